This is an optimization exercise on Yosys and OpenROAD, whose aim is small area, not a production implementation.
RTL that was checked went through simulation tests only; none was proved equivalent to the original.
Runs are listed by start time; runs that overlapped did not see each other's results, and the first one shown may already differ from the original design.
Not every run is shown, and edits may drop behaviour that the tests do not exercise.
Only the layout flow was run in runs 3 to 5 and 11; the RTL was not checked for function there.

File: run.sh
#!/bin/bash
# synth_recipe.tcl (not shown) runs the flow's synth.tcl, then flattens the netlist and writes it again
# the make line also repeats each setting of config.mk as NAME=value (left out here)
make -C /OpenROAD-flow-scripts/flow DESIGN_CONFIG=/design/flow/config.mk WORK_HOME=/design/flow/orfs CLKGATE_MAP_FILE= SYNTH_SCRIPT=/design/flow/synth_recipe.tcl finish
File: config.mk
export PLATFORM = sky130hd
export DESIGN_NAME = predictor_top
export DESIGN_NICKNAME = predictor_top
export VERILOG_FILES = /design/flow/design.v
export SDC_FILE = /design/flow/constraint.sdc
export NUM_CORES = 4
export LEC_CHECK = 0
export CAP_MARGIN = 20
export CORE_MARGIN = 2
export CORE_UTILIZATION = 40
export PLACE_DENSITY = 0.6
export SLEW_MARGIN = 20
File: constraint.sdc
create_clock -name core_clock -period 6.0 [get_ports {clk}]
set_input_delay 1.2000 -clock core_clock [delete_from_list [all_inputs] [get_ports {clk}]]
set_output_delay 1.2000 -clock core_clock [all_outputs]
set_load 0.01 [all_outputs]
File: design.v
module branch_history_register #(parameter M = 4) (
    input logic clk,
    input logic reset,
    input logic branch_outcome,   
    output logic [M-1:0] bhr_out  
);
    always_ff @(posedge clk or posedge reset) begin
        if (reset) 
            bhr_out <= 0;  
        else 
            bhr_out <= {bhr_out[M-2:0], branch_outcome};  
    end
endmodule
module mnk_bit_predictor #(parameter K = 4,
                        parameter N = 2,
                        parameter M = 4
                        ) (
    input logic clk,
    input logic reset,
    input logic [K-1:0] index,
    input logic [M-1:0] bhr_in,
    input logic branch_outcome,        
    output logic prediction            
);
    logic [N-1:0] pht [((1<<K)*(1<<M))-1:0];  
    logic [K + M -1:0] new_index;
    assign new_index = {bhr_in,index};
    assign prediction = pht[new_index][N-1];
    always_ff @(posedge clk , posedge reset) begin
        if (reset) begin
            for (int i = 0; i < (1<<K)*(1<<M); i++)
                pht[i] <= 0;  
        end
        else begin
            if (branch_outcome) begin
                if (~(&pht[new_index]))
                    pht[new_index] <= pht[new_index] + 1;
            end
            else begin
                if (pht[new_index] > 0)
                    pht[new_index] <= pht[new_index] - 1;
            end
        end
    end
endmodule
module predictor_top #(parameter M = 3, parameter K = 4, parameter N = 3) (
    input logic clk,
    input logic reset,
    input logic [K-1:0] index,
    input logic branch_outcome,  
    output logic prediction,      
    output logic success
);
    logic [M-1:0] bhr_out;      
    branch_history_register #(M) bhr_inst (
        .clk(clk),
        .reset(reset),
        .branch_outcome(branch_outcome),
        .bhr_out(bhr_out)
    );
    mnk_bit_predictor #(K, N, M) pht_inst (
        .clk(clk),
        .reset(reset),
        .index(index),
        .bhr_in (bhr_out),
        .branch_outcome(branch_outcome),
        .prediction(prediction)
    );
    always_comb  begin
        if (prediction == branch_outcome)
        begin success = 1; end
        else begin
        success = 0;
        end
    end 
endmodule
==> results of run 1 <==
-- worst max-delay path, delay by kind of cell --
family                    cells  cell delay, ns
xor gates and xnor gates      1            0.22
and+or+nand+nor               6            1.90
buffers and inverters         4            1.18
AOI/OAI and AO/OA             1            0.11
-- area by class of cell --
cell class | instances | area, sq um
clock buffer | 60 | 1290
antenna | 2 | 5.00
fill | 4350 | 24900
inverter | 15 | 60.1
multi-input combinational | 1212 | 8970
clock inverter | 23 | 318
timing repair buffer | 203 | 1990
tap | 615 | 769
sequential | 387 | 9690
-- worst paths after layout --
check	to	slack, ns	depth (start not counted)
setup / recovery	success	0.17	12
hold / removal	pht_inst.pht[98][1]$_DFFE_PP0P_	0.49	1
setup reg to reg	pht_inst.pht[10][0]$_DFFE_PP0P_	1.08	15
hold reg to reg	pht_inst.pht[98][1]$_DFFE_PP0P_	0.49	1
max in group asynchronous	pht_inst.pht[98][1]$_DFFE_PP0P_	3.98	3
min in group asynchronous	pht_inst.pht[6][2]$_DFFE_PP0P_	1.17	3
-- per-stage QoR --
step                cells  setup TNS [ns]
finish               2517               0
global route         2515               0
CTS                  2515               0
detailed placement   2432         -0.0136
global placement     2431         -0.0648
floorplan            1795         -156.32
-- synthesized netlist by cell type, drive strengths merged (3+ instances only) --
cell	n	area share, %
inv	15	0.29
o211ai	36	1.7
or2	8	0.26
a31oi	5	0.16
o2bb2ai	6	0.27
buf	96	3.0
nor4	13	0.45
a32o	5	0.26
a21oi	21	0.54
mux2	277	16
a211o	4	0.18
or3	3	0.096
and2	7	0.22
and3b	19	0.85
clkbuf	85	1.6
nand4	16	0.51
nand3b	8	0.31
o221ai	3	0.17
and3	15	0.48
a222oi	4	0.21
nand2b	4	0.13
nand4bb	3	0.17
nor3	9	0.23
nand3	67	1.7
o31ai	5	0.19
and4b	7	0.36
nor4bb	12	0.62
a22oi	58	2.2
nor3b	16	0.72
a22o	10	0.45
nor2b	17	0.55
a32oi	27	1.2
nor2	137	2.7
or3b	3	0.13
a2111oi	4	0.19
o22ai	20	0.64
o2111ai	4	0.18
o32ai	5	0.22
nand2	61	1.2
dfrtp	387	50
o21ai	248	6.4
and4	3	0.13
nor4b	8	0.52
mux2i	7	0.36
-- per-layer routing --
layer,GRT usage [%],vias up,wire length (um),part of all wire [%]
li1,-,6766,-,-
met1,47.9,8536,36100,41
met2,52.3,983,38100,44
met3,7.96,233,8450,9.7
met4,15.6,0,4590,5.3
met5,0,-,0,0
-- cells by family (layout without fill, tap and decap cells) --
family / after synthesis / after routing / synth area share (%)
compound gates: 483 / 483 / 16.0
fa+ha+maj: 1 / 1 / 0.103
other cells: 0 / 2 / 0
mux: 284 / 284 / 16.7
flops: 387 / 387 / 49.6
buf+inv: 196 / 301 / 4.89
simple gates: 441 / 441 / 12.6
xor+xnor: 3 / 3 / 0.135
-- sequential cells by signal, summed over array words and instances, names as in the netlist --
register	count
pht_inst.pht	384
bhr_inst.bhr_out	3
-- cells in the final DEF (no fill, tap or decap), drive strengths merged, types with 8 or more instances in the layout --
| master | n |
|---|---|
| a21oi | 21 |
| a22o | 10 |
| a22oi | 58 |
| a32oi | 27 |
| and3 | 15 |
| and3b | 19 |
| buf | 198 |
| clkbuf | 61 |
| clkinv | 11 |
| dfrtp | 387 |
| inv | 18 |
| mux2 | 277 |
| nand2 | 61 |
| nand3 | 67 |
| nand3b | 8 |
| nand4 | 16 |
| nor2 | 137 |
| nor2b | 17 |
| nor3 | 9 |
| nor3b | 16 |
| nor4 | 13 |
| nor4b | 8 |
| nor4bb | 12 |
| o211ai | 36 |
| o21ai | 248 |
| o22ai | 20 |
| or2 | 8 |
-- what timing repair did --
| action | 4_1_cts | 5_1_grt |
|---|---|---|
| resized for setup | 2 | 5 |
| buffers inserted | 0 | 0 |
| setup endpoints to repair | 1 | 1 |
==> summary.txt, run 1 <==
Placement
  • Minimum setup slack after placement: -0.0136 ns
  • Post-detailed-placement cell area: 0.0215 sq mm
  • IO Port Bufs: 8
  • DPL Wire Length: 60800 um
  • Gpl congestion: 1.03

Synthesis
  • Post-synthesis instance area: 0.0195 sq mm
  • Async set-or-reset flop fraction in the synthesized netlist: 100%
  • Part of the Yosys area used for sequential elements: 49.6%
  • Number of enable-type register cells in the synthesized netlist: 0
  • Flip-flop and latch count after synthesis: 387
  • Cells after Synth: 1795
  • Mean post-synth cell area: 10.9 sq um
  • Synthesis Warnings: 4
  • Number of distinct library cells after synthesis: 85
  • Leading register cell type out of synthesis: sky130_fd_sc_hd__dfrtp_1
  • Nets in the synthesized netlist: 1803

Global routing
  • Remaining Overflow, GRT: 0
  • Initial antenna violation count: 3
  • Total track usage: 34.8%
  • Number of global-route vias before repair: 16.2k
  • Pin count of the biggest net entering global routing: 134
  • First-pass GRT wire length: 124000 um

Route
  • First DRT Iteration DRCs: 2393
  • Remaining design rule violation count: 0
  • Ratio of routed vias to standard cells: 6.56
  • Post-detailed-route count of antenna-violating nets: 0
  • Wire length per cell: 34.7 um
  • Via count: 16.5k
  • First-pass DRT Iterations: 5
  • Overall routed net length: 87300 um

Clocking
  • Clock tree from TritonCTS: done
  • Number of sinks handled by clock tree synthesis: 387
  • Clock H-tree levels: 2
  • Maximum buffer depth of the clock tree: 3
  • Root Buffer: sky130_fd_sc_hd__clkbuf_16
  • Worst-Skew Late Latency: 0.60 ns
  • Num CTS Buffers: 45
  • Clk pin slew, worst setup/hold paths: 0.06 ns
  • Hold-fix buffers at CTS: 0

Die
  • Row count: 80
  • Initial Util: 40.7%
  • Die Ht: 225 um
  • Ports: 9
  • Chip width: 225 um
  • Core ar.: 0.0479 sq mm
  • Area of the die: 0.0506 sq mm

Timing
  • Hold slack: 0.488 ns
  • Worst setup skew after layout: 0.0250 ns
  • Worst max-slew margin expressed relative to the limit: 32.2%
  • Slew Viols, Final: 0
  • Slew at the pin with the worst max-slew slack: 1.01 ns
  • Final worst path period need: 5.83 ns
  • Hold Violations, Final: 0
  • Unrepaired setup endpoints after global routing: false
  • Final WS setup: 0.174 ns
  • Period utilisation layout: 97.1%
  • Setup violation total in the final timing report: 0
  • Maximum achievable frequency: 172 MHz

Final layout
  • Fraction of layout cells with a size suffix above 1: 31.3%
  • Post-layout util: 48.2%
  • Post-layout nets: 1872
  • Area overhead of the layout relative to synthesis: 18.4%
  • Area of all placed cells without fillers: 0.0231 sq mm

Setup path
  • Required time of the critical path: 4.80 ns
  • Critical Setup Path Class: input pin to output port
  • Cell-by-cell trace of the critical path: buf_2 -> buf_12 -> nor2_1 -> or3_1 -> o2111ai_1 -> or4_1 -> or2_0 -> buf_4 -> nor2_1 -> nor2_1 -> xnor2_1 -> clkdlybuf4s50_1
  • Launch instance of the worst register-to-register path: bhr_inst.bhr_out[1]$_DFF_PP0_
  • Worst-path cell with the longest stage delay: sky130_fd_sc_hd__nor2_1
  • Kind of start point of the critical path: input pin
  • Largest stage delay on the critical path: 0.68 ns
  • Most repeated library cell on the critical path: sky130_fd_sc_hd__nor2_1
  • CP Launch Point: index[1]
  • Kind of end point of the critical path: output port
  • Peak fanout along the critical path: 10
  • Signal arrival time at the worst endpoint: 4.63 ns

Worst hold path
  • Worst Hold Launch: pht_inst.pht[98][1]$_DFFE_PP0P_
  • Class of the tightest hold or removal check: flip-flop to flip-flop

Job
  • # Max-Cap Violations: 0

Status
  • Status: timing/DRC/antenna clean
Power of run 1 is not shown: the default activity estimate is doubtful for this run.
==> inputs of run 2 (changes only) <==
==> design.v (replaced) <==
module branch_history_register #(parameter M = 4) (
    input logic clk,
    input logic reset,
    input logic branch_outcome,   
    output logic [M-1:0] bhr_out  
);
    always_ff @(posedge clk or posedge reset) begin
        if (reset)
            bhr_out <= '0;  
        else
            bhr_out <= {bhr_out[M-2:0], branch_outcome};  
    end
endmodule
module pht_counter #(parameter N = 3) (
    input  logic         clk,
    input  logic         row,       
    input  logic         col,       
    input  logic [N-1:0] rownew,    
    output logic [N-1:0] q
);
    logic hold;
    assign hold = ~(row & col);
    always_ff @(posedge clk)
        q <= (q & {N{hold}}) | ({N{col}} & rownew);
endmodule
module pht_row #(parameter N = 3, parameter C = 16) (
    input  logic           clk,
    input  logic           row,
    input  logic [C-1:0]   col,
    input  logic [N-1:0]   rownew,
    output logic [N-1:0]   rd        
);
    logic [C*N-1:0] q;
    genvar gc;
    generate
        for (gc = 0; gc < C; gc++) begin : g_c
            pht_counter #(N) ctr (
                .clk(clk), .row(row), .col(col[gc]),
                .rownew(rownew), .q(q[gc*N +: N])
            );
        end
    endgenerate
    always_comb begin
        rd = '0;
        for (int c = 0; c < C; c++)
            rd = rd | ({N{col[c]}} & q[c*N +: N]);
    end
endmodule
module mnk_bit_predictor #(parameter K = 4,
                        parameter N = 2,
                        parameter M = 4
                        ) (
    input logic clk,
    input logic reset,
    input logic [K-1:0] index,
    input logic [M-1:0] bhr_in,
    input logic branch_outcome,        
    output logic prediction            
);
    localparam R = 1 << M;    
    localparam C = 1 << K;    
    logic [R-1:0] row;
    logic [C-1:0] col;
    logic [N-1:0] nxt;
    logic [R*N-1:0] rownew;
    logic [R*N-1:0] rd;
    genvar gr, gc;
    generate
        for (gr = 0; gr < R; gr++) begin : g_rsel
            assign row[gr] = (bhr_in == M'(gr)) | reset;
            assign rownew[gr*N +: N] = {N{row[gr]}} & nxt;
        end
        for (gc = 0; gc < C; gc++) begin : g_csel
            assign col[gc] = (index == K'(gc)) | reset;
        end
        for (gr = 0; gr < R; gr++) begin : g_r
            pht_row #(N, C) prow (
                .clk(clk), .row(row[gr]), .col(col), .rownew(rownew[gr*N +: N]),
                .rd(rd[gr*N +: N])
            );
        end
    endgenerate
    logic [N-1:0] cur;
    always_comb begin
        cur = '0;
        for (int r = 0; r < R; r++)
            cur = cur | ({N{row[r]}} & rd[r*N +: N]);
    end
    assign prediction = cur[N-1];
    always_comb begin
        if (reset)
            nxt = '0;
        else if (branch_outcome)
            nxt = (&cur) ? cur : cur + 1'b1;
        else
            nxt = (|cur) ? cur - 1'b1 : cur;
    end
endmodule
module predictor_top #(parameter M = 3, parameter K = 4, parameter N = 3) (
    input logic clk,
    input logic reset,
    input logic [K-1:0] index,
    input logic branch_outcome,  
    output logic prediction,      
    output logic success
);
    logic [M-1:0] bhr_out;
    branch_history_register #(M) bhr_inst (
        .clk(clk),
        .reset(reset),
        .branch_outcome(branch_outcome),
        .bhr_out(bhr_out)
    );
    mnk_bit_predictor #(K, N, M) pht_inst (
        .clk(clk),
        .reset(reset),
        .index(index),
        .bhr_in(bhr_out),
        .branch_outcome(branch_outcome),
        .prediction(prediction)
    );
    assign success = ~(prediction ^ branch_outcome);
endmodule
--- a/config.mk
+++ b/config.mk
@@ -12 +12,3 @@
 export SLEW_MARGIN = 20
+export SYNTH_HIERARCHICAL = 1
+export SYNTH_MINIMUM_KEEP_SIZE = 0
==> summary.txt, run 2 <==
Route
  • Ratio of routed vias to standard cells: 6.16
  • Overall routed net length: 42900 um
  • First DRT Iteration DRCs: 934
  • Via count: 12.2k
  • Length of routed met3 wiring: 2510 um
  • First-pass DRT Iterations: 7
  • Routed length on met1: 20300 um
  • Remaining design rule violation count: 0
  • Met2 wirelength from detailed routing: 18900 um
  • Highest routing layer actually used: met4
  • Wire length per cell: 21.6 um
  • Post-detailed-route count of antenna-violating nets: 0

Timing
  • Hold Violations, Final: 0
  • Worst setup skew after layout: 0.0219 ns
  • Worst max-slew margin expressed relative to the limit: 34.5%
  • Setup violation total in the final timing report: 0
  • Maximum achievable frequency: 169 MHz
  • Slew at the pin with the worst max-slew slack: 0.983 ns
  • Period utilisation layout: 98.6%
  • Final WS setup: 0.0841 ns
  • Final worst path period need: 5.92 ns
  • Unrepaired setup endpoints after global routing: false
  • Slew Viols, Final: 0

Final layout
  • Fraction of layout cells with a size suffix above 1: 27.1%
  • Flip-flop count of the largest register after layout: 384
  • Post-layout nets: 1491
  • Register with the highest flop count: pht_inst.g_r.prow.g_c.ctr.q
  • Post-layout util: 50.6%
  • Largest registers ranked by flip-flop count: pht_inst.g_r.prow.g_c.ctr.q (384), bhr_inst.bhr_out (3)
  • Most frequent cells in the layout: sky130_fd_sc_hd__a22o_1, sky130_fd_sc_hd__dfxtp_1, sky130_fd_sc_hd__buf_4, sky130_fd_sc_hd__nand2_2, sky130_fd_sc_hd__a221oi_1
  • Area overhead of the layout relative to synthesis: 24.6%
  • Most common cell after layout, fill and taps aside: sky130_fd_sc_hd__a22o_1

Synthesis
  • Nets in the synthesized netlist: 1275
  • Leading register cell type out of synthesis: sky130_fd_sc_hd__dfxtp_1
  • Synthesis Warnings: 10
  • Number of enable-type register cells in the synthesized netlist: 0
  • Mean post-synth cell area: 11.7 sq um
  • Post-synthesis instance area: 0.0149 sq mm
  • Leading post-synthesis cells by cell area: sky130_fd_sc_hd__dfxtp_1, sky130_fd_sc_hd__a22o_1, sky130_fd_sc_hd__a221oi_1, sky130_fd_sc_hd__nand2_2, sky130_fd_sc_hd__nand4_1
  • Cells after Synth: 1266
  • Cell taking the most area after synthesis: sky130_fd_sc_hd__dfxtp_1
  • Area fraction of the dominant cell type after synthesis: 51.7%
  • Async set-or-reset flop fraction in the synthesized netlist: 0.775%
  • Cell with the most instances after synthesis: sky130_fd_sc_hd__a22o_1
  • Flip-flop and latch count after synthesis: 387
  • Part of the Yosys area used for sequential elements: 52.2%
  • Ranking of synthesized cells by instance count: sky130_fd_sc_hd__a22o_1, sky130_fd_sc_hd__dfxtp_1, sky130_fd_sc_hd__nand2_2
  • Number of distinct library cells after synthesis: 54

Setup path
  • Critical Setup Path Class: input pin to output port
  • Largest stage delay on the critical path: 0.54 ns
  • Required time of the critical path: 4.80 ns
  • Kind of start point of the critical path: input pin
  • Cell-by-cell trace of the critical path: clkdlybuf4s50_1 -> buf_12 -> a31o_2 -> buf_12 -> a22o_1 -> a221oi_1 -> buf_4 -> nand4_1 -> mux4_2 -> mux2_4 -> nor2_8 -> inv_2 -> buf_4 -> clkdlybuf4s50_1
  • Signal arrival time at the worst endpoint: 4.72 ns
  • Worst-path cell with the longest stage delay: sky130_fd_sc_hd__mux4_2
  • Count of cells along the worst register-to-register path: 16
  • Kind of end point of the critical path: output port
  • Peak fanout along the critical path: 15

Global routing
  • First-pass GRT wire length: 67700 um
  • Initial antenna violation count: 1
  • Number of global-route vias before repair: 11.8k
  • Pin count of the biggest net entering global routing: 22
  • Remaining Overflow, GRT: 0
  • Total track usage: 22.1%

Die
  • Ports: 9
  • Core ar.: 0.0366 sq mm
  • Die Ht: 197 um
  • Area of the die: 0.0387 sq mm
  • Row count: 70
  • Initial Util: 40.6%
  • Chip width: 197 um

Clocking
  • Number of sinks handled by clock tree synthesis: 387
  • Root Buffer: sky130_fd_sc_hd__clkbuf_16
  • Clock tree from TritonCTS: done
  • Clk pin slew, worst setup/hold paths: 0.06 ns
  • Worst-Skew Late Latency: 0.56 ns
  • Hold-fix buffers at CTS: 0
  • Num CTS Buffers: 41
  • Clock H-tree levels: 2
  • Maximum buffer depth of the clock tree: 3

Worst hold path
  • Worst hold path stage count: 1
  • Class of the tightest hold or removal check: flip-flop to flip-flop

Placement
  • Gpl congestion: 0.867
  • IO Port Bufs: 8
  • DPL Wire Length: 29000 um
  • Minimum setup slack after placement: -0.233 ns

Job
  • # Max-Cap Violations: 0

Status
  • Status: timing/DRC/antenna clean
## run 2: changes by cell type in the layout (fill, tap and decap cells not counted), moves of 53 or more
cell                       change
sky130_fd_sc_hd__mux2_2      -252
sky130_fd_sc_hd__o21ai_0     -246
sky130_fd_sc_hd__nor2_1      -118
sky130_fd_sc_hd__a221oi_1     +90
sky130_fd_sc_hd__dfrtp_1     -382
sky130_fd_sc_hd__nand2_2     +128
sky130_fd_sc_hd__a22oi_1      -58
sky130_fd_sc_hd__dfxtp_1     +384
sky130_fd_sc_hd__a22o_1      +470
sky130_fd_sc_hd__nand3_1      -64
sky130_fd_sc_hd__nand2_1      -53
## run 2: area by class of cell
type,instances,area (sq um)
fillers,3258,18100
diodes,2,5.00
multi-input cells,862,7090
flip-flops and latches,387,7760
inverters,6,22.5
clock inverters,12,171
repair buffers,184,1670
clock buffers,60,1220
well taps,468,586
## run 2: worst paths after layout
check / slack, ns / to / start
min: 0.47 / pht_inst.g_r[0].prow.g_c[13].ctr.q[1]$_DFF_P_ / pht_inst.g_r[0].prow.g_c[13].ctr.q[1]$_DFF_P_
min in group asynchronous: 1.29 / bhr_inst.bhr_out[0]$_DFF_PP0_ / reset
max in group asynchronous: 4.59 / bhr_inst.bhr_out[1]$_DFF_PP0_ / reset
max reg2reg: 2.11 / pht_inst.g_r[6].prow.g_c[1].ctr.q[1]$_DFF_P_ / pht_inst.g_r[1].prow.g_c[5].ctr.q[0]$_DFF_P_
min reg2reg: 0.47 / pht_inst.g_r[0].prow.g_c[13].ctr.q[1]$_DFF_P_ / pht_inst.g_r[0].prow.g_c[13].ctr.q[1]$_DFF_P_
max: 0.08 / prediction / reset
## run 2: kinds of logic after synthesis
family / count (synthesis) / synth area share, %
AO/OA/AOI/OAI: 636 / 37.1
flip-flops: 387 / 52.2
AND/OR/NAND/NOR: 206 / 8.43
buffers and inverters: 17 / 0.572
multiplexers: 17 / 1.41
adder cells (fa/ha/maj): 2 / 0.168
XOR/XNOR: 1 / 0.0589
## run 2: critical path: cells and delay by family
family                 cells  cell delay, ns
buffers and inverters      7            1.62
multiplexers               2            0.85
AO/OA/AOI/OAI              3            0.72
AND/OR/NAND/NOR            2            0.31
## run 2: repair_timing
action / in CTS / in global routing
setup endpoints to repair: 2 / 1
buffers inserted: 1 / 0
pin swaps: 3 / 2
gates resized for setup: 13 / 3
## run 2: through the flow
step	hold WS [ns]	instance area, sq um	TNS, ns	instances
final	0.470	18500	0	1981
after global routing	0.481	18500	0	1979
after CTS	0.473	18500	0	1979
after detailed placement	0.454	17100	-16.28	1906
after global placement	0.453	17100	-8.86	1906
after floorplan	0.374	14900	0	1266
## run 2: per-layer routing
| layer | vias up | global-route usage [%] |
|---|---|---|
| met2 | 343 | 34.0 |
| met1 | 6021 | 31.5 |
| met3 | 71 | 4.26 |
| met5 | - | 0 |
| met4 | 0 | 6.82 |
| li1 | 5769 | - |
Power of run 2 is not shown: the default activity estimate is doubtful for this run.
==> inputs of run 3 (changes only) <==
--- a/design.v
+++ b/design.v
@@ -25,24 +25,34 @@
 endmodule
-module pht_row #(parameter N = 3, parameter C = 16) (
+module pht_sel #(parameter W = 8) (
+    input  logic [W-1:0] sel,
+    input  logic [W-1:0] d,
+    output logic         y
+);
+    assign y = |(sel & d);
+endmodule
+module pht_col #(parameter N = 3, parameter R = 8) (
     input  logic           clk,
-    input  logic           row,
-    input  logic [C-1:0]   col,
-    input  logic [N-1:0]   rownew,
+    input  logic [R-1:0]   row_w,    
+    input  logic [R-1:0]   row_r,    
+    input  logic           col_w,    
+    input  logic [R*N-1:0] rownew,
     output logic [N-1:0]   rd        
 );
-    logic [C*N-1:0] q;
-    genvar gc;
+    logic [N-1:0] q [R-1:0];
+    logic [R-1:0] qb [N-1:0];
+    genvar gr, gb;
     generate
-        for (gc = 0; gc < C; gc++) begin : g_c
+        for (gr = 0; gr < R; gr++) begin : g_r
             pht_counter #(N) ctr (
-                .clk(clk), .row(row), .col(col[gc]),
-                .rownew(rownew), .q(q[gc*N +: N])
+                .clk(clk), .row(row_w[gr]), .col(col_w),
+                .rownew(rownew[gr*N +: N]), .q(q[gr])
             );
+            for (gb = 0; gb < N; gb++) begin : g_b
+                assign qb[gb][gr] = q[gr][gb];
+            end
+        end
+        for (gb = 0; gb < N; gb++) begin : g_rd
+            pht_sel #(R) rsel (.sel(row_r), .d(qb[gb]), .y(rd[gb]));
         end
     endgenerate
-    always_comb begin
-        rd = '0;
-        for (int c = 0; c < C; c++)
-            rd = rd | ({N{col[c]}} & q[c*N +: N]);
-    end
 endmodule
@@ -61,29 +71,33 @@
     localparam C = 1 << K;    
-    logic [R-1:0] row;
-    logic [C-1:0] col;
+    logic [R-1:0] row_r, row_w;
+    logic [C-1:0] col_r, col_w;
     logic [N-1:0] nxt;
     logic [R*N-1:0] rownew;
-    logic [R*N-1:0] rd;
-    genvar gr, gc;
+    logic [N-1:0] rd [C-1:0];
+    logic [C-1:0] rdb [N-1:0];
+    logic [N-1:0] cur;
+    genvar gr, gc, gb;
     generate
         for (gr = 0; gr < R; gr++) begin : g_rsel
-            assign row[gr] = (bhr_in == M'(gr)) | reset;
-            assign rownew[gr*N +: N] = {N{row[gr]}} & nxt;
+            assign row_r[gr] = (bhr_in == M'(gr));
+            assign row_w[gr] = row_r[gr] | reset;
+            assign rownew[gr*N +: N] = {N{row_w[gr]}} & nxt;
         end
         for (gc = 0; gc < C; gc++) begin : g_csel
-            assign col[gc] = (index == K'(gc)) | reset;
+            assign col_r[gc] = (index == K'(gc));
+            assign col_w[gc] = col_r[gc] | reset;
         end
-        for (gr = 0; gr < R; gr++) begin : g_r
-            pht_row #(N, C) prow (
-                .clk(clk), .row(row[gr]), .col(col), .rownew(rownew[gr*N +: N]),
-                .rd(rd[gr*N +: N])
+        for (gc = 0; gc < C; gc++) begin : g_c
+            pht_col #(N, R) pcol (
+                .clk(clk), .row_w(row_w), .row_r(row_r), .col_w(col_w[gc]),
+                .rownew(rownew), .rd(rd[gc])
             );
+            for (gb = 0; gb < N; gb++) begin : g_b
+                assign rdb[gb][gc] = rd[gc][gb];
+            end
+        end
+        for (gb = 0; gb < N; gb++) begin : g_rd
+            pht_sel #(C) csel (.sel(col_r), .d(rdb[gb]), .y(cur[gb]));
         end
     endgenerate
-    logic [N-1:0] cur;
-    always_comb begin
-        cur = '0;
-        for (int r = 0; r < R; r++)
-            cur = cur | ({N{row[r]}} & rd[r*N +: N]);
-    end
     assign prediction = cur[N-1];
--- a/config.mk
+++ b/config.mk
@@ -7,7 +7,8 @@
 export LEC_CHECK = 0
-export CAP_MARGIN = 20
+export CAP_MARGIN = 0
 export CORE_MARGIN = 2
-export CORE_UTILIZATION = 40
-export PLACE_DENSITY = 0.6
-export SLEW_MARGIN = 20
+export CORE_UTILIZATION = 60
+export CTS_BUF_LIST = sky130_fd_sc_hd__clkbuf_4 sky130_fd_sc_hd__clkbuf_8
+export PLACE_DENSITY = 0.75
+export SLEW_MARGIN = 0
 export SYNTH_HIERARCHICAL = 1
==> summary.txt, run 3 <==
Clocking
  • Num CTS Buffers: 59
  • Number of sinks handled by clock tree synthesis: 387
  • Clock H-tree levels: 2
  • Hold-fix buffers at CTS: 0
  • Root Buffer: sky130_fd_sc_hd__clkbuf_8
  • Number of post-CTS setup repair buffers: 0
  • Clk pin slew, worst setup/hold paths: 0.06 ns
  • Worst-Skew Late Latency: 0.61 ns
  • Cells resized by post-CTS repair: 0
  • Clock tree from TritonCTS: done
  • Maximum buffer depth of the clock tree: 3

Setup path
  • Most repeated library cell on the critical path: sky130_fd_sc_hd__nand4_1
  • Required time of the critical path: 4.80 ns
  • Worst-path cell with the longest stage delay: sky130_fd_sc_hd__clkdlybuf4s50_1
  • Kind of start point of the critical path: flip-flop
  • Family with the most delay on the worst path: simple AND/OR/NAND/NOR gates
  • Total buffers and inverters traversed by the critical path: 2
  • Largest stage delay on the critical path: 0.56 ns
  • Count of cells along the worst register-to-register path: 14
  • Critical Setup Path Class: flip-flop to output port
  • Signal arrival time at the worst endpoint: 4.38 ns
  • Total stage count of the critical path: 10
  • Peak fanout along the critical path: 38
  • Kind of end point of the critical path: output port
  • Cell-by-cell trace of the critical path: nor2b_1 -> and2_2 -> buf_4 -> a22oi_1 -> nand4_1 -> a22o_1 -> a221oi_2 -> nand4_1 -> xnor2_1 -> clkdlybuf4s50_1

Synthesis
  • Flip-flop and latch count after synthesis: 387
  • Post-synthesis instance area: 0.0146 sq mm
  • Ranking of synthesized cells by instance count: sky130_fd_sc_hd__a22o_1, sky130_fd_sc_hd__dfxtp_1, sky130_fd_sc_hd__a22oi_1
  • Async set-or-reset flop fraction in the synthesized netlist: 0.775%
  • Number of distinct library cells after synthesis: 34
  • Mean post-synth cell area: 11.4 sq um
  • Number of enable-type register cells in the synthesized netlist: 0
  • Part of the Yosys area used for sequential elements: 53.1%
  • Cell with the most instances after synthesis: sky130_fd_sc_hd__a22o_1
  • Nets in the synthesized netlist: 1292
  • Leading register cell type out of synthesis: sky130_fd_sc_hd__dfxtp_1
  • Area fraction of the dominant cell type after synthesis: 52.6%
  • Cell taking the most area after synthesis: sky130_fd_sc_hd__dfxtp_1
  • Leading post-synthesis cells by cell area: sky130_fd_sc_hd__dfxtp_1, sky130_fd_sc_hd__a22o_1, sky130_fd_sc_hd__a22oi_1, sky130_fd_sc_hd__nand2_2, sky130_fd_sc_hd__nand4_1
  • Synthesis Warnings: 16
  • Cells after Synth: 1283

Route
  • Ratio of routed vias to standard cells: 7.19
  • Remaining design rule violation count: 0
  • Overall routed net length: 47700 um
  • Wire length per cell: 27.2 um
  • Post-detailed-route count of antenna-violating nets: 0
  • Via count: 12.6k
  • First-pass DRT Iterations: 6
  • First DRT Iteration DRCs: 1706

Global routing
  • Pin count of the biggest net entering global routing: 50
  • First-pass GRT wire length: 72400 um
  • Initial antenna violation count: 1
  • Total track usage: 36.8%
  • Number of global-route vias before repair: 11.9k
  • Remaining Overflow, GRT: 0

Die
  • Row count: 57
  • Area of the die: 0.0256 sq mm
  • Core ar.: 0.0241 sq mm
  • Die Ht: 160 um
  • Initial Util: 60.7%
  • Chip width: 160 um
  • Ports: 9

Placement
  • IO Port Bufs: 8
  • Gpl congestion: 1.01
  • DPL Wire Length: 30700 um

Timing
  • Fin Setup TNS: 0 ns
  • Worst max-slew margin expressed relative to the limit: 7.98%
  • Final worst path period need: 5.58 ns
  • Hold Violations, Final: 0
  • Slew at the pin with the worst max-slew slack: 1.37 ns
  • Maximum achievable frequency: 179 MHz
  • Unrepaired setup endpoints after global routing: false
  • Worst setup skew after layout: 0.0217 ns
  • Period utilisation layout: 93.0%
  • Slew Viols, Final: 0
  • Setup violation total in the final timing report: 0

Final layout
  • Area taken by multi-input logic gates: 0.00695 sq mm
  • Post-layout nets: 1392
  • Flip-flop and latch area: 0.00776 sq mm
  • Filler instances: 1829
  • Area overhead of the layout relative to synthesis: 15.0%
  • Most common cell after layout, fill and taps aside: sky130_fd_sc_hd__a22o_1
  • Flip-flop count of the largest register after layout: 384
  • Register with the highest flop count: pht_inst.g_c.pcol.g_r.ctr.q
  • Fraction of layout cells with a size suffix above 1: 23.9%
  • Largest registers ranked by flip-flop count: pht_inst.g_c.pcol.g_r.ctr.q (384), bhr_inst.bhr_out (3)
  • Most frequent cells in the layout: sky130_fd_sc_hd__a22o_1, sky130_fd_sc_hd__dfxtp_1, sky130_fd_sc_hd__a22oi_1, sky130_fd_sc_hd__nand2_2, sky130_fd_sc_hd__clkbuf_8

Status
  • Status: timing/DRC/antenna clean

Job
  • # Max-Cap Violations: 0

Worst hold path
  • Worst hold path stage count: 1
  • Class of the tightest hold or removal check: flip-flop to flip-flop
==> run 3: changes by cell type in the layout (fill, tap and decap cells not counted), moves of 23 or more <==
cell                        before  now
sky130_fd_sc_hd__a221oi_1       91    0
sky130_fd_sc_hd__clkbuf_16      42    0
sky130_fd_sc_hd__or2_2           0   24
sky130_fd_sc_hd__clkbuf_8       10   82
sky130_fd_sc_hd__nand4_1        28   51
sky130_fd_sc_hd__a22oi_1         0  192
sky130_fd_sc_hd__buf_4         154   32
sky130_fd_sc_hd__a22o_1        480  396
==> run 3: worst reg2reg max path, stage by stage, from the launching register on <==
cell and delay, ns:
sky130_fd_sc_hd__dfrtp_1 0.51, sky130_fd_sc_hd__nor2_1 0.13, sky130_fd_sc_hd__and2_2 0.57, sky130_fd_sc_hd__a22oi_1 0.46
sky130_fd_sc_hd__nand4_1 0.34, sky130_fd_sc_hd__a22o_1 0.33, sky130_fd_sc_hd__a221oi_2 0.16, sky130_fd_sc_hd__nand4_1 0.29
sky130_fd_sc_hd__inv_1 0.13, sky130_fd_sc_hd__ha_1 0.18, sky130_fd_sc_hd__mux2_2 0.16, sky130_fd_sc_hd__o211ai_2 0.22
sky130_fd_sc_hd__nor3_2 0.96, sky130_fd_sc_hd__buf_4 0.36, sky130_fd_sc_hd__a22o_1 0.17
==> run 3: final timing paths <==
| kind | start | endpoint | slack (ns) |
|---|---|---|---|
| worst max-delay path | bhr_inst.bhr_out[1]$_DFF_PP0_ | success | 0.42 |
| worst min-delay path | pht_inst.g_c[4].pcol.g_r[2].ctr.q[1]$_DFF_P_ | pht_inst.g_c[4].pcol.g_r[2].ctr.q[1]$_DFF_P_ | 0.47 |
| worst max register to register | bhr_inst.bhr_out[0]$_DFF_PP0_ | pht_inst.g_c[0].pcol.g_r[1].ctr.q[2]$_DFF_P_ | 0.99 |
| worst min register to register | pht_inst.g_c[4].pcol.g_r[2].ctr.q[1]$_DFF_P_ | pht_inst.g_c[4].pcol.g_r[2].ctr.q[1]$_DFF_P_ | 0.47 |
| max in group asynchronous | reset | bhr_inst.bhr_out[0]$_DFF_PP0_ | 4.85 |
| min in group asynchronous | reset | bhr_inst.bhr_out[2]$_DFF_PP0_ | 1.00 |
==> run 3: cells by family (layout without fill, tap and decap cells) <==
| group | Yosys count | after routing | share of synthesized area [%] |
|---|---|---|---|
| fa+ha+maj | 2 | 2 | 0.171 |
| mux | 1 | 1 | 0.0770 |
| xor+xnor | 1 | 1 | 0.0599 |
| flops | 387 | 387 | 53.1 |
| other cells | 0 | 1 | 0 |
| simple gates | 270 | 270 | 10.9 |
| compound gates | 614 | 614 | 35.5 |
| buf+inv | 8 | 154 | 0.257 |
==> run 3: cell type report <==
type / count / area share (%)
Clock inverter: 8 / 0.253
Inverter: 4 / 0.0893
Sequential cell: 387 / 46.2
Timing Repair Buffer: 43 / 2.26
Antenna cell: 1 / 0.0149
Tap cell: 324 / 2.41
Multi-Input combinational cell: 888 / 41.3
Clock buffer: 99 / 7.47
==> run 3: routing by layer <==
metal	vias up	track usage (%)	part of all wire, %
met5	-	0	0
met4	0	16.0	4.4
met3	154	8.18	11
met2	793	53.8	43
met1	6151	52.6	42
li1	5509	-	-
==> run 3: through the flow <==
stage | hold WS [ns] | std cells | util (%) | area (sq um) | worst slack, ns
after floorplan | 0.440 | 1283 | - | 14600 | 0.258
after global routing | 0.483 | 1753 | 69.7 | 16800 | 0.323
final | 0.470 | 1754 | 69.7 | 16800 | 0.423
after detailed placement | 0.453 | 1646 | 64.3 | 15500 | 0.866
after global placement | 0.452 | 1646 | 64.3 | 15500 | 0.947
after CTS | 0.473 | 1753 | 69.7 | 16800 | 0.513
Power of run 3 is not shown: the default activity estimate is doubtful for this run.
==> inputs of run 4 (changes only) <==
--- a/config.mk
+++ b/config.mk
@@ -7,8 +7,7 @@
 export LEC_CHECK = 0
-export CAP_MARGIN = 0
+export CAP_MARGIN = 20
 export CORE_MARGIN = 2
-export CORE_UTILIZATION = 60
-export CTS_BUF_LIST = sky130_fd_sc_hd__clkbuf_4 sky130_fd_sc_hd__clkbuf_8
-export PLACE_DENSITY = 0.75
-export SLEW_MARGIN = 0
+export CORE_UTILIZATION = 40
+export PLACE_DENSITY = 0.6
+export SLEW_MARGIN = 20
 export SYNTH_HIERARCHICAL = 1
==> summary.txt, run 4 <==
Timing
  • Slew at the pin with the worst max-slew slack: 1.07 ns
  • Slew Viols, Final: 0
  • Period utilisation layout: 90.2%
  • Hold Violations, Final: 0
  • Hold slack: 0.472 ns
  • Final worst path period need: 5.41 ns
  • Final WS setup: 0.588 ns
  • Worst setup skew after layout: 0.0184 ns
  • Fin Setup TNS: 0 ns
  • Worst max-slew margin expressed relative to the limit: 28.4%
  • Unrepaired setup endpoints after global routing: false
  • Maximum achievable frequency: 185 MHz
  • Setup violation total in the final timing report: 0

Synthesis
  • Leading register cell type out of synthesis: sky130_fd_sc_hd__dfxtp_1
  • Number of distinct library cells after synthesis: 34
  • Number of enable-type register cells in the synthesized netlist: 0
  • Cell with the most instances after synthesis: sky130_fd_sc_hd__a22o_1
  • Cells after Synth: 1283
  • Mean post-synth cell area: 11.4 sq um
  • Leading post-synthesis cells by cell area: sky130_fd_sc_hd__dfxtp_1, sky130_fd_sc_hd__a22o_1, sky130_fd_sc_hd__a22oi_1, sky130_fd_sc_hd__nand2_2, sky130_fd_sc_hd__nand4_1
  • Post-synthesis instance area: 0.0146 sq mm
  • Async set-or-reset flop fraction in the synthesized netlist: 0.775%
  • Synthesis Warnings: 16
  • Nets in the synthesized netlist: 1292
  • Cell taking the most area after synthesis: sky130_fd_sc_hd__dfxtp_1
  • Ranking of synthesized cells by instance count: sky130_fd_sc_hd__a22o_1, sky130_fd_sc_hd__dfxtp_1, sky130_fd_sc_hd__a22oi_1
  • Flip-flop and latch count after synthesis: 387
  • Part of the Yosys area used for sequential elements: 53.1%
  • Area fraction of the dominant cell type after synthesis: 52.6%

Clocking
  • Clock H-tree levels: 2
  • Hold-fix buffers at CTS: 0
  • Worst-Skew Late Latency: 0.54 ns
  • Clock tree from TritonCTS: done
  • Number of sinks handled by clock tree synthesis: 387
  • Cells resized by post-CTS repair: 0
  • Num CTS Buffers: 42
  • Number of post-CTS setup repair buffers: 0
  • Root Buffer: sky130_fd_sc_hd__clkbuf_16
  • Clk pin slew, worst setup/hold paths: 0.05 ns
  • Maximum buffer depth of the clock tree: 3

Route
  • Wire length per cell: 26.6 um
  • First-pass DRT Iterations: 5
  • Ratio of routed vias to standard cells: 6.47
  • Remaining design rule violation count: 0
  • Post-detailed-route count of antenna-violating nets: 0
  • Via count: 12.1k
  • Overall routed net length: 49700 um
  • First DRT Iteration DRCs: 1328

Status
  • Status: timing/DRC/antenna clean

Die
  • Die Ht: 195 um
  • Core ar.: 0.0363 sq mm
  • Initial Util: 40.2%
  • Chip width: 195 um
  • Area of the die: 0.0381 sq mm
  • Row count: 70
  • Ports: 9

Setup path
  • Critical Setup Path Class: flip-flop to output port
  • Count of cells along the worst register-to-register path: 14
  • Kind of start point of the critical path: flip-flop
  • Launch instance of the worst register-to-register path: bhr_inst.bhr_out[0]$_DFF_PP0_
  • Required time of the critical path: 4.80 ns
  • Setup slack, reg-to-reg: 1.02 ns
  • Peak fanout along the critical path: 37
  • Kind of end point of the critical path: output port
  • Signal arrival time at the worst endpoint: 4.21 ns
  • Reg2Reg Capture Point: pht_inst.g_c[12].pcol.g_r[0].ctr.q[2]$_DFF_P_

Final layout
  • Most frequent cells in the layout: sky130_fd_sc_hd__a22o_1, sky130_fd_sc_hd__dfxtp_1, sky130_fd_sc_hd__a22oi_1, sky130_fd_sc_hd__nand2_2, sky130_fd_sc_hd__nand4_1
  • Most common cell after layout, fill and taps aside: sky130_fd_sc_hd__a22o_1
  • Flip-flop count of the largest register after layout: 384
  • Post-layout nets: 1380
  • Fraction of layout cells with a size suffix above 1: 21.5%
  • Area overhead of the layout relative to synthesis: 16.8%
  • Largest registers ranked by flip-flop count: pht_inst.g_c.pcol.g_r.ctr.q (384), bhr_inst.bhr_out (3)
  • Register with the highest flop count: pht_inst.g_c.pcol.g_r.ctr.q

Worst hold path
  • Class of the tightest hold or removal check: flip-flop to flip-flop
  • Worst hold path stage count: 1
  • Worst Hold Launch: pht_inst.g_c[9].pcol.g_r[0].ctr.q[1]$_DFF_P_
  • Worst-case hold path end point: pht_inst.g_c[9].pcol.g_r[0].ctr.q[1]$_DFF_P_

Placement
  • Minimum setup slack after placement: 0.953 ns
  • Gpl congestion: 0.913
  • DPL Wire Length: 33100 um
  • IO Port Bufs: 8

Global routing
  • Total track usage: 25.6%
  • Remaining Overflow, GRT: 0
  • Number of global-route vias before repair: 11.5k
  • First-pass GRT wire length: 74000 um
  • Initial antenna violation count: 1
  • Pin count of the biggest net entering global routing: 49

Job
  • # Max-Cap Violations: 0
-- run 4: layout make-up --
type                       count  area (sq um)
antenna                        1          2.50
clock buffer                  61          1250
clock inverter                10           128
fill                        3329         19300
inverter                       4          15.0
multi-input combinational    888          6950
sequential                   387          7760
tap                          468           586
timing repair buffer          48           393
-- run 4: routing by layer --
metal  part of all wire, %  global-route usage [%]  wire length, um
met1                    45                    35.5            22200
met4                   3.7                    10.4             1860
met5                     0                       0                0
met3                   7.1                    4.58             3520
met2                    44                    39.6            22100
-- run 4: cell families (layout without fill, tap and decap cells) --
| kind of cell | after synthesis | count (layout) | synth area share, % |
|---|---|---|---|
| AND/OR/NAND/NOR | 270 | 270 | 10.9 |
| AO/OA/AOI/OAI | 614 | 614 | 35.5 |
| flip-flops | 387 | 387 | 53.1 |
| adder cells (fa/ha/maj) | 2 | 2 | 0.171 |
| buffers and inverters | 8 | 123 | 0.257 |
| XOR/XNOR | 1 | 1 | 0.0599 |
| multiplexers | 1 | 1 | 0.0770 |
| other | 0 | 1 | 0 |
-- run 4: per-stage QoR --
stage,utilization [%],area (sq um),cells
floorplan,-,14600,1283
global placement,43.2,15700,1795
detailed placement,43.2,15700,1795
CTS,47.0,17100,1866
global route,47.0,17100,1867
finish,47.0,17100,1867
-- run 4: worst max-delay path, cell delays in order, from the launching register on --
cell and delay, ns:
sky130_fd_sc_hd__dfrtp_1 0.47, sky130_fd_sc_hd__nor2b_1 0.21, sky130_fd_sc_hd__and2_2 0.50, sky130_fd_sc_hd__buf_4 0.35, sky130_fd_sc_hd__a22oi_1 0.31, sky130_fd_sc_hd__nand4_1 0.17, sky130_fd_sc_hd__a22o_1 0.24, sky130_fd_sc_hd__a221oi_2 0.17
sky130_fd_sc_hd__nand4_1 0.41, sky130_fd_sc_hd__xnor2_1 0.28, sky130_fd_sc_hd__clkdlybuf4s50_1 0.57
-- run 4: worst max-delay path by stage --
stage	from	to	slack, ns	depth (start not counted)
6_report	bhr_inst.bhr_out[1]$_DFF_PP0_	success	0.59	10
5_1_grt	bhr_inst.bhr_out[0]$_DFF_PP0_	success	0.42	10
4_1_cts	bhr_inst.bhr_out[1]$_DFF_PP0_	success	0.66	10
3_5_place_dp	index[3]	pht_inst.g_c[5].pcol.g_r[3].ctr.q[1]$_DFF_P_	0.95	11
3_3_place_gp	index[3]	pht_inst.g_c[5].pcol.g_r[3].ctr.q[1]$_DFF_P_	0.95	11
2_1_floorplan	bhr_inst.bhr_out[2]$_DFF_PP0_	pht_inst.g_c[0].pcol.g_r[0].ctr.q[2]$_DFF_P_	0.26	13
Power of run 4 is not shown: the default activity estimate is doubtful for this run.
==> inputs of run 5 (changes only) <==
--- a/config.mk
+++ b/config.mk
@@ -7,7 +7,10 @@
 export LEC_CHECK = 0
-export CAP_MARGIN = 20
+export CAP_MARGIN = 0
 export CORE_MARGIN = 2
-export CORE_UTILIZATION = 40
-export PLACE_DENSITY = 0.6
-export SLEW_MARGIN = 20
+export CORE_UTILIZATION = 60
+export CTS_BUF_LIST = sky130_fd_sc_hd__clkbuf_8 sky130_fd_sc_hd__clkbuf_16
+export CTS_CLUSTER_DIAMETER = 100
+export CTS_CLUSTER_SIZE = 30
+export PLACE_DENSITY = 0.75
+export SLEW_MARGIN = 0
 export SYNTH_HIERARCHICAL = 1
==> summary.txt, run 5 <==
Global routing
  • Pin count of the biggest net entering global routing: 50
  • Total track usage: 35.8%
  • First-pass GRT wire length: 70500 um
  • Initial antenna violation count: 0
  • Number of global-route vias before repair: 11.4k
  • Remaining Overflow, GRT: 0

Status
  • Status: timing/DRC/antenna clean

Setup path
  • Total buffers and inverters traversed by the critical path: 2
  • Kind of start point of the critical path: flip-flop
  • Signal arrival time at the worst endpoint: 4.34 ns
  • Cell-by-cell trace of the critical path: nor2b_1 -> and2_2 -> buf_4 -> a22oi_1 -> nand4_1 -> a22o_1 -> a221oi_2 -> nand4_1 -> xnor2_1 -> clkdlybuf4s50_1
  • Critical Setup Path Class: flip-flop to output port
  • Peak fanout along the critical path: 38
  • Family with the most delay on the worst path: simple AND/OR/NAND/NOR gates
  • Kind of end point of the critical path: output port
  • Largest stage delay on the critical path: 0.56 ns
  • Worst-path cell with the longest stage delay: sky130_fd_sc_hd__clkdlybuf4s50_1
  • Required time of the critical path: 4.80 ns
  • Most repeated library cell on the critical path: sky130_fd_sc_hd__nand4_1

Clocking
  • Clock tree from TritonCTS: done
  • Number of post-CTS setup repair buffers: 0
  • Worst-Skew Late Latency: 0.53 ns
  • Number of sinks handled by clock tree synthesis: 387
  • Cells resized by post-CTS repair: 0
  • Num CTS Buffers: 16
  • Clock H-tree levels: 1
  • Clk pin slew, worst setup/hold paths: 0.12 ns
  • Hold-fix buffers at CTS: 0
  • Maximum buffer depth of the clock tree: 3
  • Root Buffer: sky130_fd_sc_hd__clkbuf_16

Timing
  • Worst max-slew margin expressed relative to the limit: 7.96%
  • Slew at the pin with the worst max-slew slack: 1.37 ns
  • Fin Setup TNS: 0 ns
  • Setup violation total in the final timing report: 0
  • Final WS setup: 0.457 ns
  • Unrepaired setup endpoints after global routing: false
  • Final worst path period need: 5.54 ns
  • Slew Viols, Final: 0
  • Hold Violations, Final: 0
  • Period utilisation layout: 92.4%
  • Maximum achievable frequency: 180 MHz
  • Worst setup skew after layout: 0.0197 ns

Die
  • Chip width: 160 um
  • Row count: 57
  • Area of the die: 0.0256 sq mm
  • Die Ht: 160 um
  • Initial Util: 60.7%
  • Core ar.: 0.0241 sq mm
  • Ports: 9

Final layout
  • Post-layout nets: 1349
  • Area of all placed cells without fillers: 0.0159 sq mm
  • Number of antenna cells inserted: 0
  • Most frequent cells in the layout: sky130_fd_sc_hd__a22o_1, sky130_fd_sc_hd__dfxtp_1, sky130_fd_sc_hd__a22oi_1, sky130_fd_sc_hd__nand2_2, sky130_fd_sc_hd__nand4_1
  • Register with the highest flop count: pht_inst.g_c.pcol.g_r.ctr.q
  • Post-layout util: 66.2%
  • Fraction of layout cells with a size suffix above 1: 18.9%
  • Flip-flop count of the largest register after layout: 384
  • Area overhead of the layout relative to synthesis: 9.05%
  • Flip-flop and latch area: 0.00776 sq mm
  • Most common cell after layout, fill and taps aside: sky130_fd_sc_hd__a22o_1
  • Filler instances: 1938
  • Area taken by multi-input logic gates: 0.00695 sq mm
  • Largest registers ranked by flip-flop count: pht_inst.g_c.pcol.g_r.ctr.q (384), bhr_inst.bhr_out (3)

Synthesis
  • Synthesis Warnings: 16
  • Area fraction of the dominant cell type after synthesis: 52.6%
  • Async set-or-reset flop fraction in the synthesized netlist: 0.775%
  • Ranking of synthesized cells by instance count: sky130_fd_sc_hd__a22o_1, sky130_fd_sc_hd__dfxtp_1, sky130_fd_sc_hd__a22oi_1
  • Leading register cell type out of synthesis: sky130_fd_sc_hd__dfxtp_1
  • Cell taking the most area after synthesis: sky130_fd_sc_hd__dfxtp_1
  • Cells after Synth: 1283
  • Part of the Yosys area used for sequential elements: 53.1%
  • Cell with the most instances after synthesis: sky130_fd_sc_hd__a22o_1
  • Number of distinct library cells after synthesis: 34
  • Leading post-synthesis cells by cell area: sky130_fd_sc_hd__dfxtp_1, sky130_fd_sc_hd__a22o_1, sky130_fd_sc_hd__a22oi_1, sky130_fd_sc_hd__nand2_2, sky130_fd_sc_hd__nand4_1
  • Nets in the synthesized netlist: 1292
  • Post-synthesis instance area: 0.0146 sq mm
  • Number of enable-type register cells in the synthesized netlist: 0
  • Mean post-synth cell area: 11.4 sq um
  • Flip-flop and latch count after synthesis: 387

Route
  • Remaining design rule violation count: 0
  • Via count: 12.2k
  • Ratio of routed vias to standard cells: 7.32
  • First-pass DRT Iterations: 7
  • Post-detailed-route count of antenna-violating nets: 0
  • Wire length per cell: 28.0 um
  • Overall routed net length: 46600 um
  • First DRT Iteration DRCs: 1691

Placement
  • DPL Wire Length: 30700 um
  • Minimum setup slack after placement: 0.866 ns
  • IO Port Bufs: 8
  • Gpl congestion: 1.01
  • Post-detailed-placement cell area: 0.0155 sq mm

Job
  • # Max-Cap Violations: 0

Worst hold path
  • Class of the tightest hold or removal check: flip-flop to flip-flop
==> run 5: cell counts after synthesis <==
Identical to the previous run, type by type.
==> run 5: logic make-up (layout without fill, tap and decap cells) <==
| kind of cell | count (synthesis) | after routing | share of synthesized area, % |
|---|---|---|---|
| mux | 1 | 1 | 0.0770 |
| fa+ha+maj | 2 | 2 | 0.171 |
| buf+inv | 8 | 67 | 0.257 |
| flops | 387 | 387 | 53.1 |
| simple gates | 270 | 270 | 10.9 |
| compound gates | 614 | 614 | 35.5 |
| xor+xnor | 1 | 1 | 0.0599 |
==> run 5: worst paths after layout <==
path                                                                    from                                           end  slack [ns]  cells past startpoint
worst max-delay path                           bhr_inst.bhr_out[1]$_DFF_PP0_                                       success        0.46                     10
worst min-delay path            pht_inst.g_c[7].pcol.g_r[1].ctr.q[1]$_DFF_P_  pht_inst.g_c[7].pcol.g_r[1].ctr.q[1]$_DFF_P_        0.48                      1
worst max register to register                 bhr_inst.bhr_out[1]$_DFF_PP0_  pht_inst.g_c[0].pcol.g_r[1].ctr.q[2]$_DFF_P_        0.93                     14
min in group asynchronous                                              reset                 bhr_inst.bhr_out[1]$_DFF_PP0_        1.07                      3
worst min register to register  pht_inst.g_c[7].pcol.g_r[1].ctr.q[1]$_DFF_P_  pht_inst.g_c[7].pcol.g_r[1].ctr.q[1]$_DFF_P_        0.48                      1
max in group asynchronous                                              reset                 bhr_inst.bhr_out[0]$_DFF_PP0_        4.80                      3
==> run 5: stage by stage <==
stage,cells,hold WS (ns)
floorplan,1283,0.440
detailed placement,1646,0.453
global placement,1646,0.452
global route,1666,0.498
finish,1666,0.483
CTS,1666,0.484
==> run 5: cell type report <==
type | count | area share [%]
inverters | 4 | 0.0942
well taps | 324 | 2.54
clock buffers | 17 | 2.67
multi-input cells | 888 | 43.6
flip-flops and latches | 387 | 48.7
repair buffers | 43 | 2.39
clock inverters | 3 | 0.0785
==> run 5: metal layers <==
metal / global-route usage (%) / share of wire, % / up-vias
met4: 12.2 / 3.8 / 0
met2: 53.7 / 43 / 690
met3: 6.23 / 9.8 / 111
met1: 52.3 / 43 / 6013
li1: - / - / 5384
met5: 0 / 0 / -
Power of run 5 is not shown: the default activity estimate is doubtful for this run.
==> inputs of run 6 (changes only) <==
--- a/design.v
+++ b/design.v
@@ -13,5 +13,17 @@
 endmodule
+module pht_nand2 (input logic a, input logic b, output logic y);
+    assign y = ~(a & b);
+endmodule
+module pht_nand3 (input logic a, input logic b, input logic c, output logic y);
+    assign y = ~(a & b & c);
+endmodule
+module pht_nand4 (input logic [3:0] a, output logic y);
+    assign y = ~(&a);
+endmodule
+module pht_aoi222 (input logic [2:0] s, input logic [2:0] d, output logic y);
+    assign y = ~((s[0] & d[0]) | (s[1] & d[1]) | (s[2] & d[2]));
+endmodule
 module pht_counter #(parameter N = 3) (
     input  logic         clk,
-    input  logic         row,       
+    input  logic         hold,      
     input  logic         col,       
@@ -20,4 +32,2 @@
 );
-    logic hold;
-    assign hold = ~(row & col);
     always_ff @(posedge clk)
@@ -25,8 +35,31 @@
 endmodule
-module pht_sel #(parameter W = 8) (
-    input  logic [W-1:0] sel,
-    input  logic [W-1:0] d,
-    output logic         y
+module pht_sel8 (
+    input  logic [7:0] sel,
+    input  logic [7:0] d,
+    output logic       y
 );
-    assign y = |(sel & d);
+    logic [3:0] t;
+    pht_aoi222 g0 (.s(sel[2:0]), .d(d[2:0]), .y(t[0]));
+    pht_aoi222 g1 (.s(sel[5:3]), .d(d[5:3]), .y(t[1]));
+    pht_nand2  g2 (.a(sel[6]), .b(d[6]), .y(t[2]));
+    pht_nand2  g3 (.a(sel[7]), .b(d[7]), .y(t[3]));
+    pht_nand4  g4 (.a(t), .y(y));
+endmodule
+module pht_sel16 (
+    input  logic [15:0] sel,
+    input  logic [15:0] d,
+    output logic        y
+);
+    logic [5:0] t;
+    logic [1:0] u;
+    genvar i;
+    generate
+        for (i = 0; i < 5; i++) begin : g_a
+            pht_aoi222 g (.s(sel[3*i +: 3]), .d(d[3*i +: 3]), .y(t[i]));
+        end
+    endgenerate
+    pht_nand2 g5 (.a(sel[15]), .b(d[15]), .y(t[5]));
+    pht_nand3 g6 (.a(t[0]), .b(t[1]), .c(t[2]), .y(u[0]));
+    pht_nand3 g7 (.a(t[3]), .b(t[4]), .c(t[5]), .y(u[1]));
+    assign y = u[0] | u[1];
 endmodule
@@ -42,2 +75,3 @@
     logic [R-1:0] qb [N-1:0];
+    logic [R-1:0] hold;
     genvar gr, gb;
@@ -45,4 +79,5 @@
         for (gr = 0; gr < R; gr++) begin : g_r
+            pht_nand2 hg (.a(row_w[gr]), .b(col_w), .y(hold[gr]));
             pht_counter #(N) ctr (
-                .clk(clk), .row(row_w[gr]), .col(col_w),
+                .clk(clk), .hold(hold[gr]), .col(col_w),
                 .rownew(rownew[gr*N +: N]), .q(q[gr])
@@ -54,3 +89,3 @@
         for (gb = 0; gb < N; gb++) begin : g_rd
-            pht_sel #(R) rsel (.sel(row_r), .d(qb[gb]), .y(rd[gb]));
+            pht_sel8 rsel (.sel(row_r), .d(qb[gb]), .y(rd[gb]));
         end
@@ -99,3 +134,3 @@
         for (gb = 0; gb < N; gb++) begin : g_rd
-            pht_sel #(C) csel (.sel(col_r), .d(rdb[gb]), .y(cur[gb]));
+            pht_sel16 csel (.sel(col_r), .d(rdb[gb]), .y(cur[gb]));
         end
==> summary.txt, run 6 <==
Status
  • Status: timing/DRC/antenna clean

Global routing
  • First-pass GRT wire length: 67400 um
  • Number of global-route vias before repair: 11.3k
  • Initial antenna violation count: 0
  • Total track usage: 35.7%
  • Remaining Overflow, GRT: 0
  • Pin count of the biggest net entering global routing: 50

Synthesis
  • Area fraction of the dominant cell type after synthesis: 54.6%
  • Nets in the synthesized netlist: 1292
  • Part of the Yosys area used for sequential elements: 55.1%
  • Synthesis Warnings: 16
  • Async set-or-reset flop fraction in the synthesized netlist: 0.775%
  • Mean post-synth cell area: 11.0 sq um
  • Post-synthesis instance area: 0.0141 sq mm
  • Ranking of synthesized cells by instance count: sky130_fd_sc_hd__a22o_1, sky130_fd_sc_hd__dfxtp_1, sky130_fd_sc_hd__nand2_1
  • Cells after Synth: 1283
  • Number of distinct library cells after synthesis: 33
  • Leading post-synthesis cells by cell area: sky130_fd_sc_hd__dfxtp_1, sky130_fd_sc_hd__a22o_1, sky130_fd_sc_hd__a222oi_1, sky130_fd_sc_hd__nand2_1, sky130_fd_sc_hd__nand4_1
  • Leading register cell type out of synthesis: sky130_fd_sc_hd__dfxtp_1
  • Flip-flop and latch count after synthesis: 387
  • Number of enable-type register cells in the synthesized netlist: 0
  • Cell taking the most area after synthesis: sky130_fd_sc_hd__dfxtp_1

Setup path
  • Critical Setup Path Class: flip-flop to output port
  • Required time of the critical path: 4.80 ns
  • Worst-path cell with the longest stage delay: sky130_fd_sc_hd__and2_2
  • Largest stage delay on the critical path: 0.59 ns
  • Most repeated library cell on the critical path: sky130_fd_sc_hd__a222oi_1
  • Cell-by-cell trace of the critical path: nor2b_1 -> and2_2 -> a222oi_1 -> nand4_1 -> a222oi_1 -> nand3_1 -> or2_1 -> xnor2_1 -> clkdlybuf4s50_1
  • Signal arrival time at the worst endpoint: 4.34 ns
  • Kind of end point of the critical path: output port
  • Kind of start point of the critical path: flip-flop
  • Peak fanout along the critical path: 49
  • Count of cells along the worst register-to-register path: 14

Timing
  • Unrepaired setup endpoints after global routing: false
  • Slew Viols, Final: 0
  • Slew at the pin with the worst max-slew slack: 1.24 ns
  • Final worst path period need: 5.54 ns
  • Maximum achievable frequency: 181 MHz
  • Worst setup skew after layout: 0.0205 ns
  • Fin Setup TNS: 0 ns
  • Setup violation total in the final timing report: 0
  • Hold Violations, Final: 0
  • Period utilisation layout: 92.3%
  • Worst max-slew margin expressed relative to the limit: 17.4%

Placement
  • Gpl congestion: 0.947
  • IO Port Bufs: 8
  • DPL Wire Length: 28900 um

Final layout
  • Area overhead of the layout relative to synthesis: 9.02%
  • Register with the highest flop count: pht_inst.g_c.pcol.g_r.ctr.q
  • Most frequent cells in the layout: sky130_fd_sc_hd__a22o_1, sky130_fd_sc_hd__dfxtp_1, sky130_fd_sc_hd__nand2_1, sky130_fd_sc_hd__a222oi_1, sky130_fd_sc_hd__nand4_1
  • Post-layout nets: 1345
  • Number of antenna cells inserted: 0
  • Post-layout util: 66.0%
  • Largest registers ranked by flip-flop count: pht_inst.g_c.pcol.g_r.ctr.q (384), bhr_inst.bhr_out (3)
  • Fraction of layout cells with a size suffix above 1: 8.15%
  • Flip-flop count of the largest register after layout: 384

Die
  • Die Ht: 157 um
  • Core ar.: 0.0233 sq mm
  • Row count: 56
  • Initial Util: 60.6%
  • Chip width: 157 um
  • Ports: 9
  • Area of the die: 0.0247 sq mm

Job
  • # Max-Cap Violations: 0

Clocking
  • Worst-Skew Late Latency: 0.53 ns
  • Num CTS Buffers: 16
  • Maximum buffer depth of the clock tree: 3
  • Clk pin slew, worst setup/hold paths: 0.12 ns
  • Cells resized by post-CTS repair: 0
  • Clock tree from TritonCTS: done
  • Hold-fix buffers at CTS: 0
  • Root Buffer: sky130_fd_sc_hd__clkbuf_16
  • Number of post-CTS setup repair buffers: 0
  • Number of sinks handled by clock tree synthesis: 387
  • Clock H-tree levels: 1

Route
  • Wire length per cell: 27.2 um
  • First-pass DRT Iterations: 8
  • Post-detailed-route count of antenna-violating nets: 0
  • First DRT Iteration DRCs: 2025
  • Via count: 12.2k
  • Overall routed net length: 45000 um
  • Remaining design rule violation count: 0
  • Ratio of routed vias to standard cells: 7.35

Worst hold path
  • Worst hold path stage count: 1
  • Class of the tightest hold or removal check: flip-flop to flip-flop
run 6: cell count changes in the layout (fill, tap and decap cells not counted), sizes merged:
cell,delta
inv,-1
nand3,+6
a22oi,-192
nand4,-3
a22o,-12
or2,+3
a221oi,-12
buf,-4
nand2,+99
a222oi,+111
run 6: path summary, 6_finish.rpt:
kind | from | endpoint | slack (ns)
hold / removal | pht_inst.g_c[9].pcol.g_r[4].ctr.q[0]$_DFF_P_ | pht_inst.g_c[9].pcol.g_r[4].ctr.q[0]$_DFF_P_ | 0.49
max in group asynchronous | reset | bhr_inst.bhr_out[2]$_DFF_PP0_ | 4.23
hold reg to reg | pht_inst.g_c[9].pcol.g_r[4].ctr.q[0]$_DFF_P_ | pht_inst.g_c[9].pcol.g_r[4].ctr.q[0]$_DFF_P_ | 0.49
setup reg to reg | bhr_inst.bhr_out[0]$_DFF_PP0_ | pht_inst.g_c[7].pcol.g_r[0].ctr.q[2]$_DFF_P_ | 0.78
setup / recovery | bhr_inst.bhr_out[0]$_DFF_PP0_ | success | 0.46
min in group asynchronous | reset | bhr_inst.bhr_out[0]$_DFF_PP0_ | 1.58
run 6: per-module statistics from Yosys (local to each module, per instance), excerpt:
module,flip-flops and latches,cells,copies in the design
pht_aoi222,0,1,111
pht_nand3,0,1,6
pht_nand2,0,1,227
pht_sel16,0,1,3
predictor_top,0,1,1
pht_nand4,0,1,48
run 6: worst max-delay path: cells and delay by family, from the launching register on:
kind | cells | cell delay, ns
compound gates | 2 | 1.01
simple gates | 5 | 1.53
flops | 1 | 0.48
xor+xnor | 1 | 0.21
buf+inv | 1 | 0.56
run 6: cell families after synthesis:
kind of cell    after synthesis  share of synthesized area [%]
simple gates                375                           11.9
buf+inv                       8                          0.266
mux                           1                         0.0799
fa+ha+maj                     2                          0.178
compound gates              509                           32.4
flops                       387                           55.1
xor+xnor                      1                         0.0622
run 6: layout make-up:
class	count	area (sq um)
clock buffer	17	425
fill	1860	7900
tap	319	399
multi-input combinational	888	6410
sequential	387	7760
inverter	4	15.0
clock inverter	2	8.76
timing repair buffer	39	338
run 6: per-layer routing:
metal | part of all wire (%) | vias to the layer above | global-route usage (%)
li1 | - | 5372 | -
met1 | 41 | 5983 | 49.3
met2 | 43 | 687 | 53.5
met3 | 11 | 131 | 8.34
met4 | 4.6 | 0 | 16.1
met5 | 0 | - | 0
run 6: metrics by stage:
| stage | setup slack (ns) | hold WS, ns | std cells | instance area, sq um |
|---|---|---|---|---|
| global placement | 0.913 | 0.461 | 1637 | 14900 |
| floorplan | 0.340 | 0.448 | 1283 | 14100 |
| global route | 0.317 | 0.503 | 1656 | 15400 |
| detailed placement | 0.903 | 0.463 | 1637 | 14900 |
| finish | 0.464 | 0.490 | 1656 | 15400 |
| CTS | 0.537 | 0.493 | 1656 | 15400 |
Power of run 6 is not shown: the default activity estimate is doubtful for this run.
==> inputs of run 7 (changes only) <==
--- a/config.mk
+++ b/config.mk
@@ -9,3 +9,3 @@
 export CORE_MARGIN = 2
-export CORE_UTILIZATION = 60
+export CORE_UTILIZATION = 75
 export CTS_BUF_LIST = sky130_fd_sc_hd__clkbuf_8 sky130_fd_sc_hd__clkbuf_16
@@ -13,3 +13,4 @@
 export CTS_CLUSTER_SIZE = 30
-export PLACE_DENSITY = 0.75
+export GPL_TIMING_DRIVEN = 0
+export PLACE_DENSITY = 0.9
 export SLEW_MARGIN = 0
==> summary.txt, run 7 <==
Final layout
  • Area overhead of the layout relative to synthesis: 10.3%
  • Fraction of layout cells with a size suffix above 1: 8.48%
  • Flip-flop count of the largest register after layout: 384
  • Filler-free cell count of the finished design: 1578
  • Number of antenna cells inserted: 0
  • Largest registers ranked by flip-flop count: pht_inst.g_c.pcol.g_r.ctr.q (384), bhr_inst.bhr_out (3)
  • Filler instances: 1062
  • Register with the highest flop count: pht_inst.g_c.pcol.g_r.ctr.q
  • Area of all placed cells without fillers: 0.0155 sq mm
  • Post-layout nets: 1352
  • Area taken by multi-input logic gates: 0.00641 sq mm
  • Most frequent cells in the layout: sky130_fd_sc_hd__a22o_1, sky130_fd_sc_hd__dfxtp_1, sky130_fd_sc_hd__nand2_1, sky130_fd_sc_hd__a222oi_1, sky130_fd_sc_hd__nand4_1
  • Flip-flop and latch area: 0.00776 sq mm

Setup path
  • Critical Setup Path Class: flip-flop to output port
  • Worst-path cell with the longest stage delay: sky130_fd_sc_hd__dfrtp_1
  • Signal arrival time at the worst endpoint: 4.63 ns
  • Cell-by-cell trace of the critical path: nor3_2 -> buf_4 -> buf_4 -> a222oi_1 -> nand4_1 -> a222oi_1 -> nand3_1 -> or2_1 -> xnor2_1 -> clkdlybuf4s50_1
  • Peak fanout along the critical path: 15
  • Required time of the critical path: 4.80 ns
  • Count of cells along the worst register-to-register path: 15
  • Largest stage delay on the critical path: 0.67 ns
  • Kind of end point of the critical path: output port
  • Kind of start point of the critical path: flip-flop

Synthesis
  • Ranking of synthesized cells by instance count: sky130_fd_sc_hd__a22o_1, sky130_fd_sc_hd__dfxtp_1, sky130_fd_sc_hd__nand2_1
  • Number of distinct library cells after synthesis: 33
  • Area fraction of the dominant cell type after synthesis: 54.6%
  • Number of enable-type register cells in the synthesized netlist: 0
  • Leading register cell type out of synthesis: sky130_fd_sc_hd__dfxtp_1
  • Mean post-synth cell area: 11.0 sq um
  • Cell taking the most area after synthesis: sky130_fd_sc_hd__dfxtp_1
  • Nets in the synthesized netlist: 1292
  • Leading post-synthesis cells by cell area: sky130_fd_sc_hd__dfxtp_1, sky130_fd_sc_hd__a22o_1, sky130_fd_sc_hd__a222oi_1, sky130_fd_sc_hd__nand2_1, sky130_fd_sc_hd__nand4_1
  • Async set-or-reset flop fraction in the synthesized netlist: 0.775%
  • Post-synthesis instance area: 0.0141 sq mm
  • Cells after Synth: 1283
  • Part of the Yosys area used for sequential elements: 55.1%
  • Synthesis Warnings: 16
  • Flip-flop and latch count after synthesis: 387

Route
  • Remaining design rule violation count: 0
  • Ratio of routed vias to standard cells: 8.15
  • Post-detailed-route count of antenna-violating nets: 0
  • First DRT Iteration DRCs: 2614
  • Via count: 12.9k
  • Wire length per cell: 29.1 um
  • Overall routed net length: 45900 um
  • First-pass DRT Iterations: 8

Die
  • Row count: 50
  • Area of the die: 0.0199 sq mm
  • Chip width: 141 um
  • Die Ht: 141 um
  • Core ar.: 0.0186 sq mm
  • Initial Util: 75.8%
  • Ports: 9

Timing
  • Slew at the pin with the worst max-slew slack: 1.18 ns
  • Worst setup skew after layout: 0.0311 ns
  • Unrepaired setup endpoints after global routing: false
  • Period utilisation layout: 97.1%
  • Fin Setup TNS: 0 ns
  • Setup violation total in the final timing report: 0
  • Slew Viols, Final: 0
  • Maximum achievable frequency: 172 MHz
  • Hold Violations, Final: 0
  • Worst max-slew margin expressed relative to the limit: 21.6%
  • Final WS setup: 0.175 ns
  • Final worst path period need: 5.83 ns

Clocking
  • Root Buffer: sky130_fd_sc_hd__clkbuf_16
  • Maximum buffer depth of the clock tree: 3
  • Cells resized by post-CTS repair: 0
  • Hold-fix buffers at CTS: 0
  • Clock tree from TritonCTS: done
  • Num CTS Buffers: 16
  • Worst-Skew Late Latency: 0.53 ns
  • Number of post-CTS setup repair buffers: 0
  • Number of sinks handled by clock tree synthesis: 387
  • Clock H-tree levels: 1
  • Clk pin slew, worst setup/hold paths: 0.11 ns

Global routing
  • Remaining Overflow, GRT: 0
  • Initial antenna violation count: 0
  • First-pass GRT wire length: 69700 um
  • Number of global-route vias before repair: 12.1k
  • Total track usage: 45.3%
  • Pin count of the biggest net entering global routing: 47

Placement
  • Minimum setup slack after placement: 0.567 ns
  • Gpl congestion: 0.935
  • Cells after DPL: 1560
  • Post-detailed-placement cell area: 0.0151 sq mm
  • IO Port Bufs: 8
  • DPL Wire Length: 29700 um

Job
  • # Max-Cap Violations: 0

Worst hold path
  • Class of the tightest hold or removal check: flip-flop to flip-flop
  • Worst hold path stage count: 1

Status
  • Status: timing/DRC/antenna clean
-- run 7: routing by layer --
metal	vias up	global-route usage [%]	part of all wire [%]
met5	-	0	0
li1	5388	-	-
met3	313	15.6	17
met2	1174	64.0	40
met1	5980	60.9	36
met4	0	25.3	7.1
-- run 7: worst max-delay path, delay by kind of cell, from the launching register on --
kind	cells	cell delay, ns
DFF	1	0.67
xor gates and xnor gates	1	0.20
buffers and inverters	3	1.05
and+or+nand+nor	4	1.11
AOI/OAI and AO/OA	2	1.07
-- run 7: per-module statistics from Yosys (local to each module, per instance), a selection --
module / times used / flip-flops and latches / cells inside
pht_aoi222: 111 / 0 / 1
pht_nand2: 227 / 0 / 1
pht_nand3: 6 / 0 / 1
pht_nand4: 48 / 0 / 1
pht_sel16: 3 / 0 / 1
predictor_top: 1 / 0 / 1
-- run 7: kinds of logic (layout without fill, tap and decap cells) --
logic type / after synthesis / count (layout) / share of synthesized area [%]
xor+xnor: 1 / 1 / 0.0622
simple gates: 375 / 375 / 11.9
mux: 1 / 1 / 0.0799
compound gates: 509 / 509 / 32.4
buf+inv: 8 / 69 / 0.266
flops: 387 / 387 / 55.1
fa+ha+maj: 2 / 2 / 0.178
-- run 7: worst paths after layout --
path | start | endpoint | slack [ns]
min | pht_inst.g_c[7].pcol.g_r[4].ctr.q[0]$_DFF_P_ | pht_inst.g_c[7].pcol.g_r[4].ctr.q[0]$_DFF_P_ | 0.49
max reg2reg | bhr_inst.bhr_out[2]$_DFF_PP0_ | pht_inst.g_c[4].pcol.g_r[2].ctr.q[2]$_DFF_P_ | 0.31
min in group asynchronous | reset | bhr_inst.bhr_out[0]$_DFF_PP0_ | 1.21
max in group asynchronous | reset | bhr_inst.bhr_out[2]$_DFF_PP0_ | 4.63
max | bhr_inst.bhr_out[2]$_DFF_PP0_ | success | 0.17
min reg2reg | pht_inst.g_c[7].pcol.g_r[4].ctr.q[0]$_DFF_P_ | pht_inst.g_c[7].pcol.g_r[4].ctr.q[0]$_DFF_P_ | 0.49
-- run 7: cell type report --
class / instances / share of cell area, %
plain buffers: 3 / 0.121
clock buffers: 17 / 2.74
clock inverters: 2 / 0.0563
inverters: 4 / 0.0966
multi-input cells: 888 / 41.2
flip-flops and latches: 387 / 49.9
well taps: 234 / 1.88
repair buffers: 43 / 3.94
-- run 7: metrics by stage --
step                      utilization (%)  hold WS (ns)
after CTS                            83.7         0.493
after global routing                 83.7         0.505
after global placement               77.8         0.461
after detailed placement             81.4         0.464
final                                83.7         0.493
after floorplan                         -         0.448
Power of run 7 is not shown: the default activity estimate is doubtful for this run.
==> inputs of run 8 (changes only) <==
--- a/config.mk
+++ b/config.mk
@@ -9,3 +9,3 @@
 export CORE_MARGIN = 2
-export CORE_UTILIZATION = 75
+export CORE_UTILIZATION = 50
 export CTS_BUF_LIST = sky130_fd_sc_hd__clkbuf_8 sky130_fd_sc_hd__clkbuf_16
@@ -13,4 +13,3 @@
 export CTS_CLUSTER_SIZE = 30
-export GPL_TIMING_DRIVEN = 0
-export PLACE_DENSITY = 0.9
+export PLACE_DENSITY = 0.65
 export SLEW_MARGIN = 0
==> summary.txt, run 8 <==
Global routing
  • Pin count of the biggest net entering global routing: 50
  • Number of global-route vias before repair: 10.9k
  • Initial antenna violation count: 0
  • Remaining Overflow, GRT: 0
  • Total track usage: 30.6%
  • First-pass GRT wire length: 68500 um

Final layout
  • Register with the highest flop count: pht_inst.g_c.pcol.g_r.ctr.q
  • Flip-flop count of the largest register after layout: 384
  • Area overhead of the layout relative to synthesis: 9.84%
  • Fraction of layout cells with a size suffix above 1: 8.48%
  • Most frequent cells in the layout: sky130_fd_sc_hd__a22o_1, sky130_fd_sc_hd__dfxtp_1, sky130_fd_sc_hd__nand2_1, sky130_fd_sc_hd__a222oi_1, sky130_fd_sc_hd__nand4_1
  • Largest registers ranked by flip-flop count: pht_inst.g_c.pcol.g_r.ctr.q (384), bhr_inst.bhr_out (3)
  • Post-layout nets: 1350
  • Number of antenna cells inserted: 0
  • Filler instances: 2468

Setup path
  • Kind of end point of the critical path: output port
  • Required time of the critical path: 4.80 ns
  • Total buffers and inverters traversed by the critical path: 1
  • Peak fanout along the critical path: 46
  • Worst-path cell with the longest stage delay: sky130_fd_sc_hd__clkdlybuf4s50_1
  • Largest stage delay on the critical path: 0.56 ns
  • Cell-by-cell trace of the critical path: nor2b_1 -> and2_2 -> a222oi_1 -> nand4_1 -> a222oi_1 -> nand3_1 -> or2_1 -> xnor2_1 -> clkdlybuf4s50_1
  • Family with the most delay on the worst path: simple AND/OR/NAND/NOR gates
  • Most repeated library cell on the critical path: sky130_fd_sc_hd__a222oi_1
  • Kind of start point of the critical path: flip-flop
  • Signal arrival time at the worst endpoint: 4.50 ns
  • Critical Setup Path Class: flip-flop to output port

Clocking
  • Maximum buffer depth of the clock tree: 3
  • Clock tree from TritonCTS: done
  • Hold-fix buffers at CTS: 0
  • Root Buffer: sky130_fd_sc_hd__clkbuf_16
  • Num CTS Buffers: 16
  • Cells resized by post-CTS repair: 0
  • Clock H-tree levels: 1
  • Worst-Skew Late Latency: 0.54 ns
  • Clk pin slew, worst setup/hold paths: 0.12 ns
  • Number of post-CTS setup repair buffers: 0
  • Number of sinks handled by clock tree synthesis: 387

Placement
  • Minimum setup slack after placement: 0.960 ns
  • Gpl congestion: 0.914
  • DPL Wire Length: 30000 um
  • IO Port Bufs: 8

Synthesis
  • Cells after Synth: 1283
  • Part of the Yosys area used for sequential elements: 55.1%
  • Number of distinct library cells after synthesis: 33
  • Leading register cell type out of synthesis: sky130_fd_sc_hd__dfxtp_1
  • Number of enable-type register cells in the synthesized netlist: 0
  • Ranking of synthesized cells by instance count: sky130_fd_sc_hd__a22o_1, sky130_fd_sc_hd__dfxtp_1, sky130_fd_sc_hd__nand2_1
  • Flip-flop and latch count after synthesis: 387
  • Leading post-synthesis cells by cell area: sky130_fd_sc_hd__dfxtp_1, sky130_fd_sc_hd__a22o_1, sky130_fd_sc_hd__a222oi_1, sky130_fd_sc_hd__nand2_1, sky130_fd_sc_hd__nand4_1
  • Area fraction of the dominant cell type after synthesis: 54.6%
  • Nets in the synthesized netlist: 1292
  • Cell taking the most area after synthesis: sky130_fd_sc_hd__dfxtp_1
  • Synthesis Warnings: 16
  • Mean post-synth cell area: 11.0 sq um
  • Post-synthesis instance area: 0.0141 sq mm
  • Async set-or-reset flop fraction in the synthesized netlist: 0.775%

Timing
  • Worst setup skew after layout: 0.0347 ns
  • Setup violation total in the final timing report: 0
  • Final worst path period need: 5.70 ns
  • Final WS setup: 0.297 ns
  • Slew Viols, Final: 0
  • Period utilisation layout: 95.0%
  • Unrepaired setup endpoints after global routing: false
  • Hold Violations, Final: 0
  • Maximum achievable frequency: 175 MHz
  • Slew at the pin with the worst max-slew slack: 1.09 ns
  • Fin Setup TNS: 0 ns
  • Worst max-slew margin expressed relative to the limit: 27.6%

Die
  • Core ar.: 0.0278 sq mm
  • Die Ht: 172 um
  • Initial Util: 50.7%
  • Ports: 9
  • Chip width: 172 um
  • Row count: 61
  • Area of the die: 0.0295 sq mm

Route
  • First-pass DRT Iterations: 10
  • Wire length per cell: 26.6 um
  • Via count: 11.9k
  • Remaining design rule violation count: 0
  • Overall routed net length: 45800 um
  • First DRT Iteration DRCs: 1641
  • Ratio of routed vias to standard cells: 6.90
  • Post-detailed-route count of antenna-violating nets: 0

Job
  • # Max-Cap Violations: 0

Worst hold path
  • Class of the tightest hold or removal check: flip-flop to flip-flop

Status
  • Status: timing/DRC/antenna clean
==> run 8: changes by cell type in the layout (fill, tap and decap cells not counted), sizes merged <==
cell,previous run,this run
inv,5,7
clkinv,1,0
clkbuf,19,18
==> run 8: logic make-up after synthesis <==
logic type,after synthesis,synth area share (%)
fa+ha+maj,2,0.178
compound gates,509,32.4
mux,1,0.0799
simple gates,375,11.9
xor+xnor,1,0.0622
buf+inv,8,0.266
flops,387,55.1
==> run 8: routing by layer <==
layer  vias up  wire (um)  GRT usage (%)  part of all wire [%]
met5         -          0              0                     0
met1      5817      19300           41.5                    42
met4         0       1600           10.5                   3.5
met2       589      20700           48.8                    45
met3        89       4230           6.41                   9.2
li1       5379          -              -                     -
==> run 8: worst paths after layout <==
kind / from / endpoint / slack (ns) / cells past startpoint
worst max-delay path: bhr_inst.bhr_out[0]$_DFF_PP0_ / success / 0.30 / 9
worst min-delay path: pht_inst.g_c[6].pcol.g_r[6].ctr.q[0]$_DFF_P_ / pht_inst.g_c[6].pcol.g_r[6].ctr.q[0]$_DFF_P_ / 0.49 / 1
worst max register to register: bhr_inst.bhr_out[0]$_DFF_PP0_ / pht_inst.g_c[4].pcol.g_r[1].ctr.q[1]$_DFF_P_ / 0.85 / 13
worst min register to register: pht_inst.g_c[6].pcol.g_r[6].ctr.q[0]$_DFF_P_ / pht_inst.g_c[6].pcol.g_r[6].ctr.q[0]$_DFF_P_ / 0.49 / 1
max in group asynchronous: reset / bhr_inst.bhr_out[2]$_DFF_PP0_ / 4.22 / 2
min in group asynchronous: reset / bhr_inst.bhr_out[0]$_DFF_PP0_ / 1.56 / 2
==> run 8: modules after synthesis, one instance, submodules excluded, excerpt <==
module / times used / cell area (sq um) / flip-flops and latches / cells
predictor_top: 1 / 8.76 / 0 / 1
pht_aoi222: 111 / 10.0 / 0 / 1
pht_sel16: 3 / 6.26 / 0 / 1
pht_nand4: 48 / 6.26 / 0 / 1
pht_nand3: 6 / 5.00 / 0 / 1
pht_nand2: 227 / 3.75 / 0 / 1
==> run 8: worst reg2reg max path, cell delays in order, from the launching register on <==
cell and delay [ns]:
sky130_fd_sc_hd__dfrtp_1 0.49, sky130_fd_sc_hd__nor2b_1 0.20, sky130_fd_sc_hd__and2_2 0.54, sky130_fd_sc_hd__a222oi_1 0.66, sky130_fd_sc_hd__nand4_1 0.23, sky130_fd_sc_hd__a222oi_1 0.41
sky130_fd_sc_hd__nand3_1 0.18, sky130_fd_sc_hd__or2_1 0.33, sky130_fd_sc_hd__inv_1 0.09, sky130_fd_sc_hd__ha_1 0.23, sky130_fd_sc_hd__a221o_2 0.43, sky130_fd_sc_hd__a21oi_2 0.79
sky130_fd_sc_hd__buf_4 0.35, sky130_fd_sc_hd__a22o_1 0.15
==> run 8: cell type report <==
cell class	count	area (sq um)	area share (%)
clock buffer	18	439	2.84
clock inverter	3	11.3	0.0728
inverter	4	15.0	0.0970
multi-input combinational	888	6410	41.4
sequential	387	7760	50.2
tap	378	473	3.06
timing repair buffer	44	363	2.34
==> run 8: stage by stage <==
stage / hold WS, ns / utilization [%] / cells / cell area (sq um)
after floorplan: 0.448 / - / 1283 / 14100
after global placement: 0.461 / 54.1 / 1701 / 15000
after detailed placement: 0.464 / 54.1 / 1701 / 15000
after CTS: 0.494 / 55.7 / 1722 / 15500
after global routing: 0.505 / 55.7 / 1722 / 15500
final: 0.493 / 55.7 / 1722 / 15500
Power of run 8 is not shown: the default activity estimate is doubtful for this run.
==> inputs of run 9 (changes only) <==
--- a/config.mk
+++ b/config.mk
@@ -9,3 +9,3 @@
 export CORE_MARGIN = 2
-export CORE_UTILIZATION = 50
+export CORE_UTILIZATION = 75
 export CTS_BUF_LIST = sky130_fd_sc_hd__clkbuf_8 sky130_fd_sc_hd__clkbuf_16
@@ -13,3 +13,3 @@
 export CTS_CLUSTER_SIZE = 30
-export PLACE_DENSITY = 0.65
+export PLACE_DENSITY = 0.9
 export SLEW_MARGIN = 0
==> summary.txt, run 9 <==
Synthesis
  • Part of the Yosys area used for sequential elements: 55.1%
  • Leading register cell type out of synthesis: sky130_fd_sc_hd__dfxtp_1
  • Nets in the synthesized netlist: 1292
  • Async set-or-reset flop fraction in the synthesized netlist: 0.775%
  • Mean post-synth cell area: 11.0 sq um
  • Number of enable-type register cells in the synthesized netlist: 0
  • Leading post-synthesis cells by cell area: sky130_fd_sc_hd__dfxtp_1, sky130_fd_sc_hd__a22o_1, sky130_fd_sc_hd__a222oi_1, sky130_fd_sc_hd__nand2_1, sky130_fd_sc_hd__nand4_1
  • Number of distinct library cells after synthesis: 33
  • Flip-flop and latch count after synthesis: 387
  • Cell taking the most area after synthesis: sky130_fd_sc_hd__dfxtp_1
  • Area fraction of the dominant cell type after synthesis: 54.6%
  • Post-synthesis instance area: 0.0141 sq mm
  • Ranking of synthesized cells by instance count: sky130_fd_sc_hd__a22o_1, sky130_fd_sc_hd__dfxtp_1, sky130_fd_sc_hd__nand2_1
  • Cells after Synth: 1283
  • Synthesis Warnings: 16

Global routing
  • Pin count of the biggest net entering global routing: 50
  • First-pass GRT wire length: 66200 um
  • Remaining Overflow, GRT: 0
  • Number of global-route vias before repair: 11.5k
  • Initial antenna violation count: 1
  • Total track usage: 42.8%

Placement
  • DPL Wire Length: 28100 um
  • Gpl congestion: 0.950
  • Post-detailed-placement cell area: 0.0148 sq mm
  • IO Port Bufs: 8
  • Cells after DPL: 1554

Route
  • Highest routing layer actually used: met5
  • Routed length on met1: 16500 um
  • Post-detailed-route count of antenna-violating nets: 0
  • Wire length per cell: 28.1 um
  • Via count: 12.6k
  • First-pass DRT Iterations: 10
  • First DRT Iteration DRCs: 2279
  • Length of routed met3 wiring: 6370 um
  • Ratio of routed vias to standard cells: 7.99
  • Overall routed net length: 44200 um
  • Remaining design rule violation count: 0
  • Met2 wirelength from detailed routing: 18700 um

Timing
  • Slew Viols, Final: 0
  • Period utilisation layout: 90.9%
  • Hold Violations, Final: 0
  • Maximum achievable frequency: 183 MHz
  • Setup violation total in the final timing report: 0
  • Final worst path period need: 5.45 ns
  • Worst max-slew margin expressed relative to the limit: 17.6%
  • Slew at the pin with the worst max-slew slack: 1.24 ns
  • Worst setup skew after layout: 0.0145 ns
  • Unrepaired setup endpoints after global routing: false
  • Fin Setup TNS: 0 ns

Final layout
  • Register with the highest flop count: pht_inst.g_c.pcol.g_r.ctr.q
  • Area of all placed cells without fillers: 0.0152 sq mm
  • Fraction of layout cells with a size suffix above 1: 7.69%
  • Filler-free cell count of the finished design: 1573
  • Area overhead of the layout relative to synthesis: 8.14%
  • Number of antenna cells inserted: 0
  • Flip-flop count of the largest register after layout: 384
  • Filler instances: 1141
  • Post-layout nets: 1347
  • Largest registers ranked by flip-flop count: pht_inst.g_c.pcol.g_r.ctr.q (384), bhr_inst.bhr_out (3)
  • Most frequent cells in the layout: sky130_fd_sc_hd__a22o_1, sky130_fd_sc_hd__dfxtp_1, sky130_fd_sc_hd__nand2_1, sky130_fd_sc_hd__a222oi_1, sky130_fd_sc_hd__nand4_1

Worst hold path
  • Worst Hold Launch: pht_inst.g_c[15].pcol.g_r[1].ctr.q[0]$_DFF_P_
  • Worst-case hold path end point: pht_inst.g_c[15].pcol.g_r[1].ctr.q[0]$_DFF_P_
  • Class of the tightest hold or removal check: flip-flop to flip-flop
  • Worst hold path stage count: 1

Clocking
  • Clk pin slew, worst setup/hold paths: 0.11 ns
  • Clock tree from TritonCTS: done
  • Cells resized by post-CTS repair: 0
  • Hold-fix buffers at CTS: 0
  • Number of post-CTS setup repair buffers: 0
  • Maximum buffer depth of the clock tree: 3
  • Worst-Skew Late Latency: 0.53 ns
  • Number of sinks handled by clock tree synthesis: 387
  • Root Buffer: sky130_fd_sc_hd__clkbuf_16
  • Clock H-tree levels: 1
  • Num CTS Buffers: 16

Die
  • Core ar.: 0.0186 sq mm
  • Chip width: 141 um
  • Ports: 9
  • Die Ht: 141 um
  • Row count: 50
  • Area of the die: 0.0199 sq mm
  • Initial Util: 75.8%

Setup path
  • Launch instance of the worst register-to-register path: bhr_inst.bhr_out[0]$_DFF_PP0_
  • Setup slack, reg-to-reg: 0.80 ns
  • Signal arrival time at the worst endpoint: 4.25 ns
  • Peak fanout along the critical path: 49
  • Reg2Reg Capture Point: pht_inst.g_c[2].pcol.g_r[5].ctr.q[2]$_DFF_P_
  • Required time of the critical path: 4.80 ns
  • Count of cells along the worst register-to-register path: 13
  • Kind of end point of the critical path: output port
  • Kind of start point of the critical path: flip-flop
  • Critical Setup Path Class: flip-flop to output port

Job
  • # Max-Cap Violations: 0

Status
  • Status: timing/DRC/antenna clean
==> run 9: cell counts after synthesis <==
Identical to the previous run, type by type.
==> run 9: cells by family (layout without fill, tap and decap cells) <==
logic type,count (synthesis),in the layout,share of synthesized area (%)
buffers and inverters,8,64,0.266
flip-flops,387,387,55.1
multiplexers,1,1,0.0799
AO/OA/AOI/OAI,509,509,32.4
XOR/XNOR,1,1,0.0622
adder cells (fa/ha/maj),2,2,0.178
AND/OR/NAND/NOR,375,375,11.9
==> run 9: worst max-delay path: stages (launching register included) <==
cell and delay, ns:
sky130_fd_sc_hd__dfrtp_1 0.48, sky130_fd_sc_hd__nor2b_1 0.20, sky130_fd_sc_hd__and2_2 0.60, sky130_fd_sc_hd__a222oi_1 0.61
sky130_fd_sc_hd__nand4_1 0.23, sky130_fd_sc_hd__a222oi_1 0.34, sky130_fd_sc_hd__nand3_1 0.12, sky130_fd_sc_hd__or2_1 0.37
sky130_fd_sc_hd__xnor2_1 0.20, sky130_fd_sc_hd__clkdlybuf4s50_1 0.56
==> run 9: through the flow <==
step | util [%] | setup slack (ns) | hold slack, ns
detailed placement | 79.7 | 1.01 | 0.464
finish | 82.0 | 0.547 | 0.486
CTS | 82.0 | 0.634 | 0.492
global placement | 79.7 | 1.10 | 0.460
floorplan | - | 0.340 | 0.448
global route | 82.0 | 0.408 | 0.503
==> run 9: metal layers <==
layer / up-vias / track usage, %
met5: - / 0
met3: 250 / 10.4
met1: 5947 / 58.4
met4: 4 / 21.6
li1: 5371 / -
met2: 1004 / 64.1
==> run 9: worst max path at each step <==
| stage | from | to | slack [ns] | cells after the start |
|---|---|---|---|---|
| floorplan | bhr_inst.bhr_out[2]$_DFF_PP0_ | pht_inst.g_c[0].pcol.g_r[0].ctr.q[2]$_DFF_P_ | 0.34 | 13 |
| global placement | index[0] | success | 1.10 | 8 |
| detailed placement | index[3] | pht_inst.g_c[14].pcol.g_r[5].ctr.q[2]$_DFF_P_ | 1.01 | 12 |
| CTS | bhr_inst.bhr_out[0]$_DFF_PP0_ | success | 0.63 | 9 |
| global route | bhr_inst.bhr_out[1]$_DFF_PP0_ | success | 0.41 | 10 |
| finish | bhr_inst.bhr_out[0]$_DFF_PP0_ | success | 0.55 | 9 |
==> run 9: cell type report <==
class	count	area (sq um)	area share, %
timing repair buffer	41	340	2.23
sequential	387	7760	50.9
clock inverter	2	8.76	0.0575
inverter	4	15.0	0.0985
tap	234	293	1.92
clock buffer	17	425	2.79
multi-input combinational	888	6390	41.9
==> run 9: modules after synthesis (local to each module, per instance), a selection <==
module         flip-flops and latches  area (sq um)  times used  cells
pht_nand2                           0          3.75         227      1
pht_nand4                           0          6.26          48      1
predictor_top                       0          8.76           1      1
pht_aoi222                          0          10.0         111      1
pht_nand3                           0          5.00           6      1
pht_sel16                           0          6.26           3      1
Power of run 9 is not shown: the default activity estimate is doubtful for this run.
==> inputs of run 10 (changes only) <==
--- a/config.mk
+++ b/config.mk
@@ -9,7 +9,8 @@
 export CORE_MARGIN = 2
-export CORE_UTILIZATION = 75
-export CTS_BUF_LIST = sky130_fd_sc_hd__clkbuf_8 sky130_fd_sc_hd__clkbuf_16
+export CORE_UTILIZATION = 60
+export CTS_BUF_LIST = sky130_fd_sc_hd__clkbuf_16
 export CTS_CLUSTER_DIAMETER = 100
 export CTS_CLUSTER_SIZE = 30
-export PLACE_DENSITY = 0.9
+export GPL_ROUTABILITY_DRIVEN = 0
+export PLACE_DENSITY = 0.75
 export SLEW_MARGIN = 0
==> summary.txt, run 10 <==
Synthesis
  • Ranking of synthesized cells by instance count: sky130_fd_sc_hd__a22o_1, sky130_fd_sc_hd__dfxtp_1, sky130_fd_sc_hd__nand2_1
  • Leading register cell type out of synthesis: sky130_fd_sc_hd__dfxtp_1
  • Nets in the synthesized netlist: 1292
  • Part of the Yosys area used for sequential elements: 55.1%
  • Flip-flop and latch count after synthesis: 387
  • Mean post-synth cell area: 11.0 sq um
  • Cells after Synth: 1283
  • Synthesis Warnings: 16
  • Cell taking the most area after synthesis: sky130_fd_sc_hd__dfxtp_1
  • Number of distinct library cells after synthesis: 33
  • Number of enable-type register cells in the synthesized netlist: 0
  • Async set-or-reset flop fraction in the synthesized netlist: 0.775%
  • Leading post-synthesis cells by cell area: sky130_fd_sc_hd__dfxtp_1, sky130_fd_sc_hd__a22o_1, sky130_fd_sc_hd__a222oi_1, sky130_fd_sc_hd__nand2_1, sky130_fd_sc_hd__nand4_1
  • Post-synthesis instance area: 0.0141 sq mm
  • Area fraction of the dominant cell type after synthesis: 54.6%

Setup path
  • Largest stage delay on the critical path: 0.60 ns
  • Cell-by-cell trace of the critical path: nor2b_1 -> and2_2 -> a222oi_1 -> nand4_1 -> a222oi_1 -> nand3_1 -> or2_1 -> xnor2_1 -> clkdlybuf4s50_1
  • Critical Setup Path Class: flip-flop to output port
  • Most repeated library cell on the critical path: sky130_fd_sc_hd__a222oi_1
  • Signal arrival time at the worst endpoint: 4.45 ns
  • Family with the most delay on the worst path: simple AND/OR/NAND/NOR gates
  • Kind of start point of the critical path: flip-flop
  • Worst-path cell with the longest stage delay: sky130_fd_sc_hd__and2_2
  • Peak fanout along the critical path: 49
  • Total buffers and inverters traversed by the critical path: 1
  • Kind of end point of the critical path: output port
  • Required time of the critical path: 4.80 ns

Timing
  • Slew at the pin with the worst max-slew slack: 1.35 ns
  • Slew Viols, Final: 0
  • Maximum achievable frequency: 177 MHz
  • Final worst path period need: 5.65 ns
  • Fin Setup TNS: 0 ns
  • Worst max-slew margin expressed relative to the limit: 9.52%
  • Worst setup skew after layout: 0.0187 ns
  • Hold Violations, Final: 0
  • Setup violation total in the final timing report: 0
  • Unrepaired setup endpoints after global routing: false
  • Period utilisation layout: 94.1%

Final layout
  • Register with the highest flop count: pht_inst.g_c.pcol.g_r.ctr.q
  • Most frequent cells in the layout: sky130_fd_sc_hd__a22o_1, sky130_fd_sc_hd__dfxtp_1, sky130_fd_sc_hd__nand2_1, sky130_fd_sc_hd__a222oi_1, sky130_fd_sc_hd__nand4_1
  • Flip-flop and latch area: 0.00776 sq mm
  • Post-layout nets: 1349
  • Fraction of layout cells with a size suffix above 1: 8.43%
  • Flip-flop count of the largest register after layout: 384
  • Largest registers ranked by flip-flop count: pht_inst.g_c.pcol.g_r.ctr.q (384), bhr_inst.bhr_out (3)
  • Post-layout util: 66.2%
  • Filler instances: 1889
  • Area taken by multi-input logic gates: 0.00641 sq mm
  • Area overhead of the layout relative to synthesis: 9.24%
  • Number of antenna cells inserted: 0

Clocking
  • Hold-fix buffers at CTS: 0
  • Num CTS Buffers: 16
  • Clock H-tree levels: 1
  • Worst-Skew Late Latency: 0.53 ns
  • Number of sinks handled by clock tree synthesis: 387
  • Number of post-CTS setup repair buffers: 0
  • Clk pin slew, worst setup/hold paths: 0.12 ns
  • Cells resized by post-CTS repair: 0
  • Root Buffer: sky130_fd_sc_hd__clkbuf_16
  • Clock tree from TritonCTS: done
  • Maximum buffer depth of the clock tree: 3

Global routing
  • Pin count of the biggest net entering global routing: 50
  • Remaining Overflow, GRT: 0
  • Initial antenna violation count: 0
  • Number of global-route vias before repair: 11.0k
  • First-pass GRT wire length: 67800 um
  • Total track usage: 36.0%

Die
  • Core ar.: 0.0233 sq mm
  • Area of the die: 0.0247 sq mm
  • Die Ht: 157 um
  • Ports: 9
  • Initial Util: 60.6%
  • Chip width: 157 um
  • Row count: 56

Placement
  • IO Port Bufs: 8
  • DPL Wire Length: 29000 um

Route
  • First DRT Iteration DRCs: 2195
  • Post-detailed-route count of antenna-violating nets: 0
  • Remaining design rule violation count: 0
  • Overall routed net length: 45400 um
  • Wire length per cell: 27.3 um
  • First-pass DRT Iterations: 9
  • Ratio of routed vias to standard cells: 7.40
  • Via count: 12.3k

Job
  • # Max-Cap Violations: 0

Status
  • Status: timing/DRC/antenna clean

Worst hold path
  • Class of the tightest hold or removal check: flip-flop to flip-flop
-- run 10: cell types whose count changed in the layout (fill, tap and decap cells not counted), sizes merged --
cell / before / now
buf: 33 / 35
-- run 10: Yosys stat by module, one instance, submodules excluded, a selection --
module / cells inside / cell area, sq um
pht_nand4: 1 / 6.26
predictor_top: 1 / 8.76
pht_aoi222: 1 / 10.0
pht_sel16: 1 / 6.26
pht_nand3: 1 / 5.00
pht_nand2: 1 / 3.75
-- run 10: stage by stage --
step,setup slack [ns],hold slack (ns),instances,area [sq um]
final,0.352,0.489,1660,15400
after CTS,0.490,0.493,1660,15400
after detailed placement,0.719,0.464,1641,15000
after global routing,0.285,0.506,1660,15400
after floorplan,0.340,0.448,1283,14100
after global placement,0.849,0.460,1641,15000
-- run 10: area by class of cell --
type	count	share of cell area (%)
repair buffers	43	2.39
clock inverters	2	0.0569
inverters	4	0.0976
clock buffers	17	2.76
flip-flops and latches	387	50.4
multi-input cells	888	41.7
well taps	319	2.59
-- run 10: cell families after synthesis --
family	share of synthesized area, %
AOI/OAI and AO/OA	32.4
adders and majority gates	0.178
buffers and inverters	0.266
DFF	55.1
and+or+nand+nor	11.9
xor gates and xnor gates	0.0622
muxes	0.0799
-- run 10: per-layer routing --
layer  up-vias  global-route usage (%)  wire, um  share of wire, %
met1      5986                    52.1     18400                41
met2       809                    54.3     19900                44
met3       113                    7.13      5490                12
li1       5369                       -         -                 -
met4         0                    11.5      1600               3.5
met5         -                       0         0                 0
-- run 10: path summary, 6_finish.rpt --
kind,start,end,slack [ns],cells past startpoint
max in group asynchronous,reset,bhr_inst.bhr_out[2]$_DFF_PP0_,4.26,2
max,bhr_inst.bhr_out[0]$_DFF_PP0_,success,0.35,9
min,pht_inst.g_c[15].pcol.g_r[1].ctr.q[0]$_DFF_P_,pht_inst.g_c[15].pcol.g_r[1].ctr.q[0]$_DFF_P_,0.49,1
min in group asynchronous,reset,bhr_inst.bhr_out[0]$_DFF_PP0_,1.55,2
min reg2reg,pht_inst.g_c[15].pcol.g_r[1].ctr.q[0]$_DFF_P_,pht_inst.g_c[15].pcol.g_r[1].ctr.q[0]$_DFF_P_,0.49,1
max reg2reg,bhr_inst.bhr_out[0]$_DFF_PP0_,pht_inst.g_c[4].pcol.g_r[6].ctr.q[2]$_DFF_P_,0.59,14
-- run 10: worst reg2reg max path: stages (launching register included) --
cell and delay, ns:
sky130_fd_sc_hd__dfrtp_1 0.48, sky130_fd_sc_hd__nor2b_1 0.21, sky130_fd_sc_hd__and2_2 0.60, sky130_fd_sc_hd__a222oi_1 0.61
sky130_fd_sc_hd__nand4_1 0.25, sky130_fd_sc_hd__a222oi_1 0.45, sky130_fd_sc_hd__nand3_1 0.17, sky130_fd_sc_hd__or2_1 0.34
sky130_fd_sc_hd__inv_1 0.09, sky130_fd_sc_hd__ha_1 0.16, sky130_fd_sc_hd__mux2_2 0.17, sky130_fd_sc_hd__o211ai_2 0.23
sky130_fd_sc_hd__nor3_2 1.13, sky130_fd_sc_hd__buf_4 0.32, sky130_fd_sc_hd__a22o_1 0.14
Power of run 10 is not shown: the default activity estimate is doubtful for this run.
==> inputs of run 11 (changes only) <==
--- a/design.v
+++ b/design.v
@@ -106,4 +106,4 @@
     localparam C = 1 << K;    
-    logic [R-1:0] row_r, row_w;
-    logic [C-1:0] col_r, col_w;
+    logic [R-1:0] row_w;
+    logic [C-1:0] col_w;
     logic [N-1:0] nxt;
@@ -116,4 +116,3 @@
         for (gr = 0; gr < R; gr++) begin : g_rsel
-            assign row_r[gr] = (bhr_in == M'(gr));
-            assign row_w[gr] = row_r[gr] | reset;
+            assign row_w[gr] = (bhr_in == M'(gr)) | reset;
             assign rownew[gr*N +: N] = {N{row_w[gr]}} & nxt;
@@ -121,4 +120,3 @@
         for (gc = 0; gc < C; gc++) begin : g_csel
-            assign col_r[gc] = (index == K'(gc));
-            assign col_w[gc] = col_r[gc] | reset;
+            assign col_w[gc] = (index == K'(gc)) | reset;
         end
@@ -126,3 +124,3 @@
             pht_col #(N, R) pcol (
-                .clk(clk), .row_w(row_w), .row_r(row_r), .col_w(col_w[gc]),
+                .clk(clk), .row_w(row_w), .row_r(row_w), .col_w(col_w[gc]),
                 .rownew(rownew), .rd(rd[gc])
@@ -134,3 +132,3 @@
         for (gb = 0; gb < N; gb++) begin : g_rd
-            pht_sel16 csel (.sel(col_r), .d(rdb[gb]), .y(cur[gb]));
+            pht_sel16 csel (.sel(col_w), .d(rdb[gb]), .y(cur[gb]));
         end
--- a/config.mk
+++ b/config.mk
@@ -10,6 +10,5 @@
 export CORE_UTILIZATION = 60
-export CTS_BUF_LIST = sky130_fd_sc_hd__clkbuf_16
+export CTS_BUF_LIST = sky130_fd_sc_hd__clkbuf_8 sky130_fd_sc_hd__clkbuf_16
 export CTS_CLUSTER_DIAMETER = 100
 export CTS_CLUSTER_SIZE = 30
-export GPL_ROUTABILITY_DRIVEN = 0
 export PLACE_DENSITY = 0.75
==> summary.txt, run 11 <==
Status
  • Status: timing/DRC/antenna clean

Clocking
  • Clock tree from TritonCTS: done
  • Hold-fix buffers at CTS: 0
  • Root Buffer: sky130_fd_sc_hd__clkbuf_16
  • Num CTS Buffers: 16
  • Number of sinks handled by clock tree synthesis: 387
  • Clock H-tree levels: 1
  • Maximum buffer depth of the clock tree: 3
  • Worst-Skew Late Latency: 0.53 ns
  • Number of post-CTS setup repair buffers: 0
  • Clk pin slew, worst setup/hold paths: 0.11 ns

Die
  • Area of the die: 0.0246 sq mm
  • Core ar.: 0.0228 sq mm
  • Chip width: 157 um
  • Die Ht: 157 um
  • Initial Util: 61.5%
  • Row count: 55
  • Ports: 9

Timing
  • Worst max-slew margin expressed relative to the limit: 10.9%
  • Final worst path period need: 5.67 ns
  • Hold Violations, Final: 0
  • Fin Setup TNS: 0 ns
  • Worst setup skew after layout: 0.0162 ns
  • Setup violation total in the final timing report: 0
  • Period utilisation layout: 94.5%
  • Slew Viols, Final: 0
  • Maximum achievable frequency: 176 MHz
  • Unrepaired setup endpoints after global routing: false
  • Slew at the pin with the worst max-slew slack: 1.34 ns

Route
  • First DRT Iteration DRCs: 1716
  • Via count: 12.0k
  • Remaining design rule violation count: 0
  • Post-detailed-route count of antenna-violating nets: 0
  • Overall routed net length: 41700 um
  • First-pass DRT Iterations: 8
  • Ratio of routed vias to standard cells: 7.19
  • Wire length per cell: 24.9 um

Worst hold path
  • Worst Hold Launch: pht_inst.g_c[3].pcol.g_r[2].ctr.q[0]$_DFF_P_
  • Worst hold path stage count: 1
  • Worst-case hold path end point: pht_inst.g_c[3].pcol.g_r[2].ctr.q[0]$_DFF_P_
  • Class of the tightest hold or removal check: flip-flop to flip-flop

Setup path
  • Reg2Reg Capture Point: pht_inst.g_c[1].pcol.g_r[0].ctr.q[2]$_DFF_P_
  • Kind of end point of the critical path: output port
  • Signal arrival time at the worst endpoint: 4.47 ns
  • Setup slack, reg-to-reg: 1.05 ns
  • Count of cells along the worst register-to-register path: 15
  • Critical Setup Path Class: input pin to output port
  • Kind of start point of the critical path: input pin
  • Launch instance of the worst register-to-register path: bhr_inst.bhr_out[1]$_DFF_PP0_
  • Peak fanout along the critical path: 36
  • Required time of the critical path: 4.80 ns

Final layout
  • Most frequent cells in the layout: sky130_fd_sc_hd__a22o_1, sky130_fd_sc_hd__dfxtp_1, sky130_fd_sc_hd__nand2_1, sky130_fd_sc_hd__a222oi_1, sky130_fd_sc_hd__buf_4
  • Area overhead of the layout relative to synthesis: 12.1%
  • Largest registers ranked by flip-flop count: pht_inst.g_c.pcol.g_r.ctr.q (384), bhr_inst.bhr_out (3)
  • Flip-flop and latch area: 0.00776 sq mm
  • Filler-free cell count of the finished design: 1673
  • Post-layout util: 69.0%
  • Number of antenna cells inserted: 0
  • Fraction of layout cells with a size suffix above 1: 10.2%
  • Flip-flop count of the largest register after layout: 384
  • Area taken by multi-input logic gates: 0.00631 sq mm
  • Post-layout nets: 1368
  • Filler instances: 1722
  • Register with the highest flop count: pht_inst.g_c.pcol.g_r.ctr.q

Placement
  • IO Port Bufs: 8
  • DPL Wire Length: 27400 um
  • Cells after DPL: 1654
  • Gpl congestion: 0.903

Job
  • # Max-Cap Violations: 0

Synthesis
  • Ranking of synthesized cells by instance count: sky130_fd_sc_hd__a22o_1, sky130_fd_sc_hd__dfxtp_1, sky130_fd_sc_hd__nand2_1
  • Post-synthesis instance area: 0.0140 sq mm
  • Async set-or-reset flop fraction in the synthesized netlist: 0.775%
  • Leading post-synthesis cells by cell area: sky130_fd_sc_hd__dfxtp_1, sky130_fd_sc_hd__a22o_1, sky130_fd_sc_hd__a222oi_1, sky130_fd_sc_hd__nand2_1, sky130_fd_sc_hd__nand4_1
  • Area fraction of the dominant cell type after synthesis: 54.9%
  • Mean post-synth cell area: 11.1 sq um
  • Number of enable-type register cells in the synthesized netlist: 0
  • Part of the Yosys area used for sequential elements: 55.4%
  • Synthesis Warnings: 16
  • Cells after Synth: 1259
  • Leading register cell type out of synthesis: sky130_fd_sc_hd__dfxtp_1
  • Nets in the synthesized netlist: 1268
  • Flip-flop and latch count after synthesis: 387
  • Number of distinct library cells after synthesis: 30
  • Cell taking the most area after synthesis: sky130_fd_sc_hd__dfxtp_1

Global routing
  • First-pass GRT wire length: 63600 um
  • Pin count of the biggest net entering global routing: 45
  • Remaining Overflow, GRT: 0
  • Number of global-route vias before repair: 11.0k
  • Total track usage: 33.3%
  • Initial antenna violation count: 0
[run 11: metal layers]
layer	track usage [%]	share of wire, %	vias up
met3	6.06	10	114
met1	48.6	43	5850
li1	-	-	5414
met4	12.0	4.0	0
met5	0	0	-
met2	49.4	43	644
[run 11: modules after synthesis (local to each module, per instance), a selection]
module | cell area (sq um) | copies in the design | flip-flops and latches | cells
pht_nand4 | 6.26 | 48 | 0 | 1
pht_nand3 | 5.00 | 6 | 0 | 1
pht_nand2 | 3.75 | 227 | 0 | 1
predictor_top | 8.76 | 1 | 0 | 1
pht_sel16 | 6.26 | 3 | 0 | 1
pht_aoi222 | 10.0 | 111 | 0 | 1
[run 11: final cells by class]
cell class	instances	area share (%)
inverter	5	0.119
clock buffer	17	2.71
clock inverter	2	0.0558
sequential	387	49.4
timing repair buffer	86	5.05
multi-input combinational	863	40.2
tap	313	2.49
[run 11: worst max-delay path by stage]
stage / startpoint / endpoint / cells past startpoint
6_report: reset / prediction / 10
5_1_grt: reset / prediction / 10
4_1_cts: reset / success / 11
3_5_place_dp: reset / success / 11
3_3_place_gp: reset / success / 11
2_1_floorplan: reset / pht_inst.g_c[0].pcol.g_r[0].ctr.q[2]$_DFF_P_ / 14
[run 11: cells by family after synthesis]
| group | after synthesis | share of synthesized area (%) |
|---|---|---|
| compound gates | 533 | 34.0 |
| flops | 387 | 55.4 |
| simple gates | 326 | 10.0 |
| buf+inv | 9 | 0.295 |
| fa+ha+maj | 2 | 0.179 |
| xor+xnor | 1 | 0.0625 |
| mux | 1 | 0.0804 |
[run 11: critical path, stage by stage]
cell	delay [ns]
sky130_fd_sc_hd__clkdlybuf4s50_1	0.47
sky130_fd_sc_hd__buf_4	0.20
sky130_fd_sc_hd__a21o_2	0.22
sky130_fd_sc_hd__buf_12	0.17
sky130_fd_sc_hd__a222oi_1	0.48
sky130_fd_sc_hd__nand4_1	0.17
sky130_fd_sc_hd__a222oi_1	0.52
sky130_fd_sc_hd__nand3_1	0.17
sky130_fd_sc_hd__or2_4	0.32
sky130_fd_sc_hd__clkdlybuf4s50_1	0.50
[run 11: through the flow]
step	worst slack [ns]	instance area, sq um	hold WS (ns)
final	0.330	15700	0.492
after global routing	0.137	15700	0.506
after CTS	0.00984	15700	0.493
after detailed placement	0.0567	15300	0.464
after global placement	0.0694	15300	0.461
after floorplan	0.743	14000	0.448
[run 11: repair_timing]
action	in CTS	in global routing
endpoints found under the setup margin	0	1
resized for setup	0	2
endpoints found under the hold margin	0	0
Power of run 11 is not shown: the default activity estimate is doubtful for this run.
==> inputs of run 12 (changes only) <==
--- a/design.v
+++ b/design.v
@@ -106,4 +106,4 @@
     localparam C = 1 << K;    
-    logic [R-1:0] row_w;
-    logic [C-1:0] col_w;
+    logic [R-1:0] row_r, row_w;
+    logic [C-1:0] col_r, col_w;
     logic [N-1:0] nxt;
@@ -116,3 +116,4 @@
         for (gr = 0; gr < R; gr++) begin : g_rsel
-            assign row_w[gr] = (bhr_in == M'(gr)) | reset;
+            assign row_r[gr] = (bhr_in == M'(gr));
+            assign row_w[gr] = row_r[gr] | reset;
             assign rownew[gr*N +: N] = {N{row_w[gr]}} & nxt;
@@ -120,3 +121,4 @@
         for (gc = 0; gc < C; gc++) begin : g_csel
-            assign col_w[gc] = (index == K'(gc)) | reset;
+            assign col_r[gc] = (index == K'(gc));
+            assign col_w[gc] = col_r[gc] | reset;
         end
@@ -124,3 +126,3 @@
             pht_col #(N, R) pcol (
-                .clk(clk), .row_w(row_w), .row_r(row_w), .col_w(col_w[gc]),
+                .clk(clk), .row_w(row_w), .row_r(row_r), .col_w(col_w[gc]),
                 .rownew(rownew), .rd(rd[gc])
@@ -132,3 +134,3 @@
         for (gb = 0; gb < N; gb++) begin : g_rd
-            pht_sel16 csel (.sel(col_w), .d(rdb[gb]), .y(cur[gb]));
+            pht_sel16 csel (.sel(col_r), .d(rdb[gb]), .y(cur[gb]));
         end
==> flow/run.sh (new file) <==
#!/bin/bash
# Layout flow: the standard flow (standard.sh, ORFS), with three changes:
#  - right after synthesis, combinational cells that ABC upsized are set back
#    to their smallest drive strength (downsize.tcl); the resizer later
#    upsizes whatever placement shows needs it;
#  - ports are buffered with buf_1 (the smallest buffer);
#  - CTS runs without dummy loads.
# Each ORFS step writes its own log under orfs/logs; standard.sh's own
# output goes to standard.log.
set -e
HERE=$(pwd)
export PRE_FLOORPLAN_TCL=$HERE/flow/downsize.tcl
export BUFFER_PORTS_ARGS="-buffer_cell sky130_fd_sc_hd__buf_1"
export CTS_ARGS="-sink_clustering_enable -repair_clock_nets -dont_use_dummy_load -sink_clustering_size 30 -sink_clustering_max_diameter 100 -buf_list {sky130_fd_sc_hd__clkbuf_8 sky130_fd_sc_hd__clkbuf_16}"
bash standard.sh > standard.log 2>&1
==> flow/downsize.tcl (new file) <==
# Set every combinational cell back to the smallest drive strength of its
# family (same function and pins), leaving flip-flops, buffers and tie
# cells alone. Timing repair later in the flow upsizes where needed.
set db [ord::get_db]
set block [ord::get_db_block]
set n 0
foreach inst [$block getInsts] {
  set m [[$inst getMaster] getName]
  if { ![regexp {^(sky130_fd_sc_hd__)([a-z0-9]+)_([0-9]+)$} $m -> pre fam sz] } { continue }
  if { [regexp {^(df|edf|sdf|sedf|dl|buf|clk|conb|inv)} $fam] } { continue }
  foreach s {0 1} {
    if { $s >= $sz } { break }
    set small [$db findMaster "${pre}${fam}_${s}"]
    if { $small != "NULL" && $small != "" } {
      if { [$inst swapMaster $small] } { incr n }
      break
    }
  }
}
puts "downsize.tcl: swapped $n instances to smaller masters"
==> standard.sh (new file) <==
#!/bin/bash
# synth_recipe.tcl (not shown) runs the flow's synth.tcl, then flattens the netlist and writes it again
# the make line also repeats each setting of config.mk as NAME=value (left out here)
make -C /OpenROAD-flow-scripts/flow DESIGN_CONFIG=/design/flow/config.mk WORK_HOME=/design/flow/orfs CLKGATE_MAP_FILE= SYNTH_SCRIPT=/design/flow/synth_recipe.tcl "${@:-finish}"
removed: run.sh
==> summary.txt, run 12 <==
Status
  • Status: finished with violations
  • Layout Check Fail Reasons: max-capacitance violations, max-slew violations

Die
  • Die Ht: 157 um
  • Area of the die: 0.0247 sq mm
  • Row count: 56
  • Core ar.: 0.0233 sq mm
  • Initial Util: 60.5%
  • Ports: 9
  • Chip width: 157 um

Placement
  • Post-detailed-placement cell area: 0.0151 sq mm
  • Gpl congestion: 0.966
  • IO Port Bufs: 8
  • DPL Wire Length: 28700 um

Setup path
  • Most repeated library cell on the critical path: sky130_fd_sc_hd__a222oi_1
  • Worst-path cell with the longest stage delay: sky130_fd_sc_hd__and2_2
  • Required time of the critical path: 4.80 ns
  • Kind of end point of the critical path: output port
  • Largest stage delay on the critical path: 0.49 ns
  • Cell-by-cell trace of the critical path: nor2b_1 -> and2_2 -> buf_4 -> a222oi_1 -> nand4_1 -> a222oi_1 -> nand3_1 -> or2_0 -> xnor2_1 -> buf_1
  • Signal arrival time at the worst endpoint: 4.26 ns
  • Kind of start point of the critical path: flip-flop
  • Peak fanout along the critical path: 32
  • Critical Setup Path Class: flip-flop to output port

Route
  • Overall routed net length: 44900 um
  • First-pass DRT Iterations: 8
  • Wire length per cell: 26.6 um
  • First DRT Iteration DRCs: 2326
  • Post-detailed-route count of antenna-violating nets: 0
  • Remaining design rule violation count: 0
  • Via count: 12.2k
  • Ratio of routed vias to standard cells: 7.26

Final layout
  • Area of all placed cells without fillers: 0.0155 sq mm
  • Flip-flop count of the largest register after layout: 384
  • Register with the highest flop count: pht_inst.g_c.pcol.g_r.ctr.q
  • Largest registers ranked by flip-flop count: pht_inst.g_c.pcol.g_r.ctr.q (384), bhr_inst.bhr_out (3)
  • Post-layout nets: 1376
  • Area overhead of the layout relative to synthesis: 10.0%
  • Post-layout util: 66.6%
  • Fraction of layout cells with a size suffix above 1: 8.06%
  • Most frequent cells in the layout: sky130_fd_sc_hd__a22o_1, sky130_fd_sc_hd__dfxtp_1, sky130_fd_sc_hd__nand2_1, sky130_fd_sc_hd__a222oi_1, sky130_fd_sc_hd__buf_4

Timing
  • Final worst path period need: 5.46 ns
  • Maximum achievable frequency: 183 MHz
  • Fin Setup TNS: 0 ns
  • Unrepaired setup endpoints after global routing: false
  • Worst setup skew after layout: 0.0317 ns
  • Hold Violations, Final: 0
  • Slew Viols, Final: 17
  • Slew at the pin with the worst max-slew slack: 1.58 ns
  • Period utilisation layout: 91.0%
  • Setup violation total in the final timing report: 0
  • Worst max-slew margin expressed relative to the limit: -5.47%

Synthesis
  • Ranking of synthesized cells by instance count: sky130_fd_sc_hd__a22o_1, sky130_fd_sc_hd__dfxtp_1, sky130_fd_sc_hd__nand2_1
  • Adder-Cell Fraction of Synth Area: 0.178%
  • Cell taking the most area after synthesis: sky130_fd_sc_hd__dfxtp_1
  • Combinational family with the most area after synthesis: compound AO/OA/AOI/OAI gates
  • Nets in the synthesized netlist: 1292
  • Part of the Yosys area used for sequential elements: 55.1%
  • Synthesis Warnings: 16
  • Number of distinct library cells after synthesis: 33
  • Mean post-synth cell area: 11.0 sq um
  • Compound-cell area share of the yosys netlist: 32.4%
  • Synthesized-area fraction occupied by and/or/nand/nor cells: 11.9%
  • Flip-flop and latch count after synthesis: 387
  • Post-synthesis mux area share: 0.0799%
  • Xor and xnor fraction of the mapped netlist area: 0.0622%
  • Leading register cell type out of synthesis: sky130_fd_sc_hd__dfxtp_1
  • Leading post-synthesis cells by cell area: sky130_fd_sc_hd__dfxtp_1, sky130_fd_sc_hd__a22o_1, sky130_fd_sc_hd__a222oi_1, sky130_fd_sc_hd__nand2_1, sky130_fd_sc_hd__nand4_1
  • Area fraction of the dominant cell type after synthesis: 54.6%
  • Post-synthesis instance area: 0.0141 sq mm
  • Async set-or-reset flop fraction in the synthesized netlist: 0.775%
  • Number of enable-type register cells in the synthesized netlist: 0
  • Cells after Synth: 1283

Clocking
  • Maximum buffer depth of the clock tree: 3
  • Clk pin slew, worst setup/hold paths: 0.11 ns
  • Root Buffer: sky130_fd_sc_hd__clkbuf_16
  • Cells resized by post-CTS repair: 0
  • Hold-fix buffers at CTS: 0
  • Clock tree from TritonCTS: done
  • Worst-Skew Late Latency: 0.53 ns
  • Number of post-CTS setup repair buffers: 0
  • Clock H-tree levels: 1
  • Number of sinks handled by clock tree synthesis: 387
  • Num CTS Buffers: 16

Worst hold path
  • Class of the tightest hold or removal check: flip-flop to flip-flop

Global routing
  • Met1 Resource Use GR: 51.7%
  • Met2 layer usage reported by global route: 53.5%
  • Pin count of the biggest net entering global routing: 50
  • Number of global-route vias before repair: 11.1k
  • First-pass GRT wire length: 67300 um
  • Met3 demand-to-capacity share in global routing: 4.27%
  • GRT busiest layer: met2
  • Total track usage: 35.6%
  • Initial antenna violation count: 1
  • Remaining Overflow, GRT: 0

Job
  • # Max-Cap Violations: 1
## run 12: final cells by class
type / instances / area [sq um]
fill: 1844 / 7770
tap: 319 / 399
antenna: 1 / 2.50
multi-input combinational: 888 / 6400
timing repair buffer: 70 / 508
sequential: 387 / 7760
inverter: 4 / 15.0
clock buffer: 16 / 400
## run 12: final timing paths
kind | startpoint | endpoint | slack (ns) | cells past startpoint
worst max-delay path | bhr_inst.bhr_out[0]$_DFF_PP0_ | success | 0.54 | 10
worst min-delay path | pht_inst.g_c[9].pcol.g_r[4].ctr.q[0]$_DFF_P_ | pht_inst.g_c[9].pcol.g_r[4].ctr.q[0]$_DFF_P_ | 0.49 | 1
worst max register to register | bhr_inst.bhr_out[0]$_DFF_PP0_ | pht_inst.g_c[15].pcol.g_r[0].ctr.q[2]$_DFF_P_ | 0.80 | 14
worst min register to register | pht_inst.g_c[9].pcol.g_r[4].ctr.q[0]$_DFF_P_ | pht_inst.g_c[9].pcol.g_r[4].ctr.q[0]$_DFF_P_ | 0.49 | 1
max in group asynchronous | reset | bhr_inst.bhr_out[1]$_DFF_PP0_ | 5.11 | 3
min in group asynchronous | reset | bhr_inst.bhr_out[0]$_DFF_PP0_ | 0.74 | 3
## run 12: worst max-delay path: cells and delay by family, from the launching register on
family                    cells  cell delay (ns)
DFF                           1             0.48
buffers and inverters         2             0.51
AOI/OAI and AO/OA             2             0.93
xor gates and xnor gates      1             0.24
and+or+nand+nor               5             1.54
## run 12: kinds of logic (layout without fill, tap and decap cells)
family / count (synthesis) / in the layout
multiplexers: 1 / 1
adder cells (fa/ha/maj): 2 / 2
buffers and inverters: 8 / 90
AO/OA/AOI/OAI: 509 / 509
XOR/XNOR: 1 / 1
other: 0 / 1
AND/OR/NAND/NOR: 375 / 375
flip-flops: 387 / 387
## run 12: routing by layer
| metal | routed length (um) | part of all wire, % |
|---|---|---|
| met3 | 4730 | 11 |
| met2 | 19400 | 43 |
| met4 | 2190 | 4.9 |
| met5 | 0 | 0 |
| met1 | 18600 | 41 |
## run 12: Yosys stat by module, one instance, submodules excluded, a selection
module         cells  copies in the design
pht_nand3          1                     6
pht_sel16          1                     3
pht_nand4          1                    48
predictor_top      1                     1
pht_aoi222         1                   111
pht_nand2          1                   227
## run 12: metrics by stage
stage	cells	hold slack, ns	setup slack [ns]
2_1_floorplan	1283	0.448	0.212
3_3_place_gp	1668	0.460	1.06
3_5_place_dp	1668	0.463	1.09
4_1_cts	1684	0.492	0.698
5_1_grt	1685	0.503	0.485
6_report	1685	0.491	0.543
Power of run 12 is not shown: the default activity estimate is doubtful for this run.
==> inputs of run 13 (changes only) <==
==> run.sh (new file) <==
#!/bin/bash
# synth_recipe.tcl (not shown) runs the flow's synth.tcl, then flattens the netlist and writes it again
# the make line also repeats each setting of config.mk as NAME=value (left out here)
make -C /OpenROAD-flow-scripts/flow DESIGN_CONFIG=/design/flow/config.mk WORK_HOME=/design/flow/orfs CLKGATE_MAP_FILE= SYNTH_SCRIPT=/design/flow/synth_recipe.tcl finish
--- a/config.mk
+++ b/config.mk
@@ -9,3 +9,3 @@
 export CORE_MARGIN = 2
-export CORE_UTILIZATION = 60
+export CORE_UTILIZATION = 70
 export CTS_BUF_LIST = sky130_fd_sc_hd__clkbuf_8 sky130_fd_sc_hd__clkbuf_16
@@ -13,3 +13,3 @@
 export CTS_CLUSTER_SIZE = 30
-export PLACE_DENSITY = 0.75
+export PLACE_DENSITY = 0.85
 export SLEW_MARGIN = 0
removed: flow/run.sh
removed: flow/downsize.tcl
removed: standard.sh
==> summary.txt, run 13 <==
Timing
  • Slew Viols, Final: 0
  • Unrepaired setup endpoints after global routing: false
  • Hold Violations, Final: 0
  • Final WS setup: 0.417 ns
  • Worst setup skew after layout: 0.0273 ns
  • Fin Setup TNS: 0 ns
  • Maximum achievable frequency: 179 MHz
  • Setup violation total in the final timing report: 0
  • Worst max-slew margin expressed relative to the limit: 22.2%
  • Final worst path period need: 5.58 ns
  • Slew at the pin with the worst max-slew slack: 1.16 ns
  • Period utilisation layout: 93.1%

Die
  • Ports: 9
  • Row count: 51
  • Chip width: 146 um
  • Initial Util: 71.9%
  • Die Ht: 146 um
  • Core ar.: 0.0196 sq mm
  • Area of the die: 0.0213 sq mm

Synthesis
  • Ranking of synthesized cells by instance count: sky130_fd_sc_hd__a22o_1, sky130_fd_sc_hd__dfxtp_1, sky130_fd_sc_hd__nand2_1
  • Post-synthesis instance area: 0.0141 sq mm
  • Nets in the synthesized netlist: 1292
  • Number of enable-type register cells in the synthesized netlist: 0
  • Async set-or-reset flop fraction in the synthesized netlist: 0.775%
  • Part of the Yosys area used for sequential elements: 55.1%
  • Flip-flop and latch count after synthesis: 387
  • Mean post-synth cell area: 11.0 sq um
  • Leading post-synthesis cells by cell area: sky130_fd_sc_hd__dfxtp_1, sky130_fd_sc_hd__a22o_1, sky130_fd_sc_hd__a222oi_1, sky130_fd_sc_hd__nand2_1, sky130_fd_sc_hd__nand4_1
  • Number of distinct library cells after synthesis: 33
  • Cells after Synth: 1283
  • Area fraction of the dominant cell type after synthesis: 54.6%
  • Synthesis Warnings: 16
  • Leading register cell type out of synthesis: sky130_fd_sc_hd__dfxtp_1
  • Cell taking the most area after synthesis: sky130_fd_sc_hd__dfxtp_1

Route
  • Overall routed net length: 47500 um
  • Remaining design rule violation count: 0
  • Post-detailed-route count of antenna-violating nets: 0
  • Via count: 12.8k
  • Ratio of routed vias to standard cells: 7.94
  • First DRT Iteration DRCs: 2459
  • Wire length per cell: 29.5 um
  • First-pass DRT Iterations: 11

Placement
  • Gpl congestion: 1.01
  • Post-detailed-placement cell area: 0.0149 sq mm
  • DPL Wire Length: 29900 um
  • IO Port Bufs: 8
  • Minimum setup slack after placement: 0.974 ns

Clocking
  • Maximum buffer depth of the clock tree: 3
  • Clk pin slew, worst setup/hold paths: 0.11 ns
  • Cells resized by post-CTS repair: 0
  • Clock H-tree levels: 1
  • Num CTS Buffers: 16
  • Worst-Skew Late Latency: 0.53 ns
  • Clock tree from TritonCTS: done
  • Number of sinks handled by clock tree synthesis: 387
  • Hold-fix buffers at CTS: 0
  • Number of post-CTS setup repair buffers: 0
  • Root Buffer: sky130_fd_sc_hd__clkbuf_16

Final layout
  • Fraction of layout cells with a size suffix above 1: 8.27%
  • Largest registers ranked by flip-flop count: pht_inst.g_c.pcol.g_r.ctr.q (384), bhr_inst.bhr_out (3)
  • Filler instances: 1351
  • Most frequent cells in the layout: sky130_fd_sc_hd__a22o_1, sky130_fd_sc_hd__dfxtp_1, sky130_fd_sc_hd__nand2_1, sky130_fd_sc_hd__a222oi_1, sky130_fd_sc_hd__nand4_1
  • Post-layout nets: 1350
  • Area of all placed cells without fillers: 0.0153 sq mm
  • Area overhead of the layout relative to synthesis: 8.77%
  • Flip-flop count of the largest register after layout: 384
  • Flip-flop and latch area: 0.00776 sq mm
  • Register with the highest flop count: pht_inst.g_c.pcol.g_r.ctr.q
  • Area taken by multi-input logic gates: 0.00640 sq mm

Setup path
  • Kind of start point of the critical path: flip-flop
  • Setup slack, reg-to-reg: 0.71 ns
  • Kind of end point of the critical path: output port
  • Required time of the critical path: 4.80 ns
  • Most repeated library cell on the critical path: sky130_fd_sc_hd__a222oi_1
  • Cell-by-cell trace of the critical path: nor2_1 -> and2_2 -> buf_4 -> a222oi_1 -> nand4_1 -> a222oi_1 -> nand3_1 -> or2_1 -> xnor2_1 -> clkdlybuf4s50_1
  • Signal arrival time at the worst endpoint: 4.38 ns
  • Largest stage delay on the critical path: 0.56 ns
  • Worst-path cell with the longest stage delay: sky130_fd_sc_hd__clkdlybuf4s50_1
  • Critical Setup Path Class: flip-flop to output port
  • Peak fanout along the critical path: 32

Status
  • Status: timing/DRC/antenna clean

Global routing
  • Total track usage: 42.9%
  • Number of global-route vias before repair: 11.8k
  • First-pass GRT wire length: 70700 um
  • Initial antenna violation count: 0
  • Remaining Overflow, GRT: 0
  • Pin count of the biggest net entering global routing: 50

Job
  • # Max-Cap Violations: 0

Worst hold path
  • Class of the tightest hold or removal check: flip-flop to flip-flop
run 13: cell count changes in the layout (fill, tap and decap cells not counted), sizes merged:
| cell | delta |
|---|---|
| clkdlybuf4s50 | +8 |
| inv | +1 |
| clkinv | +1 |
| clkbuf | +1 |
| buf | -34 |
run 13: path summary, 6_finish.rpt:
kind,cells past startpoint,from,to
worst min register to register,1,pht_inst.g_c[3].pcol.g_r[7].ctr.q[0]$_DFF_P_,pht_inst.g_c[3].pcol.g_r[7].ctr.q[0]$_DFF_P_
worst min-delay path,1,pht_inst.g_c[3].pcol.g_r[7].ctr.q[0]$_DFF_P_,pht_inst.g_c[3].pcol.g_r[7].ctr.q[0]$_DFF_P_
max in group asynchronous,3,reset,bhr_inst.bhr_out[1]$_DFF_PP0_
worst max-delay path,10,bhr_inst.bhr_out[0]$_DFF_PP0_,success
min in group asynchronous,3,reset,bhr_inst.bhr_out[0]$_DFF_PP0_
worst max register to register,14,bhr_inst.bhr_out[0]$_DFF_PP0_,pht_inst.g_c[9].pcol.g_r[0].ctr.q[2]$_DFF_P_
run 13: cell type report:
type	count	area share (%)
timing repair buffer	44	2.45
inverter	4	0.0980
antenna	1	0.0163
sequential	387	50.7
clock buffer	17	2.78
tap	265	2.16
multi-input combinational	888	41.8
clock inverter	2	0.0572
run 13: kinds of logic after synthesis:
logic type,Yosys count,synth area share [%]
AOI/OAI and AO/OA,509,32.4
xor gates and xnor gates,1,0.0622
adders and majority gates,2,0.178
buffers and inverters,8,0.266
DFF,387,55.1
muxes,1,0.0799
and+or+nand+nor,375,11.9
run 13: critical path: cells and delay by family, from the launching register on:
family | cells | cell delay [ns]
AO/OA/AOI/OAI | 2 | 0.92
XOR/XNOR | 1 | 0.19
buffers and inverters | 2 | 0.90
flip-flops | 1 | 0.51
AND/OR/NAND/NOR | 5 | 1.32
run 13: routing by layer:
layer | GRT usage, % | share of wire (%) | vias to the layer above
li1 | - | - | 5385
met1 | 59.4 | 37 | 6079
met2 | 60.3 | 40 | 1068
met3 | 12.9 | 16 | 232
met4 | 23.1 | 6.7 | 0
met5 | 0 | 0 | -
run 13: per-stage QoR:
stage / instances / hold slack [ns] / util (%)
after floorplan: 1283 / 0.448 / -
after global placement: 1588 / 0.460 / 76.0
after detailed placement: 1588 / 0.463 / 76.0
after CTS: 1607 / 0.493 / 78.2
after global routing: 1607 / 0.508 / 78.2
final: 1608 / 0.494 / 78.2
run 13: per-module statistics from Yosys, one instance, submodules excluded, excerpt:
module	cells	times used	flip-flops and latches	area [sq um]
pht_nand4	1	48	0	6.26
pht_nand2	1	227	0	3.75
pht_aoi222	1	111	0	10.0
predictor_top	1	1	0	8.76
pht_nand3	1	6	0	5.00
pht_sel16	1	3	0	6.26
Power of run 13 is not shown: the default activity estimate is doubtful for this run.
==> inputs of run 14 (changes only) <==
--- a/config.mk
+++ b/config.mk
@@ -9,7 +9,7 @@
 export CORE_MARGIN = 2
-export CORE_UTILIZATION = 70
-export CTS_BUF_LIST = sky130_fd_sc_hd__clkbuf_8 sky130_fd_sc_hd__clkbuf_16
-export CTS_CLUSTER_DIAMETER = 100
+export CORE_UTILIZATION = 75
+export CTS_BUF_LIST = sky130_fd_sc_hd__clkbuf_16
+export CTS_CLUSTER_DIAMETER = 80
 export CTS_CLUSTER_SIZE = 30
-export PLACE_DENSITY = 0.85
+export PLACE_DENSITY = 0.9
 export SLEW_MARGIN = 0
==> summary.txt, run 14 <==
Timing
  • Unrepaired setup endpoints after global routing: false
  • Slew at the pin with the worst max-slew slack: 1.23 ns
  • Setup violation total in the final timing report: 0
  • Slew Viols, Final: 0
  • Period utilisation layout: 91.7%
  • Hold slack: 0.486 ns
  • Hold Violations, Final: 0
  • Fin Setup TNS: 0 ns
  • Worst max-slew margin expressed relative to the limit: 17.8%
  • Worst setup skew after layout: 0.0156 ns
  • Final WS setup: 0.501 ns
  • Maximum achievable frequency: 182 MHz
  • Final worst path period need: 5.50 ns

Die
  • Chip width: 141 um
  • Ports: 9
  • Die Ht: 141 um
  • Core ar.: 0.0186 sq mm
  • Row count: 50
  • Area of the die: 0.0199 sq mm
  • Initial Util: 75.8%

Final layout
  • Filler instances: 1141
  • Filler-free cell count of the finished design: 1572
  • Area overhead of the layout relative to synthesis: 8.12%
  • Flip-flop and latch area: 0.00776 sq mm
  • Post-layout nets: 1347
  • Area taken by multi-input logic gates: 0.00639 sq mm
  • Flip-flop count of the largest register after layout: 384
  • Most frequent cells in the layout: sky130_fd_sc_hd__a22o_1, sky130_fd_sc_hd__dfxtp_1, sky130_fd_sc_hd__nand2_1, sky130_fd_sc_hd__a222oi_1, sky130_fd_sc_hd__nand4_1
  • Number of antenna cells inserted: 0
  • Register with the highest flop count: pht_inst.g_c.pcol.g_r.ctr.q
  • Largest registers ranked by flip-flop count: pht_inst.g_c.pcol.g_r.ctr.q (384), bhr_inst.bhr_out (3)
  • Fraction of layout cells with a size suffix above 1: 7.70%

Global routing
  • First-pass GRT wire length: 66400 um
  • Initial antenna violation count: 1
  • Number of global-route vias before repair: 11.5k
  • Remaining Overflow, GRT: 0
  • Total track usage: 43.0%
  • Pin count of the biggest net entering global routing: 50

Synthesis
  • Synthesis Warnings: 16
  • Area fraction of the dominant cell type after synthesis: 54.6%
  • Flip-flop and latch count after synthesis: 387
  • Cell taking the most area after synthesis: sky130_fd_sc_hd__dfxtp_1
  • Number of distinct library cells after synthesis: 33
  • Cells after Synth: 1283
  • Leading post-synthesis cells by cell area: sky130_fd_sc_hd__dfxtp_1, sky130_fd_sc_hd__a22o_1, sky130_fd_sc_hd__a222oi_1, sky130_fd_sc_hd__nand2_1, sky130_fd_sc_hd__nand4_1
  • Post-synthesis instance area: 0.0141 sq mm
  • Mean post-synth cell area: 11.0 sq um
  • Leading register cell type out of synthesis: sky130_fd_sc_hd__dfxtp_1
  • Nets in the synthesized netlist: 1292
  • Ranking of synthesized cells by instance count: sky130_fd_sc_hd__a22o_1, sky130_fd_sc_hd__dfxtp_1, sky130_fd_sc_hd__nand2_1
  • Async set-or-reset flop fraction in the synthesized netlist: 0.775%
  • Number of enable-type register cells in the synthesized netlist: 0
  • Part of the Yosys area used for sequential elements: 55.1%

Setup path
  • Kind of start point of the critical path: flip-flop
  • Kind of end point of the critical path: output port
  • Most repeated library cell on the critical path: sky130_fd_sc_hd__a222oi_1
  • Critical Setup Path Class: flip-flop to output port
  • Signal arrival time at the worst endpoint: 4.30 ns
  • Cell-by-cell trace of the critical path: nor2b_1 -> and2_2 -> a222oi_1 -> nand4_1 -> a222oi_1 -> nand3_1 -> or2_1 -> xnor2_1 -> clkdlybuf4s50_1
  • Peak fanout along the critical path: 49
  • Required time of the critical path: 4.80 ns
  • Largest stage delay on the critical path: 0.62 ns
  • Worst-path cell with the longest stage delay: sky130_fd_sc_hd__a222oi_1

Placement
  • Minimum setup slack after placement: 1.01 ns
  • Gpl congestion: 0.950
  • DPL Wire Length: 28100 um
  • IO Port Bufs: 8
  • Cells after DPL: 1554

Clocking
  • Number of sinks handled by clock tree synthesis: 387
  • Clock tree from TritonCTS: done
  • Hold-fix buffers at CTS: 0
  • Clk pin slew, worst setup/hold paths: 0.11 ns
  • Worst-Skew Late Latency: 0.52 ns
  • Maximum buffer depth of the clock tree: 3
  • Clock H-tree levels: 1
  • Root Buffer: sky130_fd_sc_hd__clkbuf_16
  • Num CTS Buffers: 16
  • Number of post-CTS setup repair buffers: 0
  • Cells resized by post-CTS repair: 0

Route
  • Post-detailed-route count of antenna-violating nets: 0
  • Remaining design rule violation count: 0
  • Overall routed net length: 44300 um
  • Wire length per cell: 28.2 um
  • First-pass DRT Iterations: 8
  • First DRT Iteration DRCs: 2270
  • Ratio of routed vias to standard cells: 8.02
  • Via count: 12.6k

Status
  • Status: timing/DRC/antenna clean

Worst hold path
  • Class of the tightest hold or removal check: flip-flop to flip-flop

Job
  • # Max-Cap Violations: 0
==> run 14: cell counts after synthesis <==
Identical to the previous run, type by type.
==> run 14: cell type report <==
cell class	instances	share of cell area (%)
sequential	387	51.0
clock inverter	1	0.0329
timing repair buffer	41	2.23
inverter	4	0.0986
clock buffer	17	2.79
tap	234	1.92
multi-input combinational	888	42.0
==> run 14: cell families (layout without fill, tap and decap cells) <==
| family | after synthesis | after routing | share of synthesized area [%] |
|---|---|---|---|
| fa+ha+maj | 2 | 2 | 0.178 |
| compound gates | 509 | 509 | 32.4 |
| buf+inv | 8 | 63 | 0.266 |
| xor+xnor | 1 | 1 | 0.0622 |
| mux | 1 | 1 | 0.0799 |
| flops | 387 | 387 | 55.1 |
| simple gates | 375 | 375 | 11.9 |
==> run 14: critical path: cells and delay by family, from the launching register on <==
| family | cells | cell delay, ns |
|---|---|---|
| buffers and inverters | 1 | 0.56 |
| AO/OA/AOI/OAI | 2 | 0.99 |
| XOR/XNOR | 1 | 0.20 |
| AND/OR/NAND/NOR | 5 | 1.54 |
| flip-flops | 1 | 0.48 |
==> run 14: path summary, 6_finish.rpt <==
kind / slack, ns / cells after the start / start / to
setup reg to reg: 0.80 / 13 / bhr_inst.bhr_out[0]$_DFF_PP0_ / pht_inst.g_c[1].pcol.g_r[5].ctr.q[1]$_DFF_P_
hold / removal: 0.49 / 1 / pht_inst.g_c[15].pcol.g_r[1].ctr.q[0]$_DFF_P_ / pht_inst.g_c[15].pcol.g_r[1].ctr.q[0]$_DFF_P_
max in group asynchronous: 4.34 / 2 / reset / bhr_inst.bhr_out[1]$_DFF_PP0_
hold reg to reg: 0.49 / 1 / pht_inst.g_c[15].pcol.g_r[1].ctr.q[0]$_DFF_P_ / pht_inst.g_c[15].pcol.g_r[1].ctr.q[0]$_DFF_P_
min in group asynchronous: 1.49 / 2 / reset / bhr_inst.bhr_out[2]$_DFF_PP0_
setup / recovery: 0.50 / 9 / bhr_inst.bhr_out[0]$_DFF_PP0_ / success
==> run 14: stage by stage <==
| stage | utilization [%] | instance area [sq um] |
|---|---|---|
| 2_1_floorplan | - | 14100 |
| 3_3_place_gp | 79.7 | 14800 |
| 3_5_place_dp | 79.7 | 14800 |
| 4_1_cts | 82.0 | 15200 |
| 5_1_grt | 82.0 | 15200 |
| 6_report | 82.0 | 15200 |
==> run 14: Yosys stat by module (local to each module, per instance), excerpt <==
module	times used	cells inside	area, sq um	flip-flops and latches
pht_aoi222	111	1	10.0	0
predictor_top	1	1	8.76	0
pht_nand4	48	1	6.26	0
pht_sel16	3	1	6.26	0
pht_nand3	6	1	5.00	0
pht_nand2	227	1	3.75	0
==> run 14: metal layers <==
metal | wire length, um | GRT usage [%] | vias up | share of wire, %
li1 | - | - | 5373 | -
met1 | 16500 | 58.4 | 5982 | 37
met2 | 19000 | 64.5 | 1014 | 43
met3 | 6030 | 9.68 | 236 | 14
met4 | 2720 | 22.5 | 2 | 6.1
met5 | 15 | 0 | - | 0.034
Power of run 14 is not shown: the default activity estimate is doubtful for this run.
==> inputs of run 15 (changes only) <==
--- a/design.v
+++ b/design.v
@@ -19,4 +19,7 @@
 endmodule
-module pht_nand4 (input logic [3:0] a, output logic y);
-    assign y = ~(&a);
+module pht_aoi22_nand3 (input logic [1:0] s, input logic [1:0] d,
+                        input logic a, input logic b, output logic y);
+    logic t;
+    assign t = ~((s[0] & d[0]) | (s[1] & d[1]));
+    assign y = ~(a & b & t);
 endmodule
@@ -40,8 +43,6 @@
 );
-    logic [3:0] t;
-    pht_aoi222 g0 (.s(sel[2:0]), .d(d[2:0]), .y(t[0]));
-    pht_aoi222 g1 (.s(sel[5:3]), .d(d[5:3]), .y(t[1]));
-    pht_nand2  g2 (.a(sel[6]), .b(d[6]), .y(t[2]));
-    pht_nand2  g3 (.a(sel[7]), .b(d[7]), .y(t[3]));
-    pht_nand4  g4 (.a(t), .y(y));
+    logic [1:0] t;
+    pht_aoi222      g0 (.s(sel[2:0]), .d(d[2:0]), .y(t[0]));
+    pht_aoi222      g1 (.s(sel[5:3]), .d(d[5:3]), .y(t[1]));
+    pht_aoi22_nand3 g2 (.s(sel[7:6]), .d(d[7:6]), .a(t[0]), .b(t[1]), .y(y));
 endmodule
==> summary.txt, run 15 <==
Synthesis
  • Ranking of synthesized cells by instance count: sky130_fd_sc_hd__a22o_1, sky130_fd_sc_hd__dfxtp_1, sky130_fd_sc_hd__nand2_1
  • Number of enable-type register cells in the synthesized netlist: 0
  • Nets in the synthesized netlist: 1244
  • Adder-Cell Fraction of Synth Area: 0.178%
  • Async set-or-reset flop fraction in the synthesized netlist: 0.775%
  • Mean post-synth cell area: 11.4 sq um
  • Flip-flop and latch count after synthesis: 387
  • Xor and xnor fraction of the mapped netlist area: 0.0624%
  • Synthesized-area fraction occupied by and/or/nand/nor cells: 8.93%
  • Compound-cell area share of the yosys netlist: 35.1%
  • Post-synthesis instance area: 0.0140 sq mm
  • Post-synthesis mux area share: 0.0803%
  • Combinational family with the most area after synthesis: compound AO/OA/AOI/OAI gates
  • Cells after Synth: 1235
  • Synthesis Warnings: 16
  • Part of the Yosys area used for sequential elements: 55.3%
  • Leading register cell type out of synthesis: sky130_fd_sc_hd__dfxtp_1
  • Cell taking the most area after synthesis: sky130_fd_sc_hd__dfxtp_1
  • Number of distinct library cells after synthesis: 33
  • Area fraction of the dominant cell type after synthesis: 54.8%
  • Leading post-synthesis cells by cell area: sky130_fd_sc_hd__dfxtp_1, sky130_fd_sc_hd__a22o_1, sky130_fd_sc_hd__a222oi_1, sky130_fd_sc_hd__nand2_1, sky130_fd_sc_hd__a22oi_1

Final layout
  • Area of all placed cells without fillers: 0.0152 sq mm
  • Most frequent cells in the layout: sky130_fd_sc_hd__a22o_1, sky130_fd_sc_hd__dfxtp_1, sky130_fd_sc_hd__nand2_1, sky130_fd_sc_hd__a222oi_1, sky130_fd_sc_hd__nand3_1
  • Fraction of layout cells with a size suffix above 1: 8.51%
  • Area overhead of the layout relative to synthesis: 8.37%
  • Filler instances: 1128
  • Post-layout nets: 1299
  • Register with the highest flop count: pht_inst.g_c.pcol.g_r.ctr.q
  • Flip-flop and latch area: 0.00776 sq mm
  • Area taken by multi-input logic gates: 0.00635 sq mm
  • Largest registers ranked by flip-flop count: pht_inst.g_c.pcol.g_r.ctr.q (384), bhr_inst.bhr_out (3)
  • Number of antenna cells inserted: 0
  • Flip-flop count of the largest register after layout: 384

Global routing
  • Remaining Overflow, GRT: 0
  • Total track usage: 44.4%
  • First-pass GRT wire length: 68200 um
  • Initial antenna violation count: 0
  • Pin count of the biggest net entering global routing: 50
  • Number of global-route vias before repair: 11.6k

Setup path
  • Signal arrival time at the worst endpoint: 4.31 ns
  • Worst-path cell with the longest stage delay: sky130_fd_sc_hd__clkdlybuf4s50_1
  • Cell-by-cell trace of the critical path: nor2b_1 -> and2_2 -> buf_4 -> a222oi_1 -> nand3_1 -> a222oi_1 -> nand3_1 -> or2_1 -> xnor2_1 -> clkdlybuf4s50_1
  • Largest stage delay on the critical path: 0.55 ns
  • Critical Setup Path Class: flip-flop to output port
  • Kind of end point of the critical path: output port
  • Kind of start point of the critical path: flip-flop
  • Peak fanout along the critical path: 35
  • Required time of the critical path: 4.80 ns

Die
  • Ports: 9
  • Chip width: 141 um
  • Die Ht: 141 um
  • Initial Util: 75.8%
  • Core ar.: 0.0185 sq mm
  • Row count: 50
  • Area of the die: 0.0198 sq mm

Timing
  • Hold Violations, Final: 0
  • Final WS setup: 0.494 ns
  • Slew Viols, Final: 0
  • Maximum achievable frequency: 182 MHz
  • Fin Setup TNS: 0 ns
  • Setup violation total in the final timing report: 0
  • Unrepaired setup endpoints after global routing: false
  • Period utilisation layout: 91.8%
  • Worst setup skew after layout: 0.0216 ns
  • Final worst path period need: 5.51 ns
  • Worst max-slew margin expressed relative to the limit: 14.8%
  • Slew at the pin with the worst max-slew slack: 1.28 ns

Clocking
  • Cells resized by post-CTS repair: 0
  • Clock tree from TritonCTS: done
  • Root Buffer: sky130_fd_sc_hd__clkbuf_16
  • Number of post-CTS setup repair buffers: 0
  • Clock H-tree levels: 1
  • Num CTS Buffers: 16
  • Clk pin slew, worst setup/hold paths: 0.11 ns
  • Hold-fix buffers at CTS: 0
  • Number of sinks handled by clock tree synthesis: 387
  • Maximum buffer depth of the clock tree: 3
  • Worst-Skew Late Latency: 0.53 ns

Worst hold path
  • Class of the tightest hold or removal check: flip-flop to flip-flop

Placement
  • Gpl congestion: 0.992
  • Minimum setup slack after placement: 1.06 ns
  • IO Port Bufs: 8
  • DPL Wire Length: 28600 um
  • Post-detailed-placement cell area: 0.0148 sq mm

Route
  • Post-detailed-route count of antenna-violating nets: 0
  • Wire length per cell: 29.5 um
  • Via count: 12.2k
  • First DRT Iteration DRCs: 2336
  • Ratio of routed vias to standard cells: 8.01
  • Overall routed net length: 45100 um
  • Remaining design rule violation count: 0
  • First-pass DRT Iterations: 9

Job
  • # Max-Cap Violations: 0

Status
  • Status: timing/DRC/antenna clean
==> run 15: kinds of logic (layout without fill, tap and decap cells) <==
group / count (synthesis) / in the layout
muxes: 1 / 1
adders and majority gates: 2 / 2
xor gates and xnor gates: 1 / 1
and+or+nand+nor: 279 / 279
AOI/OAI and AO/OA: 557 / 557
DFF: 387 / 387
buffers and inverters: 8 / 66
==> run 15: cell type report <==
type | instances | share of cell area (%)
clock inverters | 4 | 0.0988
clock buffers | 17 | 2.80
inverters | 4 | 0.0988
repair buffers | 41 | 2.24
multi-input cells | 840 | 41.8
flip-flops and latches | 387 | 51.1
well taps | 234 | 1.93
==> run 15: routing by layer <==
metal	routed length [um]	global-route usage (%)	part of all wire, %
met1	16600	61.9	37
met2	19000	65.1	42
met3	6830	10.5	15
met4	2640	22.4	5.9
met5	0	0	0
==> run 15: path summary, 6_finish.rpt <==
check                                                             start                                             to  slack, ns  depth (start not counted)
setup / recovery                          bhr_inst.bhr_out[0]$_DFF_PP0_                                        success       0.49                         10
min in group asynchronous                                         reset                  bhr_inst.bhr_out[1]$_DFF_PP0_       1.51                          2
hold / removal             pht_inst.g_c[6].pcol.g_r[4].ctr.q[0]$_DFF_P_   pht_inst.g_c[6].pcol.g_r[4].ctr.q[0]$_DFF_P_       0.49                          1
setup reg to reg                          bhr_inst.bhr_out[0]$_DFF_PP0_  pht_inst.g_c[11].pcol.g_r[3].ctr.q[2]$_DFF_P_       0.80                         15
hold reg to reg            pht_inst.g_c[6].pcol.g_r[4].ctr.q[0]$_DFF_P_   pht_inst.g_c[6].pcol.g_r[4].ctr.q[0]$_DFF_P_       0.49                          1
max in group asynchronous                                         reset                  bhr_inst.bhr_out[0]$_DFF_PP0_       4.29                          2
==> run 15: through the flow <==
stage	utilization, %	hold slack, ns	cells
6_report	82.1	0.492	1527
5_1_grt	82.1	0.506	1527
4_1_cts	82.1	0.492	1527
3_5_place_dp	79.7	0.463	1506
3_3_place_gp	79.7	0.460	1506
2_1_floorplan	-	0.448	1235
==> run 15: modules after synthesis (local to each module, per instance), excerpt <==
module,copies in the design,flops+latches,area (sq um),cells inside
pht_nand2,131,0,3.75,1
pht_nand3,6,0,5.00,1
pht_aoi222,111,0,10.0,1
predictor_top,1,0,8.76,1
pht_aoi22_nand3,48,0,12.5,2
pht_sel16,3,0,6.26,1
==> run 15: critical path, delay by kind of cell (launching register included) <==
| kind | cells | cell delay [ns] |
|---|---|---|
| compound gates | 2 | 0.80 |
| flops | 1 | 0.49 |
| simple gates | 5 | 1.39 |
| buf+inv | 2 | 0.89 |
| xor+xnor | 1 | 0.19 |
Power of run 15 is not shown: the default activity estimate is doubtful for this run.
==> inputs of run 16 (changes only) <==
--- a/design.v
+++ b/design.v
@@ -15,2 +15,5 @@
     assign y = ~(a & b);
+endmodule
+module pht_and2 (input logic a, input logic b, output logic y);
+    assign y = a & b;
 endmodule
@@ -119,3 +122,5 @@
             assign row_w[gr] = row_r[gr] | reset;
-            assign rownew[gr*N +: N] = {N{row_w[gr]}} & nxt;
+            for (gb = 0; gb < N; gb++) begin : g_rn
+                pht_and2 rn (.a(row_w[gr]), .b(nxt[gb]), .y(rownew[gr*N + gb]));
+            end
         end
==> summary.txt, run 16 <==
Status
  • Status: timing/DRC/antenna clean

Timing
  • Unrepaired setup endpoints after global routing: false
  • Setup violation total in the final timing report: 0
  • Maximum achievable frequency: 187 MHz
  • Worst max-slew margin expressed relative to the limit: 21.3%
  • Final worst path period need: 5.35 ns
  • Fin Setup TNS: 0 ns
  • Hold Violations, Final: 0
  • Period utilisation layout: 89.2%
  • Slew at the pin with the worst max-slew slack: 1.18 ns
  • Slew Viols, Final: 0
  • Worst setup skew after layout: 0.0140 ns

Placement
  • IO Port Bufs: 8
  • Gpl congestion: 1.02
  • DPL Wire Length: 26800 um
  • Cells after DPL: 1483

Synthesis
  • Number of enable-type register cells in the synthesized netlist: 0
  • Leading post-synthesis cells by cell area: sky130_fd_sc_hd__dfxtp_1, sky130_fd_sc_hd__a22o_1, sky130_fd_sc_hd__a222oi_1, sky130_fd_sc_hd__nand2_1, sky130_fd_sc_hd__a22oi_1
  • Async set-or-reset flop fraction in the synthesized netlist: 0.775%
  • Nets in the synthesized netlist: 1229
  • Part of the Yosys area used for sequential elements: 55.4%
  • Area fraction of the dominant cell type after synthesis: 54.8%
  • Cells after Synth: 1220
  • Number of distinct library cells after synthesis: 31
  • Flip-flop and latch count after synthesis: 387
  • Synthesis Warnings: 16
  • Ranking of synthesized cells by instance count: sky130_fd_sc_hd__a22o_1, sky130_fd_sc_hd__dfxtp_1, sky130_fd_sc_hd__nand2_1
  • Leading register cell type out of synthesis: sky130_fd_sc_hd__dfxtp_1
  • Post-synthesis instance area: 0.0140 sq mm
  • Mean post-synth cell area: 11.5 sq um
  • Cell taking the most area after synthesis: sky130_fd_sc_hd__dfxtp_1

Global routing
  • First-pass GRT wire length: 65700 um
  • Number of global-route vias before repair: 11.4k
  • Total track usage: 42.5%
  • Remaining Overflow, GRT: 0
  • Pin count of the biggest net entering global routing: 50
  • Initial antenna violation count: 0

Setup path
  • Kind of end point of the critical path: output port
  • Required time of the critical path: 4.80 ns
  • Critical Setup Path Class: flip-flop to output port
  • Kind of start point of the critical path: flip-flop
  • Signal arrival time at the worst endpoint: 4.15 ns
  • Peak fanout along the critical path: 49

Die
  • Row count: 50
  • Ports: 9
  • Core ar.: 0.0185 sq mm
  • Area of the die: 0.0198 sq mm
  • Chip width: 141 um
  • Die Ht: 141 um
  • Initial Util: 75.7%

Final layout
  • Post-layout util: 81.1%
  • Most frequent cells in the layout: sky130_fd_sc_hd__a22o_1, sky130_fd_sc_hd__dfxtp_1, sky130_fd_sc_hd__nand2_1, sky130_fd_sc_hd__a222oi_1, sky130_fd_sc_hd__nand3_1
  • Register with the highest flop count: pht_inst.g_c.pcol.g_r.ctr.q
  • Fraction of layout cells with a size suffix above 1: 5.28%
  • Flip-flop count of the largest register after layout: 384
  • Filler-free cell count of the finished design: 1503
  • Area overhead of the layout relative to synthesis: 7.18%
  • Post-layout nets: 1276
  • Largest registers ranked by flip-flop count: pht_inst.g_c.pcol.g_r.ctr.q (384), bhr_inst.bhr_out (3)
  • Number of antenna cells inserted: 0

Job
  • # Max-Cap Violations: 0

Route
  • First-pass DRT Iterations: 6
  • First DRT Iteration DRCs: 1983
  • Ratio of routed vias to standard cells: 8.13
  • Post-detailed-route count of antenna-violating nets: 0
  • Met2 wirelength from detailed routing: 19100 um
  • Overall routed net length: 43500 um
  • Routed length on met1: 16100 um
  • Wire length per cell: 28.9 um
  • Via count: 12.2k
  • Length of routed met3 wiring: 5250 um
  • Highest routing layer actually used: met4
  • Remaining design rule violation count: 0

Clocking
  • Worst-Skew Late Latency: 0.53 ns
  • Cells resized by post-CTS repair: 0
  • Clk pin slew, worst setup/hold paths: 0.10 ns
  • Maximum buffer depth of the clock tree: 3
  • Number of sinks handled by clock tree synthesis: 387
  • Hold-fix buffers at CTS: 0
  • Clock tree from TritonCTS: done
  • Root Buffer: sky130_fd_sc_hd__clkbuf_16
  • Num CTS Buffers: 16
  • Clock H-tree levels: 1
  • Number of post-CTS setup repair buffers: 0

Worst hold path
  • Class of the tightest hold or removal check: flip-flop to flip-flop
==> run 16: cell count changes after synthesis, moves of 4 or more <==
cell | previous run | this run
sky130_fd_sc_hd__a21oi_1 | 8 | 2
sky130_fd_sc_hd__and2_1 | 3 | 24
sky130_fd_sc_hd__nand2_1 | 142 | 134
sky130_fd_sc_hd__nor2_1 | 21 | 13
sky130_fd_sc_hd__nor2b_1 | 4 | 0
sky130_fd_sc_hd__nor3_1 | 15 | 5
sky130_fd_sc_hd__or2_1 | 3 | 14
sky130_fd_sc_hd__or2_2 | 24 | 13
==> run 16: worst max-delay path, stage by stage, from the launching register on <==
cell and delay (ns):
sky130_fd_sc_hd__dfrtp_1 0.52, sky130_fd_sc_hd__and3b_2 0.65, sky130_fd_sc_hd__a222oi_1 0.60, sky130_fd_sc_hd__nand3_1 0.15, sky130_fd_sc_hd__a222oi_1 0.38, sky130_fd_sc_hd__nand3_1 0.15
sky130_fd_sc_hd__or2_1 0.39, sky130_fd_sc_hd__xnor2_1 0.21, sky130_fd_sc_hd__clkdlybuf4s50_1 0.56
==> run 16: Yosys stat by module (local to each module, per instance), excerpt <==
| module | flip-flops and latches | cells inside | times used |
|---|---|---|---|
| pht_and2 | 0 | 1 | 24 |
| pht_aoi222 | 0 | 1 | 111 |
| pht_aoi22_nand3 | 0 | 2 | 48 |
| pht_nand2 | 0 | 1 | 131 |
| pht_nand3 | 0 | 1 | 6 |
| predictor_top | 0 | 1 | 1 |
| pht_sel16 | 0 | 1 | 3 |
==> run 16: cells by family (layout without fill, tap and decap cells) <==
family	after synthesis	after routing	synth area share, %
AO/OA/AOI/OAI	553	553	35.1
adder cells (fa/ha/maj)	2	2	0.178
buffers and inverters	6	55	0.161
XOR/XNOR	1	1	0.0625
AND/OR/NAND/NOR	271	271	9.17
flip-flops	387	387	55.4
==> run 16: layout make-up <==
class	count	area (sq um)
fill	1159	3490
multi-input combinational	827	6270
tap	234	293
timing repair buffer	31	253
inverter	4	15.0
clock inverter	3	11.3
sequential	387	7760
clock buffer	17	425
==> run 16: final timing paths <==
check | startpoint | to | slack [ns] | depth (start not counted)
max reg2reg | bhr_inst.bhr_out[1]$_DFF_PP0_ | pht_inst.g_c[9].pcol.g_r[5].ctr.q[2]$_DFF_P_ | 0.79 | 14
min reg2reg | pht_inst.g_c[0].pcol.g_r[7].ctr.q[0]$_DFF_P_ | pht_inst.g_c[0].pcol.g_r[7].ctr.q[0]$_DFF_P_ | 0.49 | 1
max | bhr_inst.bhr_out[1]$_DFF_PP0_ | success | 0.65 | 8
max in group asynchronous | reset | bhr_inst.bhr_out[0]$_DFF_PP0_ | 4.21 | 2
min | pht_inst.g_c[0].pcol.g_r[7].ctr.q[0]$_DFF_P_ | pht_inst.g_c[0].pcol.g_r[7].ctr.q[0]$_DFF_P_ | 0.49 | 1
min in group asynchronous | reset | bhr_inst.bhr_out[1]$_DFF_PP0_ | 1.60 | 2
==> run 16: through the flow <==
| stage | setup WS, ns | area [sq um] | hold slack, ns |
|---|---|---|---|
| 6_report | 0.649 | 15000 | 0.491 |
| 4_1_cts | 0.755 | 15000 | 0.492 |
| 3_3_place_gp | 1.03 | 14600 | 0.460 |
| 5_1_grt | 0.501 | 15000 | 0.504 |
| 3_5_place_dp | 0.870 | 14600 | 0.464 |
| 2_1_floorplan | 0.518 | 14000 | 0.448 |
==> run 16: routing by layer <==
| layer | track usage [%] | vias up |
|---|---|---|
| li1 | - | 5210 |
| met1 | 56.5 | 5842 |
| met2 | 65.8 | 927 |
| met3 | 8.53 | 243 |
| met4 | 23.4 | 0 |
| met5 | 0.251 | - |
Power of run 16 is not shown: the default activity estimate is doubtful for this run.
==> inputs of run 17 (changes only) <==
--- a/design.v
+++ b/design.v
@@ -18,2 +18,5 @@
     assign y = a & b;
+endmodule
+module pht_and3 (input logic a, input logic b, input logic c, output logic y);
+    assign y = a & b & c;
 endmodule
@@ -120,3 +123,8 @@
         for (gr = 0; gr < R; gr++) begin : g_rsel
-            assign row_r[gr] = (bhr_in == M'(gr));
+            pht_and3 rdec (
+                .a(gr[0] ? bhr_in[0] : ~bhr_in[0]),
+                .b(gr[1] ? bhr_in[1] : ~bhr_in[1]),
+                .c(gr[2] ? bhr_in[2] : ~bhr_in[2]),
+                .y(row_r[gr])
+            );
             assign row_w[gr] = row_r[gr] | reset;
--- a/config.mk
+++ b/config.mk
@@ -13,2 +13,3 @@
 export CTS_CLUSTER_SIZE = 30
+export GPL_TIMING_DRIVEN = 0
 export PLACE_DENSITY = 0.9
==> summary.txt, run 17 <==
Timing
  • Slew at the pin with the worst max-slew slack: 1.38 ns
  • Hold Violations, Final: 0
  • Final worst path period need: 5.48 ns
  • Slew Viols, Final: 0
  • Setup violation total in the final timing report: 0
  • Unrepaired setup endpoints after global routing: false
  • Final WS setup: 0.523 ns
  • Worst max-slew margin expressed relative to the limit: 8.19%
  • Worst setup skew after layout: 0.0187 ns
  • Fin Setup TNS: 0 ns
  • Maximum achievable frequency: 183 MHz
  • Period utilisation layout: 91.3%

Synthesis
  • Leading post-synthesis cells by cell area: sky130_fd_sc_hd__dfxtp_1, sky130_fd_sc_hd__a22o_1, sky130_fd_sc_hd__a222oi_1, sky130_fd_sc_hd__nand2_1, sky130_fd_sc_hd__a22oi_1
  • Compound-cell area share of the yosys netlist: 35.1%
  • Combinational family with the most area after synthesis: compound AO/OA/AOI/OAI gates
  • Flip-flop and latch count after synthesis: 387
  • Cells after Synth: 1223
  • Number of distinct library cells after synthesis: 30
  • Xor and xnor fraction of the mapped netlist area: 0.0625%
  • Leading register cell type out of synthesis: sky130_fd_sc_hd__dfxtp_1
  • Synthesis Warnings: 16
  • Area fraction of the dominant cell type after synthesis: 54.9%
  • Adder-Cell Fraction of Synth Area: 0.179%
  • Part of the Yosys area used for sequential elements: 55.4%
  • Nets in the synthesized netlist: 1232
  • Post-synthesis instance area: 0.0140 sq mm
  • Number of enable-type register cells in the synthesized netlist: 0
  • Ranking of synthesized cells by instance count: sky130_fd_sc_hd__a22o_1, sky130_fd_sc_hd__dfxtp_1, sky130_fd_sc_hd__nand2_1
  • Synthesized-area fraction occupied by and/or/nand/nor cells: 9.00%
  • Cell taking the most area after synthesis: sky130_fd_sc_hd__dfxtp_1
  • Async set-or-reset flop fraction in the synthesized netlist: 0.775%
  • Post-synthesis mux area share: 0%
  • Mean post-synth cell area: 11.5 sq um

Setup path
  • Count of cells along the worst register-to-register path: 15
  • Largest stage delay on the critical path: 1.11 ns
  • Total buffers and inverters traversed by the critical path: 4
  • Required time of the critical path: 6.46 ns
  • Family with the most delay on the worst path: simple AND/OR/NAND/NOR gates
  • Worst-path cell with the longest stage delay: sky130_fd_sc_hd__and2_1
  • Most repeated library cell on the critical path: sky130_fd_sc_hd__inv_1
  • Kind of start point of the critical path: flip-flop
  • Critical Setup Path Class: flip-flop to flip-flop
  • Kind of end point of the critical path: flip-flop
  • Cell-by-cell trace of the critical path: inv_1 -> and3_2 -> buf_16 -> a222oi_1 -> nand3_1 -> a222oi_1 -> nand3_1 -> or2_1 -> inv_1 -> ha_1 -> inv_1 -> o211a_1 -> a2111oi_2 -> and2_1 -> a22o_1
  • Total stage count of the critical path: 15
  • Signal arrival time at the worst endpoint: 5.94 ns
  • Peak fanout along the critical path: 25

Worst hold path
  • Worst hold path stage count: 1
  • Class of the tightest hold or removal check: flip-flop to flip-flop

Job
  • # Max-Cap Violations: 0

Clocking
  • Cells resized by post-CTS repair: 0
  • Num CTS Buffers: 16
  • Maximum buffer depth of the clock tree: 3
  • Worst-Skew Late Latency: 0.53 ns
  • Clock H-tree levels: 1
  • Clk pin slew, worst setup/hold paths: 0.10 ns
  • Number of post-CTS setup repair buffers: 0
  • Clock tree from TritonCTS: done
  • Root Buffer: sky130_fd_sc_hd__clkbuf_16
  • Hold-fix buffers at CTS: 0
  • Number of sinks handled by clock tree synthesis: 387

Die
  • Die Ht: 141 um
  • Initial Util: 77.2%
  • Row count: 49
  • Area of the die: 0.0198 sq mm
  • Ports: 9
  • Chip width: 141 um
  • Core ar.: 0.0181 sq mm

Final layout
  • Largest registers ranked by flip-flop count: pht_inst.g_c.pcol.g_r.ctr.q (384), bhr_inst.bhr_out (3)
  • Filler instances: 1082
  • Register with the highest flop count: pht_inst.g_c.pcol.g_r.ctr.q
  • Flip-flop and latch area: 0.00776 sq mm
  • Most frequent cells in the layout: sky130_fd_sc_hd__a22o_1, sky130_fd_sc_hd__dfxtp_1, sky130_fd_sc_hd__nand2_1, sky130_fd_sc_hd__a222oi_1, sky130_fd_sc_hd__nand3_1
  • Post-layout util: 82.8%
  • Fraction of layout cells with a size suffix above 1: 4.60%
  • Filler-free cell count of the finished design: 1489
  • Flip-flop count of the largest register after layout: 384
  • Number of antenna cells inserted: 0
  • Area taken by multi-input logic gates: 0.00621 sq mm
  • Post-layout nets: 1266
  • Area overhead of the layout relative to synthesis: 7.25%

Global routing
  • Total track usage: 43.0%
  • Number of global-route vias before repair: 11.5k
  • First-pass GRT wire length: 66100 um
  • Remaining Overflow, GRT: 0
  • Initial antenna violation count: 0
  • Pin count of the biggest net entering global routing: 33

Route
  • Wire length per cell: 29.3 um
  • Overall routed net length: 43700 um
  • First-pass DRT Iterations: 7
  • Via count: 12.0k
  • First DRT Iteration DRCs: 2366
  • Ratio of routed vias to standard cells: 8.08
  • Post-detailed-route count of antenna-violating nets: 0
  • Remaining design rule violation count: 0

Placement
  • DPL Wire Length: 25700 um
  • Cells after DPL: 1468
  • Gpl congestion: 0.902
  • IO Port Bufs: 8
  • Minimum setup slack after placement: 0.445 ns

Status
  • Status: timing/DRC/antenna clean
[run 17: cell types whose count changed after synthesis, sizes merged, moves of 2 or more]
cell,delta
and3,+7
and3b,-2
inv,+4
nor2,-2
nor3b,-3
[run 17: per-layer routing]
metal / up-vias / share of wire [%] / GRT usage (%)
met5: - / 0 / 0
met3: 264 / 14 / 10.0
met4: 0 / 7.2 / 24.9
li1: 5199 / - / -
met2: 890 / 42 / 62.8
met1: 5684 / 37 / 58.9
[run 17: kinds of logic after synthesis]
logic type	after synthesis
AO/OA/AOI/OAI	552
flip-flops	387
AND/OR/NAND/NOR	271
buffers and inverters	10
adder cells (fa/ha/maj)	2
XOR/XNOR	1
[run 17: cell type report]
| type | instances | area share [%] |
|---|---|---|
| inverters | 8 | 0.200 |
| flip-flops and latches | 387 | 51.7 |
| repair buffers | 16 | 1.85 |
| plain buffers | 2 | 0.0500 |
| multi-input cells | 826 | 41.4 |
| clock inverters | 4 | 0.100 |
| clock buffers | 17 | 2.83 |
| well taps | 229 | 1.91 |
[run 17: Yosys stat by module, one instance, submodules excluded, excerpt]
module / times used / cell area, sq um / cells inside
pht_aoi22_nand3: 48 / 12.5 / 2
pht_aoi222: 111 / 10.0 / 1
predictor_top: 1 / 8.76 / 1
pht_and2: 24 / 6.26 / 1
pht_and3: 8 / 6.26 / 1
pht_sel16: 3 / 6.26 / 1
pht_nand3: 6 / 5.00 / 1
pht_nand2: 131 / 3.75 / 1
[run 17: per-stage QoR]
| step | area (sq um) | hold WS (ns) |
|---|---|---|
| after global routing | 15000 | 0.506 |
| after floorplan | 14000 | 0.403 |
| after detailed placement | 14600 | 0.464 |
| after global placement | 14400 | 0.425 |
| final | 15000 | 0.487 |
| after CTS | 15000 | 0.492 |
[run 17: path summary, 6_finish.rpt]
kind / start / to / slack (ns)
max: bhr_inst.bhr_out[2]$_DFF_PP0_ / pht_inst.g_c[1].pcol.g_r[2].ctr.q[2]$_DFF_P_ / 0.52
min: pht_inst.g_c[8].pcol.g_r[1].ctr.q[0]$_DFF_P_ / pht_inst.g_c[8].pcol.g_r[1].ctr.q[0]$_DFF_P_ / 0.49
max reg2reg: bhr_inst.bhr_out[2]$_DFF_PP0_ / pht_inst.g_c[1].pcol.g_r[2].ctr.q[2]$_DFF_P_ / 0.52
min reg2reg: pht_inst.g_c[8].pcol.g_r[1].ctr.q[0]$_DFF_P_ / pht_inst.g_c[8].pcol.g_r[1].ctr.q[0]$_DFF_P_ / 0.49
max in group asynchronous: reset / bhr_inst.bhr_out[2]$_DFF_PP0_ / 4.63
min in group asynchronous: reset / bhr_inst.bhr_out[1]$_DFF_PP0_ / 1.21
Power of run 17 is not shown: the default activity estimate is doubtful for this run.
==> inputs of run 18 (changes only) <==
--- a/config.mk
+++ b/config.mk
@@ -13,3 +13,2 @@
 export CTS_CLUSTER_SIZE = 30
-export GPL_TIMING_DRIVEN = 0
 export PLACE_DENSITY = 0.9
==> summary.txt, run 18 <==
Status
  • Status: timing/DRC/antenna clean

Clocking
  • Worst-Skew Late Latency: 0.52 ns
  • Clock H-tree levels: 1
  • Hold-fix buffers at CTS: 0
  • Clock tree from TritonCTS: done
  • Num CTS Buffers: 16
  • Number of sinks handled by clock tree synthesis: 387
  • Root Buffer: sky130_fd_sc_hd__clkbuf_16
  • Cells resized by post-CTS repair: 0
  • Clk pin slew, worst setup/hold paths: 0.11 ns
  • Maximum buffer depth of the clock tree: 3
  • Number of post-CTS setup repair buffers: 0

Timing
  • Slew Viols, Final: 0
  • Fin Setup TNS: 0 ns
  • Final worst path period need: 5.51 ns
  • Setup violation total in the final timing report: 0
  • Period utilisation layout: 91.9%
  • Worst setup skew after layout: 0.0198 ns
  • Maximum achievable frequency: 181 MHz
  • Unrepaired setup endpoints after global routing: false
  • Slew at the pin with the worst max-slew slack: 1.25 ns
  • Hold Violations, Final: 0
  • Worst max-slew margin expressed relative to the limit: 16.6%

Die
  • Core ar.: 0.0181 sq mm
  • Ports: 9
  • Chip width: 141 um
  • Area of the die: 0.0198 sq mm
  • Row count: 49
  • Initial Util: 77.2%
  • Die Ht: 141 um

Synthesis
  • Mean post-synth cell area: 11.5 sq um
  • Flip-flop and latch count after synthesis: 387
  • Number of distinct library cells after synthesis: 30
  • Leading post-synthesis cells by cell area: sky130_fd_sc_hd__dfxtp_1, sky130_fd_sc_hd__a22o_1, sky130_fd_sc_hd__a222oi_1, sky130_fd_sc_hd__nand2_1, sky130_fd_sc_hd__a22oi_1
  • Async set-or-reset flop fraction in the synthesized netlist: 0.775%
  • Synthesis Warnings: 16
  • Ranking of synthesized cells by instance count: sky130_fd_sc_hd__a22o_1, sky130_fd_sc_hd__dfxtp_1, sky130_fd_sc_hd__nand2_1
  • Nets in the synthesized netlist: 1232
  • Number of enable-type register cells in the synthesized netlist: 0
  • Cells after Synth: 1223
  • Area fraction of the dominant cell type after synthesis: 54.9%
  • Post-synthesis instance area: 0.0140 sq mm
  • Leading register cell type out of synthesis: sky130_fd_sc_hd__dfxtp_1
  • Part of the Yosys area used for sequential elements: 55.4%
  • Cell taking the most area after synthesis: sky130_fd_sc_hd__dfxtp_1

Final layout
  • Number of antenna cells inserted: 0
  • Register with the highest flop count: pht_inst.g_c.pcol.g_r.ctr.q
  • Post-layout nets: 1277
  • Flip-flop count of the largest register after layout: 384
  • Largest registers ranked by flip-flop count: pht_inst.g_c.pcol.g_r.ctr.q (384), bhr_inst.bhr_out (3)
  • Area overhead of the layout relative to synthesis: 6.97%
  • Fraction of layout cells with a size suffix above 1: 5.59%
  • Most frequent cells in the layout: sky130_fd_sc_hd__a22o_1, sky130_fd_sc_hd__dfxtp_1, sky130_fd_sc_hd__nand2_1, sky130_fd_sc_hd__a222oi_1, sky130_fd_sc_hd__nand3_1

Worst hold path
  • Worst Hold Launch: bhr_inst.bhr_out[0]$_DFF_PP0_
  • Worst-case hold path end point: bhr_inst.bhr_out[1]$_DFF_PP0_
  • Worst hold path stage count: 0
  • Class of the tightest hold or removal check: flip-flop to flip-flop

Route
  • Via count: 12.2k
  • First-pass DRT Iterations: 7
  • Ratio of routed vias to standard cells: 8.16
  • Overall routed net length: 44600 um
  • Post-detailed-route count of antenna-violating nets: 0
  • Remaining design rule violation count: 0
  • First DRT Iteration DRCs: 2041
  • Wire length per cell: 29.7 um

Global routing
  • Number of global-route vias before repair: 11.9k
  • Total track usage: 43.8%
  • First-pass GRT wire length: 67300 um
  • Initial antenna violation count: 0
  • Remaining Overflow, GRT: 0
  • Pin count of the biggest net entering global routing: 50

Setup path
  • Kind of start point of the critical path: flip-flop
  • Count of cells along the worst register-to-register path: 14
  • Launch instance of the worst register-to-register path: bhr_inst.bhr_out[0]$_DFF_PP0_
  • Reg2Reg Capture Point: pht_inst.g_c[15].pcol.g_r[0].ctr.q[2]$_DFF_P_
  • Setup slack, reg-to-reg: 0.69 ns
  • Signal arrival time at the worst endpoint: 4.31 ns
  • Peak fanout along the critical path: 49
  • Critical Setup Path Class: flip-flop to output port
  • Kind of end point of the critical path: output port
  • Required time of the critical path: 4.80 ns

Placement
  • Gpl congestion: 1.03
  • IO Port Bufs: 8
  • DPL Wire Length: 27200 um

Job
  • # Max-Cap Violations: 0
==> run 18: cell count changes in the layout (fill, tap and decap cells not counted), sizes merged <==
cell / previous run / this run
buf: 8 / 21
clkbuf: 19 / 17
inv: 11 / 10
==> run 18: modules after synthesis (local to each module, per instance), excerpt <==
module / flops+latches / copies in the design / cells
pht_sel16: 0 / 3 / 1
pht_and2: 0 / 24 / 1
pht_nand2: 0 / 131 / 1
pht_aoi222: 0 / 111 / 1
pht_and3: 0 / 8 / 1
pht_aoi22_nand3: 0 / 48 / 2
pht_nand3: 0 / 6 / 1
predictor_top: 0 / 1 / 1
==> run 18: layout make-up <==
class,instances,area (sq um)
repair buffers,29,250
flip-flops and latches,387,7760
fillers,1126,3170
inverters,8,30.0
clock buffers,17,425
clock inverters,3,11.3
well taps,229,287
multi-input cells,826,6210
==> run 18: stage by stage <==
step	utilization (%)	cells	area [sq um]	worst slack (ns)	hold slack, ns
after floorplan	-	1223	14000	2.19	0.403
after global placement	80.1	1479	14500	0.747	0.423
after detailed placement	80.1	1479	14500	0.661	0.449
after CTS	82.5	1499	15000	0.724	0.474
after global routing	82.5	1499	15000	0.486	0.504
final	82.5	1499	15000	0.486	0.482
==> run 18: logic make-up after synthesis <==
| kind of cell | Yosys count | share of synthesized area, % |
|---|---|---|
| compound gates | 552 | 35.1 |
| fa+ha+maj | 2 | 0.179 |
| xor+xnor | 1 | 0.0626 |
| buf+inv | 10 | 0.268 |
| flops | 387 | 55.4 |
| simple gates | 271 | 9.00 |
==> run 18: layer usage <==
layer	vias up	track usage, %	wire length, um
met5	-	0	0
met4	0	22.1	2550
met3	205	13.4	6640
met2	986	65.3	19100
met1	5820	58.1	16300
li1	5215	-	-
==> run 18: critical path: stages, from the launching register on <==
cell and delay (ns):
sky130_fd_sc_hd__dfrtp_1 0.43, sky130_fd_sc_hd__inv_1 0.10, sky130_fd_sc_hd__and3_2 0.63, sky130_fd_sc_hd__a222oi_1 0.57, sky130_fd_sc_hd__nand3_1 0.13, sky130_fd_sc_hd__a222oi_1 0.50, sky130_fd_sc_hd__nand3_1 0.23, sky130_fd_sc_hd__or2_1 0.45
sky130_fd_sc_hd__xnor2_1 0.20, sky130_fd_sc_hd__clkdlybuf4s50_1 0.55
==> run 18: how the worst max path moves through the flow <==
stage / cells past startpoint / startpoint / to / slack [ns]
after detailed placement: 13 / index[0] / pht_inst.g_c[1].pcol.g_r[0].ctr.q[2]$_DFF_P_ / 0.66
after global placement: 13 / index[0] / pht_inst.g_c[4].pcol.g_r[0].ctr.q[2]$_DFF_P_ / 0.75
final: 9 / bhr_inst.bhr_out[0]$_DFF_PP0_ / success / 0.49
after floorplan: 14 / bhr_inst.bhr_out[0]$_DFF_PP0_ / pht_inst.g_c[2].pcol.g_r[0].ctr.q[2]$_DFF_P_ / 2.19
after CTS: 9 / bhr_inst.bhr_out[2]$_DFF_PP0_ / success / 0.72
after global routing: 9 / bhr_inst.bhr_out[2]$_DFF_PP0_ / success / 0.49
Power of run 18 is not shown: the default activity estimate is doubtful for this run.
==> inputs of run 19 (changes only) <==
--- a/design.v
+++ b/design.v
@@ -113,3 +113,4 @@
     localparam C = 1 << K;    
-    logic [R-1:0] row_r, row_w;
+    logic [R-1:0] row_r [2];
+    logic [R-1:0] row_w;
     logic [C-1:0] col_r, col_w;
@@ -120,12 +121,14 @@
     logic [N-1:0] cur;
-    genvar gr, gc, gb;
+    genvar gr, gc, gb, gh;
     generate
         for (gr = 0; gr < R; gr++) begin : g_rsel
-            pht_and3 rdec (
-                .a(gr[0] ? bhr_in[0] : ~bhr_in[0]),
-                .b(gr[1] ? bhr_in[1] : ~bhr_in[1]),
-                .c(gr[2] ? bhr_in[2] : ~bhr_in[2]),
-                .y(row_r[gr])
-            );
-            assign row_w[gr] = row_r[gr] | reset;
+            for (gh = 0; gh < 2; gh++) begin : g_h
+                pht_and3 rdec (
+                    .a(gr[0] ? bhr_in[0] : ~bhr_in[0]),
+                    .b(gr[1] ? bhr_in[1] : ~bhr_in[1]),
+                    .c(gr[2] ? bhr_in[2] : ~bhr_in[2]),
+                    .y(row_r[gh][gr])
+                );
+            end
+            assign row_w[gr] = row_r[0][gr] | reset;
             for (gb = 0; gb < N; gb++) begin : g_rn
@@ -140,3 +143,3 @@
             pht_col #(N, R) pcol (
-                .clk(clk), .row_w(row_w), .row_r(row_r), .col_w(col_w[gc]),
+                .clk(clk), .row_w(row_w), .row_r(row_r[gc / (C / 2)]), .col_w(col_w[gc]),
                 .rownew(rownew), .rd(rd[gc])
==> summary.txt, run 19 <==
Clocking
  • Num CTS Buffers: 16
  • Root Buffer: sky130_fd_sc_hd__clkbuf_16
  • Clock H-tree levels: 1
  • Clock tree from TritonCTS: done
  • Number of post-CTS setup repair buffers: 0
  • Clk pin slew, worst setup/hold paths: 0.11 ns
  • Number of sinks handled by clock tree synthesis: 387
  • Maximum buffer depth of the clock tree: 3
  • Cells resized by post-CTS repair: 0
  • Worst-Skew Late Latency: 0.53 ns
  • Hold-fix buffers at CTS: 0

Global routing
  • First-pass GRT wire length: 65400 um
  • Pin count of the biggest net entering global routing: 33
  • Remaining Overflow, GRT: 0
  • Total track usage: 42.8%
  • Number of global-route vias before repair: 11.4k
  • Initial antenna violation count: 1

Job
  • # Max-Cap Violations: 0

Synthesis
  • Cell taking the most area after synthesis: sky130_fd_sc_hd__dfxtp_1
  • Number of distinct library cells after synthesis: 29
  • Part of the Yosys area used for sequential elements: 55.2%
  • Cells after Synth: 1230
  • Post-synthesis instance area: 0.0141 sq mm
  • Area fraction of the dominant cell type after synthesis: 54.6%
  • Leading post-synthesis cells by cell area: sky130_fd_sc_hd__dfxtp_1, sky130_fd_sc_hd__a22o_1, sky130_fd_sc_hd__a222oi_1, sky130_fd_sc_hd__nand2_1, sky130_fd_sc_hd__a22oi_1
  • Flip-flop and latch count after synthesis: 387
  • Leading register cell type out of synthesis: sky130_fd_sc_hd__dfxtp_1
  • Nets in the synthesized netlist: 1239
  • Mean post-synth cell area: 11.4 sq um
  • Async set-or-reset flop fraction in the synthesized netlist: 0.775%
  • Number of enable-type register cells in the synthesized netlist: 0
  • Ranking of synthesized cells by instance count: sky130_fd_sc_hd__a22o_1, sky130_fd_sc_hd__dfxtp_1, sky130_fd_sc_hd__nand2_1
  • Synthesis Warnings: 17

Setup path
  • Peak fanout along the critical path: 25
  • Required time of the critical path: 4.80 ns
  • Critical Setup Path Class: flip-flop to output port
  • Kind of start point of the critical path: flip-flop
  • Setup slack, reg-to-reg: 0.72 ns
  • Kind of end point of the critical path: output port
  • Signal arrival time at the worst endpoint: 4.44 ns

Route
  • Remaining design rule violation count: 0
  • Via count: 12.2k
  • Post-detailed-route count of antenna-violating nets: 0
  • First DRT Iteration DRCs: 2102
  • Overall routed net length: 44100 um
  • Ratio of routed vias to standard cells: 8.05
  • Wire length per cell: 29.2 um
  • First-pass DRT Iterations: 8

Placement
  • IO Port Bufs: 8
  • DPL Wire Length: 27400 um
  • Gpl congestion: 0.959

Timing
  • Fin Setup TNS: 0 ns
  • Final worst path period need: 5.64 ns
  • Unrepaired setup endpoints after global routing: false
  • Period utilisation layout: 93.9%
  • Worst max-slew margin expressed relative to the limit: 16.8%
  • Hold Violations, Final: 0
  • Slew Viols, Final: 0
  • Setup violation total in the final timing report: 0
  • Worst setup skew after layout: 0.0173 ns
  • Maximum achievable frequency: 177 MHz
  • Slew at the pin with the worst max-slew slack: 1.25 ns

Final layout
  • Register with the highest flop count: pht_inst.g_c.pcol.g_r.ctr.q
  • Largest registers ranked by flip-flop count: pht_inst.g_c.pcol.g_r.ctr.q (384), bhr_inst.bhr_out (3)
  • Flip-flop count of the largest register after layout: 384
  • Filler instances: 1178
  • Fraction of layout cells with a size suffix above 1: 4.77%
  • Post-layout util: 80.9%
  • Most frequent cells in the layout: sky130_fd_sc_hd__a22o_1, sky130_fd_sc_hd__dfxtp_1, sky130_fd_sc_hd__nand2_1, sky130_fd_sc_hd__a222oi_1, sky130_fd_sc_hd__nand3_1
  • Area overhead of the layout relative to synthesis: 6.92%
  • Post-layout nets: 1286

Die
  • Row count: 50
  • Ports: 9
  • Core ar.: 0.0186 sq mm
  • Die Ht: 141 um
  • Area of the die: 0.0199 sq mm
  • Initial Util: 75.7%
  • Chip width: 141 um

Status
  • Status: timing/DRC/antenna clean

Worst hold path
  • Class of the tightest hold or removal check: flip-flop to flip-flop
## run 19: cell count changes after synthesis, moves of 2 or more
cell and delta:
sky130_fd_sc_hd__and3_1 +9, sky130_fd_sc_hd__nand2b_1 -2, sky130_fd_sc_hd__nand2b_4 +2, sky130_fd_sc_hd__or2_1 +6, sky130_fd_sc_hd__or2_2 -6
## run 19: Yosys stat by module (local to each module, per instance), a selection
module | flops+latches | copies in the design
pht_aoi222 | 0 | 111
predictor_top | 0 | 1
pht_nand2 | 0 | 131
pht_aoi22_nand3 | 0 | 48
pht_nand3 | 0 | 6
pht_sel16 | 0 | 3
pht_and3 | 0 | 16
pht_and2 | 0 | 24
## run 19: worst paths after layout
kind                                                               from                                            to  cells past startpoint
max in group asynchronous                                         reset                 bhr_inst.bhr_out[0]$_DFF_PP0_                      2
min reg2reg                pht_inst.g_c[5].pcol.g_r[1].ctr.q[0]$_DFF_P_  pht_inst.g_c[5].pcol.g_r[1].ctr.q[0]$_DFF_P_                      1
min                        pht_inst.g_c[5].pcol.g_r[1].ctr.q[0]$_DFF_P_  pht_inst.g_c[5].pcol.g_r[1].ctr.q[0]$_DFF_P_                      1
max reg2reg                               bhr_inst.bhr_out[0]$_DFF_PP0_  pht_inst.g_c[3].pcol.g_r[5].ctr.q[2]$_DFF_P_                     15
max                                       bhr_inst.bhr_out[0]$_DFF_PP0_                                       success                      9
min in group asynchronous                                         reset                 bhr_inst.bhr_out[1]$_DFF_PP0_                      2
## run 19: final cells by class
class | instances | area (sq um) | share of cell area [%]
multi-input cells | 834 | 6270 | 41.7
clock inverters | 2 | 7.51 | 0.0499
clock buffers | 17 | 425 | 2.83
repair buffers | 31 | 253 | 1.68
flip-flops and latches | 387 | 7760 | 51.6
well taps | 234 | 293 | 1.95
diodes | 1 | 2.50 | 0.0166
inverters | 7 | 26.3 | 0.175
## run 19: critical path, stage by stage (launching register included)
cell,delay [ns]
sky130_fd_sc_hd__dfrtp_1,0.48
sky130_fd_sc_hd__inv_1,0.16
sky130_fd_sc_hd__and3_1,0.59
sky130_fd_sc_hd__a222oi_1,0.76
sky130_fd_sc_hd__nand3_1,0.21
sky130_fd_sc_hd__a222oi_1,0.31
sky130_fd_sc_hd__nand3_1,0.12
sky130_fd_sc_hd__or2_1,0.34
sky130_fd_sc_hd__xnor2_1,0.33
sky130_fd_sc_hd__clkdlybuf4s50_1,0.60
## run 19: cells by family after synthesis
family          count (synthesis)  synth area share [%]
xor+xnor                        1                0.0623
flops                         387                  55.2
compound gates                553                  34.9
buf+inv                         9                 0.240
fa+ha+maj                       2                 0.178
simple gates                  278                  9.39
## run 19: metrics by stage
stage	setup slack [ns]	instance area, sq um	std cells	hold slack [ns]
floorplan	2.35	14100	1230	0.448
global placement	0.987	14600	1493	0.461
detailed placement	0.868	14600	1493	0.462
CTS	0.533	15000	1512	0.493
global route	0.222	15000	1513	0.505
finish	0.364	15000	1513	0.489
## run 19: per-layer routing
layer | track usage [%] | up-vias | share of wire, %
met3 | 11.6 | 206 | 15
met5 | 0 | - | 0
met1 | 57.6 | 5798 | 37
met2 | 62.8 | 939 | 42
met4 | 24.1 | 0 | 6.3
li1 | - | 5233 | -
Power of run 19 is not shown: the default activity estimate is doubtful for this run.
==> inputs of run 20 (changes only) <==
--- a/config.mk
+++ b/config.mk
@@ -13,2 +13,3 @@
 export CTS_CLUSTER_SIZE = 30
+export GPL_TIMING_DRIVEN = 0
 export PLACE_DENSITY = 0.9
==> summary.txt, run 20 <==
Status
  • Status: timing/DRC/antenna clean

Synthesis
  • Post-synthesis mux area share: 0%
  • Leading register cell type out of synthesis: sky130_fd_sc_hd__dfxtp_1
  • Adder-Cell Fraction of Synth Area: 0.178%
  • Synthesis Warnings: 17
  • Flip-flop and latch count after synthesis: 387
  • Synthesized-area fraction occupied by and/or/nand/nor cells: 9.39%
  • Number of enable-type register cells in the synthesized netlist: 0
  • Combinational family with the most area after synthesis: compound AO/OA/AOI/OAI gates
  • Mean post-synth cell area: 11.4 sq um
  • Number of distinct library cells after synthesis: 29
  • Cell taking the most area after synthesis: sky130_fd_sc_hd__dfxtp_1
  • Part of the Yosys area used for sequential elements: 55.2%
  • Post-synthesis instance area: 0.0141 sq mm
  • Nets in the synthesized netlist: 1239
  • Area fraction of the dominant cell type after synthesis: 54.6%
  • Cells after Synth: 1230
  • Xor and xnor fraction of the mapped netlist area: 0.0623%
  • Ranking of synthesized cells by instance count: sky130_fd_sc_hd__a22o_1, sky130_fd_sc_hd__dfxtp_1, sky130_fd_sc_hd__nand2_1
  • Async set-or-reset flop fraction in the synthesized netlist: 0.775%
  • Leading post-synthesis cells by cell area: sky130_fd_sc_hd__dfxtp_1, sky130_fd_sc_hd__a22o_1, sky130_fd_sc_hd__a222oi_1, sky130_fd_sc_hd__nand2_1, sky130_fd_sc_hd__a22oi_1
  • Compound-cell area share of the yosys netlist: 34.9%

Final layout
  • Number of antenna cells inserted: 0
  • Largest registers ranked by flip-flop count: pht_inst.g_c.pcol.g_r.ctr.q (384), bhr_inst.bhr_out (3)
  • Fraction of layout cells with a size suffix above 1: 3.02%
  • Post-layout util: 80.1%
  • Register with the highest flop count: pht_inst.g_c.pcol.g_r.ctr.q
  • Filler instances: 1152
  • Area overhead of the layout relative to synthesis: 5.75%
  • Most frequent cells in the layout: sky130_fd_sc_hd__a22o_1, sky130_fd_sc_hd__dfxtp_1, sky130_fd_sc_hd__nand2_1, sky130_fd_sc_hd__a222oi_1, sky130_fd_sc_hd__nand3_1
  • Post-layout nets: 1265
  • Flip-flop count of the largest register after layout: 384

Route
  • Post-detailed-route count of antenna-violating nets: 0
  • Remaining design rule violation count: 0
  • Wire length per cell: 28.8 um
  • Via count: 12.0k
  • Ratio of routed vias to standard cells: 8.01
  • Overall routed net length: 43000 um
  • First DRT Iteration DRCs: 1962
  • First-pass DRT Iterations: 9

Clocking
  • Clock tree from TritonCTS: done
  • Worst-Skew Late Latency: 0.53 ns
  • Root Buffer: sky130_fd_sc_hd__clkbuf_16
  • Number of post-CTS setup repair buffers: 0
  • Clock H-tree levels: 1
  • Cells resized by post-CTS repair: 0
  • Hold-fix buffers at CTS: 0
  • Clk pin slew, worst setup/hold paths: 0.11 ns
  • Number of sinks handled by clock tree synthesis: 387
  • Num CTS Buffers: 16
  • Maximum buffer depth of the clock tree: 3

Placement
  • Gpl congestion: 0.942
  • DPL Wire Length: 24900 um
  • IO Port Bufs: 8
  • Minimum setup slack after placement: 0.521 ns

Timing
  • Hold Violations, Final: 0
  • Period utilisation layout: 95.9%
  • Worst setup skew after layout: 0.0211 ns
  • Final worst path period need: 5.76 ns
  • Unrepaired setup endpoints after global routing: false
  • Slew Viols, Final: 0
  • Setup violation total in the final timing report: 0
  • Hold slack: 0.491 ns
  • Slew at the pin with the worst max-slew slack: 1.39 ns
  • Fin Setup TNS: 0 ns
  • Maximum achievable frequency: 174 MHz
  • Final WS setup: 0.244 ns
  • Worst max-slew margin expressed relative to the limit: 7.57%

Global routing
  • Number of global-route vias before repair: 11.4k
  • Remaining Overflow, GRT: 0
  • Total track usage: 42.2%
  • Initial antenna violation count: 0
  • First-pass GRT wire length: 64800 um
  • Pin count of the biggest net entering global routing: 33

Die
  • Ports: 9
  • Core ar.: 0.0186 sq mm
  • Chip width: 141 um
  • Initial Util: 75.7%
  • Area of the die: 0.0199 sq mm
  • Row count: 50
  • Die Ht: 141 um

Worst hold path
  • Class of the tightest hold or removal check: flip-flop to flip-flop
  • Worst-case hold path end point: pht_inst.g_c[11].pcol.g_r[4].ctr.q[0]$_DFF_P_
  • Worst Hold Launch: pht_inst.g_c[11].pcol.g_r[4].ctr.q[0]$_DFF_P_
  • Worst hold path stage count: 1

Setup path
  • Setup slack, reg-to-reg: 0.44 ns
  • Required time of the critical path: 4.80 ns
  • Launch instance of the worst register-to-register path: bhr_inst.bhr_out[2]$_DFF_PP0_
  • Reg2Reg Capture Point: pht_inst.g_c[1].pcol.g_r[7].ctr.q[2]$_DFF_P_
  • Kind of start point of the critical path: flip-flop
  • Critical Setup Path Class: flip-flop to output port
  • Kind of end point of the critical path: output port
  • Count of cells along the worst register-to-register path: 14
  • Peak fanout along the critical path: 25
  • Signal arrival time at the worst endpoint: 4.56 ns

Job
  • # Max-Cap Violations: 0
## run 20: cell counts after synthesis
No cell type changed its count.
## run 20: per-layer routing
metal  up-vias  GRT usage (%)  wire length [um]
met5         -              0                 0
met4         0           21.6              2630
met3       198           9.10              5980
met2       886           63.1             18200
met1      5671           58.2             16200
li1       5195              -                 -
## run 20: worst max-delay path by stage
stage,cells after the start,endpoint,slack [ns],from
floorplan,6,success,2.35,index[2]
global route,9,success,0.24,bhr_inst.bhr_out[0]$_DFF_PP0_
finish,9,success,0.24,bhr_inst.bhr_out[2]$_DFF_PP0_
CTS,9,success,0.48,bhr_inst.bhr_out[0]$_DFF_PP0_
global placement,8,success,0.67,index[0]
detailed placement,13,pht_inst.g_c[1].pcol.g_r[7].ctr.q[2]$_DFF_P_,0.52,index[0]
## run 20: Yosys stat by module, one instance, submodules excluded, excerpt
module	times used	cell area [sq um]	flip-flops and latches
pht_nand2	131	3.75	0
pht_nand3	6	5.00	0
pht_sel16	3	6.26	0
pht_aoi222	111	10.0	0
predictor_top	1	8.76	0
pht_and2	24	6.26	0
pht_and3	16	6.26	0
pht_aoi22_nand3	48	12.5	0
## run 20: worst max-delay path, stage by stage (launching register included)
cell	delay, ns
sky130_fd_sc_hd__dfrtp_1	0.49
sky130_fd_sc_hd__inv_1	0.17
sky130_fd_sc_hd__and3_1	0.65
sky130_fd_sc_hd__a222oi_1	0.55
sky130_fd_sc_hd__nand3_1	0.16
sky130_fd_sc_hd__a222oi_1	0.51
sky130_fd_sc_hd__nand3_1	0.15
sky130_fd_sc_hd__or2_1	0.36
sky130_fd_sc_hd__xnor2_1	0.37
sky130_fd_sc_hd__clkdlybuf4s50_1	0.61
## run 20: area by class of cell
cell class / count / area, sq um / area share (%)
Clock inverter: 3 / 11.3 / 0.0757
Sequential cell: 387 / 7760 / 52.2
Tap cell: 234 / 293 / 1.97
Multi-Input combinational cell: 834 / 6270 / 42.2
Buffer: 2 / 7.51 / 0.0505
Timing Repair Buffer: 8 / 80.1 / 0.538
Inverter: 7 / 26.3 / 0.177
Clock buffer: 17 / 425 / 2.86
## run 20: through the flow
stage / instances / cell area (sq um)
floorplan: 1230 / 14100
finish: 1492 / 14900
global route: 1492 / 14900
detailed placement: 1472 / 14400
CTS: 1492 / 14900
global placement: 1472 / 14400
## run 20: logic make-up after synthesis
| kind of cell | after synthesis |
|---|---|
| AO/OA/AOI/OAI | 553 |
| flip-flops | 387 |
| AND/OR/NAND/NOR | 278 |
| buffers and inverters | 9 |
| adder cells (fa/ha/maj) | 2 |
| XOR/XNOR | 1 |
Power of run 20 is not shown: the default activity estimate is doubtful for this run.
==> inputs of run 21 (changes only) <==
--- a/config.mk
+++ b/config.mk
@@ -11,4 +11,4 @@
 export CTS_BUF_LIST = sky130_fd_sc_hd__clkbuf_16
-export CTS_CLUSTER_DIAMETER = 80
-export CTS_CLUSTER_SIZE = 30
+export CTS_CLUSTER_DIAMETER = 90
+export CTS_CLUSTER_SIZE = 32
 export GPL_TIMING_DRIVEN = 0
==> summary.txt, run 21 <==
Die
  • Row count: 50
  • Core ar.: 0.0186 sq mm
  • Ports: 9
  • Chip width: 141 um
  • Die Ht: 141 um
  • Area of the die: 0.0199 sq mm
  • Initial Util: 75.7%

Final layout
  • Largest registers ranked by flip-flop count: pht_inst.g_c.pcol.g_r.ctr.q (384), bhr_inst.bhr_out (3)
  • Area overhead of the layout relative to synthesis: 5.91%
  • Register with the highest flop count: pht_inst.g_c.pcol.g_r.ctr.q
  • Fraction of layout cells with a size suffix above 1: 3.10%
  • Post-layout nets: 1265
  • Most frequent cells in the layout: sky130_fd_sc_hd__a22o_1, sky130_fd_sc_hd__dfxtp_1, sky130_fd_sc_hd__nand2_1, sky130_fd_sc_hd__a222oi_1, sky130_fd_sc_hd__nand3_1
  • Flip-flop and latch area: 0.00776 sq mm
  • Number of antenna cells inserted: 0
  • Filler instances: 1160
  • Flip-flop count of the largest register after layout: 384
  • Area taken by multi-input logic gates: 0.00627 sq mm

Timing
  • Final worst path period need: 5.76 ns
  • Worst max-slew margin expressed relative to the limit: 9.47%
  • Hold Violations, Final: 0
  • Period utilisation layout: 95.9%
  • Maximum achievable frequency: 174 MHz
  • Worst setup skew after layout: 0.0376 ns
  • Slew at the pin with the worst max-slew slack: 1.36 ns
  • Setup violation total in the final timing report: 0
  • Slew Viols, Final: 0
  • Fin Setup TNS: 0 ns
  • Unrepaired setup endpoints after global routing: false
  • Final WS setup: 0.245 ns

Setup path
  • Peak fanout along the critical path: 24
  • Signal arrival time at the worst endpoint: 4.56 ns
  • End of the critical path: success
  • CP Launch Point: bhr_inst.bhr_out[2]$_DFF_PP0_
  • Kind of end point of the critical path: output port
  • Required time of the critical path: 4.80 ns
  • Reg2Reg Capture Point: pht_inst.g_c[5].pcol.g_r[7].ctr.q[2]$_DFF_P_
  • Count of cells along the worst register-to-register path: 14
  • Critical Setup Path Class: flip-flop to output port
  • Kind of start point of the critical path: flip-flop
  • Setup slack, reg-to-reg: 0.45 ns
  • Launch instance of the worst register-to-register path: bhr_inst.bhr_out[2]$_DFF_PP0_

Clocking
  • Num CTS Buffers: 16
  • Clk pin slew, worst setup/hold paths: 0.12 ns
  • Hold-fix buffers at CTS: 0
  • Root Buffer: sky130_fd_sc_hd__clkbuf_16
  • Maximum buffer depth of the clock tree: 3
  • Worst-Skew Late Latency: 0.52 ns
  • Clock H-tree levels: 1
  • Number of sinks handled by clock tree synthesis: 387
  • Cells resized by post-CTS repair: 0
  • Clock tree from TritonCTS: done
  • Number of post-CTS setup repair buffers: 0

Synthesis
  • Synthesis Warnings: 17
  • Async set-or-reset flop fraction in the synthesized netlist: 0.775%
  • Leading register cell type out of synthesis: sky130_fd_sc_hd__dfxtp_1
  • Number of enable-type register cells in the synthesized netlist: 0
  • Cells after Synth: 1230
  • Ranking of synthesized cells by instance count: sky130_fd_sc_hd__a22o_1, sky130_fd_sc_hd__dfxtp_1, sky130_fd_sc_hd__nand2_1
  • Area fraction of the dominant cell type after synthesis: 54.6%
  • Post-synthesis instance area: 0.0141 sq mm
  • Number of distinct library cells after synthesis: 29
  • Flip-flop and latch count after synthesis: 387
  • Cell taking the most area after synthesis: sky130_fd_sc_hd__dfxtp_1
  • Mean post-synth cell area: 11.4 sq um
  • Leading post-synthesis cells by cell area: sky130_fd_sc_hd__dfxtp_1, sky130_fd_sc_hd__a22o_1, sky130_fd_sc_hd__a222oi_1, sky130_fd_sc_hd__nand2_1, sky130_fd_sc_hd__a22oi_1
  • Nets in the synthesized netlist: 1239
  • Part of the Yosys area used for sequential elements: 55.2%

Route
  • Post-detailed-route count of antenna-violating nets: 0
  • Ratio of routed vias to standard cells: 8.10
  • First DRT Iteration DRCs: 2241
  • Overall routed net length: 43500 um
  • First-pass DRT Iterations: 8
  • Remaining design rule violation count: 0
  • Via count: 12.1k
  • Wire length per cell: 29.2 um

Global routing
  • Initial antenna violation count: 0
  • Met1 Resource Use GR: 58.0%
  • Pin count of the biggest net entering global routing: 34
  • Met3 demand-to-capacity share in global routing: 10.2%
  • First-pass GRT wire length: 65300 um
  • Met2 layer usage reported by global route: 63.4%
  • Remaining Overflow, GRT: 0
  • Total track usage: 42.5%
  • GRT busiest layer: met2
  • Number of global-route vias before repair: 11.5k

Placement
  • Minimum setup slack after placement: 0.521 ns
  • DPL Wire Length: 24900 um
  • Gpl congestion: 0.942
  • IO Port Bufs: 8

Job
  • # Max-Cap Violations: 0

Worst hold path
  • Class of the tightest hold or removal check: flip-flop to flip-flop

Status
  • Status: timing/DRC/antenna clean
[run 21: cell counts after synthesis]
Identical to the previous run, type by type.
[run 21: area by class of cell]
class                   instances  area share [%]
clock inverters                 2           0.227
flip-flops and latches        387            52.1
plain buffers                   2          0.0504
clock buffers                  17            2.86
repair buffers                  8           0.537
inverters                       7           0.176
well taps                     234            1.97
multi-input cells             834            42.1
[run 21: critical path, cell delays in order, from the launching register on]
cell and delay, ns:
sky130_fd_sc_hd__dfrtp_1 0.48, sky130_fd_sc_hd__inv_1 0.17, sky130_fd_sc_hd__and3_1 0.60, sky130_fd_sc_hd__a222oi_1 0.62, sky130_fd_sc_hd__nand3_1 0.21, sky130_fd_sc_hd__a222oi_1 0.39, sky130_fd_sc_hd__nand3_1 0.19, sky130_fd_sc_hd__or2_1 0.38
sky130_fd_sc_hd__xnor2_1 0.38, sky130_fd_sc_hd__clkdlybuf4s50_1 0.61
[run 21: how the worst min path moves through the flow]
stage,cells past startpoint,endpoint,from
CTS,1,pht_inst.g_c[5].pcol.g_r[2].ctr.q[1]$_DFF_P_,pht_inst.g_c[5].pcol.g_r[2].ctr.q[1]$_DFF_P_
global placement,1,pht_inst.g_c[3].pcol.g_r[5].ctr.q[0]$_DFF_P_,pht_inst.g_c[3].pcol.g_r[5].ctr.q[0]$_DFF_P_
detailed placement,1,pht_inst.g_c[15].pcol.g_r[2].ctr.q[0]$_DFF_P_,pht_inst.g_c[15].pcol.g_r[2].ctr.q[0]$_DFF_P_
global route,1,pht_inst.g_c[3].pcol.g_r[4].ctr.q[0]$_DFF_P_,pht_inst.g_c[3].pcol.g_r[4].ctr.q[0]$_DFF_P_
finish,1,pht_inst.g_c[11].pcol.g_r[4].ctr.q[0]$_DFF_P_,pht_inst.g_c[11].pcol.g_r[4].ctr.q[0]$_DFF_P_
floorplan,1,pht_inst.g_c[0].pcol.g_r[0].ctr.q[0]$_DFF_P_,pht_inst.g_c[0].pcol.g_r[0].ctr.q[0]$_DFF_P_
[run 21: Yosys stat by module, one instance, submodules excluded, a selection]
module | cells | area, sq um
pht_and2 | 1 | 6.26
pht_and3 | 1 | 6.26
pht_aoi222 | 1 | 10.0
pht_aoi22_nand3 | 2 | 12.5
pht_nand2 | 1 | 3.75
pht_nand3 | 1 | 5.00
pht_sel16 | 1 | 6.26
predictor_top | 1 | 8.76
[run 21: cells by family after synthesis]
| logic type | after synthesis | synth area share [%] |
|---|---|---|
| AO/OA/AOI/OAI | 553 | 34.9 |
| buffers and inverters | 9 | 0.240 |
| adder cells (fa/ha/maj) | 2 | 0.178 |
| AND/OR/NAND/NOR | 278 | 9.39 |
| flip-flops | 387 | 55.2 |
| XOR/XNOR | 1 | 0.0623 |
[run 21: routing by layer]
| metal | vias up | wire [um] |
|---|---|---|
| met5 | - | 0 |
| met4 | 0 | 2850 |
| met3 | 232 | 6040 |
| met2 | 964 | 18300 |
| met1 | 5673 | 16200 |
| li1 | 5204 | - |
[run 21: through the flow]
stage	utilization (%)	area [sq um]	instances	hold WS, ns
2_1_floorplan	-	14100	1230	0.448
3_3_place_gp	77.7	14400	1472	0.460
3_5_place_dp	77.7	14400	1472	0.465
4_1_cts	80.2	14900	1491	0.492
5_1_grt	80.2	14900	1491	0.506
6_report	80.2	14900	1491	0.492
Power of run 21 is not shown: the default activity estimate is doubtful for this run.
==> inputs of run 22 (changes only) <==
--- a/config.mk
+++ b/config.mk
@@ -9,8 +9,8 @@
 export CORE_MARGIN = 2
-export CORE_UTILIZATION = 75
+export CORE_UTILIZATION = 60
 export CTS_BUF_LIST = sky130_fd_sc_hd__clkbuf_16
-export CTS_CLUSTER_DIAMETER = 90
-export CTS_CLUSTER_SIZE = 32
+export CTS_CLUSTER_DIAMETER = 80
+export CTS_CLUSTER_SIZE = 30
 export GPL_TIMING_DRIVEN = 0
-export PLACE_DENSITY = 0.9
+export PLACE_DENSITY = 0.75
 export SLEW_MARGIN = 0
==> summary.txt, run 22 <==
Die
  • Chip width: 157 um
  • Die Ht: 157 um
  • Initial Util: 60.5%
  • Ports: 9
  • Area of the die: 0.0247 sq mm
  • Row count: 56
  • Core ar.: 0.0233 sq mm

Clocking
  • Clk pin slew, worst setup/hold paths: 0.11 ns
  • Maximum buffer depth of the clock tree: 3
  • Cells resized by post-CTS repair: 0
  • Clock tree from TritonCTS: done
  • Clock H-tree levels: 1
  • Number of sinks handled by clock tree synthesis: 387
  • Root Buffer: sky130_fd_sc_hd__clkbuf_16
  • Worst-Skew Late Latency: 0.52 ns
  • Num CTS Buffers: 16
  • Number of post-CTS setup repair buffers: 0
  • Hold-fix buffers at CTS: 0

Final layout
  • Filler instances: 1889
  • Area overhead of the layout relative to synthesis: 6.47%
  • Flip-flop count of the largest register after layout: 384
  • Fraction of layout cells with a size suffix above 1: 3.11%
  • Number of antenna cells inserted: 0
  • Register with the highest flop count: pht_inst.g_c.pcol.g_r.ctr.q
  • Post-layout nets: 1265
  • Most frequent cells in the layout: sky130_fd_sc_hd__a22o_1, sky130_fd_sc_hd__dfxtp_1, sky130_fd_sc_hd__nand2_1, sky130_fd_sc_hd__a222oi_1, sky130_fd_sc_hd__nand3_1
  • Largest registers ranked by flip-flop count: pht_inst.g_c.pcol.g_r.ctr.q (384), bhr_inst.bhr_out (3)

Timing
  • Period utilisation layout: 93.5%
  • Slew Viols, Final: 0
  • Slew at the pin with the worst max-slew slack: 1.12 ns
  • Worst setup skew after layout: 0.0140 ns
  • Fin Setup TNS: 0 ns
  • Setup violation total in the final timing report: 0
  • Unrepaired setup endpoints after global routing: false
  • Maximum achievable frequency: 178 MHz
  • Hold Violations, Final: 0
  • Final worst path period need: 5.61 ns
  • Worst max-slew margin expressed relative to the limit: 25.6%

Setup path
  • Count of cells along the worst register-to-register path: 13
  • Launch instance of the worst register-to-register path: bhr_inst.bhr_out[0]$_DFF_PP0_
  • Reg2Reg Capture Point: pht_inst.g_c[6].pcol.g_r[2].ctr.q[2]$_DFF_P_
  • Signal arrival time at the worst endpoint: 4.41 ns
  • Critical Setup Path Class: flip-flop to output port
  • Kind of end point of the critical path: output port
  • Setup slack, reg-to-reg: 0.61 ns
  • Required time of the critical path: 4.80 ns
  • Peak fanout along the critical path: 24
  • Kind of start point of the critical path: flip-flop

Global routing
  • Remaining Overflow, GRT: 0
  • Pin count of the biggest net entering global routing: 33
  • Total track usage: 32.5%
  • Initial antenna violation count: 0
  • Number of global-route vias before repair: 10.7k
  • First-pass GRT wire length: 61800 um

Route
  • First-pass DRT Iterations: 8
  • Overall routed net length: 40300 um
  • Remaining design rule violation count: 0
  • Ratio of routed vias to standard cells: 7.23
  • First DRT Iteration DRCs: 1566
  • Post-detailed-route count of antenna-violating nets: 0
  • Wire length per cell: 25.6 um
  • Via count: 11.4k

Synthesis
  • Cell taking the most area after synthesis: sky130_fd_sc_hd__dfxtp_1
  • Number of enable-type register cells in the synthesized netlist: 0
  • Leading post-synthesis cells by cell area: sky130_fd_sc_hd__dfxtp_1, sky130_fd_sc_hd__a22o_1, sky130_fd_sc_hd__a222oi_1, sky130_fd_sc_hd__nand2_1, sky130_fd_sc_hd__a22oi_1
  • Synthesis Warnings: 17
  • Nets in the synthesized netlist: 1239
  • Area fraction of the dominant cell type after synthesis: 54.6%
  • Cells after Synth: 1230
  • Part of the Yosys area used for sequential elements: 55.2%
  • Flip-flop and latch count after synthesis: 387
  • Leading register cell type out of synthesis: sky130_fd_sc_hd__dfxtp_1
  • Async set-or-reset flop fraction in the synthesized netlist: 0.775%
  • Post-synthesis instance area: 0.0141 sq mm
  • Number of distinct library cells after synthesis: 29
  • Mean post-synth cell area: 11.4 sq um
  • Ranking of synthesized cells by instance count: sky130_fd_sc_hd__a22o_1, sky130_fd_sc_hd__dfxtp_1, sky130_fd_sc_hd__nand2_1

Worst hold path
  • Class of the tightest hold or removal check: flip-flop to flip-flop
  • Worst-case hold path end point: pht_inst.g_c[14].pcol.g_r[1].ctr.q[0]$_DFF_P_
  • Worst Hold Launch: pht_inst.g_c[14].pcol.g_r[1].ctr.q[0]$_DFF_P_
  • Worst hold path stage count: 1

Placement
  • Gpl congestion: 0.966
  • IO Port Bufs: 8
  • DPL Wire Length: 25100 um

Job
  • # Max-Cap Violations: 0

Status
  • Status: timing/DRC/antenna clean
==> run 22: changes by cell type in the layout (fill, tap and decap cells not counted) <==
cell / previous run / this run
sky130_fd_sc_hd__clkinv_16: 1 / 0
sky130_fd_sc_hd__clkinv_2: 0 / 1
sky130_fd_sc_hd__inv_1: 8 / 7
==> run 22: how the worst max path moves through the flow <==
stage | start | endpoint | slack [ns] | cells after the start
after floorplan | index[2] | success | 2.35 | 6
after global placement | index[2] | pht_inst.g_c[9].pcol.g_r[2].ctr.q[1]$_DFF_P_ | 0.72 | 12
after detailed placement | index[2] | pht_inst.g_c[3].pcol.g_r[6].ctr.q[1]$_DFF_P_ | 0.65 | 12
after CTS | bhr_inst.bhr_out[1]$_DFF_PP0_ | success | 0.54 | 9
after global routing | bhr_inst.bhr_out[1]$_DFF_PP0_ | success | 0.28 | 9
final | bhr_inst.bhr_out[1]$_DFF_PP0_ | success | 0.39 | 9
==> run 22: per-layer routing <==
layer	vias up	track usage, %	part of all wire (%)
li1	5205	-	-
met1	5574	45.9	42
met2	511	51.5	46
met3	95	2.81	7.6
met4	0	13.3	4.2
met5	-	0	0
==> run 22: logic make-up (layout without fill, tap and decap cells) <==
logic type | Yosys count | in the layout | share of synthesized area, %
compound gates | 553 | 553 | 34.9
xor+xnor | 1 | 1 | 0.0623
fa+ha+maj | 2 | 2 | 0.178
buf+inv | 9 | 35 | 0.240
flops | 387 | 387 | 55.2
simple gates | 278 | 278 | 9.39
==> run 22: per-module statistics from Yosys, one instance, submodules excluded, excerpt <==
module | cells inside | area [sq um] | copies in the design
pht_aoi22_nand3 | 2 | 12.5 | 48
predictor_top | 1 | 8.76 | 1
pht_sel16 | 1 | 6.26 | 3
pht_nand3 | 1 | 5.00 | 6
pht_aoi222 | 1 | 10.0 | 111
pht_and3 | 1 | 6.26 | 16
pht_nand2 | 1 | 3.75 | 131
pht_and2 | 1 | 6.26 | 24
==> run 22: worst max-delay path, cell delays in order (launching register included) <==
cell and delay, ns:
sky130_fd_sc_hd__dfrtp_1 0.53, sky130_fd_sc_hd__inv_1 0.20, sky130_fd_sc_hd__and3_1 0.54, sky130_fd_sc_hd__a222oi_1 0.69
sky130_fd_sc_hd__nand3_1 0.23, sky130_fd_sc_hd__a222oi_1 0.39, sky130_fd_sc_hd__nand3_1 0.17, sky130_fd_sc_hd__or2_1 0.40
sky130_fd_sc_hd__xnor2_1 0.18, sky130_fd_sc_hd__clkdlybuf4s50_1 0.55
==> run 22: stage by stage <==
stage,std cells,utilization [%],hold slack (ns),instance area (sq um),worst slack (ns)
after global routing,1575,64.4,0.505,15000,0.279
after global placement,1557,62.5,0.460,14500,0.717
after floorplan,1230,-,0.448,14100,2.35
final,1575,64.4,0.489,15000,0.392
after CTS,1575,64.4,0.493,15000,0.536
after detailed placement,1557,62.5,0.463,14500,0.645
==> run 22: cell type report <==
type | instances | area [sq um] | area share (%)
clock buffers | 17 | 425 | 2.84
repair buffers | 8 | 80.1 | 0.535
multi-input cells | 834 | 6270 | 41.9
well taps | 319 | 399 | 2.66
flip-flops and latches | 387 | 7760 | 51.8
inverters | 7 | 26.3 | 0.175
clock inverters | 1 | 5.00 | 0.0334
plain buffers | 2 | 7.51 | 0.0501
Power of run 22 is not shown: the default activity estimate is doubtful for this run.
==> inputs of run 23 (changes only) <==
--- a/design.v
+++ b/design.v
@@ -134,3 +134,4 @@
             for (gb = 0; gb < N; gb++) begin : g_rn
-                pht_and2 rn (.a(row_w[gr]), .b(nxt[gb]), .y(rownew[gr*N + gb]));
+                pht_and3 rn (.a(row_w[gr]), .b(nxt[gb]), .c(~reset),
+                             .y(rownew[gr*N + gb]));
             end
==> summary.txt, run 23 <==
Status
  • Status: timing/DRC/antenna clean

Setup path
  • Cell-by-cell trace of the critical path: inv_1 -> and3_1 -> a222oi_1 -> nand3_1 -> a222oi_1 -> nand3_1 -> or2_1 -> inv_1 -> ha_1 -> inv_1 -> a211o_1 -> a221oi_2 -> and3_1 -> a22o_1
  • Worst-path cell with the longest stage delay: sky130_fd_sc_hd__and3_1
  • Count of cells along the worst register-to-register path: 14
  • Kind of start point of the critical path: flip-flop
  • Largest stage delay on the critical path: 1.24 ns
  • Peak fanout along the critical path: 25
  • Family with the most delay on the worst path: simple AND/OR/NAND/NOR gates
  • Critical Setup Path Class: flip-flop to flip-flop
  • Kind of end point of the critical path: flip-flop
  • Required time of the critical path: 6.45 ns
  • Total stage count of the critical path: 14
  • Total buffers and inverters traversed by the critical path: 3
  • Most repeated library cell on the critical path: sky130_fd_sc_hd__inv_1
  • Signal arrival time at the worst endpoint: 6.06 ns

Final layout
  • Most frequent cells in the layout: sky130_fd_sc_hd__a22o_1, sky130_fd_sc_hd__dfxtp_1, sky130_fd_sc_hd__nand2_1, sky130_fd_sc_hd__a222oi_1, sky130_fd_sc_hd__nand3_1
  • Area of all placed cells without fillers: 0.0152 sq mm
  • Post-layout nets: 1275
  • Area overhead of the layout relative to synthesis: 8.25%
  • Register with the highest flop count: pht_inst.g_c.pcol.g_r.ctr.q
  • Number of antenna cells inserted: 0
  • Fraction of layout cells with a size suffix above 1: 4.33%
  • Flip-flop count of the largest register after layout: 384
  • Largest registers ranked by flip-flop count: pht_inst.g_c.pcol.g_r.ctr.q (384), bhr_inst.bhr_out (3)

Synthesis
  • Combinational family with the most area after synthesis: compound AO/OA/AOI/OAI gates
  • Flip-flop and latch count after synthesis: 387
  • Xor and xnor fraction of the mapped netlist area: 0.0624%
  • Number of distinct library cells after synthesis: 28
  • Mean post-synth cell area: 11.4 sq um
  • Adder-Cell Fraction of Synth Area: 0.178%
  • Part of the Yosys area used for sequential elements: 55.3%
  • Async set-or-reset flop fraction in the synthesized netlist: 0.775%
  • Number of enable-type register cells in the synthesized netlist: 0
  • Post-synthesis instance area: 0.0140 sq mm
  • Ranking of synthesized cells by instance count: sky130_fd_sc_hd__a22o_1, sky130_fd_sc_hd__dfxtp_1, sky130_fd_sc_hd__nand2_1
  • Synthesized-area fraction occupied by and/or/nand/nor cells: 8.90%
  • Synthesis Warnings: 17
  • Cells after Synth: 1230
  • Leading post-synthesis cells by cell area: sky130_fd_sc_hd__dfxtp_1, sky130_fd_sc_hd__a22o_1, sky130_fd_sc_hd__a222oi_1, sky130_fd_sc_hd__nand2_1, sky130_fd_sc_hd__a22oi_1
  • Cell taking the most area after synthesis: sky130_fd_sc_hd__dfxtp_1
  • Nets in the synthesized netlist: 1239
  • Compound-cell area share of the yosys netlist: 35.3%
  • Leading register cell type out of synthesis: sky130_fd_sc_hd__dfxtp_1
  • Area fraction of the dominant cell type after synthesis: 54.7%
  • Post-synthesis mux area share: 0%

Placement
  • DPL Wire Length: 25500 um
  • Gpl congestion: 0.857
  • IO Port Bufs: 8
  • Post-detailed-placement cell area: 0.0147 sq mm
  • Minimum setup slack after placement: 0.167 ns

Die
  • Chip width: 157 um
  • Initial Util: 61.6%
  • Area of the die: 0.0246 sq mm
  • Die Ht: 157 um
  • Ports: 9
  • Core ar.: 0.0228 sq mm
  • Row count: 55

Clocking
  • Root Buffer: sky130_fd_sc_hd__clkbuf_16
  • Clock H-tree levels: 1
  • Number of post-CTS setup repair buffers: 0
  • Worst-Skew Late Latency: 0.53 ns
  • Hold-fix buffers at CTS: 0
  • Num CTS Buffers: 17
  • Cells resized by post-CTS repair: 0
  • Clk pin slew, worst setup/hold paths: 0.11 ns
  • Clock tree from TritonCTS: done
  • Number of sinks handled by clock tree synthesis: 387
  • Maximum buffer depth of the clock tree: 3

Route
  • First-pass DRT Iterations: 8
  • Overall routed net length: 44800 um
  • Via count: 11.9k
  • Ratio of routed vias to standard cells: 7.50
  • Remaining design rule violation count: 0
  • First DRT Iteration DRCs: 1755
  • Wire length per cell: 28.3 um
  • Post-detailed-route count of antenna-violating nets: 0

Timing
  • Unrepaired setup endpoints after global routing: false
  • Final worst path period need: 5.60 ns
  • Period utilisation layout: 93.4%
  • Worst setup skew after layout: 0.0276 ns
  • Slew Viols, Final: 0
  • Final WS setup: 0.399 ns
  • Hold Violations, Final: 0
  • Maximum achievable frequency: 179 MHz
  • Slew at the pin with the worst max-slew slack: 1.48 ns
  • Worst max-slew margin expressed relative to the limit: 1.29%
  • Setup violation total in the final timing report: 0
  • Fin Setup TNS: 0 ns

Worst hold path
  • Worst hold path stage count: 1
  • Class of the tightest hold or removal check: flip-flop to flip-flop

Global routing
  • Number of global-route vias before repair: 11.1k
  • Initial antenna violation count: 0
  • Remaining Overflow, GRT: 0
  • Total track usage: 36.0%
  • First-pass GRT wire length: 66800 um
  • Pin count of the biggest net entering global routing: 34

Job
  • # Max-Cap Violations: 0
run 23: cell types whose count changed in the layout (fill, tap and decap cells not counted), sizes merged:
| cell | before | now |
|---|---|---|
| or2 | 27 | 18 |
| and3 | 17 | 41 |
| clkinv | 1 | 4 |
| and2 | 24 | 0 |
| buf | 0 | 9 |
| inv | 7 | 10 |
| clkbuf | 19 | 18 |
| bufinv | 0 | 1 |
| o21ai | 1 | 10 |
run 23: path summary, 6_finish.rpt:
path	from	slack [ns]	to
min in group asynchronous	reset	1.37	bhr_inst.bhr_out[2]$_DFF_PP0_
worst max-delay path	bhr_inst.bhr_out[0]$_DFF_PP0_	0.40	pht_inst.g_c[13].pcol.g_r[7].ctr.q[2]$_DFF_P_
worst min-delay path	pht_inst.g_c[13].pcol.g_r[4].ctr.q[0]$_DFF_P_	0.49	pht_inst.g_c[13].pcol.g_r[4].ctr.q[0]$_DFF_P_
worst max register to register	bhr_inst.bhr_out[0]$_DFF_PP0_	0.40	pht_inst.g_c[13].pcol.g_r[7].ctr.q[2]$_DFF_P_
worst min register to register	pht_inst.g_c[13].pcol.g_r[4].ctr.q[0]$_DFF_P_	0.49	pht_inst.g_c[13].pcol.g_r[4].ctr.q[0]$_DFF_P_
max in group asynchronous	reset	4.46	bhr_inst.bhr_out[1]$_DFF_PP0_
run 23: through the flow:
| step | util [%] | hold slack, ns | cells |
|---|---|---|---|
| after global routing | 66.7 | 0.504 | 1584 |
| after floorplan | - | 0.448 | 1230 |
| final | 66.7 | 0.492 | 1584 |
| after global placement | 63.7 | 0.460 | 1551 |
| after detailed placement | 64.5 | 0.462 | 1560 |
| after CTS | 66.7 | 0.493 | 1584 |
run 23: per-module statistics from Yosys, one instance, submodules excluded, excerpt:
module | flip-flops and latches | cell area, sq um
predictor_top | 0 | 8.76
pht_nand3 | 0 | 5.00
pht_sel16 | 0 | 6.26
pht_nand2 | 0 | 3.75
pht_and3 | 0 | 6.26
pht_aoi222 | 0 | 10.0
pht_aoi22_nand3 | 0 | 12.5
run 23: kinds of logic after synthesis:
family / after synthesis
AOI/OAI and AO/OA: 562
DFF: 387
adders and majority gates: 2
buffers and inverters: 9
xor gates and xnor gates: 1
and+or+nand+nor: 269
run 23: cell type report:
class                      count  area (sq um)
sequential                   387          7760
fill                        1828          7580
multi-input combinational    834          6280
clock buffer                  17           425
tap                          313           392
timing repair buffer          17           236
clock inverter                 7          71.3
inverter                       8          30.0
buffer                         1          3.75
run 23: routing by layer:
| layer | vias to the layer above | global-route usage [%] | wire length (um) |
|---|---|---|---|
| met4 | 0 | 16.6 | 2380 |
| met5 | - | 0 | 0 |
| met1 | 5735 | 51.3 | 18500 |
| met2 | 702 | 53.7 | 19000 |
| met3 | 175 | 6.14 | 4980 |
| li1 | 5267 | - | - |
Power of run 23 is not shown: the default activity estimate is doubtful for this run.
==> inputs of run 24 (changes only) <==
--- a/design.v
+++ b/design.v
@@ -18,2 +18,5 @@
     assign y = a & b;
+endmodule
+module pht_or2 (input logic a, input logic b, output logic y);
+    assign y = a | b;
 endmodule
@@ -132,3 +135,3 @@
             end
-            assign row_w[gr] = row_r[0][gr] | reset;
+            pht_or2 rw (.a(row_r[0][gr]), .b(reset), .y(row_w[gr]));
             for (gb = 0; gb < N; gb++) begin : g_rn
@@ -140,3 +143,3 @@
             assign col_r[gc] = (index == K'(gc));
-            assign col_w[gc] = col_r[gc] | reset;
+            pht_or2 cw (.a(col_r[gc]), .b(reset), .y(col_w[gc]));
         end
==> summary.txt, run 24 <==
Status
  • Status: timing/DRC/antenna clean

Route
  • Ratio of routed vias to standard cells: 7.29
  • First DRT Iteration DRCs: 1466
  • First-pass DRT Iterations: 10
  • Post-detailed-route count of antenna-violating nets: 0
  • Via count: 11.5k
  • Remaining design rule violation count: 0
  • Overall routed net length: 41300 um
  • Wire length per cell: 26.2 um

Die
  • Area of the die: 0.0246 sq mm
  • Initial Util: 61.7%
  • Ports: 9
  • Chip width: 157 um
  • Die Ht: 157 um
  • Core ar.: 0.0228 sq mm
  • Row count: 55

Synthesis
  • Number of enable-type register cells in the synthesized netlist: 0
  • Leading post-synthesis cells by cell area: sky130_fd_sc_hd__dfxtp_1, sky130_fd_sc_hd__a22o_1, sky130_fd_sc_hd__a222oi_1, sky130_fd_sc_hd__nand2_1, sky130_fd_sc_hd__a22oi_1
  • Cell taking the most area after synthesis: sky130_fd_sc_hd__dfxtp_1
  • Number of distinct library cells after synthesis: 25
  • Async set-or-reset flop fraction in the synthesized netlist: 0.775%
  • Post-synthesis instance area: 0.0140 sq mm
  • Nets in the synthesized netlist: 1238
  • Ranking of synthesized cells by instance count: sky130_fd_sc_hd__a22o_1, sky130_fd_sc_hd__dfxtp_1, sky130_fd_sc_hd__nand2_1
  • Mean post-synth cell area: 11.4 sq um
  • Part of the Yosys area used for sequential elements: 55.3%
  • Cells after Synth: 1229
  • Area fraction of the dominant cell type after synthesis: 54.7%
  • Flip-flop and latch count after synthesis: 387
  • Synthesis Warnings: 17
  • Leading register cell type out of synthesis: sky130_fd_sc_hd__dfxtp_1

Final layout
  • Post-layout nets: 1265
  • Register with the highest flop count: pht_inst.g_c.pcol.g_r.ctr.q
  • Most frequent cells in the layout: sky130_fd_sc_hd__a22o_1, sky130_fd_sc_hd__dfxtp_1, sky130_fd_sc_hd__nand2_1, sky130_fd_sc_hd__a222oi_1, sky130_fd_sc_hd__nand3_1
  • Filler instances: 1830
  • Fraction of layout cells with a size suffix above 1: 1.82%
  • Area overhead of the layout relative to synthesis: 6.76%
  • Largest registers ranked by flip-flop count: pht_inst.g_c.pcol.g_r.ctr.q (384), bhr_inst.bhr_out (3)
  • Flip-flop count of the largest register after layout: 384
  • Number of antenna cells inserted: 0
  • Area of all placed cells without fillers: 0.0150 sq mm

Global routing
  • Initial antenna violation count: 0
  • Number of global-route vias before repair: 10.7k
  • Total track usage: 33.2%
  • Pin count of the biggest net entering global routing: 33
  • Remaining Overflow, GRT: 0
  • First-pass GRT wire length: 62800 um

Timing
  • Setup violation total in the final timing report: 0
  • Slew Viols, Final: 0
  • Worst max-slew margin expressed relative to the limit: 21.6%
  • Worst setup skew after layout: 0.0216 ns
  • Unrepaired setup endpoints after global routing: false
  • Slew at the pin with the worst max-slew slack: 1.18 ns
  • Final worst path period need: 5.65 ns
  • Fin Setup TNS: 0 ns
  • Hold Violations, Final: 0
  • Period utilisation layout: 94.1%
  • Maximum achievable frequency: 177 MHz

Setup path
  • Kind of start point of the critical path: flip-flop
  • Signal arrival time at the worst endpoint: 4.45 ns
  • Critical Setup Path Class: flip-flop to output port
  • Required time of the critical path: 4.80 ns
  • Kind of end point of the critical path: output port
  • Count of cells along the worst register-to-register path: 14
  • Peak fanout along the critical path: 24

Clocking
  • Num CTS Buffers: 17
  • Hold-fix buffers at CTS: 0
  • Maximum buffer depth of the clock tree: 3
  • Clock tree from TritonCTS: done
  • Worst-Skew Late Latency: 0.53 ns
  • Number of post-CTS setup repair buffers: 0
  • Root Buffer: sky130_fd_sc_hd__clkbuf_16
  • Cells resized by post-CTS repair: 0
  • Clk pin slew, worst setup/hold paths: 0.11 ns
  • Number of sinks handled by clock tree synthesis: 387
  • Clock H-tree levels: 1

Placement
  • IO Port Bufs: 8
  • Gpl congestion: 0.861
  • Post-detailed-placement cell area: 0.0145 sq mm
  • DPL Wire Length: 25500 um

Worst hold path
  • Worst hold path stage count: 1
  • Class of the tightest hold or removal check: flip-flop to flip-flop

Job
  • # Max-Cap Violations: 0
[run 24: metrics by stage]
stage,setup slack [ns],utilization [%],instances,hold slack (ns)
2_1_floorplan,2.33,-,1229,0.448
3_3_place_gp,0.571,63.7,1550,0.460
3_5_place_dp,0.530,63.7,1550,0.464
4_1_cts,0.499,65.8,1574,0.493
5_1_grt,0.129,65.8,1574,0.506
6_report,0.352,65.8,1574,0.490
[run 24: path summary, 6_finish.rpt]
path                                                                     from                                             to  slack [ns]
worst max register to register                  bhr_inst.bhr_out[2]$_DFF_PP0_  pht_inst.g_c[13].pcol.g_r[2].ctr.q[2]$_DFF_P_        0.49
worst max-delay path                            bhr_inst.bhr_out[2]$_DFF_PP0_                                        success        0.35
max in group asynchronous                                               reset                  bhr_inst.bhr_out[1]$_DFF_PP0_        4.21
worst min-delay path            pht_inst.g_c[10].pcol.g_r[4].ctr.q[0]$_DFF_P_  pht_inst.g_c[10].pcol.g_r[4].ctr.q[0]$_DFF_P_        0.49
worst min register to register  pht_inst.g_c[10].pcol.g_r[4].ctr.q[0]$_DFF_P_  pht_inst.g_c[10].pcol.g_r[4].ctr.q[0]$_DFF_P_        0.49
min in group asynchronous                                               reset                  bhr_inst.bhr_out[0]$_DFF_PP0_        1.60
[run 24: Yosys stat by module, one instance, submodules excluded, a selection]
| module | cells | flip-flops and latches | times used | cell area [sq um] |
|---|---|---|---|---|
| pht_and3 | 1 | 0 | 40 | 6.26 |
| pht_aoi222 | 1 | 0 | 111 | 10.0 |
| pht_aoi22_nand3 | 2 | 0 | 48 | 12.5 |
| pht_nand2 | 1 | 0 | 131 | 3.75 |
| pht_nand3 | 1 | 0 | 6 | 5.00 |
| pht_or2 | 1 | 0 | 24 | 6.26 |
| pht_sel16 | 1 | 0 | 3 | 6.26 |
| predictor_top | 1 | 0 | 1 | 8.76 |
[run 24: routing by layer]
metal  global-route usage [%]  share of wire (%)
met1                     48.5                 42
met2                     50.6                 44
met3                     6.06                 12
met4                     9.00                2.2
met5                        0                  0
[run 24: critical path: stages, from the launching register on]
cell	delay, ns
sky130_fd_sc_hd__dfrtp_1	0.48
sky130_fd_sc_hd__inv_1	0.17
sky130_fd_sc_hd__and3_1	0.54
sky130_fd_sc_hd__a222oi_1	0.80
sky130_fd_sc_hd__nand3_1	0.21
sky130_fd_sc_hd__a222oi_1	0.39
sky130_fd_sc_hd__nand3_1	0.14
sky130_fd_sc_hd__or2_1	0.43
sky130_fd_sc_hd__xnor2_1	0.20
sky130_fd_sc_hd__clkdlybuf4s50_1	0.55
[run 24: cell families after synthesis]
family / after synthesis / share of synthesized area (%)
buffers and inverters: 8 / 0.214
AOI/OAI and AO/OA: 553 / 35.0
xor gates and xnor gates: 1 / 0.0624
DFF: 387 / 55.3
and+or+nand+nor: 278 / 9.27
adders and majority gates: 2 / 0.178
[run 24: layout make-up]
| type | count | area (sq um) | area share (%) |
|---|---|---|---|
| Tap cell | 313 | 392 | 2.61 |
| Timing Repair Buffer | 8 | 80.1 | 0.534 |
| Clock buffer | 17 | 425 | 2.84 |
| Clock inverter | 7 | 52.6 | 0.350 |
| Multi-Input combinational cell | 834 | 6250 | 41.7 |
| Inverter | 8 | 30.0 | 0.200 |
| Sequential cell | 387 | 7760 | 51.8 |
Power of run 24 is not shown: the default activity estimate is doubtful for this run.
==> inputs of run 25 (changes only) <==
--- a/config.mk
+++ b/config.mk
@@ -9,3 +9,3 @@
 export CORE_MARGIN = 2
-export CORE_UTILIZATION = 60
+export CORE_UTILIZATION = 75
 export CTS_BUF_LIST = sky130_fd_sc_hd__clkbuf_16
@@ -14,3 +14,3 @@
 export GPL_TIMING_DRIVEN = 0
-export PLACE_DENSITY = 0.75
+export PLACE_DENSITY = 0.9
 export SLEW_MARGIN = 0
==> summary.txt, run 25 <==
Synthesis
  • Synthesis Warnings: 17
  • Combinational family with the most area after synthesis: compound AO/OA/AOI/OAI gates
  • Number of enable-type register cells in the synthesized netlist: 0
  • Cell taking the most area after synthesis: sky130_fd_sc_hd__dfxtp_1
  • Synthesized-area fraction occupied by and/or/nand/nor cells: 9.27%
  • Compound-cell area share of the yosys netlist: 35.0%
  • Flip-flop and latch count after synthesis: 387
  • Async set-or-reset flop fraction in the synthesized netlist: 0.775%
  • Ranking of synthesized cells by instance count: sky130_fd_sc_hd__a22o_1, sky130_fd_sc_hd__dfxtp_1, sky130_fd_sc_hd__nand2_1
  • Part of the Yosys area used for sequential elements: 55.3%
  • Post-synthesis mux area share: 0%
  • Leading register cell type out of synthesis: sky130_fd_sc_hd__dfxtp_1
  • Leading post-synthesis cells by cell area: sky130_fd_sc_hd__dfxtp_1, sky130_fd_sc_hd__a22o_1, sky130_fd_sc_hd__a222oi_1, sky130_fd_sc_hd__nand2_1, sky130_fd_sc_hd__a22oi_1
  • Area fraction of the dominant cell type after synthesis: 54.7%
  • Mean post-synth cell area: 11.4 sq um
  • Cells after Synth: 1229
  • Nets in the synthesized netlist: 1238
  • Number of distinct library cells after synthesis: 25
  • Adder-Cell Fraction of Synth Area: 0.178%
  • Xor and xnor fraction of the mapped netlist area: 0.0624%
  • Post-synthesis instance area: 0.0140 sq mm

Die
  • Ports: 9
  • Core ar.: 0.0185 sq mm
  • Die Ht: 141 um
  • Area of the die: 0.0198 sq mm
  • Initial Util: 75.8%
  • Chip width: 141 um
  • Row count: 50

Route
  • Overall routed net length: 41800 um
  • First-pass DRT Iterations: 7
  • Post-detailed-route count of antenna-violating nets: 0
  • Via count: 12.0k
  • Remaining design rule violation count: 0
  • First DRT Iteration DRCs: 2161
  • Wire length per cell: 28.0 um
  • Ratio of routed vias to standard cells: 8.02

Setup path
  • Signal arrival time at the worst endpoint: 4.50 ns
  • Total buffers and inverters traversed by the critical path: 2
  • Setup slack, reg-to-reg: 0.35 ns
  • Peak fanout along the critical path: 25
  • Largest stage delay on the critical path: 0.86 ns
  • Cell-by-cell trace of the critical path: inv_1 -> and3_1 -> a222oi_1 -> nand3_1 -> a222oi_1 -> nand3_1 -> or2_1 -> xnor2_1 -> clkdlybuf4s50_1
  • Worst-path cell with the longest stage delay: sky130_fd_sc_hd__a222oi_1
  • Total stage count of the critical path: 9
  • Critical Setup Path Class: flip-flop to output port
  • Required time of the critical path: 4.80 ns
  • Kind of end point of the critical path: output port
  • Kind of start point of the critical path: flip-flop
  • Launch instance of the worst register-to-register path: bhr_inst.bhr_out[2]$_DFF_PP0_
  • Reg2Reg Capture Point: pht_inst.g_c[14].pcol.g_r[2].ctr.q[2]$_DFF_P_
  • Count of cells along the worst register-to-register path: 13
  • Family with the most delay on the worst path: simple AND/OR/NAND/NOR gates

Final layout
  • Register with the highest flop count: pht_inst.g_c.pcol.g_r.ctr.q
  • Area overhead of the layout relative to synthesis: 5.79%
  • Post-layout nets: 1264
  • Flip-flop count of the largest register after layout: 384
  • Number of antenna cells inserted: 0
  • Largest registers ranked by flip-flop count: pht_inst.g_c.pcol.g_r.ctr.q (384), bhr_inst.bhr_out (3)
  • Filler instances: 1185
  • Most frequent cells in the layout: sky130_fd_sc_hd__a22o_1, sky130_fd_sc_hd__dfxtp_1, sky130_fd_sc_hd__nand2_1, sky130_fd_sc_hd__a222oi_1, sky130_fd_sc_hd__nand3_1
  • Fraction of layout cells with a size suffix above 1: 1.51%

Timing
  • Hold Violations, Final: 0
  • Slew at the pin with the worst max-slew slack: 1.20 ns
  • Setup violation total in the final timing report: 0
  • Slew Viols, Final: 0
  • Worst setup skew after layout: 0.0196 ns
  • Worst max-slew margin expressed relative to the limit: 20.1%
  • Maximum achievable frequency: 175 MHz
  • Unrepaired setup endpoints after global routing: false
  • Fin Setup TNS: 0 ns
  • Final worst path period need: 5.70 ns
  • Period utilisation layout: 95.1%

Clocking
  • Worst-Skew Late Latency: 0.53 ns
  • Num CTS Buffers: 16
  • Number of sinks handled by clock tree synthesis: 387
  • Clock H-tree levels: 1
  • Hold-fix buffers at CTS: 0
  • Maximum buffer depth of the clock tree: 3
  • Root Buffer: sky130_fd_sc_hd__clkbuf_16
  • Clk pin slew, worst setup/hold paths: 0.11 ns
  • Cells resized by post-CTS repair: 0
  • Number of post-CTS setup repair buffers: 0
  • Clock tree from TritonCTS: done

Global routing
  • First-pass GRT wire length: 63300 um
  • Total track usage: 41.0%
  • Pin count of the biggest net entering global routing: 33
  • Remaining Overflow, GRT: 0
  • Initial antenna violation count: 2
  • Number of global-route vias before repair: 11.2k

Status
  • Status: timing/DRC/antenna clean

Worst hold path
  • Worst hold path stage count: 1
  • Class of the tightest hold or removal check: flip-flop to flip-flop
  • Worst-case hold path end point: pht_inst.g_c[5].pcol.g_r[1].ctr.q[0]$_DFF_P_
  • Worst Hold Launch: pht_inst.g_c[5].pcol.g_r[1].ctr.q[0]$_DFF_P_

Placement
  • Gpl congestion: 0.964
  • IO Port Bufs: 8
  • DPL Wire Length: 25600 um

Job
  • # Max-Cap Violations: 0
[run 25: changes by cell type in the layout (fill, tap and decap cells not counted)]
cell,change
sky130_fd_sc_hd__inv_1,+1
sky130_fd_sc_hd__clkinv_4,-1
sky130_fd_sc_hd__clkinvlp_4,-1
sky130_fd_sc_hd__clkinv_8,-1
sky130_fd_sc_hd__inv_6,-1
[run 25: per-stage QoR]
stage	cell area (sq um)	hold slack [ns]	worst slack (ns)	util, %	instances
finish	14900	0.491	0.295	80.2	1492
global route	14900	0.505	0.108	80.2	1492
CTS	14900	0.493	0.455	80.2	1492
detailed placement	14400	0.462	0.553	77.9	1471
global placement	14400	0.460	0.663	77.9	1471
floorplan	14000	0.448	2.33	-	1229
[run 25: final cells by class]
type / instances / area (sq um) / area share [%]
Sequential cell: 387 / 7760 / 52.2
Multi-Input combinational cell: 834 / 6250 / 42.1
Clock buffer: 17 / 425 / 2.86
Tap cell: 234 / 293 / 1.97
Timing Repair Buffer: 8 / 80.1 / 0.539
Inverter: 8 / 30.0 / 0.202
Clock inverter: 4 / 15.0 / 0.101
[run 25: kinds of logic (layout without fill, tap and decap cells)]
kind of cell / count (synthesis) / after routing
and+or+nand+nor: 278 / 278
DFF: 387 / 387
xor gates and xnor gates: 1 / 1
adders and majority gates: 2 / 2
buffers and inverters: 8 / 37
AOI/OAI and AO/OA: 553 / 553
[run 25: worst max path at each step]
stage	from	end	slack, ns
after floorplan	index[1]	pht_inst.g_c[12].pcol.g_r[0].ctr.q[2]$_DFF_P_	2.33
after global placement	index[0]	pht_inst.g_c[4].pcol.g_r[2].ctr.q[2]$_DFF_P_	0.66
after detailed placement	index[1]	pht_inst.g_c[11].pcol.g_r[2].ctr.q[1]$_DFF_P_	0.55
after CTS	bhr_inst.bhr_out[2]$_DFF_PP0_	success	0.46
after global routing	bhr_inst.bhr_out[2]$_DFF_PP0_	success	0.11
final	bhr_inst.bhr_out[2]$_DFF_PP0_	success	0.30
[run 25: Yosys stat by module, one instance, submodules excluded, excerpt]
| module | cells | copies in the design |
|---|---|---|
| pht_aoi22_nand3 | 2 | 48 |
| pht_aoi222 | 1 | 111 |
| predictor_top | 1 | 1 |
| pht_and3 | 1 | 40 |
| pht_or2 | 1 | 24 |
| pht_sel16 | 1 | 3 |
| pht_nand3 | 1 | 6 |
| pht_nand2 | 1 | 131 |
[run 25: per-layer routing]
metal	vias up	share of wire (%)	GRT usage [%]
met5	-	0.057	0
met4	4	4.3	16.0
met3	169	14	10.6
met2	837	43	61.3
met1	5718	38	57.4
li1	5232	-	-
[run 25: worst register-to-register path, stage by stage (launching register included)]
cell	delay [ns]
sky130_fd_sc_hd__dfrtp_1	0.49
sky130_fd_sc_hd__inv_1	0.16
sky130_fd_sc_hd__and3_1	0.53
sky130_fd_sc_hd__a222oi_1	0.89
sky130_fd_sc_hd__nand3_1	0.24
sky130_fd_sc_hd__a222oi_1	0.40
sky130_fd_sc_hd__nand3_1	0.18
sky130_fd_sc_hd__or2_1	0.34
sky130_fd_sc_hd__ha_1	0.23
sky130_fd_sc_hd__a21boi_1	0.13
sky130_fd_sc_hd__a21o_1	0.19
sky130_fd_sc_hd__a221oi_2	0.53
sky130_fd_sc_hd__and3_1	1.02
sky130_fd_sc_hd__a22o_1	0.26
Power of run 25 is not shown: the default activity estimate is doubtful for this run.
==> inputs of run 26 (changes only) <==
==> flow/run.sh (new file) <==
#!/bin/bash
# Layout flow: the standard flow (standard.sh, ORFS) unchanged except
# for the clock tree synthesis arguments: the same clustering as config.mk
# asks for, without dummy loads, and with buffers only where the tree branches far apart.
# ORFS writes each step's log under orfs/logs; standard.sh's own output
# goes to standard.log.
set -e
export CTS_ARGS="-sink_clustering_enable -repair_clock_nets -dont_use_dummy_load -sink_clustering_size 30 -sink_clustering_max_diameter 80 -buf_list sky130_fd_sc_hd__clkbuf_16 -branching_point_buffers_distance 1000 -distance_between_buffers 1000"
bash standard.sh > standard.log 2>&1
==> standard.sh (new file) <==
#!/bin/bash
# synth_recipe.tcl (not shown) runs the flow's synth.tcl, then flattens the netlist and writes it again
# the make line also repeats each setting of config.mk as NAME=value (left out here)
make -C /OpenROAD-flow-scripts/flow DESIGN_CONFIG=/design/flow/config.mk WORK_HOME=/design/flow/orfs CLKGATE_MAP_FILE= SYNTH_SCRIPT=/design/flow/synth_recipe.tcl "${@:-finish}"
removed: run.sh
==> summary.txt, run 26 <==
Status
  • Status: timing/DRC/antenna clean

Die
  • Chip width: 141 um
  • Area of the die: 0.0198 sq mm
  • Initial Util: 75.8%
  • Die Ht: 141 um
  • Ports: 9
  • Row count: 50
  • Core ar.: 0.0185 sq mm

Clocking
  • Cells resized by post-CTS repair: 0
  • Clock H-tree levels: 1
  • Number of post-CTS setup repair buffers: 0
  • Number of sinks handled by clock tree synthesis: 387
  • Hold-fix buffers at CTS: 0
  • Worst-Skew Late Latency: 0.53 ns
  • Num CTS Buffers: 16
  • Clk pin slew, worst setup/hold paths: 0.11 ns
  • Maximum buffer depth of the clock tree: 3
  • Root Buffer: sky130_fd_sc_hd__clkbuf_16
  • Clock tree from TritonCTS: done

Route
  • Via count: 12.0k
  • First DRT Iteration DRCs: 1883
  • Wire length per cell: 28.0 um
  • Routed length on met1: 15900 um
  • Post-detailed-route count of antenna-violating nets: 0
  • Met2 wirelength from detailed routing: 17900 um
  • Overall routed net length: 41700 um
  • Remaining design rule violation count: 0
  • Length of routed met3 wiring: 5940 um
  • Highest routing layer actually used: met5
  • First-pass DRT Iterations: 9
  • Ratio of routed vias to standard cells: 8.05

Synthesis
  • Flip-flop and latch count after synthesis: 387
  • Synthesis Warnings: 17
  • Part of the Yosys area used for sequential elements: 55.3%
  • Cells after Synth: 1229
  • Cell taking the most area after synthesis: sky130_fd_sc_hd__dfxtp_1
  • Async set-or-reset flop fraction in the synthesized netlist: 0.775%
  • Area fraction of the dominant cell type after synthesis: 54.7%
  • Mean post-synth cell area: 11.4 sq um
  • Leading register cell type out of synthesis: sky130_fd_sc_hd__dfxtp_1
  • Post-synthesis instance area: 0.0140 sq mm
  • Nets in the synthesized netlist: 1238
  • Leading post-synthesis cells by cell area: sky130_fd_sc_hd__dfxtp_1, sky130_fd_sc_hd__a22o_1, sky130_fd_sc_hd__a222oi_1, sky130_fd_sc_hd__nand2_1, sky130_fd_sc_hd__a22oi_1
  • Number of distinct library cells after synthesis: 25
  • Ranking of synthesized cells by instance count: sky130_fd_sc_hd__a22o_1, sky130_fd_sc_hd__dfxtp_1, sky130_fd_sc_hd__nand2_1
  • Number of enable-type register cells in the synthesized netlist: 0

Timing
  • Maximum achievable frequency: 175 MHz
  • Period utilisation layout: 95.4%
  • Setup violation total in the final timing report: 0
  • Hold slack: 0.489 ns
  • Worst max-slew margin expressed relative to the limit: 17.5%
  • Final worst path period need: 5.72 ns
  • Slew at the pin with the worst max-slew slack: 1.24 ns
  • Hold Violations, Final: 0
  • Slew Viols, Final: 0
  • Fin Setup TNS: 0 ns
  • Unrepaired setup endpoints after global routing: false
  • Worst setup skew after layout: 0.0291 ns

Setup path
  • Kind of end point of the critical path: output port
  • Critical Setup Path Class: flip-flop to output port
  • Peak fanout along the critical path: 25
  • Signal arrival time at the worst endpoint: 4.52 ns
  • Required time of the critical path: 4.80 ns
  • Setup slack, reg-to-reg: 0.30 ns
  • Kind of start point of the critical path: flip-flop

Job
  • # Max-Cap Violations: 0

Worst hold path
  • Class of the tightest hold or removal check: flip-flop to flip-flop

Global routing
  • First-pass GRT wire length: 63100 um
  • Total track usage: 40.8%
  • Remaining Overflow, GRT: 0
  • Number of global-route vias before repair: 11.2k
  • Initial antenna violation count: 1
  • Pin count of the biggest net entering global routing: 33

Placement
  • Gpl congestion: 0.964
  • DPL Wire Length: 25600 um
  • IO Port Bufs: 8

Final layout
  • Most frequent cells in the layout: sky130_fd_sc_hd__a22o_1, sky130_fd_sc_hd__dfxtp_1, sky130_fd_sc_hd__nand2_1, sky130_fd_sc_hd__a222oi_1, sky130_fd_sc_hd__nand3_1
  • Area overhead of the layout relative to synthesis: 5.51%
  • Number of antenna cells inserted: 0
  • Largest registers ranked by flip-flop count: pht_inst.g_c.pcol.g_r.ctr.q (384), bhr_inst.bhr_out (3)
  • Flip-flop count of the largest register after layout: 384
  • Post-layout nets: 1264
  • Fraction of layout cells with a size suffix above 1: 1.44%
  • Register with the highest flop count: pht_inst.g_c.pcol.g_r.ctr.q
run 26: cell counts after synthesis:
Identical to the previous run, type by type.
run 26: path summary, 6_finish.rpt:
path                                                                  to  cells after the start                                    startpoint
max reg2reg                pht_inst.g_c[10].pcol.g_r[2].ctr.q[1]$_DFF_P_                     13                 bhr_inst.bhr_out[2]$_DFF_PP0_
max                                                              success                      9                 bhr_inst.bhr_out[2]$_DFF_PP0_
min reg2reg                 pht_inst.g_c[5].pcol.g_r[2].ctr.q[0]$_DFF_P_                      1  pht_inst.g_c[5].pcol.g_r[2].ctr.q[0]$_DFF_P_
max in group asynchronous                  bhr_inst.bhr_out[1]$_DFF_PP0_                      2                                         reset
min                         pht_inst.g_c[5].pcol.g_r[2].ctr.q[0]$_DFF_P_                      1  pht_inst.g_c[5].pcol.g_r[2].ctr.q[0]$_DFF_P_
min in group asynchronous                  bhr_inst.bhr_out[0]$_DFF_PP0_                      2                                         reset
run 26: cells by family (layout without fill, tap and decap cells):
family | count (synthesis) | in the layout | share of synthesized area, %
AO/OA/AOI/OAI | 553 | 553 | 35.0
adder cells (fa/ha/maj) | 2 | 2 | 0.178
buffers and inverters | 8 | 32 | 0.214
XOR/XNOR | 1 | 1 | 0.0624
flip-flops | 387 | 387 | 55.3
AND/OR/NAND/NOR | 278 | 278 | 9.27
run 26: through the flow:
stage | util, % | area [sq um] | setup slack [ns] | instances
after floorplan | - | 14000 | 2.33 | 1229
after global placement | 77.9 | 14400 | 0.663 | 1471
after detailed placement | 77.9 | 14400 | 0.553 | 1471
after CTS | 80.0 | 14800 | 0.468 | 1487
after global routing | 80.0 | 14800 | 0.127 | 1487
final | 80.0 | 14800 | 0.275 | 1487
run 26: per-module statistics from Yosys, one instance, submodules excluded, excerpt:
module           copies in the design  cells
pht_sel16                           3      1
pht_aoi22_nand3                    48      2
pht_or2                            24      1
pht_aoi222                        111      1
predictor_top                       1      1
pht_nand2                         131      1
pht_nand3                           6      1
pht_and3                           40      1
run 26: cell type report:
type                            count  area, sq um
Clock buffer                       16          400
Inverter                            8         30.0
Tap cell                          234          293
Sequential cell                   387         7760
Fill cell                        1191         3700
Timing Repair Buffer                8         80.1
Multi-Input combinational cell    834         6250
run 26: routing by layer:
metal / vias up / track usage, %
met3: 176 / 10.4
met4: 2 / 15.8
met2: 859 / 61.3
li1: 5226 / -
met1: 5704 / 57.2
met5: - / 0
run 26: worst max-delay path, stage by stage (launching register included):
cell,delay (ns)
sky130_fd_sc_hd__dfrtp_1,0.49
sky130_fd_sc_hd__inv_1,0.15
sky130_fd_sc_hd__and3_1,0.54
sky130_fd_sc_hd__a222oi_1,0.90
sky130_fd_sc_hd__nand3_1,0.18
sky130_fd_sc_hd__a222oi_1,0.41
sky130_fd_sc_hd__nand3_1,0.20
sky130_fd_sc_hd__or2_1,0.40
sky130_fd_sc_hd__xnor2_1,0.19
sky130_fd_sc_hd__clkdlybuf4s50_1,0.55
Power of run 26 is not shown: the default activity estimate is doubtful for this run.
==> inputs of run 27 (changes only) <==
==> flow/run.sh (replaced) <==
#!/bin/bash
# Layout flow: the standard flow (standard.sh, ORFS) unchanged except
# for the clock tree synthesis arguments: the same clustering as config.mk
# asks for, but without dummy loads.
# ORFS writes each step's log under orfs/logs; standard.sh's own output
# goes to standard.log.
set -e
export CTS_ARGS="-sink_clustering_enable -repair_clock_nets -dont_use_dummy_load -sink_clustering_size 30 -sink_clustering_max_diameter 80 -buf_list sky130_fd_sc_hd__clkbuf_16"
bash standard.sh > standard.log 2>&1
==> summary.txt, run 27 <==
Synthesis
  • Cells after Synth: 1229
  • Leading post-synthesis cells by cell area: sky130_fd_sc_hd__dfxtp_1, sky130_fd_sc_hd__a22o_1, sky130_fd_sc_hd__a222oi_1, sky130_fd_sc_hd__nand2_1, sky130_fd_sc_hd__a22oi_1
  • Synthesis Warnings: 17
  • Mean post-synth cell area: 11.4 sq um
  • Cell taking the most area after synthesis: sky130_fd_sc_hd__dfxtp_1
  • Flip-flop and latch count after synthesis: 387
  • Nets in the synthesized netlist: 1238
  • Post-synthesis instance area: 0.0140 sq mm
  • Number of enable-type register cells in the synthesized netlist: 0
  • Ranking of synthesized cells by instance count: sky130_fd_sc_hd__a22o_1, sky130_fd_sc_hd__dfxtp_1, sky130_fd_sc_hd__nand2_1
  • Leading register cell type out of synthesis: sky130_fd_sc_hd__dfxtp_1
  • Number of distinct library cells after synthesis: 25
  • Async set-or-reset flop fraction in the synthesized netlist: 0.775%
  • Area fraction of the dominant cell type after synthesis: 54.7%
  • Part of the Yosys area used for sequential elements: 55.3%

Route
  • First DRT Iteration DRCs: 1883
  • Overall routed net length: 41700 um
  • First-pass DRT Iterations: 9
  • Post-detailed-route count of antenna-violating nets: 0
  • Via count: 12.0k
  • Ratio of routed vias to standard cells: 8.05
  • Wire length per cell: 28.0 um
  • Remaining design rule violation count: 0

Global routing
  • Remaining Overflow, GRT: 0
  • Number of global-route vias before repair: 11.2k
  • Initial antenna violation count: 1
  • First-pass GRT wire length: 63100 um
  • Pin count of the biggest net entering global routing: 33
  • Total track usage: 40.8%

Timing
  • Setup violation total in the final timing report: 0
  • Unrepaired setup endpoints after global routing: false
  • Slew Viols, Final: 0
  • Worst max-slew margin expressed relative to the limit: 17.5%
  • Hold slack: 0.489 ns
  • Final worst path period need: 5.72 ns
  • Hold Violations, Final: 0
  • Fin Setup TNS: 0 ns
  • Worst setup skew after layout: 0.0291 ns
  • Period utilisation layout: 95.4%
  • Slew at the pin with the worst max-slew slack: 1.24 ns
  • Maximum achievable frequency: 175 MHz

Die
  • Die Ht: 141 um
  • Chip width: 141 um
  • Ports: 9
  • Area of the die: 0.0198 sq mm
  • Initial Util: 75.8%
  • Core ar.: 0.0185 sq mm
  • Row count: 50

Setup path
  • Signal arrival time at the worst endpoint: 4.52 ns
  • CP Launch Point: bhr_inst.bhr_out[2]$_DFF_PP0_
  • Critical Setup Path Class: flip-flop to output port
  • Setup slack, reg-to-reg: 0.30 ns
  • Kind of start point of the critical path: flip-flop
  • Required time of the critical path: 4.80 ns
  • Launch instance of the worst register-to-register path: bhr_inst.bhr_out[2]$_DFF_PP0_
  • Kind of end point of the critical path: output port
  • Reg2Reg Capture Point: pht_inst.g_c[10].pcol.g_r[2].ctr.q[1]$_DFF_P_
  • Largest stage delay on the critical path: 0.90 ns
  • Worst-path cell with the longest stage delay: sky130_fd_sc_hd__a222oi_1
  • Cell-by-cell trace of the critical path: inv_1 -> and3_1 -> a222oi_1 -> nand3_1 -> a222oi_1 -> nand3_1 -> or2_1 -> xnor2_1 -> clkdlybuf4s50_1
  • Peak fanout along the critical path: 25
  • Count of cells along the worst register-to-register path: 13
  • End of the critical path: success

Clocking
  • Hold-fix buffers at CTS: 0
  • Number of post-CTS setup repair buffers: 0
  • Root Buffer: sky130_fd_sc_hd__clkbuf_16
  • Number of sinks handled by clock tree synthesis: 387
  • Clock tree from TritonCTS: done
  • Num CTS Buffers: 16
  • Maximum buffer depth of the clock tree: 3
  • Clk pin slew, worst setup/hold paths: 0.11 ns
  • Worst-Skew Late Latency: 0.53 ns
  • Clock H-tree levels: 1
  • Cells resized by post-CTS repair: 0

Placement
  • IO Port Bufs: 8
  • DPL Wire Length: 25600 um
  • Gpl congestion: 0.964

Job
  • # Max-Cap Violations: 0

Final layout
  • Register with the highest flop count: pht_inst.g_c.pcol.g_r.ctr.q
  • Post-layout nets: 1264
  • Flip-flop and latch area: 0.00776 sq mm
  • Largest registers ranked by flip-flop count: pht_inst.g_c.pcol.g_r.ctr.q (384), bhr_inst.bhr_out (3)
  • Filler instances: 1191
  • Fraction of layout cells with a size suffix above 1: 1.44%
  • Flip-flop count of the largest register after layout: 384
  • Number of antenna cells inserted: 0
  • Area overhead of the layout relative to synthesis: 5.51%
  • Most frequent cells in the layout: sky130_fd_sc_hd__a22o_1, sky130_fd_sc_hd__dfxtp_1, sky130_fd_sc_hd__nand2_1, sky130_fd_sc_hd__a222oi_1, sky130_fd_sc_hd__nand3_1
  • Area taken by multi-input logic gates: 0.00625 sq mm

Worst hold path
  • Class of the tightest hold or removal check: flip-flop to flip-flop

Status
  • Status: timing/DRC/antenna clean
## run 27: worst max-delay path, delay by kind of cell (launching register included)
family,cells,cell delay [ns]
simple gates,4,1.32
compound gates,2,1.31
buf+inv,2,0.70
flops,1,0.49
xor+xnor,1,0.19
## run 27: cells by family (layout without fill, tap and decap cells)
kind of cell / count (synthesis) / in the layout / share of synthesized area (%)
xor gates and xnor gates: 1 / 1 / 0.0624
AOI/OAI and AO/OA: 553 / 553 / 35.0
buffers and inverters: 8 / 32 / 0.214
and+or+nand+nor: 278 / 278 / 9.27
adders and majority gates: 2 / 2 / 0.178
DFF: 387 / 387 / 55.3
## run 27: area by class of cell
cell class / instances / area share (%)
timing repair buffer: 8 / 0.540
multi-input combinational: 834 / 42.2
inverter: 8 / 0.203
sequential: 387 / 52.4
tap: 234 / 1.98
clock buffer: 16 / 2.70
## run 27: how the worst min path moves through the flow
stage	end	slack, ns	depth (start not counted)	start
3_5_place_dp	pht_inst.g_c[6].pcol.g_r[3].ctr.q[0]$_DFF_P_	0.46	1	pht_inst.g_c[6].pcol.g_r[3].ctr.q[0]$_DFF_P_
4_1_cts	pht_inst.g_c[5].pcol.g_r[2].ctr.q[0]$_DFF_P_	0.49	1	pht_inst.g_c[5].pcol.g_r[2].ctr.q[0]$_DFF_P_
3_3_place_gp	pht_inst.g_c[14].pcol.g_r[2].ctr.q[0]$_DFF_P_	0.46	1	pht_inst.g_c[14].pcol.g_r[2].ctr.q[0]$_DFF_P_
6_report	pht_inst.g_c[5].pcol.g_r[2].ctr.q[0]$_DFF_P_	0.49	1	pht_inst.g_c[5].pcol.g_r[2].ctr.q[0]$_DFF_P_
2_1_floorplan	pht_inst.g_c[0].pcol.g_r[0].ctr.q[0]$_DFF_P_	0.45	1	pht_inst.g_c[0].pcol.g_r[0].ctr.q[0]$_DFF_P_
5_1_grt	pht_inst.g_c[15].pcol.g_r[7].ctr.q[0]$_DFF_P_	0.51	1	pht_inst.g_c[15].pcol.g_r[7].ctr.q[0]$_DFF_P_
## run 27: metal layers
metal	up-vias	track usage (%)	wire length (um)
li1	5226	-	-
met1	5704	57.2	15900
met2	859	61.3	17900
met3	176	10.4	5940
met4	2	15.8	1930
met5	-	0	11
## run 27: modules after synthesis, one instance, submodules excluded, excerpt
module / flip-flops and latches / cell area, sq um / cells / times used
pht_and3: 0 / 6.26 / 1 / 40
pht_nand2: 0 / 3.75 / 1 / 131
pht_or2: 0 / 6.26 / 1 / 24
predictor_top: 0 / 8.76 / 1 / 1
pht_aoi22_nand3: 0 / 12.5 / 2 / 48
pht_aoi222: 0 / 10.0 / 1 / 111
pht_sel16: 0 / 6.26 / 1 / 3
pht_nand3: 0 / 5.00 / 1 / 6
## run 27: stage by stage
stage	setup slack (ns)	std cells	area (sq um)	utilization, %
6_report	0.275	1487	14800	80.0
2_1_floorplan	2.33	1229	14000	-
4_1_cts	0.468	1487	14800	80.0
3_5_place_dp	0.553	1471	14400	77.9
5_1_grt	0.127	1487	14800	80.0
3_3_place_gp	0.663	1471	14400	77.9
Power of run 27 is not shown: the default activity estimate is doubtful for this run.

## afterwards: timing with drivers on the ports
The results above use ideal ports. As a check the final layouts listed here were re-extracted and re-timed, cells and wires unchanged. Step 1, drivers: a clkbuf_16 drives clk and a buf_2 each remaining input, both assumed. Step 2 times the ports against the registers' clock, not the clock port: input delays grow and output delays shrink by t, the midpoint of the rising clock arrivals with the driver on. Three values: ideal ports, drivers, drivers and shift; two values: the first two.
| run | t, ns | setup slack, ns | worst setup path after step 2 |
|---|---|---|---|
| run 1 | 0.641 | 0.174 / 0.120 / 0.153 | input to output |
| run 2 | 0.604 | 0.084 / 0.062 / -0.053 | input to register |
| run 3 | 0.649 | 0.423 / 0.374 / 0.703 | input to register |
| run 4 | 0.588 | 0.588 / 0.533 / 0.752 | input to register |
| run 5 | 0.575 | 0.457 / 0.406 / 0.693 | input to register |
| run 6 | 0.575 | 0.464 / 0.410 / 0.736 | input to register |
| run 7 | 0.565 | 0.175 / 0.125 / 0.108 | input to register |
| run 8 | 0.577 | 0.297 / 0.245 / 0.730 | input to register |
| run 9 | 0.568 | 0.547 / 0.498 / 0.766 | input to register |
| run 10 | 0.573 | 0.352 / 0.300 / 0.474 | input to register |
| run 11 | 0.569 | 0.330 / 0.306 / -0.141 | input to register |
| run 12 | 0.560 | 0.543 / 0.493 / 0.767 | input to register |
| run 13 | 0.568 | 0.417 / 0.369 / 0.594 | input to register |
| run 14 | 0.566 | 0.501 / 0.451 / 0.777 | input to register |
| run 15 | 0.569 | 0.494 / 0.446 / 0.759 | input to register |
| run 16 | 0.566 | 0.649 / 0.601 / 0.538 | input to register |
| run 17 | 0.569 | 0.523 / 0.523 / 0.146 | input to register |
| run 18 | 0.560 | 0.486 / 0.437 / 0.387 | input to register |
| run 19 | 0.564 | 0.364 / 0.317 / 0.638 | input to register |
| run 20 | 0.566 | 0.244 / 0.197 / 0.190 | input to register |
| run 21 | 0.551 | 0.245 / 0.198 / 0.172 | input to register |
| run 22 | 0.562 | 0.392 / 0.344 / 0.402 | input to register |
| run 23 | 0.569 | 0.399 / 0.399 / -0.143 | input to register |
| run 24 | 0.565 | 0.352 / 0.302 / 0.335 | input to register |
| run 25 | 0.568 | 0.295 / 0.249 / 0.299 | input to register |
| run 26 | 0.564 | 0.275 / 0.228 / 0.230 | input to register |
| run 27 | 0.564 | 0.275 / 0.228 / 0.230 | input to register |
With both steps, setup timing fails in run 2, run 11 and run 23, where it was met with ideal ports. For run 23, which loses most, drivers alone change the setup slack by 0.000 ns; drivers and shift together by -0.542 ns.
